Context: an optimization exercise on an open-source flow, tuned for small area. The choices shown serve that exercise and are no tape-out recipe.
Where RTL was checked, it was by simulation tests only, not by an equivalence proof against the original.
Runs are listed by start time; runs that overlapped did not see each other's results, and the first one shown may already differ from the original design.
Some runs may be left out. An edit can pass the tests and still lose a function that they never use.
No functional check of the RTL was part of runs 3, 6, 7, 12 and 15.
No activity file was given, so power comes from the tool's default toggle rates.

==> flow/design.v <==
module VERILOGStart04(clk, rst, buttonWaitingIN, buttonLeftIN, buttonRightIN, buttonSelectionIN, led1, led5, en);
	output[3:0] led1, en;
	output[6:0] led5;
	input clk, rst, buttonWaitingIN, buttonLeftIN, buttonRightIN, buttonSelectionIN;
	parameter Waiting = 0,
					Selection = 1,
					Payment = 2,
					Implementation = 3,
					Unsuccessful = 4;
	reg[4:0] clkForIndication;
	reg[1:0] indicator;
	reg[3:0] en, led1;
	reg latch, buttonWaitingPrev, buttonLeftPrev, buttonRightPrev, buttonSelectionPrev, buttonWaiting, buttonLeft, buttonRight, buttonSelection, latchButtonWaitingIN, latchButtonLeftIN, latchButtonRightIN, latchButtonSelectionIN;
	reg[10:0] counter;
	reg[6:0] led5, bufferForIndicator0, bufferForIndicator1, bufferForIndicator2, bufferForIndicator3;
	reg[1:0] selectionDrink;
	reg[2:0] stateCoffeeMachine;
	reg[7:0] money, countButtonWaitingIN, countButtonLeftIN, countButtonSelectionIN, countButtonRightIN;
	reg[7:0] procent;
	reg[10:0] procentCount;
	reg[14:0] timeForUnsuccessfulMessage;
	reg[3:0] digit1, digit2, digit3, digitBuf2, digitBuf3;
	always@(posedge clk)
	begin
		if (rst)
		begin
			clkForIndication <= 0;
			indicator <= 0;
		end
		else
		begin
			if (clkForIndication < 5'd25)
				begin
					clkForIndication <= clkForIndication + 1;
				end
			else
				begin
					clkForIndication <= 0;
					if (indicator < 2'd3)
						begin
							indicator <= indicator + 1;
						end
					else
						begin
							indicator <= 0;
						end
				end
		end
	end
	always@(posedge clk)
	begin
		if (rst)
		begin
			en <= 4'b1111;
			led5 <= 7'b0000000;
		end
		else
		begin
			case (indicator)
				2'd0 :
					begin
						en <= 4'b0111;
						led5 <= bufferForIndicator0;
					end
				2'd1 :
					begin
						en <= 4'b1011;
						led5 <= bufferForIndicator1;
					end
				2'd2 :
					begin
						en <= 4'b1101;
						led5 <= bufferForIndicator2;
					end
				2'd3 :
					begin
						en <= 4'b1110;
						led5 <= bufferForIndicator3;
					end
				default :
					begin
						en <= 4'b1111;
						led5 <= 8'b0000000;
					end
			endcase;
		end
	end
	always@(posedge clk)
	begin
		if (rst)
		begin
			counter <= 0;
			latch <= 0;
			led1 <= 4'b0000;
		end
		else
		begin
			case (stateCoffeeMachine)
				Waiting :
					begin
						if (counter < 11'd1667)
							begin
								counter <= counter + 1;
							end
						else
							begin
								counter <= 0;
								if (latch == 1'b0)
									begin
										latch <= 1;
										led1 <= 4'b1111;
									end
								else
									begin
										led1 <= ~led1;
									end
							end
					end
				Selection :
					begin
						latch <= 0;
						led1 <= 4'b0011;
					end
				Payment :
					begin
						latch <= 0;
						led1 <= 4'b0001;
					end
				Implementation :
					begin
						latch <= 0;
						led1 <= 4'b0000;
					end
				Unsuccessful :
					begin
						latch <= 0;
						led1 <= 4'b0000;
					end
				default :
					begin
						latch <= 0;
						led1 <= 4'b1111;
					end
			endcase
		end
	end
	always@(posedge clk)
	begin
		if (rst)
		begin
			buttonWaitingPrev <= 1;
			buttonLeftPrev <= 1;
			buttonRightPrev <= 1;
			buttonSelectionPrev <= 1;
		end
		else
		begin
			buttonWaitingPrev <= buttonWaiting;
			buttonLeftPrev <= buttonLeft;
			buttonRightPrev <= buttonRight;
			buttonSelectionPrev <= buttonSelection;
		end
	end
	always@(posedge clk)
	begin
		if (rst)
		begin
			latchButtonWaitingIN <= 0;
			countButtonWaitingIN <= 0;
			buttonWaiting <= 1;
		end
		else
		begin
			if (buttonWaitingIN == 1)
				begin
					if (latchButtonWaitingIN == 0)
						begin
							latchButtonWaitingIN <= 1;
							countButtonWaitingIN <= 0;
						end
					else
						begin
							if (countButtonWaitingIN < 100)
								countButtonWaitingIN <= countButtonWaitingIN + 1;
							else
								begin
									buttonWaiting <= 1;
									countButtonWaitingIN <= 0;
								end
						end
				end
			else
				begin
					if (latchButtonWaitingIN == 1)
						begin
							latchButtonWaitingIN <= 0;
							countButtonWaitingIN <= 0;
						end
					else
						begin
							if (countButtonWaitingIN < 100)
								countButtonWaitingIN <= countButtonWaitingIN + 1;
							else
								begin
									buttonWaiting <= 0;
									countButtonWaitingIN <= 0;
								end
						end
				end
		end
	end
	always@(posedge clk)
	begin
		if (rst)
		begin
			latchButtonLeftIN <= 1;
			countButtonLeftIN <= 0;
			buttonLeft <= 1;
		end
		else
		begin
			if (buttonLeftIN == 1)
				begin
					if (latchButtonLeftIN == 0)
						begin
							latchButtonLeftIN <= 1;
							countButtonLeftIN <= 0;
						end
					else
						begin
							if (countButtonLeftIN < 100)
								countButtonLeftIN <= countButtonLeftIN + 1;
							else
								begin
									buttonLeft <= 1;
									countButtonLeftIN <= 0;
								end
						end
				end
			else
				begin
					if (latchButtonLeftIN == 1)
						begin
							latchButtonLeftIN <= 0;
							countButtonLeftIN <= 0;
						end
					else
						begin
							if (countButtonLeftIN < 100)
								countButtonLeftIN <= countButtonLeftIN + 1;
							else
								begin
									buttonLeft <= 0;
									countButtonLeftIN <= 0;
								end
						end
				end
		end
	end
	always@(posedge clk)
	begin
		if (rst)
		begin
			latchButtonRightIN <= 1;
			countButtonRightIN <= 0;
			buttonRight <= 1;
		end
		else
		begin
			if (buttonRightIN == 1)
				begin
					if (latchButtonRightIN == 0)
						begin
							latchButtonRightIN <= 1;
							countButtonRightIN <= 0;
						end
					else
						begin
							if (countButtonRightIN < 100)
								countButtonRightIN <= countButtonRightIN + 1;
							else
								begin
									buttonRight <= 1;
									countButtonRightIN <= 0;
								end
						end
				end
			else
				begin
					if (latchButtonRightIN == 1)
						begin
							latchButtonRightIN <= 0;
							countButtonRightIN <= 0;
						end
					else
						begin
							if (countButtonRightIN < 100)
								countButtonRightIN <= countButtonRightIN + 1;
							else
								begin
									buttonRight <= 0;
									countButtonRightIN <= 0;
								end
						end
				end
		end
	end
	always@(posedge clk)
	begin
		if (rst)
		begin
			latchButtonSelectionIN <= 1;
			countButtonSelectionIN <= 0;
			buttonSelection <= 1;
		end
		else
		begin
			if (buttonSelectionIN == 1)
				begin
					if (latchButtonSelectionIN == 0)
						begin
							latchButtonSelectionIN <= 1;
							countButtonSelectionIN <= 0;
						end
					else
						begin
							if (countButtonSelectionIN < 100)
								countButtonSelectionIN <= countButtonSelectionIN + 1;
							else
								begin
									buttonSelection <= 1;
									countButtonSelectionIN <= 0;
								end
						end
				end
			else
				begin
					if (latchButtonSelectionIN == 1)
						begin
							latchButtonSelectionIN <= 0;
							countButtonSelectionIN <= 0;
						end
					else
						begin
							if (countButtonSelectionIN < 100)
								countButtonSelectionIN <= countButtonSelectionIN + 1;
							else
								begin
									buttonSelection <= 0;
									countButtonSelectionIN <= 0;
								end
						end
				end
		end
	end
	always@(posedge clk)
	begin
		if (rst)
		begin
			stateCoffeeMachine <= Waiting;
			selectionDrink <= 0;
			money <= 0;
			procent <= 0;
			procentCount <= 0;
			timeForUnsuccessfulMessage <= 0;
		end
		else
		begin
				case (stateCoffeeMachine)
					Waiting :
						begin
							if ((buttonWaiting == 0 && buttonWaitingPrev == 1) ||
								(buttonLeft == 0 && buttonLeftPrev == 1) ||
								(buttonRight == 0 && buttonRightPrev == 1) ||
								(buttonSelection == 0 && buttonSelectionPrev == 1))
								begin
									stateCoffeeMachine <= Selection;
								end
							selectionDrink <= 0;
							money <= 0;
							procent <= 0;
							procentCount <= 0;
							timeForUnsuccessfulMessage <= 0;
						end
					Selection :
						begin
							if (buttonLeft == 0 && buttonLeftPrev == 1)
								begin
									if (selectionDrink == 0)
										selectionDrink <= 3;
									else
										selectionDrink <= selectionDrink - 1;
								end
							else if (buttonRight == 0 && buttonRightPrev == 1)
								begin
									if (selectionDrink == 3)
										selectionDrink <= 0;
									else
										selectionDrink <= selectionDrink + 1;
								end
							else if (buttonSelection == 0 && buttonSelectionPrev == 1)
								begin
									stateCoffeeMachine <= Payment;
								end
							else if (buttonWaiting == 0 && buttonWaitingPrev == 1)
								begin
									stateCoffeeMachine <= Waiting;
								end
						end
					Payment :
						begin
							if (buttonLeft == 0 && buttonLeftPrev == 1)
								begin
									if (money > 0)
										money <= money - 5;
								end
							else if (buttonRight == 0 && buttonRightPrev == 1)
								begin
									if (money < 50)
										money <= money + 5;
								end
							else if (buttonSelection == 0 && buttonSelectionPrev == 1)
								begin
									case (selectionDrink)
										0 :
											begin
												if (money >= 10)
													stateCoffeeMachine <= Implementation;
												else
													stateCoffeeMachine <= Unsuccessful;
											end
										1 :
											begin
												if (money >= 20)
													stateCoffeeMachine <= Implementation;
												else
													stateCoffeeMachine <= Unsuccessful;
											end
										2 :
											begin
												if (money >= 35)
													stateCoffeeMachine <= Implementation;
												else
													stateCoffeeMachine <= Unsuccessful;
											end
										3 :
											begin
												if (money >= 50)
													stateCoffeeMachine <= Implementation;
												else
													stateCoffeeMachine <= Unsuccessful;
											end
										default : stateCoffeeMachine <= Waiting;
									endcase
								end
							else if (buttonWaiting == 0 && buttonWaitingPrev == 1)
								begin
									stateCoffeeMachine <= Waiting;
								end
						end
					Implementation :
						begin
							if (procent > 100)
								stateCoffeeMachine <= Waiting;
							else
								begin
									if (procentCount < 2000)
										procentCount <= procentCount + 1;
									else
										begin
											procentCount <= 0;
											procent <= procent + 1;
										end
								end
						end
					Unsuccessful :
						begin
							if (timeForUnsuccessfulMessage < 20000)
								timeForUnsuccessfulMessage <= timeForUnsuccessfulMessage + 1;
							else
								stateCoffeeMachine <= Waiting;
						end
					default : ;
				endcase
		end
	end
	always@(posedge clk)
	begin
		if (rst)
		begin
			bufferForIndicator0 <= 0;
			bufferForIndicator1 <= 0;
			bufferForIndicator2 <= 0;
			bufferForIndicator3 <= 0;
			digit1 <= 0;
			digit2 <= 0;
			digit3 <= 0;
			digitBuf2 <= 0;
			digitBuf3 <= 0;
		end
		else
		begin
				case (stateCoffeeMachine)
					Waiting :
						begin
							bufferForIndicator0 <= 7'b1111111;
							bufferForIndicator1 <= 7'b1111111;
							bufferForIndicator2 <= 7'b1111111;
							bufferForIndicator3 <= 7'b1111111;
						end
					Selection :
						begin
							case (selectionDrink)
								2'd0 :
									begin
										bufferForIndicator0 <= 7'b1111111;
										bufferForIndicator1 <= 7'b0110000;
										bufferForIndicator2 <= 7'b0100100;
										bufferForIndicator3 <= 7'b0011000;
									end
								2'd1 :
									begin
										bufferForIndicator0 <= 7'b1111111;
										bufferForIndicator1 <= 7'b0110001;
										bufferForIndicator2 <= 7'b0000001;
										bufferForIndicator3 <= 7'b0111000;
									end
								2'd2 :
									begin
										bufferForIndicator0 <= 7'b1111111;
										bufferForIndicator1 <= 7'b0110001;
										bufferForIndicator2 <= 7'b0001000;
										bufferForIndicator3 <= 7'b0011000;
									end
								2'd3 :
									begin
										bufferForIndicator0 <= 7'b1111111;
										bufferForIndicator1 <= 7'b1110001;
										bufferForIndicator2 <= 7'b0001000;
										bufferForIndicator3 <= 7'b1110000;
									end
								default
									begin
										bufferForIndicator0 <= 7'b1111111;
										bufferForIndicator1 <= 7'b1111111;
										bufferForIndicator2 <= 7'b1111111;
										bufferForIndicator3 <= 7'b1111111;
									end
							endcase
						end
					Payment :
						begin
							bufferForIndicator0 <= 7'b1111111;
							bufferForIndicator1 <= 7'b1111111;
							digitBuf3 <= money % 10;
							digitBuf2 <= (money - (money % 10)) / 10;
							digit3 <= digitBuf3;
							digit2 <= digitBuf2;
								case (digit3)
									0 : bufferForIndicator3 <= 7'b0000001;
									1 : bufferForIndicator3 <= 7'b1001111;
									2 : bufferForIndicator3 <= 7'b0010010;
									3 : bufferForIndicator3 <= 7'b0000110;
									4 : bufferForIndicator3 <= 7'b1001100;
									5 : bufferForIndicator3 <= 7'b0100100;
									6 : bufferForIndicator3 <= 7'b0100000;
									7 : bufferForIndicator3 <= 7'b0001111;
									8 : bufferForIndicator3 <= 7'b0000000;
									9 : bufferForIndicator3 <= 7'b0000100;
									default : bufferForIndicator3 <= 7'b0000001;
								endcase
								case (digit2)
									0 :
										begin
											if (money > 9)
												bufferForIndicator2 <= 7'b0000001;
											else
												bufferForIndicator2 <= 7'b1111111;
										end
									1 : bufferForIndicator2 <= 7'b1001111;
									2 : bufferForIndicator2 <= 7'b0010010;
									3 : bufferForIndicator2 <= 7'b0000110;
									4 : bufferForIndicator2 <= 7'b1001100;
									5 : bufferForIndicator2 <= 7'b0100100;
									6 : bufferForIndicator2 <= 7'b0100000;
									7 : bufferForIndicator2 <= 7'b0001111;
									8 : bufferForIndicator2 <= 7'b0000000;
									9 : bufferForIndicator2 <= 7'b0000100;
									default : bufferForIndicator2 <= 7'b0000001;
								endcase
						end
					Implementation :
						begin
							bufferForIndicator0 <= 7'b1111111;
							digit3 <= procent % 10;
							if (procent == 100)
								digit2 <= 0;
							else
								digit2 <= (procent - (procent % 10)) / 10;
							digit1 <= (procent - (procent % 100)) / 100;
							case (digit3)
									0 : bufferForIndicator3 <= 7'b0000001;
									1 : bufferForIndicator3 <= 7'b1001111;
									2 : bufferForIndicator3 <= 7'b0010010;
									3 : bufferForIndicator3 <= 7'b0000110;
									4 : bufferForIndicator3 <= 7'b1001100;
									5 : bufferForIndicator3 <= 7'b0100100;
									6 : bufferForIndicator3 <= 7'b0100000;
									7 : bufferForIndicator3 <= 7'b0001111;
									8 : bufferForIndicator3 <= 7'b0000000;
									9 : bufferForIndicator3 <= 7'b0000100;
									default : bufferForIndicator3 <= 7'b0000001;
							endcase
								case (digit2)
									0 :
										begin
											if (procent > 9)
													bufferForIndicator2 <= 7'b0000001;
											else
												bufferForIndicator2 <= 7'b1111111;
										end
									1 : bufferForIndicator2 <= 7'b1001111;
									2 : bufferForIndicator2 <= 7'b0010010;
									3 : bufferForIndicator2 <= 7'b0000110;
									4 : bufferForIndicator2 <= 7'b1001100;
									5 : bufferForIndicator2 <= 7'b0100100;
									6 : bufferForIndicator2 <= 7'b0100000;
									7 : bufferForIndicator2 <= 7'b0001111;
									8 : bufferForIndicator2 <= 7'b0000000;
									9 : bufferForIndicator2 <= 7'b0000100;
									default : bufferForIndicator2 <= 7'b0000001;
								endcase
								case (digit1)
									0 :
										begin
											if (procent > 99)
												bufferForIndicator1 <= 7'b0000001;
											else
												bufferForIndicator1 <= 7'b1111111;
										end
									1 : bufferForIndicator1 <= 7'b1001111;
									2 : bufferForIndicator1 <= 7'b0010010;
									3 : bufferForIndicator1 <= 7'b0000110;
									4 : bufferForIndicator1 <= 7'b1001100;
									5 : bufferForIndicator1 <= 7'b0100100;
									6 : bufferForIndicator1 <= 7'b0100000;
									7 : bufferForIndicator1 <= 7'b0001111;
									8 : bufferForIndicator1 <= 7'b0000000;
									9 : bufferForIndicator1 <= 7'b0000100;
									default : bufferForIndicator1 <= 7'b0000001;
								endcase
						end
					Unsuccessful :
						begin
							bufferForIndicator0 <= 7'b1111111;
							bufferForIndicator1 <= 7'b1110001;
							bufferForIndicator2 <= 7'b0100100;
							bufferForIndicator3 <= 7'b0100100;
						end
					default :
						begin
							bufferForIndicator0 <= 7'b1111111;
							bufferForIndicator1 <= 7'b1111111;
							bufferForIndicator2 <= 7'b1111111;
							bufferForIndicator3 <= 7'b1111111;
						end
				endcase
		end
	end
endmodule
==> flow/run.sh <==
#!/bin/bash
# synth_recipe.tcl (not shown) runs the flow's synth.tcl, then flattens the netlist and writes it again
# the make line also repeats each setting of config.mk as NAME=value (left out here)
make -C /OpenROAD-flow-scripts/flow DESIGN_CONFIG=/design/flow/config.mk WORK_HOME=/design/flow/orfs CLKGATE_MAP_FILE= SYNTH_SCRIPT=/design/flow/synth_recipe.tcl finish
==> flow/config.mk <==
export PLATFORM = sky130hd
export DESIGN_NAME = VERILOGStart04
export DESIGN_NICKNAME = VERILOGStart04
export VERILOG_FILES = /design/flow/design.v
export SDC_FILE = /design/flow/constraint.sdc
export NUM_CORES = 4
export LEC_CHECK = 0
export CAP_MARGIN = 20
export CORE_MARGIN = 2
export CORE_UTILIZATION = 40
export SLEW_MARGIN = 20
==> flow/constraint.sdc <==
create_clock -name core_clock -period 20.0 [get_ports {clk}]
set_input_delay 4.0000 -clock core_clock [delete_from_list [all_inputs] [get_ports {clk}]]
set_output_delay 4.0000 -clock core_clock [all_outputs]
set_load 0.01 [all_outputs]
==> results of run 1 <==
[registers in the layout (all words and copies together), names as in the netlist, 4 cells and up, named ones only]
name	cells
digit2	4
money	8
procentCount	11
countButtonRightIN	8
bufferForIndicator2	7
countButtonLeftIN	8
digit1	4
counter	11
countButtonWaitingIN	8
digitBuf2	4
bufferForIndicator3	7
en	4
clkForIndication	5
bufferForIndicator1	7
digit3	4
led5	7
procent	8
countButtonSelectionIN	8
digitBuf3	4
led1	4
timeForUnsuccessfulMessage	15
[metrics by stage]
step           total power, mW  setup WS [ns]    util  hold WS (ns)  cell area [um^2]
6_report                 3.059          8.759  0.4382        0.4398             16580
5_1_grt                  3.305          7.810  0.4382        0.4623             16580
4_1_cts                  3.014          8.923  0.4382        0.4446             16580
3_5_place_dp             2.672          8.988  0.4227        0.4343             16000
3_3_place_gp             2.646          9.301  0.4227        0.4243             16000
2_1_floorplan            2.254          10.72       -        0.4132             15450
[placed cells by master (no fill, tap or decap), drive strengths merged, types with 18 or more instances in the layout]
cell / count
a21oi: 167
o21ai: 128
and2: 23
or2: 30
a22oi: 19
inv: 73
nor2: 267
o31ai: 29
a211oi: 39
a21o: 38
and3: 35
or3: 24
nor3: 81
o21a: 20
a31oi: 37
nand2: 210
dfxtp: 174
nand4: 31
clkdlybuf4s50: 19
o211ai: 20
nand2b: 27
clkbuf: 18
xnor2: 71
nor4: 22
ha: 69
nand3: 58
xor2: 47
[layout make-up]
type,count,area share
multi-input combinational,1760,0.6833
sequential,174,0.2101
tap,511,0.03856
clock buffer,18,0.02648
timing repair buffer,33,0.01766
inverter,67,0.01517
clock inverter,14,0.008753
[layer usage]
metal  vias to the layer above  track usage  wire length, um
li1                       7672            -                -
met1                      7165       0.2573            19010
met2                       385       0.3171            18300
met3                        59      0.02468             1560
met4                         0      0.05106              642
met5                         -            0                0
[critical path: cells and delay by family, from the launching register on]
| family | cells | cell delay, ns |
|---|---|---|
| AOI/OAI and AO/OA | 20 | 4.57 |
| and+or+nand+nor | 15 | 4.05 |
| DFF | 1 | 0.90 |
| adders and majority gates | 2 | 0.81 |
| muxes | 1 | 0.61 |
| buffers and inverters | 1 | 0.14 |
[worst max path at each step]
stage / from / endpoint / slack (ns) / cells after the start
6_report: money[5] / digitBuf2[0] / 8.76 / 39
5_1_grt: money[5] / digitBuf2[0] / 7.81 / 39
4_1_cts: money[5] / digitBuf2[0] / 8.92 / 39
3_5_place_dp: money[5] / digitBuf2[0] / 8.99 / 39
3_3_place_gp: money[5] / digitBuf2[0] / 9.30 / 39
2_1_floorplan: money[6] / digitBuf2[0] / 10.72 / 41
[power by group]
part,switching (mW),total (mW),internal (mW)
clock network,0.152,0.331,0.179
logic,1.45,2.30,0.849
registers,0.0429,0.432,0.390
total,1.64,3.06,1.42
[logic make-up (layout without fill, tap and decap cells)]
group / Yosys count / after routing / synth area share
compound gates: 683 / 683 / 0.3130
xor+xnor: 118 / 118 / 0.06693
fa+ha+maj: 80 / 80 / 0.06385
buf+inv: 159 / 132 / 0.04133
flops: 174 / 174 / 0.2256
mux: 19 / 19 / 0.01337
other cells: 1 / 4 / 0.0002429
simple gates: 856 / 856 / 0.2757
==> flow_summary.yaml, run 1 <==
status:
  status: "finished clean"
layout:
  fill_cells: 3854
  multi_input_area_um2: 11330
  drive_above_1_share: 0.07599
  nets: 2129
  num_antenna_cells: 0
  regArea_um2: 3483
  fin_cells: 2577
  area_growth_pct: 7.390
floorplanning:
  die_w_um: 200.5
  die_area_um2: 40190
  rows: 71
  start_util: 0.4080
  die_y_um: 200.5
  num_io_pins: 21
  core_region_area_um2: 37840
yosys:
  yosysWarningCount: 1
  async_flop_share: 0
  avgSynthCellArea_um2: 7.388
  ys_ff_latch: 174
  synth_top_area_share: 0.2256
  ys_types: 120
  synth_area_leaders: "dfxtp_1, nor2_1, ha_1, a21oi_1, nand2_1"
  synth_seq_area_share: 0.2256
  syn_area_um2: 15440
  synth_edf_count: 0
  synth_ff_type: "dfxtp_1"
  postSynthCellCount: 2090
  ys_top_cells_by_count: "nor2_1, nand2_1, dfxtp_1"
  synth_top_cell_by_area: "dfxtp_1"
  synth.most_common_cell: "nor2_1"
clock_tree:
  clkTransAtPathRegs_ns: 0.07
  cts_hold_buffers: 0
  cts_setup_buffers: 0
  ctsResizeCount: 0
  cts_made_buffers: 17
  htree_num_levels: 4
  cts.sinks: 174
  clk_latency_ns: 0.44
  tritoncts: "yes"
  clock_path_buffers: 2
  cts_root_buf: "clkbuf_16"
setup_path:
  r2r_slack_ns: 8.76
  critical_path_class: "reg -> reg"
  crit_path_end_kind: "register"
  critPathLaunchType: "register"
  arrival_ns: 11.54
  cpMostUsedCell: "nor3_1"
  r2r-start: "money[5]"
  r2r_end: "digitBuf2[0]"
  max_stage_delay_ns: 0.90
  r2r_cells: 39
  crit_required_ns: 20.30
  worst-path-max-fanout: 26
  cpMaxStageDelayCell: "dfxtp_1"
placed_design:
  dpl.cell_count: 2545
  dp_hpwl_mm: 29.00
  io_buffer_count: 20
  gp_congestion: 0.9096
route:
  num_vias: 15281
  drt_iter0_markers: 1068
  wl_mm: 39.52
  antenna_left: 0
  viasPerCell: 5.930
  drc_errors: 0
  first_pass_iters: 5
  post_drt_wl_per_cell_um: 15.33
worst_hold_path:
  min_path_type: "reg -> reg"
  holdPathStages: 1
  hp-start: "countButtonRightIN[0]"
  min_to: "countButtonRightIN[0]"
sta:
  finalMaxSlewViolations: 0
  finalHoldViolations: 0
  max_slew_margin: 0.3688
  post-route-period-util: 0.5620
  finalSetupViolCount: 0
  final.setup_skew_ns: 0.01591
  tightest_slew_ns: 0.9350
  rsz0062_at_grt: "false"
  fin_crit_ns: 11.24
  fin_tns_setup_ns: 0
  fmax_ghz: 0.08896
global_routing:
  grt_pass1_vias: 13970
  grt_usage: 0.1898
  grt_max_degree: 73
  antenna_found_initial: 0
  grt_pass1_wl_mm: 66.45
  grt_overflow_total: 0
run:
  cap_violations: 0
pwr:
  powerDensity_nw_per_um2: 184.5
  peakVddDrop_uv: 251.7
  p_leak_nw: 6.251
==> run 2: changes to the inputs <==
==> flow/design.v (replaced) <==
module deb #(parameter INIT_L = 1'b1, parameter INIT_C = 7'h7f, parameter SEED = 7'b0001101) (
	input clk, rst, x,
	output press);
	reg l;
	reg [6:0] c;
	wire settled = &c[5:0];
	wire fb = ~(c[6] ^ c[5]) | settled;
	assign press = settled & ~c[6] & ~l;
	always @(posedge clk)
		if (rst) begin
			l <= INIT_L;
			c <= INIT_C;
		end else begin
			l <= x;
			if (x != l) c <= settled ? SEED : 7'h7f;
			else c <= {c[5:0], fb};
		end
endmodule
module VERILOGStart04(clk, rst, buttonWaitingIN, buttonLeftIN, buttonRightIN, buttonSelectionIN, led1, led5, en);
	output[3:0] led1, en;
	output[6:0] led5;
	input clk, rst, buttonWaitingIN, buttonLeftIN, buttonRightIN, buttonSelectionIN;
	localparam Waiting = 3'd0, Selection = 3'd1, Payment = 3'd2, Implementation = 3'd3, Unsuccessful = 3'd4;
	localparam BL = 4'd10, L1 = 4'd11, L2 = 4'd12, L3 = 4'd13, RS = 4'd15;
	reg [4:0] scan;
	reg [1:0] ind;
	wire [1:0] ind_n = (scan == 5'd25) ? ind + 1'b1 : ind;
	always @(posedge clk)
		if (rst) begin
			scan <= 0;
			ind <= 0;
		end else begin
			scan <= (scan == 5'd25) ? 5'd0 : scan + 1'b1;
			ind <= ind_n;
		end
	wire pW, pL, pR, pS;
	deb #(.INIT_L(1'b0), .INIT_C(7'b0001101)) dW (.clk(clk), .rst(rst), .x(buttonWaitingIN), .press(pW));
	deb dL (.clk(clk), .rst(rst), .x(buttonLeftIN), .press(pL));
	deb dR (.clk(clk), .rst(rst), .x(buttonRightIN), .press(pR));
	deb dS (.clk(clk), .rst(rst), .x(buttonSelectionIN), .press(pS));
	reg [2:0] st;
	reg [1:0] sel;
	reg [3:0] tens, ones;        
	reg [10:0] tm;               
	wire tens0 = (tens == 4'd0);
	reg ok;
	always @(*)
		case (sel)
			2'd0: ok = ~tens0;
			2'd1: ok = tens >= 4'd2;
			2'd2: ok = (tens >= 4'd4) | ((tens == 4'd3) & ones[0]);
			default: ok = tens >= 4'd5;
		endcase
	always @(posedge clk)
		if (rst)
			st <= Waiting;
		else
			case (st)
				Waiting: begin
					if (pW | pL | pR | pS) st <= Selection;
					sel <= 0;
					tens <= 0;
					ones <= 0;
					tm <= 0;
				end
				Selection: begin
					if (pL) sel <= sel - 1'b1;
					else if (pR) sel <= sel + 1'b1;
					else if (pS) st <= Payment;
					else if (pW) st <= Waiting;
				end
				Payment: begin
					if (pL) begin
						if (ones[0]) ones <= 0;
						else if (~tens0) begin ones <= 4'd5; tens <= tens - 1'b1; end
					end else if (pR) begin
						if (tens != 4'd5) begin
							if (ones[0]) begin ones <= 0; tens <= tens + 1'b1; end
							else ones <= 4'd5;
						end
					end else if (pS) begin
						st <= ok ? Implementation : Unsuccessful;
						tens <= 0;
						ones <= 0;
					end else if (pW)
						st <= Waiting;
				end
				Implementation, Unsuccessful: begin
					if (st == Implementation ? ((tens == 4'd10) & ones[0]) : ((ones == 4'd9) & (tm == 11'd1991)))
						st <= Waiting;
					else if (tm != 11'd2000)
						tm <= tm + 1'b1;
					else begin
						tm <= 0;
						if (ones == 4'd9) begin
							ones <= 0;
							tens <= tens + 1'b1;
						end else
							ones <= ones + 1'b1;
					end
				end
				default: ;
			endcase
	reg [10:0] blink;
	reg [1:0] lv;                
	assign led1 = {lv == 2'd3, lv == 2'd3, lv[1], lv != 2'd0};
	always @(posedge clk)
		if (rst) begin
			blink <= 0;
			lv <= 0;
		end else
			case (st)
				Waiting:
					if (blink != 11'd1667)
						blink <= blink + 1'b1;
					else begin
						blink <= 0;
						lv <= (lv == 2'd3) ? 2'd0 : 2'd3;
					end
				Selection: lv <= 2'd2;
				Payment: lv <= 2'd1;
				default: lv <= 2'd0;
			endcase
	reg db3;                     
	reg [2:0] db2;               
	reg [3:0] d3, d2;
	reg d1;
	always @(posedge clk)
		if (rst) begin
			db3 <= 0; db2 <= 0;
			d3 <= 0; d2 <= 0; d1 <= 0;
		end else
			case (st)
				Payment: begin
					db3 <= ones[0];
					db2 <= tens[2:0];
					d3 <= db3 ? 4'd5 : 4'd0;
					d2 <= {1'b0, db2};
				end
				Implementation: begin
					d3 <= ones;
					d2 <= ((tens == 4'd10) & (ones == 4'd0)) ? 4'd0 : tens;
					d1 <= (tens == 4'd10);
				end
				default: ;
			endcase
	wire [3:0] d2c = (d2 == 4'd0) ? (tens0 ? BL : 4'd0) : ((d2 > 4'd9) ? 4'd0 : d2);
	reg [3:0] f1, f2, f3, fn;
	always @(*) begin
		case (st)
			Selection: begin
				f1 = (sel == 2'd0) ? L1 : (sel == 2'd3) ? L3 : L2;
				f2 = (sel == 2'd0) ? 4'd5 : (sel == 2'd1) ? 4'd0 : L1;
				f3 = (sel == 2'd1) ? L2 : (sel == 2'd3) ? L3 : L1;
			end
			Payment: begin
				f1 = BL;
				f2 = d2c;
				f3 = d3;
			end
			Implementation: begin
				f1 = d1 ? 4'd1 : (tens == 4'd10) ? 4'd0 : BL;
				f2 = d2c;
				f3 = d3;
			end
			Unsuccessful: begin
				f1 = L3;
				f2 = 4'd5;
				f3 = 4'd5;
			end
			default: begin
				f1 = BL;
				f2 = BL;
				f3 = BL;
			end
		endcase
		case (ind_n)
			2'd0: fn = BL;
			2'd1: fn = f1;
			2'd2: fn = f2;
			default: fn = f3;
		endcase
	end
	reg [3:0] bsel, z;
	always @(posedge clk)
		if (rst) begin
			bsel <= 4'd8;
			z <= RS;
		end else begin
			bsel <= fn;
			z <= bsel;
		end
	wire [1:0] eind = (scan == 5'd0) ? ind - 1'b1 : ind;
	assign en = (z == RS) ? 4'b1111 : ~(4'b1000 >> eind);
	reg [6:0] seg;
	always @(*)
		case (z)
			4'd0: seg = 7'b0000001;
			4'd1: seg = 7'b1001111;
			4'd2: seg = 7'b0010010;
			4'd3: seg = 7'b0000110;
			4'd4: seg = 7'b1001100;
			4'd5: seg = 7'b0100100;
			4'd6: seg = 7'b0100000;
			4'd7: seg = 7'b0001111;
			4'd8: seg = 7'b0000000;
			4'd9: seg = 7'b0000100;
			L1: seg = (eind == 2'd1) ? 7'b0110000 : (eind == 2'd2) ? 7'b0001000 : 7'b0011000;
			L2: seg = (eind == 2'd1) ? 7'b0110001 : 7'b0111000;
			L3: seg = (eind == 2'd1) ? 7'b1110001 : 7'b1110000;
			RS: seg = 7'b0000000;
			default: seg = 7'b1111111;
		endcase
	assign led5 = seg;
endmodule
==> run 2 against run 1 <==
Still clean. Register-to-register slack gained 8.5 ns. Worst setup slack gained 4.6 ns. Routed wire length shrank 72%. Global-route usage shrank 2.2 points. Synthesized area shrank 66%. Sequential power shrank 41%. Critical endpoint is now led5[0]. Core utilization grew 1.8 points. Sequential share of layout area grew 16 points. Critical path depth shrank 30. Largest cell class unchanged. First-iteration DRC count shrank 81%. Cell count shrank 70%. Flip-flop and latch count shrank 77.
==> flow_summary.yaml, run 2 <==
clock_tree:
  clkTransAtPathRegs_ns: 0.07
  tritoncts: "yes"
  cts_hold_buffers: 0
  ctsResizeCount: 0
  clk_latency_ns: 0.35
  clock_path_buffers: 2
  htree_num_levels: 3
  cts_made_buffers: 9
  cts_root_buf: "clkbuf_16"
  cts_setup_buffers: 0
  cts.sinks: 97
floorplanning:
  core_region_area_um2: 12670
  start_util: 0.4106
  die_area_um2: 13930
  die_w_um: 118.0
  die_y_um: 118.0
  num_io_pins: 21
  rows: 41
layout:
  num_antenna_cells: 0
  nets: 622
  stdcell_area_um2: 5786
  fin_cells: 775
  area_growth_pct: 11.21
  largest_registers: "blink x11, tm x11"
  layout_commonest_cell: "nor2_1"
  drive_above_1_share: 0.08789
  layout_common_cells: "nor2_1, dfxtp_1, nand2_1, a21oi_1, inv_1"
route:
  post_drt_wl_per_cell_um: 14.37
  num_vias: 4195
  drc_errors: 0
  first_pass_iters: 6
  wl_mm: 11.13
  antenna_left: 0
  drt_iter0_markers: 207
  viasPerCell: 5.413
yosys:
  ys_types: 84
  async_flop_share: 0
  avgSynthCellArea_um2: 8.788
  yosysWarningCount: 3
  synth_top_area_share: 0.2924
  syn_area_um2: 5202
  synth_edf_count: 21
  synth.most_common_cell: "nor2_1"
  synth_area_leaders: "dfxtp_1, edfxtp_1, nor2_1, ha_1, nand2_1"
  synth_ff_type: "dfxtp_1"
  ys_top_cells_by_count: "nor2_1, dfxtp_1, nand2_1"
  synth_seq_area_share: 0.4137
  postSynthCellCount: 592
  ys_ff_latch: 97
  synth_top_cell_by_area: "dfxtp_1"
global_routing:
  grt_pass1_wl_mm: 19.31
  grt_overflow_total: 0
  antenna_found_initial: 0
  grt_pass1_vias: 3948
  grt_max_degree: 71
  grt_usage: 0.1681
setup_path:
  r2r_end: "ones[3]"
  r2r-start: "st[1]"
  critical_path_class: "reg -> out"
  critPathLaunchType: "register"
  r2r_cells: 6
  crit_path_end_kind: "output pin"
  r2r_slack_ns: 17.22
  crit_required_ns: 16.00
  arrival_ns: 2.67
  worst-path-max-fanout: 5
worst_hold_path:
  min_path_type: "reg -> reg"
  min_to: "z[3]"
  holdPathStages: 1
  hp-start: "bsel[3]"
pwr:
  total_power_mw: 0.5684
  p_leak_nw: 2.160
  powerDensity_nw_per_um2: 98.25
  peakVddDrop_uv: 41.09
placed_design:
  gp_congestion: 0.8648
  placed_area_um2: 5475
  dp_hpwl_mm: 7.687
  io_buffer_count: 20
  dpl.cell_count: 758
sta:
  tightest_slew_ns: 0.8735
  final.setup_skew_ns: 0.009110
  holdWs_ns: 0.4076
  post-route-period-util: 0.3335
  finalSetupViolCount: 0
  rsz0062_at_grt: "false"
  max_slew_margin: 0.4169
  fmax_ghz: 0.1499
  finalMaxSlewViolations: 0
  finalHoldViolations: 0
  fin_crit_ns: 6.669
  fin_tns_setup_ns: 0
run:
  cap_violations: 0
status:
  status: "finished clean"
run 2: layout make-up:
| type | count | area (um^2) |
|---|---|---|
| sequential | 97 | 2152 |
| multi-input combinational | 442 | 2800 |
| clock buffer | 12 | 257.7 |
| timing repair buffer | 24 | 222.7 |
| fill | 1248 | 6885 |
| clock inverter | 4 | 47.55 |
| tap | 172 | 215.2 |
| inverter | 24 | 90.09 |
run 2: how the worst max path moves through the flow:
stage          startpoint  endpoint  depth (start not counted)
2_1_floorplan     scan[0]   led5[5]                          7
3_3_place_gp      scan[0]   led5[5]                          8
3_5_place_dp      scan[0]   led5[0]                          9
4_1_cts           scan[0]   led5[0]                          9
5_1_grt           scan[0]   led5[0]                          9
6_report          scan[0]   led5[0]                          9
run 2: power by group:
part	total (mW)	internal [mW]	switching (mW)	leakage [nW]
sequential	0.254	0.224	0.0299	0.832
combinational	0.134	0.0573	0.0763	1.18
clock	0.181	0.105	0.0759	0.153
total	0.568	0.386	0.182	2.16
run 2: per-stage QoR:
stage	setup WS, ns	util
after floorplan	14.31	-
after global placement	13.73	0.4321
after detailed placement	13.69	0.4321
after CTS	13.30	0.4562
after global routing	13.09	0.4566
final	13.33	0.4566
run 2: metal layers:
metal / share of wire / vias to the layer above / track usage
li1: - / 2118 / -
met1: 0.48 / 1962 / 0.2270
met2: 0.46 / 91 / 0.2649
met3: 0.031 / 24 / 0.02568
met4: 0.023 / 0 / 0.07681
met5: 0 / - / 0
run 2: cells by family after synthesis:
group                      synth area share
buffers and inverters               0.04954
muxes                              0.009861
adders and majority gates           0.04329
AOI/OAI and AO/OA                    0.1770
xor gates and xnor gates            0.05219
and+or+nand+nor                      0.2545
DFF                                  0.4137
run 2: worst max-delay path: stages (launching register included):
cell             delay [ns]
dfxtp_1                0.35
inv_1                  0.07
ha_1                   0.13
nor4b_2                0.39
nand2_1                0.10
o22ai_1                0.33
and3_1                 0.20
nor3_1                 0.04
a21oi_1                0.14
clkdlybuf4s50_1        0.55
==> run 3: changes to the inputs <==
--- a/flow/design.v
+++ b/flow/design.v
@@ -24,13 +24,14 @@
 	localparam BL = 4'd10, L1 = 4'd11, L2 = 4'd12, L3 = 4'd13, RS = 4'd15;
 	reg [4:0] scan;
 	reg [1:0] ind;
-	wire [1:0] ind_n = (scan == 5'd25) ? ind + 1'b1 : ind;
+	wire scan_end = (scan == 5'b01001);
+	wire [1:0] ind_n = scan_end ? ind + 1'b1 : ind;
 	always @(posedge clk)
 		if (rst) begin
 			scan <= 0;
 			ind <= 0;
 		end else begin
-			scan <= (scan == 5'd25) ? 5'd0 : scan + 1'b1;
+			scan <= scan_end ? 5'd0 : {scan[3:0], ~(scan[4] ^ scan[2])};
 			ind <= ind_n;
 		end
 	wire pW, pL, pR, pS;
@@ -42,6 +43,8 @@
 	reg [1:0] sel;
 	reg [3:0] tens, ones;        
 	reg [10:0] tm;               
+	wire [10:0] tm_n = {tm[9:0], ~(tm[10] ^ tm[8])};
+	localparam TM1991 = 11'b11110110101, TM2000 = 11'b01110100111;
 	wire tens0 = (tens == 4'd0);
 	reg ok;
 	always @(*)
@@ -51,6 +54,12 @@
 			2'd2: ok = (tens >= 4'd4) | ((tens == 4'd3) & ones[0]);
 			default: ok = tens >= 4'd5;
 		endcase
+	wire tm_run = (st == Implementation) | (st == Unsuccessful);
+	always @(posedge clk)
+		if (~tm_run | (tm == TM2000))
+			tm <= 0;
+		else
+			tm <= tm_n;
 	always @(posedge clk)
 		if (rst)
 			st <= Waiting;
@@ -61,7 +70,6 @@
 					sel <= 0;
 					tens <= 0;
 					ones <= 0;
-					tm <= 0;
 				end
 				Selection: begin
 					if (pL) sel <= sel - 1'b1;
@@ -86,12 +94,9 @@
 						st <= Waiting;
 				end
 				Implementation, Unsuccessful: begin
-					if (st == Implementation ? ((tens == 4'd10) & ones[0]) : ((ones == 4'd9) & (tm == 11'd1991)))
+					if (st == Implementation ? ((tens == 4'd10) & ones[0]) : ((ones == 4'd9) & (tm == TM1991)))
 						st <= Waiting;
-					else if (tm != 11'd2000)
-						tm <= tm + 1'b1;
-					else begin
-						tm <= 0;
+					else if (tm == TM2000) begin
 						if (ones == 4'd9) begin
 							ones <= 0;
 							tens <= tens + 1'b1;
@@ -101,7 +106,7 @@
 				end
 				default: ;
 			endcase
-	reg [10:0] blink;
+	reg [10:0] blink;            
 	reg [1:0] lv;                
 	assign led1 = {lv == 2'd3, lv == 2'd3, lv[1], lv != 2'd0};
 	always @(posedge clk)
@@ -111,8 +116,8 @@
 		end else
 			case (st)
 				Waiting:
-					if (blink != 11'd1667)
-						blink <= blink + 1'b1;
+					if (blink != 11'b01111100010)
+						blink <= {blink[9:0], ~(blink[10] ^ blink[8])};
 					else begin
 						blink <= 0;
 						lv <= (lv == 2'd3) ? 2'd0 : 2'd3;
--- a/flow/config.mk
+++ b/flow/config.mk
@@ -8,4 +8,5 @@
 export CAP_MARGIN = 20
 export CORE_MARGIN = 2
 export CORE_UTILIZATION = 40
+export CTS_BUF_LIST = sky130_fd_sc_hd__clkbuf_8
 export SLEW_MARGIN = 20
==> run 3 against run 2 <==
Clock-buffer cell count down 3. Synthesized area down 10%. First-iteration DRC count up 95%. Worst setup slack better by 0.18 ns. Routed wire length down 5.9%. Sequential power down 6%. Clock skew up 0.0049 ns. Maximum frequency up 2.7%. Worst hold slack better by 0.0080 ns. Core utilization down 1.0 points. Register-to-register slack worse by 0.18 ns. Cell count down 10%. Largest cell class unchanged. Largest power group unchanged.
==> flow_summary.yaml, run 3 <==
setup_path:
  critPathLaunchType: "register"
  r2r_cells: 4
  worst-path-max-fanout: 5
  path_cells: "nor3_1 -> nand2_1 -> nand3_1 -> o21ai_1 -> o32a_1 -> o21ai_1 -> clkdlybuf4s50_1"
  cpMaxStageDelayCell: "clkdlybuf4s50_1"
  cpMostUsedCell: "o21ai_1"
  arrival_ns: 2.49
  crit_required_ns: 16.00
  r2r-start: "st[0]"
  critical_path_class: "reg -> out"
  crit_path_end_kind: "output pin"
  r2r_end: "tens[0]"
  max_stage_delay_ns: 0.55
  r2r_slack_ns: 17.04
pwr:
  clkPwrFrac: 0.249
  powerDensity_nw_per_um2: 93.36
  peakVddDrop_uv: 46.63
  internal-power_mw: 0.3111
  switching_power_mw: 0.1648
  p_comb_frac: 0.249
  seqPwrFrac: 0.501
  swShare: 0.3462
  p_leak_nw: 1.872
layout:
  drive_above_1_share: 0.06171
  area_growth_pct: 9.106
  num_antenna_cells: 0
  fill_cells: 1165
  largest_registers: "blink x11, tm x11"
  nets: 563
  layout_common_cells: "dfxtp_1, nor2_1, nand2_1, a21oi_1, nor3_1"
  multi_input_area_um2: 2416
  regArea_um2: 2042
  layout_commonest_cell: "dfxtp_1"
  finish.utilization: 0.4464
placed_design:
  dp_hpwl_mm: 7.265
  io_buffer_count: 20
  gp_congestion: 0.8704
route:
  wl_mm: 10.48
  num_vias: 3888
  drc_errors: 0
  first_pass_iters: 5
  viasPerCell: 5.602
  antenna_left: 0
  drt_iter0_markers: 404
  post_drt_wl_per_cell_um: 15.10
floorplanning:
  die_w_um: 112.1
  core_region_area_um2: 11420
  num_io_pins: 21
  die_area_um2: 12560
  rows: 39
  die_y_um: 112.1
  start_util: 0.4092
yosys:
  yosysWarningCount: 3
  postSynthCellCount: 548
  synth_area_leaders: "dfxtp_1, edfxtp_1, nor2_1, a21oi_1, nand2_1"
  async_flop_share: 0
  synth_top_area_share: 0.3728
  synth_edf_count: 10
  avgSynthCellArea_um2: 8.526
  ys_top_cells_by_count: "dfxtp_1, nor2_1, nand2_1"
  synth.most_common_cell: "dfxtp_1"
  ys_types: 68
  ys_ff_latch: 97
  synth_ff_type: "dfxtp_1"
  syn_area_um2: 4672
  synth_top_cell_by_area: "dfxtp_1"
  synth_seq_area_share: 0.4371
global_routing:
  grt_pass1_vias: 3708
  grt_overflow_total: 0
  antenna_found_initial: 0
  grt_pass1_wl_mm: 18.17
  grtUsageMet1: 0.2295
  gr-max-usage-layer: "met2"
  grtUsageMet2: 0.2844
  grt_max_degree: 78
  use_met3: 0.03078
  grt_usage: 0.1749
clock_tree:
  cts_hold_buffers: 0
  cts_setup_buffers: 0
  cts_root_buf: "clkbuf_8"
  cts.sinks: 97
  clock_path_buffers: 2
  clkTransAtPathRegs_ns: 0.09
  clk_latency_ns: 0.38
  htree_num_levels: 3
  tritoncts: "yes"
  cts_made_buffers: 9
  ctsResizeCount: 0
sta:
  finalHoldViolations: 0
  final.setup_skew_ns: 0.01403
  fin_crit_ns: 6.491
  max_slew_margin: 0.4503
  post-route-period-util: 0.3246
  tightest_slew_ns: 0.8246
  finalSetupViolCount: 0
  rsz0062_at_grt: "false"
  finalMaxSlewViolations: 0
  fmax_ghz: 0.1541
  fin_tns_setup_ns: 0
status:
  status: "finished clean"
worst_hold_path:
  holdPathStages: 1
  min_to: "z[1]"
  min_path_type: "reg -> reg"
  hp-start: "bsel[1]"
run:
  cap_violations: 0
==> run 3: worst max-delay path by stage <==
stage	slack, ns	cells after the start	to	startpoint
detailed placement	13.90	7	led5[3]	scan[2]
finish	13.51	7	led5[3]	scan[2]
floorplan	14.56	5	led5[5]	scan[2]
global placement	13.94	7	led5[3]	scan[2]
CTS	13.47	7	led5[3]	scan[2]
global route	13.26	7	led5[3]	scan[2]
==> run 3: power groups by stage <==
stage               clock network [mW]  registers (mW)  logic (mW)
floorplan                            0           0.230      0.0963
global placement                     0           0.242       0.116
detailed placement                   0           0.243       0.118
CTS                              0.122           0.239       0.118
global route                     0.129           0.242       0.133
finish                           0.119           0.239       0.119
==> run 3: worst max-delay path, delay by kind of cell, from the launching register on <==
kind / cells / cell delay (ns)
AO/OA/AOI/OAI: 3 / 0.58
AND/OR/NAND/NOR: 3 / 0.67
buffers and inverters: 1 / 0.55
flip-flops: 1 / 0.34
==> run 3: cell families (layout without fill, tap and decap cells) <==
family	after synthesis	after routing	synth area share
and+or+nand+nor	225	225	0.2448
AOI/OAI and AO/OA	141	141	0.2046
DFF	97	97	0.4371
buffers and inverters	54	57	0.04579
xor gates and xnor gates	17	17	0.03187
adders and majority gates	12	12	0.03160
muxes	2	2	0.004285
==> run 3: area by class of cell <==
class / instances / share of cell area
clock buffer: 9 / 0.02430
clock inverter: 7 / 0.01080
tap: 143 / 0.03510
timing repair buffer: 22 / 0.04124
multi-input combinational: 397 / 0.4740
sequential: 97 / 0.4006
inverter: 19 / 0.01399
==> run 3: layer usage <==
| layer | wire [um] | part of all wire | vias to the layer above |
|---|---|---|---|
| met5 | 0 | 0 | - |
| met4 | 250 | 0.024 | 0 |
| met3 | 404 | 0.039 | 16 |
| met2 | 4825 | 0.46 | 92 |
| met1 | 4999 | 0.48 | 1818 |
| li1 | - | - | 1962 |
==> run 3: per-stage QoR <==
| step | total power [mW] | hold slack (ns) | cell area [um^2] | setup slack [ns] | std cells |
|---|---|---|---|---|---|
| final | 0.4759 | 0.4156 | 5097 | 13.51 | 694 |
| after global routing | 0.5038 | 0.4356 | 5097 | 13.26 | 694 |
| after CTS | 0.4786 | 0.4192 | 5097 | 13.47 | 694 |
| after detailed placement | 0.3607 | 0.3992 | 4918 | 13.90 | 678 |
| after global placement | 0.3583 | 0.3955 | 4918 | 13.94 | 678 |
| after floorplan | 0.3259 | 0.3895 | 4672 | 14.56 | 548 |
==> run 4: changes to the inputs <==
--- a/flow/design.v
+++ b/flow/design.v
@@ -21,7 +21,7 @@
 	output[6:0] led5;
 	input clk, rst, buttonWaitingIN, buttonLeftIN, buttonRightIN, buttonSelectionIN;
 	localparam Waiting = 3'd0, Selection = 3'd1, Payment = 3'd2, Implementation = 3'd3, Unsuccessful = 3'd4;
-	localparam BL = 4'd10, L1 = 4'd11, L2 = 4'd12, L3 = 4'd13, RS = 4'd15;
+	localparam BL = 4'd15, L1 = 4'd11, L2 = 4'd12, L3 = 4'd13, RS = 4'd14;
 	reg [4:0] scan;
 	reg [1:0] ind;
 	wire scan_end = (scan == 5'b01001);
@@ -42,6 +42,7 @@
 	reg [2:0] st;
 	reg [1:0] sel;
 	reg [3:0] tens, ones;        
+	wire [3:0] m = {tens[2:0], ones[0]};
 	reg [10:0] tm;               
 	wire [10:0] tm_n = {tm[9:0], ~(tm[10] ^ tm[8])};
 	localparam TM1991 = 11'b11110110101, TM2000 = 11'b01110100111;
@@ -79,13 +80,9 @@
 				end
 				Payment: begin
 					if (pL) begin
-						if (ones[0]) ones <= 0;
-						else if (~tens0) begin ones <= 4'd5; tens <= tens - 1'b1; end
+						if (m != 4'd0) {tens[2:0], ones[0]} <= m - 1'b1;
 					end else if (pR) begin
-						if (tens != 4'd5) begin
-							if (ones[0]) begin ones <= 0; tens <= tens + 1'b1; end
-							else ones <= 4'd5;
-						end
+						if (m != 4'd10) {tens[2:0], ones[0]} <= m + 1'b1;
 					end else if (pS) begin
 						st <= ok ? Implementation : Unsuccessful;
 						tens <= 0;
@@ -137,19 +134,18 @@
 		end else
 			case (st)
 				Payment: begin
-					db3 <= ones[0];
-					db2 <= tens[2:0];
+					{db2, db3} <= m;
 					d3 <= db3 ? 4'd5 : 4'd0;
 					d2 <= {1'b0, db2};
 				end
 				Implementation: begin
 					d3 <= ones;
-					d2 <= ((tens == 4'd10) & (ones == 4'd0)) ? 4'd0 : tens;
+					d2 <= tens;          
 					d1 <= (tens == 4'd10);
 				end
 				default: ;
 			endcase
-	wire [3:0] d2c = (d2 == 4'd0) ? (tens0 ? BL : 4'd0) : ((d2 > 4'd9) ? 4'd0 : d2);
+	wire [3:0] d2c = ((d2 == 4'd0) & tens0) ? BL : d2;
 	reg [3:0] f1, f2, f3, fn;
 	always @(*) begin
 		case (st)
@@ -210,6 +206,7 @@
 			4'd7: seg = 7'b0001111;
 			4'd8: seg = 7'b0000000;
 			4'd9: seg = 7'b0000100;
+			4'd10: seg = 7'b0000001;
 			L1: seg = (eind == 2'd1) ? 7'b0110000 : (eind == 2'd2) ? 7'b0001000 : 7'b0011000;
 			L2: seg = (eind == 2'd1) ? 7'b0110001 : 7'b0111000;
 			L3: seg = (eind == 2'd1) ? 7'b1110001 : 7'b1110000;
==> run 4 against run 3 <==
Still clean. Maximum frequency about the same. Global-route usage down 1.3 points. Worst hold slack improved by 0.0016 ns. Cell count decreased by 1.3%. Combinational power down about 10%. Synthesized area rose by 1.5%. Core utilization grew 0.10 points. Sequential share of layout area fell by 0.43 points. Critical path type unchanged. Highest routed layer unchanged.
==> flow_summary.yaml, run 4 <==
status:
  status: "finished clean"
global_routing:
  antenna_found_initial: 0
  grt_overflow_total: 0
  grt_usage: 0.1622
  grt_max_degree: 72
  grt_pass1_vias: 3537
  grt_pass1_wl_mm: 16.69
clock_tree:
  cts_setup_buffers: 0
  clk_latency_ns: 0.38
  ctsResizeCount: 0
  cts.sinks: 97
  htree_num_levels: 3
  cts_root_buf: "clkbuf_8"
  cts_hold_buffers: 0
  clock_path_buffers: 2
  clkTransAtPathRegs_ns: 0.10
  cts_made_buffers: 9
  tritoncts: "yes"
yosys:
  synth_area_leaders: "dfxtp_1, edfxtp_1, nand2_1, a21oi_1, nor2_1"
  ys_ff_latch: 97
  synth_seq_area_share: 0.4306
  synth_ff_type: "dfxtp_1"
  synth_edf_count: 10
  synth.most_common_cell: "dfxtp_1"
  syn_area_um2: 4742
  ys_types: 76
  async_flop_share: 0
  postSynthCellCount: 534
  synth_top_area_share: 0.3673
  avgSynthCellArea_um2: 8.880
  ys_top_cells_by_count: "dfxtp_1, nand2_1, nor2_1"
  yosysWarningCount: 3
  synth_top_cell_by_area: "dfxtp_1"
setup_path:
  arrival_ns: 2.49
  critical_path_buf_inv_count: 1
  cpMaxStageDelayCell: "clkdlybuf4s50_1"
  worst-path-max-fanout: 6
  path_cells: "nor3_2 -> nand2_1 -> o2bb2ai_1 -> nand3_1 -> o31ai_1 -> a22o_1 -> clkdlybuf4s50_1"
  critPathLaunchType: "register"
  critical_path_class: "reg -> out"
  max_stage_delay_ns: 0.53
  crit_required_ns: 16.00
  cpLargestDelayFamily: "simple AND/OR/NAND/NOR gates"
  crit_path_end_kind: "output pin"
floorplanning:
  core_region_area_um2: 11520
  die_w_um: 112.9
  num_io_pins: 21
  die_y_um: 112.9
  rows: 39
  start_util: 0.4118
  die_area_um2: 12740
sta:
  fmax_ghz: 0.1540
  final.setup_skew_ns: 0.01143
  rsz0062_at_grt: "false"
  tightest_slew_ns: 0.9314
  post-route-period-util: 0.3247
  fin_crit_ns: 6.494
  max_slew_margin: 0.3782
  finalSetupViolCount: 0
  fin_tns_setup_ns: 0
  finalMaxSlewViolations: 0
  finalHoldViolations: 0
route:
  antenna_left: 0
  drt_iter0_markers: 287
  wl_mm: 9.668
  drc_errors: 0
  post_drt_wl_per_cell_um: 14.11
  viasPerCell: 5.400
  num_vias: 3699
  first_pass_iters: 16
placed_design:
  gp_congestion: 0.8803
  io_buffer_count: 20
  dp_hpwl_mm: 6.859
  placed_area_um2: 4935
pwr:
  p_leak_nw: 1.874
  powerDensity_nw_per_um2: 93.19
  peakVddDrop_uv: 28.60
layout:
  layout_common_cells: "dfxtp_1, nand2_1, nor2_1, a21oi_1"
  area_growth_pct: 8.654
  stdcell_area_um2: 5152
  fill_cells: 1130
  nets: 556
  finish.utilization: 0.4474
  num_antenna_cells: 0
  drive_above_1_share: 0.08118
  layout_commonest_cell: "dfxtp_1"
  largest_registers: "blink x11, tm x11"
worst_hold_path:
  min_path_type: "reg -> reg"
run:
  cap_violations: 0
==> run 4: per-stage QoR <==
step | total power [mW] | cells | hold slack [ns] | worst slack, ns
after floorplan | 0.3180 | 534 | 0.3895 | 14.61
after global placement | 0.3443 | 669 | 0.3907 | 14.00
after detailed placement | 0.3465 | 669 | 0.3988 | 13.94
after CTS | 0.4871 | 685 | 0.4194 | 13.49
after global routing | 0.5092 | 685 | 0.4224 | 13.32
final | 0.4802 | 685 | 0.4172 | 13.51
==> run 4: cells by family after synthesis <==
kind of cell             count (synthesis)  synth area share
AO/OA/AOI/OAI                          126            0.1778
AND/OR/NAND/NOR                        226            0.2488
multiplexers                             7           0.01504
buffers and inverters                   42           0.05092
XOR/XNOR                                23           0.04248
flip-flops                              97            0.4306
adder cells (fa/ha/maj)                 13           0.03430
==> run 4: worst paths after layout <==
check | from | slack, ns | cells after the start | end
min reg2reg | bsel[2] | 0.42 | 1 | z[2]
max reg2reg | st[0] | 17.01 | 6 | tens[0]
min | bsel[2] | 0.42 | 1 | z[2]
max | scan[2] | 13.51 | 7 | led5[5]
==> run 4: cell type report <==
cell class	count	area [um^2]	area share
multi-input cells	395	2459	0.4772
flip-flops and latches	97	2042	0.3963
well taps	143	178.9	0.03473
inverters	12	45.04	0.008742
clock buffers	9	123.9	0.02404
repair buffers	22	210.2	0.04080
clock inverters	7	93.84	0.01821
==> run 4: layer usage <==
layer	routed length, um	vias to the layer above	share of wire	track usage
li1	-	1884	-	-
met4	221	0	0.023	0.08699
met2	4386	80	0.45	0.2530
met3	369	18	0.038	0.03428
met5	0	-	0	0
met1	4691	1717	0.49	0.2116
==> run 4: power breakdown <==
group          internal, mW  switching (mW)
registers             0.213          0.0223
clock network        0.0704          0.0680
logic                0.0468          0.0600
total                 0.330           0.150
==> run 5: changes to the inputs <==
==> flow/flow/run.sh (new file) <==
#!/bin/bash
# Standard layout, with the port buffers made from the smallest buffer cell.
set -euo pipefail
export BUFFER_PORTS_ARGS="-buffer_cell sky130_fd_sc_hd__buf_1"
bash standard.sh finish > standard.log 2>&1
==> flow/standard.sh (new file) <==
#!/bin/bash
# synth_recipe.tcl (not shown) runs the flow's synth.tcl, then flattens the netlist and writes it again
# the make line also repeats each setting of config.mk as NAME=value (left out here)
make -C /OpenROAD-flow-scripts/flow DESIGN_CONFIG=/design/flow/config.mk WORK_HOME=/design/flow/orfs CLKGATE_MAP_FILE= SYNTH_SCRIPT=/design/flow/synth_recipe.tcl "${@:-finish}"
removed: flow/run.sh
==> run 5 against run 4 <==
Flip-flop and latch count unchanged. Still clean on timing, DRC and antenna. Die area unchanged. Critical path depth did not move. Largest power group unchanged. Final area is 1.9% lower. Power grew 1.1%. Synthesized cell count unchanged.
==> flow_summary.yaml, run 5 <==
status:
  status: "finished clean"
yosys:
  yosys.area_share.simple: 0.2488
  yosysWarningCount: 3
  ys_top_cells_by_count: "dfxtp_1, nand2_1, nor2_1"
  ys_ff_latch: 97
  synth_top_area_share: 0.3673
  synth_adder_area_share: 0.03430
  synth.most_common_cell: "dfxtp_1"
  synth_top_cell_by_area: "dfxtp_1"
  syn_area_um2: 4742
  ys_types: 76
  synth_compound_area_frac: 0.1778
  synth_edf_count: 10
  synth_ff_type: "dfxtp_1"
  synth_xor_area_frac: 0.04248
  avgSynthCellArea_um2: 8.880
  synth_area_leaders: "dfxtp_1, edfxtp_1, nand2_1, a21oi_1, nor2_1"
  muxShareOfSynthArea: 0.01504
  synth_seq_area_share: 0.4306
  postSynthCellCount: 534
  synth_top_family_by_area: "simple AND/OR/NAND/NOR gates"
  async_flop_share: 0
floorplanning:
  die_w_um: 112.9
  die_area_um2: 12740
  die_y_um: 112.9
  num_io_pins: 21
  rows: 39
  core_region_area_um2: 11520
  start_util: 0.4118
route:
  drt_iter0_markers: 318
  first_pass_iters: 16
  num_vias: 3797
  post_drt_wl_per_cell_um: 14.42
  wl_mm: 9.875
  viasPerCell: 5.543
  antenna_left: 0
  drc_errors: 0
global_routing:
  grt_overflow_total: 0
  antenna_found_initial: 0
  grt_pass1_vias: 3524
  grt_max_degree: 72
  grt_pass1_wl_mm: 16.42
  grt_usage: 0.1595
layout:
  nets: 556
  layout_commonest_cell: "dfxtp_1"
  drive_above_1_share: 0.08303
  stdcell_area_um2: 5052
  fin_cells: 685
  area_growth_pct: 6.544
  largest_registers: "blink x11, tm x11"
  layout_common_cells: "dfxtp_1, nand2_1, nor2_1, a21oi_1"
  num_antenna_cells: 0
run:
  cap_violations: 0
pwr:
  powerDensity_nw_per_um2: 96.06
  p_leak_nw: 1.833
  peakVddDrop_uv: 39.64
setup_path:
  critical_path_class: "reg -> out"
  critPathLaunchType: "register"
  path_cells: "nor3_2 -> nand2_1 -> o2bb2ai_1 -> nand3_1 -> o31ai_1 -> a22o_1 -> buf_1"
  cpMaxStageDelayCell: "dfxtp_1"
  crit_required_ns: 16.00
  critical_path_buf_inv_count: 1
  arrival_ns: 2.12
  cpLargestDelayFamily: "compound AO/OA/AOI/OAI gates"
  crit_path_end_kind: "output pin"
  worst-path-max-fanout: 6
  max_stage_delay_ns: 0.35
clock_tree:
  htree_num_levels: 3
  clock_path_buffers: 2
  clkTransAtPathRegs_ns: 0.10
  cts_root_buf: "clkbuf_8"
  cts.sinks: 97
  clk_latency_ns: 0.39
  cts_made_buffers: 9
  ctsResizeCount: 0
  cts_setup_buffers: 0
  tritoncts: "yes"
  cts_hold_buffers: 0
placed_design:
  placed_area_um2: 4816
  dpl.cell_count: 669
  io_buffer_count: 20
  dp_hpwl_mm: 6.933
  gp_congestion: 0.8858
worst_hold_path:
  min_path_type: "reg -> reg"
sta:
  fin_tns_setup_ns: 0
  fin_crit_ns: 6.119
  max_slew_margin: 0.3713
  tightest_slew_ns: 0.9418
  fmax_ghz: 0.1634
  rsz0062_at_grt: "false"
  finalMaxSlewViolations: 0
  finalSetupViolCount: 0
  post-route-period-util: 0.3059
  final.setup_skew_ns: 0.01403
  finalHoldViolations: 0
==> run 5: path summary, 6_finish.rpt <==
| check | depth (start not counted) | startpoint | endpoint | slack [ns] |
|---|---|---|---|---|
| max reg2reg | 6 | st[0] | tens[1] | 17.07 |
| min | 1 | bsel[2] | z[2] | 0.43 |
| min reg2reg | 1 | bsel[2] | z[2] | 0.43 |
| max | 7 | scan[2] | led5[5] | 13.88 |
==> run 5: area by class of cell <==
class                           instances  area (um^2)
Tap cell                              143        178.9
Multi-Input combinational cell        395         2459
Clock buffer                           11        151.4
Timing Repair Buffer                   22        91.34
Inverter                               12        45.04
Clock inverter                          5        85.08
Fill cell                            1143         6464
Sequential cell                        97         2042
==> run 5: where the power goes <==
group	internal, mW	switching, mW
Sequential	0.213	0.0226
Clock	0.0779	0.0704
Combinational	0.0410	0.0608
Total	0.332	0.154
==> run 5: cell families after synthesis <==
group                    count (synthesis)
AND/OR/NAND/NOR                        226
AO/OA/AOI/OAI                          126
flip-flops                              97
buffers and inverters                   42
XOR/XNOR                                23
adder cells (fa/ha/maj)                 13
multiplexers                             7
==> run 5: through the flow <==
stage               setup WS, ns  hold slack [ns]  total power [mW]    util
floorplan                  14.61           0.3895            0.3180       -
global placement           14.37           0.3923            0.3380  0.4182
detailed placement         14.29           0.4053            0.3412  0.4182
CTS                        13.85           0.4282            0.4893  0.4387
global route               13.64           0.4413            0.5118  0.4387
finish                     13.88           0.4254            0.4853  0.4387
==> run 5: per-layer routing <==
metal,global-route usage,vias up,routed length [um]
li1,-,1884,-
met1,0.2063,1793,4572
met2,0.2478,99,4527
met3,0.03053,21,445
met4,0.09593,0,329
met5,0,-,0
==> run 6: changes to the inputs <==
--- a/flow/design.v
+++ b/flow/design.v
@@ -61,48 +61,48 @@
 			tm <= 0;
 		else
 			tm <= tm_n;
+	wire sW = (st == Waiting), sSel = (st == Selection), sPay = (st == Payment);
+	wire sImpl = (st == Implementation), sUns = (st == Unsuccessful);
+	wire anyp = pW | pL | pR | pS;
+	wire pay_sel = pS & ~pL & ~pR;                   
+	wire pay_wait = pW & ~pL & ~pR & ~pS;            
+	wire tm_end = (tm == TM2000);
 	always @(posedge clk)
 		if (rst)
 			st <= Waiting;
-		else
-			case (st)
-				Waiting: begin
-					if (pW | pL | pR | pS) st <= Selection;
-					sel <= 0;
-					tens <= 0;
-					ones <= 0;
-				end
-				Selection: begin
-					if (pL) sel <= sel - 1'b1;
-					else if (pR) sel <= sel + 1'b1;
-					else if (pS) st <= Payment;
-					else if (pW) st <= Waiting;
-				end
-				Payment: begin
-					if (pL) begin
-						if (m != 4'd0) {tens[2:0], ones[0]} <= m - 1'b1;
-					end else if (pR) begin
-						if (m != 4'd10) {tens[2:0], ones[0]} <= m + 1'b1;
-					end else if (pS) begin
-						st <= ok ? Implementation : Unsuccessful;
-						tens <= 0;
-						ones <= 0;
-					end else if (pW)
-						st <= Waiting;
-				end
-				Implementation, Unsuccessful: begin
-					if (st == Implementation ? ((tens == 4'd10) & ones[0]) : ((ones == 4'd9) & (tm == TM1991)))
-						st <= Waiting;
-					else if (tm == TM2000) begin
-						if (ones == 4'd9) begin
-							ones <= 0;
-							tens <= tens + 1'b1;
-						end else
-							ones <= ones + 1'b1;
-					end
-				end
-				default: ;
-			endcase
+		else if (sW & anyp)
+			st <= Selection;
+		else if ((sSel | sPay) & pay_wait)
+			st <= Waiting;
+		else if (sSel & pay_sel)
+			st <= Payment;
+		else if (sPay & pay_sel)
+			st <= ok ? Implementation : Unsuccessful;
+		else if (sImpl & (tens == 4'd10) & ones[0])
+			st <= Waiting;
+		else if (sUns & (ones == 4'd9) & (tm == TM1991))    
+			st <= Waiting;
+	always @(posedge clk)
+		if (sW)
+			sel <= 0;
+		else if (sSel & pL)
+			sel <= sel - 1'b1;
+		else if (sSel & pR)
+			sel <= sel + 1'b1;
+	wire up = sPay ? (pR & ~pL & (m != 4'd10)) : (tm_run & tm_end);
+	wire dn = sPay & pL & (m != 4'd0);
+	wire carry = ones[0] & (sPay | ones[3]);        
+	always @(posedge clk)
+		if (sW | (sPay & pay_sel)) begin
+			tens <= 0;
+			ones <= 0;
+		end else if (up) begin
+			ones <= carry ? 4'd0 : ones + 1'b1;
+			if (carry) tens <= tens + 1'b1;
+		end else if (dn) begin
+			ones[0] <= ~ones[0];
+			if (~ones[0]) tens <= tens - 1'b1;
+		end
 	reg [10:0] blink;            
 	reg [1:0] lv;                
 	assign led1 = {lv == 2'd3, lv == 2'd3, lv[1], lv != 2'd0};
==> flow/flow/run.sh (replaced) <==
#!/bin/bash
# Standard ORFS layout with two changes:
#  - synthesis maps the logic with an area-oriented ABC script (flow/abc.script) in place of
#    ORFS's abc_area.script; the rest of synthesis (synth_recipe.tcl) is unchanged, so the
#    registers are the standard synthesis's;
#  - the port buffers use the smallest buffer cell.
set -euo pipefail
here=$(pwd)
rm -rf "$here/scripts_abc"
cp -r "$FLOW_HOME/scripts" "$here/scripts_abc"
cp "$here/flow/abc.script" "$here/scripts_abc/abc_area.script"
bash standard.sh SCRIPTS_DIR="$here/scripts_abc" synth > "$here/synth.log" 2>&1
export BUFFER_PORTS_ARGS="-buffer_cell sky130_fd_sc_hd__buf_1"
bash standard.sh finish > "$here/layout.log" 2>&1
==> flow/flow/abc.script (new file) <==
strash
&get -n
&deepsyn -I 20 -J 10
&put
dch -f
map -a
topo
--- a/flow/config.mk
+++ b/flow/config.mk
@@ -5,6 +5,7 @@
 export SDC_FILE = /design/flow/constraint.sdc
 export NUM_CORES = 4
 export LEC_CHECK = 0
+export ABC_AREA = 1
 export CAP_MARGIN = 20
 export CORE_MARGIN = 2
 export CORE_UTILIZATION = 40
==> run 6 against run 5 <==
Still clean. Synthesized area down 15%. Via count down 9.5%. Maximum frequency up 4.0%. Synthesized cell count is 1.1% higher. Register-to-register slack got worse by 0.20 ns. Clock skew decreased by 0.0015 ns. Critical endpoint is now led5[6].
==> flow_summary.yaml, run 6 <==
status:
  status: "finished clean"
yosys:
  synth_ff_type: "dfxtp_1"
  postSynthCellCount: 540
  synth_top_area_share: 0.4792
  yosysWarningCount: 3
  synth_area_leaders: "dfxtp_1, clkinv_1, nor2_1, nand2_1, o21ai_0"
  synth_top_family_by_area: "simple AND/OR/NAND/NOR gates"
  synth_compound_area_frac: 0.1429
  async_flop_share: 0
  ys_ff_latch: 97
  ys_types: 26
  synth_seq_area_share: 0.4792
  syn_area_um2: 4053
  synth.most_common_cell: "clkinv_1"
  synth_xor_area_frac: 0.02593
  avgSynthCellArea_um2: 7.505
  synth_adder_area_share: 0.02161
  synth_edf_count: 0
  synth_top_cell_by_area: "dfxtp_1"
  yosys.area_share.simple: 0.2303
  muxShareOfSynthArea: 0
  ys_top_cells_by_count: "clkinv_1, dfxtp_1, nor2_1"
global_routing:
  antenna_found_initial: 0
  grt_pass1_vias: 3219
  grt_max_degree: 35
  grt_usage: 0.1631
  grt_pass1_wl_mm: 14.59
  grt_overflow_total: 0
setup_path:
  cpLargestDelayFamily: "buffers and inverters"
  crit_required_ns: 16.00
  cp_num_cells: 10
  r2r_slack_ns: 16.87
  r2r_cells: 15
  crit_path_end_kind: "output pin"
  critPathLaunchType: "register"
  cpMostUsedCell: "clkinv_1"
  critical_path_buf_inv_count: 4
  worst-path-max-fanout: 5
  arrival_ns: 1.89
  path_cells: "clkinv_1 -> nor2_1 -> nand2_1 -> clkinv_1 -> nor2_1 -> clkinv_1 -> a211oi_1 -> nand3_1 -> o21ai_0 -> buf_1"
  critical_path_class: "reg -> out"
  max_stage_delay_ns: 0.35
  cpMaxStageDelayCell: "dfxtp_1"
sta:
  post-route-period-util: 0.2943
  fin_tns_setup_ns: 0
  finalMaxSlewViolations: 0
  tightest_slew_ns: 0.9950
  rsz0062_at_grt: "false"
  max_slew_margin: 0.3296
  finalSetupViolCount: 0
  final.setup_skew_ns: 0.01249
  finalHoldViolations: 0
  fmax_ghz: 0.1699
  fin_crit_ns: 5.885
  fin_ws_ns: 14.11
route:
  num_vias: 3435
  antenna_left: 0
  post_drt_wl_per_cell_um: 11.81
  wl_mm: 8.358
  viasPerCell: 4.852
  first_pass_iters: 4
  drc_errors: 0
  drt_iter0_markers: 184
layout:
  layout_commonest_cell: "clkinv_1"
  finish.utilization: 0.4580
  num_antenna_cells: 0
  layout_common_cells: "clkinv_1, dfxtp_1, nor2_1, nand2_1, o21ai_0"
  largest_registers: "blink x11, tm x11"
  fin_cells: 708
  area_growth_pct: 10.96
  drive_above_1_share: 0.04174
  nets: 583
  stdcell_area_um2: 4497
floorplanning:
  die_y_um: 104.7
  die_w_um: 104.7
  num_io_pins: 21
  core_region_area_um2: 9819
  die_area_um2: 10950
  start_util: 0.4127
  rows: 36
run:
  cap_violations: 0
placed_design:
  io_buffer_count: 20
  dpl.cell_count: 692
  placed_area_um2: 4287
  dp_hpwl_mm: 6.412
  dp_slack_ns: 14.40
  gp_congestion: 0.9229
worst_hold_path:
  min_path_type: "reg -> reg"
  holdPathStages: 1
clock_tree:
  cts_hold_buffers: 0
  ctsResizeCount: 0
  htree_num_levels: 3
  tritoncts: "yes"
  clock_path_buffers: 2
  clk_latency_ns: 0.36
  cts_setup_buffers: 0
  cts_root_buf: "clkbuf_8"
  cts_made_buffers: 9
  cts.sinks: 97
  clkTransAtPathRegs_ns: 0.09
pwr:
  peakVddDrop_uv: 31.73
  p_leak_nw: 1.613
  powerDensity_nw_per_um2: 86.57
==> run 6: cells by family (layout without fill, tap and decap cells) <==
kind of cell             after synthesis  count (layout)
AND/OR/NAND/NOR                      219             219
buffers and inverters                106             141
AO/OA/AOI/OAI                         99              99
flip-flops                            97              97
XOR/XNOR                              12              12
adder cells (fa/ha/maj)                7               7
==> run 6: layout make-up <==
cell class | instances | area, um^2
clock buffer | 9 | 123.9
clock inverter | 7 | 86.33
fill | 1026 | 5323
inverter | 104 | 390.4
multi-input combinational | 337 | 1705
sequential | 97 | 1942
tap | 133 | 166.4
timing repair buffer | 21 | 82.58
==> run 6: per-layer routing <==
metal / share of wire / GRT usage
met2: 0.44 / 0.2610
met1: 0.51 / 0.2159
met3: 0.032 / 0.02807
met5: 0 / 0
met4: 0.014 / 0.07333
==> run 6: worst reg2reg max path: stages, from the launching register on <==
cell and delay [ns]:
dfxtp_1 0.44, clkinv_1 0.16, nor2_1 0.31, clkinv_1 0.19
nor2_1 0.19, clkinv_1 0.33, a31oi_1 0.25, nand3_1 0.11
nand2_1 0.28, nand2_1 0.11, nand2_1 0.08, ha_1 0.15
nor2_1 0.05, a21oi_1 0.15, o21ai_0 0.12, a21oi_1 0.14
==> run 6: power breakdown <==
part	total, mW	internal (mW)	switching [mW]
Sequential	0.211	0.204	0.00677
Clock	0.134	0.0696	0.0645
Combinational	0.0445	0.0148	0.0297
==> run 6: final timing paths <==
kind            from      end
min          bsel[3]     z[3]
max reg2reg    st[1]  tens[2]
min reg2reg  bsel[3]     z[3]
max             z[0]  led5[6]
==> run 6: through the flow <==
stage | hold WS [ns] | total power [mW]
2_1_floorplan | 0.3833 | 0.2473
3_3_place_gp | 0.3944 | 0.2592
3_5_place_dp | 0.3966 | 0.2602
4_1_cts | 0.4185 | 0.3939
5_1_grt | 0.4313 | 0.4094
6_report | 0.4172 | 0.3893
==> run 7: changes to the inputs <==
--- a/flow/design.v
+++ b/flow/design.v
@@ -21,7 +21,7 @@
 	output[6:0] led5;
 	input clk, rst, buttonWaitingIN, buttonLeftIN, buttonRightIN, buttonSelectionIN;
 	localparam Waiting = 3'd0, Selection = 3'd1, Payment = 3'd2, Implementation = 3'd3, Unsuccessful = 3'd4;
-	localparam BL = 4'd15, L1 = 4'd11, L2 = 4'd12, L3 = 4'd13, RS = 4'd14;
+	localparam BL = 4'd11, RS = 4'd10;
 	reg [4:0] scan;
 	reg [1:0] ind;
 	wire scan_end = (scan == 5'b01001);
@@ -150,9 +150,9 @@
 	always @(*) begin
 		case (st)
 			Selection: begin
-				f1 = (sel == 2'd0) ? L1 : (sel == 2'd3) ? L3 : L2;
-				f2 = (sel == 2'd0) ? 4'd5 : (sel == 2'd1) ? 4'd0 : L1;
-				f3 = (sel == 2'd1) ? L2 : (sel == 2'd3) ? L3 : L1;
+				f1 = {2'b11, sel};
+				f2 = {2'b11, sel};
+				f3 = {2'b11, sel};
 			end
 			Payment: begin
 				f1 = BL;
@@ -165,7 +165,7 @@
 				f3 = d3;
 			end
 			Unsuccessful: begin
-				f1 = L3;
+				f1 = 4'd15;
 				f2 = 4'd5;
 				f3 = 4'd5;
 			end
@@ -192,7 +192,8 @@
 			z <= bsel;
 		end
 	wire [1:0] eind = (scan == 5'd0) ? ind - 1'b1 : ind;
-	assign en = (z == RS) ? 4'b1111 : ~(4'b1000 >> eind);
+	wire rs = (z == RS) & (eind == 2'd3);
+	assign en = {eind != 2'd0, eind != 2'd1, eind != 2'd2, (eind != 2'd3) | rs};
 	reg [6:0] seg;
 	always @(*)
 		case (z)
@@ -206,12 +207,22 @@
 			4'd7: seg = 7'b0001111;
 			4'd8: seg = 7'b0000000;
 			4'd9: seg = 7'b0000100;
-			4'd10: seg = 7'b0000001;
-			L1: seg = (eind == 2'd1) ? 7'b0110000 : (eind == 2'd2) ? 7'b0001000 : 7'b0011000;
-			L2: seg = (eind == 2'd1) ? 7'b0110001 : 7'b0111000;
-			L3: seg = (eind == 2'd1) ? 7'b1110001 : 7'b1110000;
-			RS: seg = 7'b0000000;
-			default: seg = 7'b1111111;
+			4'd10: seg = {6'b000000, ~eind[0]};      
+			4'd11: seg = 7'b1111111;
+			default:
+				case ({eind, z[1:0]})
+					4'b1000: seg = 7'b0100100;
+					4'b1001: seg = 7'b0000001;
+					4'b1010: seg = 7'b0001000;
+					4'b1011: seg = 7'b0001000;
+					4'b1100: seg = 7'b0011000;
+					4'b1101: seg = 7'b0111000;
+					4'b1110: seg = 7'b0011000;
+					4'b1111: seg = 7'b1110000;
+					4'b0100, 4'b0000: seg = 7'b0110000;
+					4'b0111, 4'b0011: seg = 7'b1110001;
+					default: seg = 7'b0110001;
+				endcase
 		endcase
 	assign led5 = seg;
 endmodule
==> flow/flow/run.sh (replaced) <==
#!/bin/bash
# Standard ORFS layout with three changes:
#  - synthesis maps the logic with an area-oriented ABC script (flow/abc.script) in place of
#    ORFS's abc_area.script; the rest of synthesis (synth_recipe.tcl) is unchanged, so the
#    registers are the standard synthesis's;
#  - the port buffers use the smallest buffer cell;
#  - clock tree synthesis uses clkbuf_8 and adds no dummy loads.
set -euo pipefail
here=$(pwd)
rm -rf "$here/scripts_abc"
cp -r "$FLOW_HOME/scripts" "$here/scripts_abc"
cp "$here/flow/abc.script" "$here/scripts_abc/abc_area.script"
bash standard.sh SCRIPTS_DIR="$here/scripts_abc" synth > "$here/synth.log" 2>&1
export BUFFER_PORTS_ARGS="-buffer_cell sky130_fd_sc_hd__buf_1"
export CTS_ARGS="-sink_clustering_enable -repair_clock_nets -buf_list sky130_fd_sc_hd__clkbuf_8 -dont_use_dummy_load"
bash standard.sh finish > "$here/layout.log" 2>&1
==> flow/flow/abc.script (replaced) <==
strash
&get -n
&deepsyn -I 20 -J 10
&dch -f
&nf -R 1000 -E 100
&put
topo
==> run 7 against run 6 <==
Global-route usage shrank 0.76 points. Power shrank 11%. Cell count shrank 19%. Clock power shrank 28%. Worst hold slack lost 0.0046 ns. Synthesized area shrank 4.4%. Largest cell class unchanged.
==> flow_summary.yaml, run 7 <==
status:
  status: "finished clean"
pwr:
  clkPwrFrac: 0.277
  powerDensity_nw_per_um2: 82.33
  seqPwrFrac: 0.609
  internal-power_mw: 0.2609
  total_power_mw: 0.3483
  p_leak_nw: 1.557
  swShare: 0.2510
  switching_power_mw: 0.08742
  p_comb_frac: 0.114
  peakVddDrop_uv: 44.33
layout:
  area_growth_pct: 9.135
  finish.utilization: 0.4535
  fin_cells: 576
  num_antenna_cells: 0
  largest_registers: "blink x11, tm x11"
  fill_cells: 922
  layout_common_cells: "dfxtp_1, nor2_1, nand2_1, o21ai_0, a22o_1"
  drive_above_1_share: 0.02461
  nets: 462
  layout_commonest_cell: "dfxtp_1"
clock_tree:
  clkTransAtPathRegs_ns: 0.07
  cts.sinks: 97
  cts_hold_buffers: 0
  htree_num_levels: 3
  cts_root_buf: "clkbuf_8"
  tritoncts: "yes"
  clock_path_buffers: 2
  cts_made_buffers: 9
  cts_setup_buffers: 0
  clk_latency_ns: 0.35
  ctsResizeCount: 0
sta:
  fin_crit_ns: 6.705
  post-route-period-util: 0.3352
  fin_ws_ns: 13.30
  finalHoldViolations: 0
  finalSetupViolCount: 0
  fin_tns_setup_ns: 0
  fmax_ghz: 0.1491
  rsz0062_at_grt: "false"
  finalMaxSlewViolations: 0
  max_slew_margin: 0.4741
  tightest_slew_ns: 0.7889
  final.setup_skew_ns: 0.01855
setup_path:
  cpLargestDelayFamily: "simple AND/OR/NAND/NOR gates"
  critical_path_buf_inv_count: 2
  critPathLaunchType: "register"
  crit_required_ns: 16.00
  critical_path_class: "reg -> out"
  path_cells: "or3_1 -> or4_1 -> nand2_1 -> o21ai_0 -> a2111oi_0 -> a211oi_1 -> clkinv_1 -> o21ai_0 -> nand2_1 -> buf_1"
  worst-path-max-fanout: 4
  max_stage_delay_ns: 0.45
  cpMaxStageDelayCell: "or4_1"
  arrival_ns: 2.70
  crit_path_end_kind: "output pin"
global_routing:
  grt_max_degree: 41
  grt_overflow_total: 0
  grt_pass1_wl_mm: 12.86
  antenna_found_initial: 0
  grt_pass1_vias: 2785
  grt_usage: 0.1556
route:
  viasPerCell: 5.285
  num_vias: 3044
  wl_mm: 7.494
  post_drt_wl_per_cell_um: 13.01
  drc_errors: 0
  first_pass_iters: 4
  antenna_left: 0
  drt_iter0_markers: 137
floorplanning:
  core_region_area_um2: 9328
  die_y_um: 102.4
  die_w_um: 102.4
  num_io_pins: 21
  start_util: 0.4156
  rows: 35
  die_area_um2: 10490
placed_design:
  io_buffer_count: 20
  dp_slack_ns: 13.66
  dpl.cell_count: 567
  dp_hpwl_mm: 5.513
  gp_congestion: 0.7689
yosys:
  synth.most_common_cell: "dfxtp_1"
  yosysWarningCount: 3
  synth_area_leaders: "dfxtp_1, nor2_1, a22o_1, o21ai_0, nand2_1"
  synth_edf_count: 0
  synth_seq_area_share: 0.5010
  postSynthCellCount: 419
  ys_ff_latch: 97
  async_flop_share: 0
  ys_top_cells_by_count: "dfxtp_1, nor2_1, nand2_1"
  synth_ff_type: "dfxtp_1"
  synth_top_cell_by_area: "dfxtp_1"
  ys_types: 47
  syn_area_um2: 3876
  synth_top_area_share: 0.5010
  avgSynthCellArea_um2: 9.251
worst_hold_path:
  min_path_type: "reg -> reg"
run:
  cap_violations: 0
==> run 7: cells by family after synthesis <==
group           count (synthesis)  share of synthesized area
xor+xnor                       18                    0.04067
buf+inv                        18                    0.01937
flops                          97                     0.5010
fa+ha+maj                       7                    0.02259
mux                             2                   0.005165
simple gates                  181                     0.2360
compound gates                 96                     0.1753
==> run 7: through the flow <==
step / hold WS, ns / instance area [um^2]
3_3_place_gp: 0.3927 / 4106
6_report: 0.4127 / 4230
2_1_floorplan: 0.3909 / 3876
5_1_grt: 0.4375 / 4230
3_5_place_dp: 0.3989 / 4106
4_1_cts: 0.4173 / 4230
==> run 7: worst reg2reg max path, delay by kind of cell, from the launching register on <==
family | cells | cell delay (ns)
DFF | 1 | 0.50
AOI/OAI and AO/OA | 4 | 1.20
xor gates and xnor gates | 1 | 0.16
and+or+nand+nor | 5 | 1.55
==> run 7: final cells by class <==
type	instances	area (um^2)	share of cell area
Clock buffer	9	123.9	0.02928
Inverter	16	60.06	0.01420
Multi-Input combinational cell	304	1859	0.4395
Sequential cell	97	1942	0.4590
Tap cell	129	161.4	0.03815
Timing Repair Buffer	21	83.83	0.01982
==> run 7: worst paths after layout <==
path	from	endpoint	slack, ns	cells past startpoint
max	scan[1]	led5[5]	13.30	10
min	bsel[3]	z[3]	0.41	1
max reg2reg	st[1]	tens[3]	16.48	10
min reg2reg	bsel[3]	z[3]	0.41	1
==> run 7: power by group through the flow <==
| stage | sequential [mW] | clock, mW | combinational, mW |
|---|---|---|---|
| 3_5_place_dp | 0.217 | 0 | 0.0403 |
| 5_1_grt | 0.214 | 0.109 | 0.0453 |
| 3_3_place_gp | 0.217 | 0 | 0.0396 |
| 2_1_floorplan | 0.215 | 0 | 0.0313 |
| 4_1_cts | 0.212 | 0.102 | 0.0404 |
| 6_report | 0.212 | 0.0963 | 0.0398 |
==> run 7: layer usage <==
metal  vias up  GRT usage  wire length (um)  part of all wire
met5         -          0                 0                 0
met4         0    0.05436                84             0.011
met3         6    0.05472               280             0.037
met2        46     0.2474              3468              0.46
met1      1429     0.1963              3660              0.49
li1       1563          -                 -                 -
==> run 8: changes to the inputs <==
--- a/flow/design.v
+++ b/flow/design.v
@@ -45,7 +45,7 @@
 	wire [3:0] m = {tens[2:0], ones[0]};
 	reg [10:0] tm;               
 	wire [10:0] tm_n = {tm[9:0], ~(tm[10] ^ tm[8])};
-	localparam TM1991 = 11'b11110110101, TM2000 = 11'b01110100111;
+	localparam TM2000 = 11'b01110100111;
 	wire tens0 = (tens == 4'd0);
 	reg ok;
 	always @(*)
@@ -57,8 +57,10 @@
 		endcase
 	wire tm_run = (st == Implementation) | (st == Unsuccessful);
 	always @(posedge clk)
-		if (~tm_run | (tm == TM2000))
+		if (~tm_run)
 			tm <= 0;
+		else if (tm == TM2000)
+			tm <= {10'd0, st == Unsuccessful};
 		else
 			tm <= tm_n;
 	wire sW = (st == Waiting), sSel = (st == Selection), sPay = (st == Payment);
@@ -80,7 +82,7 @@
 			st <= ok ? Implementation : Unsuccessful;
 		else if (sImpl & (tens == 4'd10) & ones[0])
 			st <= Waiting;
-		else if (sUns & (ones == 4'd9) & (tm == TM1991))    
+		else if (sUns & (ones == 4'd9) & tm_end)
 			st <= Waiting;
 	always @(posedge clk)
 		if (sW)
==> run 8 against run 7 <==
Maximum frequency up 5.8%. Sequential share of layout area shrank 0.36 points. Worst setup slack better by 0.37 ns. Highest routed layer unchanged. Worst hold slack improved by 0.0020 ns. Via count up 1.1%. Still clean on timing, DRC and antenna. Clock-buffer cell count unchanged.
==> flow_summary.yaml, run 8 <==
sta:
  fin_crit_ns: 6.339
  fmax_ghz: 0.1577
  finalMaxSlewViolations: 0
  final.setup_skew_ns: 0.02792
  finalSetupViolCount: 0
  tightest_slew_ns: 0.8468
  max_slew_margin: 0.4343
  finalHoldViolations: 0
  fin_tns_setup_ns: 0
  post-route-period-util: 0.3170
  rsz0062_at_grt: "false"
  holdWs_ns: 0.4147
floorplanning:
  die_area_um2: 10570
  rows: 36
  die_w_um: 102.8
  die_y_um: 102.8
  num_io_pins: 21
  core_region_area_um2: 9639
  start_util: 0.4052
placed_design:
  io_buffer_count: 20
  placed_area_um2: 4134
  gp_congestion: 0.7898
  dp_hpwl_mm: 5.431
layout:
  area_growth_pct: 9.161
  fill_cells: 967
  num_antenna_cells: 0
  regArea_um2: 1942
  stdcell_area_um2: 4264
  layout_common_cells: "dfxtp_1, nor2_1, nand2_1, a22o_1, buf_1"
  multi_input_area_um2: 1903
  layout_commonest_cell: "dfxtp_1"
  nets: 471
  largest_registers: "blink x11, tm x11"
  drive_above_1_share: 0.02412
setup_path:
  max_stage_delay_ns: 0.38
  arrival_ns: 2.34
  worst-path-max-fanout: 3
  crit_path_end_kind: "output pin"
  critPathLaunchType: "register"
  r2r_slack_ns: 16.89
  crit_start: "scan[1]"
  critical_path_class: "reg -> out"
  crit_required_ns: 16.00
  critical_path_buf_inv_count: 1
  path_cells: "or3_1 -> nor3_1 -> xor2_1 -> nor2_1 -> o211ai_1 -> nor2_1 -> a211oi_1 -> nand2_1 -> buf_1"
  cpLargestDelayFamily: "simple AND/OR/NAND/NOR gates"
  cpMaxStageDelayCell: "or3_1"
  r2r_end: "tens[1]"
  cpMostUsedCell: "nor2_1"
  r2r-start: "st[1]"
  r2r_cells: 8
pwr:
  total_power_mw: 0.3503
  peakVddDrop_uv: 43.33
  powerDensity_nw_per_um2: 82.14
  p_leak_nw: 1.571
yosys:
  synth_area_leaders: "dfxtp_1, nor2_1, a22o_1, nand2_1, ha_1"
  avgSynthCellArea_um2: 9.105
  synth.most_common_cell: "dfxtp_1"
  synth_ff_type: "dfxtp_1"
  yosysWarningCount: 3
  ys_ff_latch: 97
  syn_area_um2: 3906
  synth_seq_area_share: 0.4971
  async_flop_share: 0
  synth_top_cell_by_area: "dfxtp_1"
  synth_edf_count: 0
  synth_top_area_share: 0.4971
  ys_top_cells_by_count: "dfxtp_1, nor2_1, nand2_1"
  ys_types: 49
  postSynthCellCount: 429
worst_hold_path:
  hp-start: "bsel[1]"
  holdPathStages: 1
  min_path_type: "reg -> reg"
  min_to: "z[1]"
global_routing:
  grt_overflow_total: 0
  grt_pass1_wl_mm: 12.94
  antenna_found_initial: 0
  grt_usage: 0.1555
  grt_max_degree: 44
  grt_pass1_vias: 2885
clock_tree:
  clock_path_buffers: 2
  clk_latency_ns: 0.37
  cts_made_buffers: 9
  cts_setup_buffers: 0
  clkTransAtPathRegs_ns: 0.08
  cts_root_buf: "clkbuf_8"
  cts_hold_buffers: 0
  tritoncts: "yes"
  cts.sinks: 97
  htree_num_levels: 3
  ctsResizeCount: 0
route:
  antenna_left: 0
  wl_met2_mm: 3.442
  num_vias: 3078
  first_pass_iters: 4
  route.met3.wl_um: 290
  highest_layer: "met4"
  drc_errors: 0
  post_drt_wl_per_cell_um: 12.81
  viasPerCell: 5.226
  wl_mm: 7.548
  wl_met1_mm: 3.668
  drt_iter0_markers: 183
run:
  cap_violations: 0
status:
  status: "finished clean"
==> run 8: final cells by class <==
class / count / area share
Tap cell: 133 / 0.03903
Inverter: 14 / 0.01232
Multi-Input combinational cell: 316 / 0.4463
Timing Repair Buffer: 20 / 0.01790
Sequential cell: 97 / 0.4554
Clock buffer: 9 / 0.02905
==> run 8: metal layers <==
layer / up-vias / global-route usage
met1: 1424 / 0.1992
met5: - / 0
met4: 0 / 0.06478
met3: 12 / 0.03458
met2: 51 / 0.2544
li1: 1591 / -
==> run 8: per-stage QoR <==
stage | setup WS [ns] | std cells | utilization
floorplan | 14.27 | 429 | -
global placement | 14.08 | 580 | 0.4289
detailed placement | 14.01 | 580 | 0.4289
CTS | 13.66 | 589 | 0.4417
global route | 13.44 | 589 | 0.4424
finish | 13.66 | 589 | 0.4424
==> run 8: cells by family (layout without fill, tap and decap cells) <==
logic type,count (synthesis),in the layout,share of synthesized area
AOI/OAI and AO/OA,88,88,0.1602
xor gates and xnor gates,19,19,0.04260
adders and majority gates,7,7,0.02242
buffers and inverters,16,43,0.01730
DFF,97,97,0.4971
muxes,1,1,0.002563
and+or+nand+nor,201,201,0.2579
==> run 8: worst max path at each step <==
stage	end	slack (ns)	depth (start not counted)
2_1_floorplan	led5[0]	14.27	8
3_3_place_gp	blink[2]	14.08	4
3_5_place_dp	blink[10]	14.01	4
4_1_cts	led5[0]	13.66	9
5_1_grt	led5[0]	13.44	9
6_report	led5[0]	13.66	9
==> run 8: worst reg2reg max path, stage by stage (launching register included) <==
cell,delay (ns)
dfxtp_1,0.45
nor2b_1,0.72
a21oi_1,0.37
o22ai_1,0.60
and2_0,0.24
o21ai_0,0.14
o21ai_0,0.16
nor3_1,0.11
a22o_1,0.22
==> run 8: power breakdown <==
group / internal [mW] / switching (mW) / total, mW
sequential: 0.204 / 0.00819 / 0.212
clock: 0.0404 / 0.0588 / 0.0992
combinational: 0.0158 / 0.0231 / 0.0388
total: 0.260 / 0.0900 / 0.350
==> run 9: changes to the inputs <==
--- a/flow/flow/run.sh
+++ b/flow/flow/run.sh
@@ -12,5 +12,5 @@
 cp "$here/flow/abc.script" "$here/scripts_abc/abc_area.script"
 bash standard.sh SCRIPTS_DIR="$here/scripts_abc" synth > "$here/synth.log" 2>&1
 export BUFFER_PORTS_ARGS="-buffer_cell sky130_fd_sc_hd__buf_1"
-export CTS_ARGS="-sink_clustering_enable -repair_clock_nets -buf_list sky130_fd_sc_hd__clkbuf_8 -dont_use_dummy_load"
+export CTS_ARGS="-sink_clustering_enable -repair_clock_nets -buf_list sky130_fd_sc_hd__clkbuf_8 -dont_use_dummy_load -sink_clustering_size 16"
 bash standard.sh finish > "$here/layout.log" 2>&1
==> run 9 against run 8 <==
Clock-buffer cell count did not move. Non-clock buffer count unchanged. Global-route usage stayed put. Flip-flop and latch count unchanged. Core utilization is the same. Final area stayed put. Combinational power about the same. Power is the same.
==> flow_summary.yaml, run 9 <==
sta:
  fmax_ghz: 0.1577
  finalSetupViolCount: 0
  fin_crit_ns: 6.339
  rsz0062_at_grt: "false"
  fin_tns_setup_ns: 0
  tightest_slew_ns: 0.8468
  max_slew_margin: 0.4343
  final.setup_skew_ns: 0.02792
  post-route-period-util: 0.3170
  finalHoldViolations: 0
  holdWs_ns: 0.4147
  finalMaxSlewViolations: 0
clock_tree:
  clkTransAtPathRegs_ns: 0.08
  clock_path_buffers: 2
  cts_setup_buffers: 0
  cts_root_buf: "clkbuf_8"
  htree_num_levels: 3
  ctsResizeCount: 0
  cts.sinks: 97
  clk_latency_ns: 0.37
  tritoncts: "yes"
  cts_made_buffers: 9
  cts_hold_buffers: 0
pwr:
  internal-power_mw: 0.2603
  peakVddDrop_uv: 43.33
  powerDensity_nw_per_um2: 82.14
  p_leak_nw: 1.571
  swShare: 0.2570
  seqPwrFrac: 0.606
  p_comb_frac: 0.111
  clkPwrFrac: 0.283
  switching_power_mw: 0.09001
floorplanning:
  die_area_um2: 10570
  num_io_pins: 21
  die_y_um: 102.8
  start_util: 0.4052
  rows: 36
  die_w_um: 102.8
  core_region_area_um2: 9639
yosys:
  synth_edf_count: 0
  synth_seq_area_share: 0.4971
  postSynthCellCount: 429
  synth_top_area_share: 0.4971
  syn_area_um2: 3906
  async_flop_share: 0
  yosysWarningCount: 3
  ys_top_cells_by_count: "dfxtp_1, nor2_1, nand2_1"
  synth_ff_type: "dfxtp_1"
  synth_top_cell_by_area: "dfxtp_1"
  synth_area_leaders: "dfxtp_1, nor2_1, a22o_1, nand2_1, ha_1"
  ys_types: 49
  avgSynthCellArea_um2: 9.105
  ys_ff_latch: 97
  synth.most_common_cell: "dfxtp_1"
layout:
  finish.utilization: 0.4424
  fill_cells: 967
  area_growth_pct: 9.161
  stdcell_area_um2: 4264
  fin_cells: 589
  layout_commonest_cell: "dfxtp_1"
  drive_above_1_share: 0.02412
  largest_registers: "blink x11, tm x11"
  num_antenna_cells: 0
  nets: 471
  layout_common_cells: "dfxtp_1, nor2_1, nand2_1, a22o_1, buf_1"
placed_design:
  gp_congestion: 0.7898
  placed_area_um2: 4134
  dpl.cell_count: 580
  io_buffer_count: 20
  dp_hpwl_mm: 5.431
global_routing:
  grt_max_degree: 44
  antenna_found_initial: 0
  grt_overflow_total: 0
  grt_pass1_wl_mm: 12.94
  grt_usage: 0.1555
  grt_pass1_vias: 2885
worst_hold_path:
  hp-start: "bsel[1]"
  min_path_type: "reg -> reg"
  holdPathStages: 1
  min_to: "z[1]"
run:
  cap_violations: 0
setup_path:
  r2r_slack_ns: 16.89
  crit_path_end_kind: "output pin"
  worst-path-max-fanout: 3
  crit_required_ns: 16.00
  r2r-start: "st[1]"
  r2r_cells: 8
  arrival_ns: 2.34
  critPathLaunchType: "register"
  r2r_end: "tens[1]"
  critical_path_class: "reg -> out"
route:
  drt_iter0_markers: 183
  num_vias: 3078
  drc_errors: 0
  first_pass_iters: 4
  wl_mm: 7.548
  antenna_left: 0
  viasPerCell: 5.226
  post_drt_wl_per_cell_um: 12.81
status:
  status: "finished clean"
==> run 9: cell counts after synthesis <==
No cell type changed its count.
==> run 9: layout make-up <==
type,count,area (um^2),share of cell area
clock buffer,9,123.9,0.02905
inverter,14,52.55,0.01232
multi-input combinational,316,1903,0.4463
sequential,97,1942,0.4554
tap,133,166.4,0.03903
timing repair buffer,20,76.32,0.01790
==> run 9: cell families (layout without fill, tap and decap cells) <==
kind of cell,Yosys count,in the layout,synth area share
simple gates,201,201,0.2579
flops,97,97,0.4971
compound gates,88,88,0.1602
xor+xnor,19,19,0.04260
buf+inv,16,43,0.01730
fa+ha+maj,7,7,0.02242
mux,1,1,0.002563
==> run 9: metal layers <==
metal  up-vias  wire (um)  GRT usage
met2        51       3442     0.2544
met3        12        290    0.03458
met5         -          0          0
met1      1424       3668     0.1992
li1       1591          -          -
met4         0        146    0.06478
==> run 9: worst max path at each step <==
stage                  from   endpoint  slack [ns]  cells past startpoint
finish              scan[1]    led5[0]       13.66                      9
global route        scan[1]    led5[0]       13.44                      9
CTS                 scan[1]    led5[0]       13.66                      9
detailed placement      rst  blink[10]       14.01                      4
global placement        rst   blink[2]       14.08                      4
floorplan           scan[1]    led5[0]       14.27                      8
==> run 9: through the flow <==
step | setup slack (ns) | total power, mW
6_report | 13.66 | 0.3503
5_1_grt | 13.44 | 0.3684
4_1_cts | 13.66 | 0.3537
3_5_place_dp | 14.01 | 0.2556
3_3_place_gp | 14.08 | 0.2547
2_1_floorplan | 14.27 | 0.2452
==> run 9: critical path, cell delays in order (launching register included) <==
cell,delay [ns]
dfxtp_1,0.32
or3_1,0.38
nor3_1,0.29
xor2_1,0.21
nor2_1,0.06
o211ai_1,0.27
nor2_1,0.07
a211oi_1,0.19
nand2_1,0.08
buf_1,0.13
==> run 9: power groups by stage <==
stage | sequential, mW | combinational [mW] | clock (mW)
floorplan | 0.214 | 0.0308 | 0
global placement | 0.216 | 0.0384 | 0
detailed placement | 0.217 | 0.0390 | 0
CTS | 0.212 | 0.0390 | 0.102
global route | 0.214 | 0.0446 | 0.110
finish | 0.212 | 0.0388 | 0.0992
==> run 10: changes to the inputs <==
--- a/flow/flow/run.sh
+++ b/flow/flow/run.sh
@@ -12,5 +12,5 @@
 cp "$here/flow/abc.script" "$here/scripts_abc/abc_area.script"
 bash standard.sh SCRIPTS_DIR="$here/scripts_abc" synth > "$here/synth.log" 2>&1
 export BUFFER_PORTS_ARGS="-buffer_cell sky130_fd_sc_hd__buf_1"
-export CTS_ARGS="-sink_clustering_enable -repair_clock_nets -buf_list sky130_fd_sc_hd__clkbuf_8 -dont_use_dummy_load -sink_clustering_size 16"
+export CTS_ARGS="-sink_clustering_enable -repair_clock_nets -buf_list sky130_fd_sc_hd__clkbuf_8 -dont_use_dummy_load -sink_clustering_size 32 -sink_clustering_max_diameter 200"
 bash standard.sh finish > "$here/layout.log" 2>&1
==> run 10 against run 9 <==
Still clean. Cell count unchanged. Sequential power barely moved. Clock-buffer cell count unchanged. Flip-flop and latch count stayed put. Maximum frequency did not move. Synthesized area stayed put. Routed wire length unchanged. Critical path depth is the same. Clock skew is the same. Critical path type unchanged. Largest power group unchanged.
==> flow_summary.yaml, run 10 <==
route:
  post_drt_wl_per_cell_um: 12.81
  antenna_left: 0
  drt_iter0_markers: 183
  viasPerCell: 5.226
  wl_mm: 7.548
  first_pass_iters: 4
  drc_errors: 0
  num_vias: 3078
yosys:
  synth.most_common_cell: "dfxtp_1"
  postSynthCellCount: 429
  yosysWarningCount: 3
  syn_area_um2: 3906
  ys_top_cells_by_count: "dfxtp_1, nor2_1, nand2_1"
  synth_edf_count: 0
  ys_types: 49
  synth_ff_type: "dfxtp_1"
  async_flop_share: 0
  synth_top_area_share: 0.4971
  synth_seq_area_share: 0.4971
  avgSynthCellArea_um2: 9.105
  synth_top_cell_by_area: "dfxtp_1"
  ys_ff_latch: 97
  synth_area_leaders: "dfxtp_1, nor2_1, a22o_1, nand2_1, ha_1"
setup_path:
  crit_required_ns: 16.00
  critPathLaunchType: "register"
  worst-path-max-fanout: 3
  arrival_ns: 2.34
  r2r_slack_ns: 16.89
  crit_path_end_kind: "output pin"
  critical_path_class: "reg -> out"
placed_design:
  io_buffer_count: 20
  placed_area_um2: 4134
  gp_congestion: 0.7898
  dp_hpwl_mm: 5.431
floorplanning:
  core_region_area_um2: 9639
  die_y_um: 102.8
  num_io_pins: 21
  die_area_um2: 10570
  start_util: 0.4052
  rows: 36
  die_w_um: 102.8
global_routing:
  antenna_found_initial: 0
  grt_max_degree: 44
  grt_usage: 0.1555
  grt_overflow_total: 0
  grt_pass1_wl_mm: 12.94
  grt_pass1_vias: 2885
sta:
  rsz0062_at_grt: "false"
  tightest_slew_ns: 0.8468
  finalHoldViolations: 0
  fin_crit_ns: 6.339
  final.setup_skew_ns: 0.02792
  max_slew_margin: 0.4343
  post-route-period-util: 0.3170
  finalMaxSlewViolations: 0
  fin_tns_setup_ns: 0
  fmax_ghz: 0.1577
  finalSetupViolCount: 0
clock_tree:
  cts_root_buf: "clkbuf_8"
  clock_path_buffers: 2
  cts.sinks: 97
  clk_latency_ns: 0.37
  cts_hold_buffers: 0
  htree_num_levels: 3
  cts_made_buffers: 9
  ctsResizeCount: 0
  tritoncts: "yes"
  cts_setup_buffers: 0
  clkTransAtPathRegs_ns: 0.08
pwr:
  peakVddDrop_uv: 43.33
  p_comb_frac: 0.111
  seqPwrFrac: 0.606
  switching_power_mw: 0.09001
  powerDensity_nw_per_um2: 82.14
  swShare: 0.2570
  p_leak_nw: 1.571
  clkPwrFrac: 0.283
  internal-power_mw: 0.2603
layout:
  stdcell_area_um2: 4264
  nets: 471
  largest_registers: "blink x11, tm x11"
  drive_above_1_share: 0.02412
  area_growth_pct: 9.161
  layout_commonest_cell: "dfxtp_1"
  num_antenna_cells: 0
  layout_common_cells: "dfxtp_1, nor2_1, nand2_1, a22o_1, buf_1"
  fill_cells: 967
status:
  status: "finished clean"
run:
  cap_violations: 0
worst_hold_path:
  min_path_type: "reg -> reg"
run 10: cell counts after synthesis:
No cell type changed its count.
run 10: logic make-up (layout without fill, tap and decap cells):
| group | Yosys count | after routing | share of synthesized area |
|---|---|---|---|
| AOI/OAI and AO/OA | 88 | 88 | 0.1602 |
| xor gates and xnor gates | 19 | 19 | 0.04260 |
| muxes | 1 | 1 | 0.002563 |
| adders and majority gates | 7 | 7 | 0.02242 |
| and+or+nand+nor | 201 | 201 | 0.2579 |
| buffers and inverters | 16 | 43 | 0.01730 |
| DFF | 97 | 97 | 0.4971 |
run 10: path summary, 6_finish.rpt:
path,start,endpoint,cells past startpoint
max,scan[1],led5[0],9
min,bsel[1],z[1],1
max reg2reg,st[1],tens[1],8
min reg2reg,bsel[1],z[1],1
run 10: power by group through the flow:
stage / logic [mW] / registers [mW] / clock network (mW)
after detailed placement: 0.0390 / 0.217 / 0
after global placement: 0.0384 / 0.216 / 0
final: 0.0388 / 0.212 / 0.0992
after floorplan: 0.0308 / 0.214 / 0
after global routing: 0.0446 / 0.214 / 0.110
after CTS: 0.0390 / 0.212 / 0.102
run 10: critical path, cell delays in order (launching register included):
cell	delay, ns
dfxtp_1	0.32
or3_1	0.38
nor3_1	0.29
xor2_1	0.21
nor2_1	0.06
o211ai_1	0.27
nor2_1	0.07
a211oi_1	0.19
nand2_1	0.08
buf_1	0.13
run 10: metrics by stage:
step                std cells  hold slack (ns)  worst slack, ns  power [mW]    util
finish                    589           0.4147            13.66      0.3503  0.4424
floorplan                 429           0.3909            14.27      0.2452       -
global route              589           0.4415            13.44      0.3684  0.4424
CTS                       589           0.4204            13.66      0.3537  0.4417
detailed placement        580           0.4027            14.01      0.2556  0.4289
global placement          580           0.3950            14.08      0.2547  0.4289
run 10: final cells by class:
class | instances | area, um^2 | area share
sequential | 97 | 1942 | 0.4554
multi-input combinational | 316 | 1903 | 0.4463
tap | 133 | 166.4 | 0.03903
clock buffer | 9 | 123.9 | 0.02905
timing repair buffer | 20 | 76.32 | 0.01790
inverter | 14 | 52.55 | 0.01232
run 10: layer usage:
metal,track usage,share of wire,vias up,routed length [um]
met2,0.2544,0.46,51,3442
li1,-,-,1591,-
met3,0.03458,0.038,12,290
met1,0.1992,0.49,1424,3668
met5,0,0,-,0
met4,0.06478,0.019,0,146
==> run 11: changes to the inputs <==
--- a/flow/flow/run.sh
+++ b/flow/flow/run.sh
@@ -12,5 +12,5 @@
 cp "$here/flow/abc.script" "$here/scripts_abc/abc_area.script"
 bash standard.sh SCRIPTS_DIR="$here/scripts_abc" synth > "$here/synth.log" 2>&1
 export BUFFER_PORTS_ARGS="-buffer_cell sky130_fd_sc_hd__buf_1"
-export CTS_ARGS="-sink_clustering_enable -repair_clock_nets -buf_list sky130_fd_sc_hd__clkbuf_8 -dont_use_dummy_load -sink_clustering_size 32 -sink_clustering_max_diameter 200"
+export CTS_ARGS="-sink_clustering_enable -repair_clock_nets -buf_list sky130_fd_sc_hd__clkbuf_8 -dont_use_dummy_load -sink_clustering_size 24 -sink_clustering_max_diameter 200"
 bash standard.sh finish > "$here/layout.log" 2>&1
==> run 11 against run 10 <==
Still clean on timing, DRC and antenna. Flip-flop and latch count unchanged. First-iteration DRC count unchanged. Sequential share of layout area did not move. Synthesized cell count unchanged. Combinational power about the same. Maximum frequency is the same. Non-clock buffer count unchanged. Worst hold slack unchanged. Critical path type unchanged. Largest cell class unchanged. Largest power group unchanged.
==> flow_summary.yaml, run 11 <==
sta:
  tightest_slew_ns: 0.8468
  rsz0062_at_grt: "false"
  finalMaxSlewViolations: 0
  final.setup_skew_ns: 0.02792
  finalHoldViolations: 0
  max_slew_margin: 0.4343
  fin_crit_ns: 6.339
  post-route-period-util: 0.3170
  fmax_ghz: 0.1577
  fin_tns_setup_ns: 0
  fin_ws_ns: 13.66
  finalSetupViolCount: 0
yosys:
  async_flop_share: 0
  avgSynthCellArea_um2: 9.105
  synth_top_area_share: 0.4971
  synth_edf_count: 0
  ys_top_cells_by_count: "dfxtp_1, nor2_1, nand2_1"
  syn_area_um2: 3906
  synth_seq_area_share: 0.4971
  ys_types: 49
  synth_top_cell_by_area: "dfxtp_1"
  yosysWarningCount: 3
  synth_area_leaders: "dfxtp_1, nor2_1, a22o_1, nand2_1, ha_1"
  synth_ff_type: "dfxtp_1"
  ys_ff_latch: 97
  synth.most_common_cell: "dfxtp_1"
  postSynthCellCount: 429
placed_design:
  gp_congestion: 0.7898
  dpl.cell_count: 580
  dp_slack_ns: 14.01
  io_buffer_count: 20
  dp_hpwl_mm: 5.431
setup_path:
  critPathLaunchType: "register"
  worst-path-max-fanout: 3
  path_cells: "or3_1 -> nor3_1 -> xor2_1 -> nor2_1 -> o211ai_1 -> nor2_1 -> a211oi_1 -> nand2_1 -> buf_1"
  arrival_ns: 2.34
  max_stage_delay_ns: 0.38
  cpMaxStageDelayCell: "or3_1"
  critical_path_class: "reg -> out"
  crit_path_end_kind: "output pin"
  cpMostUsedCell: "nor2_1"
  crit_required_ns: 16.00
clock_tree:
  cts_hold_buffers: 0
  cts_root_buf: "clkbuf_8"
  cts.sinks: 97
  clk_latency_ns: 0.37
  ctsResizeCount: 0
  tritoncts: "yes"
  clkTransAtPathRegs_ns: 0.08
  htree_num_levels: 3
  cts_made_buffers: 9
  clock_path_buffers: 2
  cts_setup_buffers: 0
route:
  drt_iter0_markers: 183
  first_pass_iters: 4
  viasPerCell: 5.226
  post_drt_wl_per_cell_um: 12.81
  antenna_left: 0
  num_vias: 3078
  wl_mm: 7.548
  drc_errors: 0
layout:
  num_antenna_cells: 0
  layout_common_cells: "dfxtp_1, nor2_1, nand2_1, a22o_1, buf_1"
  area_growth_pct: 9.161
  fill_cells: 967
  layout_commonest_cell: "dfxtp_1"
  nets: 471
  regArea_um2: 1942
  multi_input_area_um2: 1903
  drive_above_1_share: 0.02412
  largest_registers: "blink x11, tm x11"
  finish.utilization: 0.4424
  fin_cells: 589
global_routing:
  grt_usage: 0.1555
  grt_overflow_total: 0
  grt_pass1_vias: 2885
  grt_pass1_wl_mm: 12.94
  antenna_found_initial: 0
  grt_max_degree: 44
worst_hold_path:
  min_path_type: "reg -> reg"
floorplanning:
  core_region_area_um2: 9639
  die_area_um2: 10570
  start_util: 0.4052
  num_io_pins: 21
  rows: 36
  die_y_um: 102.8
  die_w_um: 102.8
run:
  cap_violations: 0
pwr:
  peakVddDrop_uv: 43.33
  powerDensity_nw_per_um2: 82.14
  total_power_mw: 0.3503
  p_leak_nw: 1.571
status:
  status: "finished clean"
## run 11: cell counts after synthesis
Identical to the previous run, type by type.
## run 11: final timing paths
| kind | slack (ns) | start | cells past startpoint | to |
|---|---|---|---|---|
| max | 13.66 | scan[1] | 9 | led5[0] |
| min | 0.41 | bsel[1] | 1 | z[1] |
| min reg2reg | 0.41 | bsel[1] | 1 | z[1] |
| max reg2reg | 16.89 | st[1] | 8 | tens[1] |
## run 11: logic make-up after synthesis
family	synth area share
flops	0.4971
mux	0.002563
fa+ha+maj	0.02242
xor+xnor	0.04260
simple gates	0.2579
compound gates	0.1602
buf+inv	0.01730
## run 11: layout make-up
class                      count  share of cell area
tap                          133             0.03903
clock buffer                   9             0.02905
timing repair buffer          20             0.01790
inverter                      14             0.01232
multi-input combinational    316              0.4463
sequential                    97              0.4554
## run 11: critical path, delay by kind of cell (launching register included)
| kind | cells | cell delay, ns |
|---|---|---|
| simple gates | 5 | 0.88 |
| compound gates | 2 | 0.46 |
| flops | 1 | 0.32 |
| xor+xnor | 1 | 0.21 |
| buf+inv | 1 | 0.13 |
## run 11: per-layer routing
| layer | share of wire | global-route usage |
|---|---|---|
| met4 | 0.019 | 0.06478 |
| met2 | 0.46 | 0.2544 |
| met1 | 0.49 | 0.1992 |
| met5 | 0 | 0 |
| met3 | 0.038 | 0.03458 |
## run 11: power breakdown
part / switching, mW / internal, mW
Clock: 0.0588 / 0.0404
Sequential: 0.00819 / 0.204
Combinational: 0.0231 / 0.0158
Total: 0.0900 / 0.260
## run 11: metrics by stage
| stage | area, um^2 | hold slack, ns |
|---|---|---|
| floorplan | 3906 | 0.3909 |
| global placement | 4134 | 0.3950 |
| detailed placement | 4134 | 0.4027 |
| CTS | 4258 | 0.4204 |
| global route | 4264 | 0.4415 |
| finish | 4264 | 0.4147 |
==> run 12: changes to the inputs <==
--- a/flow/design.v
+++ b/flow/design.v
@@ -20,7 +20,7 @@
 	output[3:0] led1, en;
 	output[6:0] led5;
 	input clk, rst, buttonWaitingIN, buttonLeftIN, buttonRightIN, buttonSelectionIN;
-	localparam Waiting = 3'd0, Selection = 3'd1, Payment = 3'd2, Implementation = 3'd3, Unsuccessful = 3'd4;
+	localparam Waiting = 3'd0, Selection = 3'd2, Payment = 3'd3, Implementation = 3'd6, Unsuccessful = 3'd4;
 	localparam BL = 4'd11, RS = 4'd10;
 	reg [4:0] scan;
 	reg [1:0] ind;
--- a/flow/flow/run.sh
+++ b/flow/flow/run.sh
@@ -12,5 +12,5 @@
 cp "$here/flow/abc.script" "$here/scripts_abc/abc_area.script"
 bash standard.sh SCRIPTS_DIR="$here/scripts_abc" synth > "$here/synth.log" 2>&1
 export BUFFER_PORTS_ARGS="-buffer_cell sky130_fd_sc_hd__buf_1"
-export CTS_ARGS="-sink_clustering_enable -repair_clock_nets -buf_list sky130_fd_sc_hd__clkbuf_8 -dont_use_dummy_load -sink_clustering_size 24 -sink_clustering_max_diameter 200"
+export CTS_ARGS="-sink_clustering_enable -repair_clock_nets -buf_list sky130_fd_sc_hd__clkbuf_8 -dont_use_dummy_load"
 bash standard.sh finish > "$here/layout.log" 2>&1
==> run 12 against run 11 <==
Routed wire length increased by 0.49%. Critical path depth unchanged. Core utilization increased by 1.0 points.
==> flow_summary.yaml, run 12 <==
status:
  status: "finished clean"
setup_path:
  crit_required_ns: 16.00
  crit_start: "scan[2]"
  cp_num_cells: 9
  cpLargestDelayFamily: "simple AND/OR/NAND/NOR gates"
  max_stage_delay_ns: 0.38
  cpMaxStageDelayCell: "xor2_1"
  path_cells: "nor3_1 -> nand2_1 -> xor2_1 -> nor2_1 -> a311oi_1 -> a31oi_1 -> and2_0 -> mux2i_1 -> buf_1"
  r2r_slack_ns: 16.89
  r2r_end: "tens[0]"
  worst-path-max-fanout: 7
  endpoint: "led5[5]"
  critical_path_buf_inv_count: 1
  critical_path_class: "reg -> out"
  crit_path_end_kind: "output pin"
  arrival_ns: 2.38
  r2r_cells: 9
  r2r-start: "st[0]"
  critPathLaunchType: "register"
clock_tree:
  clkTransAtPathRegs_ns: 0.08
  cts_made_buffers: 9
  cts_hold_buffers: 0
  clock_path_buffers: 2
  cts_root_buf: "clkbuf_8"
  ctsResizeCount: 0
  htree_num_levels: 3
  clk_latency_ns: 0.35
  tritoncts: "yes"
  cts.sinks: 97
  cts_setup_buffers: 0
sta:
  fmax_ghz: 0.1567
  rsz0062_at_grt: "false"
  finalHoldViolations: 0
  fin_crit_ns: 6.383
  tightest_slew_ns: 0.8417
  post-route-period-util: 0.3192
  finalSetupViolCount: 0
  fin_tns_setup_ns: 0
  final.setup_skew_ns: 0.02161
  max_slew_margin: 0.4337
  finalMaxSlewViolations: 0
layout:
  layout_common_cells: "dfxtp_1, nor2_1, a21oi_1, nand2_1, clkinv_1"
  area_growth_pct: 9.197
  nets: 458
  drive_above_1_share: 0.02483
  num_antenna_cells: 0
  stdcell_area_um2: 4204
  fill_cells: 938
  layout_commonest_cell: "dfxtp_1"
  largest_registers: "blink x11, tm x11"
global_routing:
  grt_pass1_wl_mm: 13.39
  antenna_found_initial: 0
  grt_max_degree: 43
  grt_overflow_total: 0
  grt_usage: 0.1626
  grt_pass1_vias: 2882
yosys:
  yosysWarningCount: 3
  synth_seq_area_share: 0.5044
  synth.most_common_cell: "dfxtp_1"
  synth_area_leaders: "dfxtp_1, a22o_1, nor2_1, a21oi_1, xor2_1"
  avgSynthCellArea_um2: 9.277
  synth_top_area_share: 0.5044
  ys_top_cells_by_count: "dfxtp_1, nor2_1, a21oi_1"
  synth_ff_type: "dfxtp_1"
  postSynthCellCount: 415
  async_flop_share: 0
  ys_types: 48
  ys_ff_latch: 97
  synth_top_cell_by_area: "dfxtp_1"
  synth_edf_count: 0
  syn_area_um2: 3850
run:
  cap_violations: 0
route:
  drc_errors: 0
  viasPerCell: 5.154
  first_pass_iters: 4
  wl_mm: 7.585
  post_drt_wl_per_cell_um: 13.26
  antenna_left: 0
  num_vias: 2948
  drt_iter0_markers: 175
worst_hold_path:
  min_path_type: "reg -> reg"
  hp-start: "bsel[1]"
placed_design:
  gp_congestion: 0.7906
  dp_hpwl_mm: 5.440
  io_buffer_count: 20
  placed_area_um2: 4080
floorplanning:
  core_region_area_um2: 9284
  start_util: 0.4147
  die_y_um: 102.1
  die_area_um2: 10430
  die_w_um: 102.1
  num_io_pins: 21
  rows: 35
pwr:
  p_leak_nw: 1.587
  powerDensity_nw_per_um2: 82.90
  peakVddDrop_uv: 46.96
==> run 12: layer usage <==
metal,share of wire,GRT usage,vias to the layer above,routed length (um)
li1,-,-,1531,-
met1,0.51,0.2227,1367,3902
met2,0.44,0.2540,39,3354
met3,0.027,0.03283,11,207
met4,0.016,0.06154,0,120
met5,0,0,-,0
==> run 12: per-stage QoR <==
step / total power [mW] / util / setup slack (ns) / hold WS [ns] / instances
2_1_floorplan: 0.2436 / - / 14.19 / 0.3909 / 415
6_report: 0.3485 / 0.4528 / 13.62 / 0.4194 / 572
4_1_cts: 0.3523 / 0.4528 / 13.56 / 0.4241 / 572
3_3_place_gp: 0.2536 / 0.4395 / 14.06 / 0.3922 / 563
3_5_place_dp: 0.2548 / 0.4395 / 13.97 / 0.4063 / 563
5_1_grt: 0.3680 / 0.4528 / 13.23 / 0.4531 / 572
==> run 12: cell families after synthesis <==
kind of cell / Yosys count / synth area share
and+or+nand+nor: 163 / 0.2125
AOI/OAI and AO/OA: 99 / 0.1794
DFF: 97 / 0.5044
buffers and inverters: 26 / 0.02730
xor gates and xnor gates: 20 / 0.04550
adders and majority gates: 7 / 0.02275
muxes: 3 / 0.008125
==> run 12: power by group <==
group	internal, mW	switching [mW]	total (mW)
Sequential	0.204	0.00816	0.212
Combinational	0.0149	0.0232	0.0381
Clock	0.0405	0.0580	0.0985
Total	0.259	0.0893	0.349
==> run 12: how the worst min path moves through the flow <==
stage,cells past startpoint,end
after global routing,2,dR.c[5]
final,1,z[1]
after floorplan,1,z[1]
after global placement,1,z[3]
after detailed placement,1,z[1]
after CTS,1,z[1]
==> run 12: layout make-up <==
| type | count | area [um^2] | share of cell area |
|---|---|---|---|
| Clock buffer | 9 | 123.9 | 0.02946 |
| Inverter | 24 | 90.09 | 0.02143 |
| Multi-Input combinational cell | 292 | 1803 | 0.4289 |
| Sequential cell | 97 | 1942 | 0.4619 |
| Tap cell | 129 | 161.4 | 0.03839 |
| Timing Repair Buffer | 21 | 83.83 | 0.01994 |
==> run 12: worst reg2reg max path, cell delays in order (launching register included) <==
cell and delay, ns:
dfxtp_1 0.65, nand3_1 0.40, a311o_1 0.42, o41ai_1 0.31
buf_4 0.22, and2_0 0.19, o21ai_0 0.21, nand2b_1 0.21
nor2b_1 0.08, mux2_1 0.29
==> run 13: changes to the inputs <==
--- a/flow/design.v
+++ b/flow/design.v
@@ -25,7 +25,7 @@
 	reg [4:0] scan;
 	reg [1:0] ind;
 	wire scan_end = (scan == 5'b01001);
-	wire [1:0] ind_n = scan_end ? ind + 1'b1 : ind;
+	wire [1:0] ind_n = {ind[1] ^ (scan_end & ind[0]), ind[0] ^ scan_end};
 	always @(posedge clk)
 		if (rst) begin
 			scan <= 0;
@@ -49,11 +49,11 @@
 	wire tens0 = (tens == 4'd0);
 	reg ok;
 	always @(*)
-		case (sel)
-			2'd0: ok = ~tens0;
-			2'd1: ok = tens >= 4'd2;
-			2'd2: ok = (tens >= 4'd4) | ((tens == 4'd3) & ones[0]);
-			default: ok = tens >= 4'd5;
+		case (sel)                        
+			2'd0: ok = m[3] | m[2] | m[1];                    
+			2'd1: ok = m[3] | m[2];                           
+			2'd2: ok = m[3] | (m[2] & m[1] & m[0]);           
+			default: ok = m[3] & m[1];                        
 		endcase
 	wire tm_run = (st == Implementation) | (st == Unsuccessful);
 	always @(posedge clk)
@@ -84,26 +84,28 @@
 			st <= Waiting;
 		else if (sUns & (ones == 4'd9) & tm_end)
 			st <= Waiting;
-	always @(posedge clk)
-		if (sW)
-			sel <= 0;
-		else if (sSel & pL)
-			sel <= sel - 1'b1;
-		else if (sSel & pR)
-			sel <= sel + 1'b1;
+	wire sel_step = sSel & (pL | pR);
+	wire sel_carry = sSel & (pL ? ~sel[0] : pR & sel[0]);
+	always @(posedge clk)
+		sel <= sW ? 2'd0 : {sel[1] ^ sel_carry, sel[0] ^ sel_step};
 	wire up = sPay ? (pR & ~pL & (m != 4'd10)) : (tm_run & tm_end);
 	wire dn = sPay & pL & (m != 4'd0);
 	wire carry = ones[0] & (sPay | ones[3]);        
+	wire tinc = up & carry;                          
+	wire tdec = dn & ~ones[0];                       
 	always @(posedge clk)
 		if (sW | (sPay & pay_sel)) begin
 			tens <= 0;
 			ones <= 0;
-		end else if (up) begin
-			ones <= carry ? 4'd0 : ones + 1'b1;
-			if (carry) tens <= tens + 1'b1;
-		end else if (dn) begin
-			ones[0] <= ~ones[0];
-			if (~ones[0]) tens <= tens - 1'b1;
+		end else begin
+			if (up & carry)
+				ones <= 4'd0;
+			else if (up | dn)
+				ones <= {ones[3] ^ (up & ones[2] & ones[1] & ones[0]), ones[2] ^ (up & ones[1] & ones[0]),
+					ones[1] ^ (up & ones[0]), ~ones[0]};
+			tens <= tens ^ {(tinc & tens[2] & tens[1] & tens[0]) | (tdec & ~tens[2] & ~tens[1] & ~tens[0]),
+				(tinc & tens[1] & tens[0]) | (tdec & ~tens[1] & ~tens[0]),
+				(tinc & tens[0]) | (tdec & ~tens[0]), tinc | tdec};
 		end
 	reg [10:0] blink;            
 	reg [1:0] lv;                
@@ -193,7 +195,8 @@
 			bsel <= fn;
 			z <= bsel;
 		end
-	wire [1:0] eind = (scan == 5'd0) ? ind - 1'b1 : ind;
+	wire scan_start = (scan == 5'd0);
+	wire [1:0] eind = {ind[1] ^ (scan_start & ~ind[0]), ind[0] ^ scan_start};
 	wire rs = (z == RS) & (eind == 2'd3);
 	assign en = {eind != 2'd0, eind != 2'd1, eind != 2'd2, (eind != 2'd3) | rs};
 	reg [6:0] seg;
==> run 13 against run 12 <==
Power rose by 0.11%. Cell count down 2.8%. Critical path depth is the same. Worst setup slack better by 0.047 ns. Flip-flop and latch count unchanged. Still clean.
==> flow_summary.yaml, run 13 <==
yosys:
  ys_ff_latch: 97
  synth_seq_area_share: 0.5132
  synth_area_leaders: "dfxtp_1, nor2_1, a22o_1, nand2_1, o21ai_0"
  syn_area_um2: 3784
  synth_ff_type: "dfxtp_1"
  synth.most_common_cell: "dfxtp_1"
  synth_top_cell_by_area: "dfxtp_1"
  postSynthCellCount: 417
  avgSynthCellArea_um2: 9.073
  synth_edf_count: 0
  ys_top_cells_by_count: "dfxtp_1, nor2_1, nand2_1"
  async_flop_share: 0
  ys_types: 42
  yosysWarningCount: 3
  synth_top_area_share: 0.5132
pwr:
  peakVddDrop_uv: 32.82
  p_leak_nw: 1.530
  powerDensity_nw_per_um2: 84.81
setup_path:
  worst-path-max-fanout: 7
  cpLargestDelayFamily: "simple AND/OR/NAND/NOR gates"
  max_stage_delay_ns: 0.33
  arrival_ns: 2.34
  critical_path_class: "reg -> out"
  crit_path_end_kind: "output pin"
  critical_path_buf_inv_count: 1
  r2r_end: "ones[1]"
  r2r-start: "dL.c[5]"
  crit_required_ns: 16.00
  r2r_cells: 9
  path_cells: "nor3_1 -> nor3b_1 -> ha_1 -> xnor2_1 -> nand2b_1 -> a211oi_1 -> o21ai_0 -> nand3_1 -> buf_1"
  cpMaxStageDelayCell: "dfxtp_1"
  critPathLaunchType: "register"
  r2r_slack_ns: 17.51
route:
  post_drt_wl_per_cell_um: 13.22
  drc_errors: 0
  wl_mm: 7.353
  antenna_left: 0
  num_vias: 2983
  drt_iter0_markers: 137
  first_pass_iters: 6
  viasPerCell: 5.365
layout:
  drive_above_1_share: 0.02247
  fin_cells: 556
  layout_common_cells: "dfxtp_1, nor2_1, nand2_1, o21ai_0"
  largest_registers: "blink x11, tm x11"
  finish.utilization: 0.4473
  area_growth_pct: 8.730
  num_antenna_cells: 0
  layout_commonest_cell: "dfxtp_1"
  nets: 455
sta:
  max_slew_margin: 0.5011
  rsz0062_at_grt: "false"
  tightest_slew_ns: 0.7415
  fin_tns_setup_ns: 0
  finalMaxSlewViolations: 0
  fin_crit_ns: 6.336
  finalSetupViolCount: 0
  final.setup_skew_ns: 0.01719
  finalHoldViolations: 0
  post-route-period-util: 0.3168
  fmax_ghz: 0.1578
floorplanning:
  num_io_pins: 21
  die_y_um: 101.3
  start_util: 0.4114
  rows: 35
  die_area_um2: 10250
  die_w_um: 101.3
  core_region_area_um2: 9196
global_routing:
  grt_usage: 0.1542
  grt_pass1_wl_mm: 12.70
  antenna_found_initial: 0
  grt_pass1_vias: 2739
  grt_max_degree: 40
  grt_overflow_total: 0
worst_hold_path:
  holdPathStages: 1
  min_to: "z[1]"
  hp-start: "bsel[1]"
  min_path_type: "reg -> reg"
placed_design:
  gp_congestion: 0.8329
  io_buffer_count: 20
  dp_hpwl_mm: 5.156
  dpl.cell_count: 547
clock_tree:
  clk_latency_ns: 0.35
  clkTransAtPathRegs_ns: 0.09
  cts_hold_buffers: 0
  cts.sinks: 97
  tritoncts: "yes"
  htree_num_levels: 3
  clock_path_buffers: 2
  cts_made_buffers: 9
  cts_setup_buffers: 0
  cts_root_buf: "clkbuf_8"
  ctsResizeCount: 0
run:
  cap_violations: 0
status:
  status: "finished clean"
==> run 13: changes by cell type after synthesis, moves of 7 or more <==
cell	delta
and2_0	-7
and3_1	+11
a21oi_1	-15
nor2_1	+13
xor2_1	-8
or2_0	+7
o21ai_0	+12
clkinv_1	-10
==> run 13: through the flow <==
step                area, um^2  setup WS (ns)  hold slack (ns)  power (mW)
finish                    4114          13.66           0.4171      0.3489
global route              4114          13.33           0.4342      0.3676
CTS                       4114          13.64           0.4218      0.3538
detailed placement        3990          14.04           0.4041      0.2561
global placement          3990          14.07           0.3954      0.2552
floorplan                 3784          14.24           0.3909      0.2454
==> run 13: layout make-up <==
type                    count  area [um^2]
multi-input cells         304         1774
clock buffers               9        123.9
repair buffers             21        82.58
fillers                   930         5082
inverters                  14        52.55
well taps                 111        138.9
flip-flops and latches     97         1942
==> run 13: layer usage <==
layer,up-vias,share of wire,GRT usage
met5,-,0,0
met4,0,0.022,0.07796
met3,13,0.038,0.03175
met2,59,0.46,0.2420
met1,1370,0.48,0.2016
li1,1541,-,-
==> run 13: kinds of logic after synthesis <==
kind of cell	count (synthesis)	share of synthesized area
flip-flops	97	0.5132
buffers and inverters	16	0.01786
AO/OA/AOI/OAI	85	0.1548
XOR/XNOR	15	0.03472
adder cells (fa/ha/maj)	2	0.006613
AND/OR/NAND/NOR	202	0.2728
==> run 13: worst reg2reg max path, stage by stage (launching register included) <==
cell and delay, ns:
dfxtp_1 0.36, and4_1 0.19, nand3_1 0.11, or3_1 0.42
clkinv_1 0.11, nor2_1 0.08, nand4_1 0.18, nor2b_1 0.43
o21ai_0 0.31, nor3b_1 0.24
==> run 13: report_power, final <==
| group | switching, mW | internal (mW) |
|---|---|---|
| logic | 0.0228 | 0.0162 |
| registers | 0.00791 | 0.204 |
| clock network | 0.0573 | 0.0404 |
| total | 0.0881 | 0.261 |
==> run 13: worst max-delay path by stage <==
| stage | startpoint | slack (ns) | endpoint | cells past startpoint |
|---|---|---|---|---|
| floorplan | scan[4] | 14.24 | led5[6] | 7 |
| global placement | scan[4] | 14.07 | led5[5] | 9 |
| detailed placement | scan[4] | 14.04 | led5[5] | 9 |
| CTS | scan[4] | 13.64 | led5[5] | 9 |
| global route | scan[4] | 13.33 | led5[5] | 9 |
| finish | scan[4] | 13.66 | led5[5] | 9 |
==> run 14: changes to the inputs <==
--- a/flow/flow/run.sh
+++ b/flow/flow/run.sh
@@ -12,5 +12,5 @@
 cp "$here/flow/abc.script" "$here/scripts_abc/abc_area.script"
 bash standard.sh SCRIPTS_DIR="$here/scripts_abc" synth > "$here/synth.log" 2>&1
 export BUFFER_PORTS_ARGS="-buffer_cell sky130_fd_sc_hd__buf_1"
-export CTS_ARGS="-sink_clustering_enable -repair_clock_nets -buf_list sky130_fd_sc_hd__clkbuf_8 -dont_use_dummy_load"
+export CTS_ARGS="-sink_clustering_enable -repair_clock_nets -buf_list sky130_fd_sc_hd__clkbuf_16 -dont_use_dummy_load"
 bash standard.sh finish > "$here/layout.log" 2>&1
==> run 14 against run 13 <==
Synthesized area unchanged. Sequential share of layout area down 1.1 points. Critical path depth unchanged. Clock-buffer cell count unchanged. Clock power up 44%. Still clean on timing, DRC and antenna. Core utilization up 1.1 points. First-iteration DRC count down 1.5%. Highest routed layer unchanged. Flip-flop and latch count unchanged.
==> flow_summary.yaml, run 14 <==
sta:
  max_slew_margin: 0.5061
  rsz0062_at_grt: "false"
  fin_crit_ns: 6.300
  finalSetupViolCount: 0
  tightest_slew_ns: 0.7374
  fmax_ghz: 0.1587
  fin_tns_setup_ns: 0
  finalMaxSlewViolations: 0
  final.setup_skew_ns: 0.009325
  finalHoldViolations: 0
  post-route-period-util: 0.3150
layout:
  layout_commonest_cell: "dfxtp_1"
  drive_above_1_share: 0.02247
  nets: 455
  fill_cells: 913
  largest_registers: "blink x11, tm x11"
  regArea_um2: 1942
  num_antenna_cells: 0
  multi_input_area_um2: 1774
  layout_common_cells: "dfxtp_1, nor2_1, nand2_1, o21ai_0"
  finish.utilization: 0.4584
  fin_cells: 556
  area_growth_pct: 11.41
route:
  post_drt_wl_per_cell_um: 13.25
  viasPerCell: 5.448
  antenna_left: 0
  first_pass_iters: 5
  drc_errors: 0
  wl_mm: 7.368
  num_vias: 3029
  drt_iter0_markers: 135
setup_path:
  r2r_slack_ns: 17.51
  arrival_ns: 2.30
  worst-path-max-fanout: 7
  crit_path_end_kind: "output pin"
  critical_path_class: "reg -> out"
  critPathLaunchType: "register"
  crit_required_ns: 16.00
floorplanning:
  rows: 35
  die_area_um2: 10250
  start_util: 0.4114
  num_io_pins: 21
  die_y_um: 101.3
  die_w_um: 101.3
  core_region_area_um2: 9196
clock_tree:
  cts_setup_buffers: 0
  ctsResizeCount: 0
  cts_root_buf: "clkbuf_16"
  clock_path_buffers: 2
  tritoncts: "yes"
  cts.sinks: 97
  cts_hold_buffers: 0
  htree_num_levels: 3
  clkTransAtPathRegs_ns: 0.06
  clk_latency_ns: 0.33
  cts_made_buffers: 9
global_routing:
  grt_usage: 0.1546
  grt_pass1_vias: 2764
  grt_max_degree: 40
  grt_overflow_total: 0
  antenna_found_initial: 0
  grt_pass1_wl_mm: 12.79
pwr:
  p_leak_nw: 1.576
  peakVddDrop_uv: 40.52
  swShare: 0.2358
  p_comb_frac: 0.100
  powerDensity_nw_per_um2: 93.10
  internal-power_mw: 0.2999
  seqPwrFrac: 0.541
  switching_power_mw: 0.09253
  clkPwrFrac: 0.359
yosys:
  synth_seq_area_share: 0.5132
  synth_area_leaders: "dfxtp_1, nor2_1, a22o_1, nand2_1, o21ai_0"
  avgSynthCellArea_um2: 9.073
  ys_ff_latch: 97
  syn_area_um2: 3784
  synth_top_area_share: 0.5132
  ys_top_cells_by_count: "dfxtp_1, nor2_1, nand2_1"
  synth_edf_count: 0
  async_flop_share: 0
  synth_ff_type: "dfxtp_1"
  ys_types: 42
  yosysWarningCount: 3
  synth_top_cell_by_area: "dfxtp_1"
  synth.most_common_cell: "dfxtp_1"
  postSynthCellCount: 417
run:
  cap_violations: 0
placed_design:
  io_buffer_count: 20
  dp_hpwl_mm: 5.156
  gp_congestion: 0.8329
  dpl.cell_count: 547
worst_hold_path:
  min_path_type: "reg -> reg"
status:
  status: "finished clean"
==> run 14: routing by layer <==
layer | GRT usage | part of all wire
met2 | 0.2415 | 0.46
met5 | 0 | 0
met1 | 0.2018 | 0.48
met4 | 0.06341 | 0.014
met3 | 0.04417 | 0.046
==> run 14: cell families after synthesis <==
logic type,count (synthesis),synth area share
AND/OR/NAND/NOR,202,0.2728
flip-flops,97,0.5132
XOR/XNOR,15,0.03472
AO/OA/AOI/OAI,85,0.1548
adder cells (fa/ha/maj),2,0.006613
buffers and inverters,16,0.01786
==> run 14: worst max-delay path: stages, from the launching register on <==
cell and delay (ns):
dfxtp_1 0.32, nor3_1 0.20, nor3b_1 0.22, ha_1 0.19, xnor2_1 0.14, nand2b_1 0.23, a211oi_1 0.31, o21ai_0 0.12
nand3_1 0.10, buf_1 0.15
==> run 14: path summary, 6_finish.rpt <==
path	cells past startpoint	startpoint	end
min	1	bsel[1]	z[1]
max	9	scan[4]	led5[5]
max reg2reg	9	dL.c[5]	ones[1]
min reg2reg	1	bsel[1]	z[1]
==> run 14: cell type report <==
cell class	instances	share of cell area
tap	111	0.03295
inverter	14	0.01247
multi-input combinational	304	0.4209
clock buffer	9	0.05343
sequential	97	0.4607
timing repair buffer	21	0.01959
==> run 14: per-stage QoR <==
step | instance area [um^2] | setup slack (ns) | hold WS, ns | power, mW
final | 4215 | 13.70 | 0.4117 | 0.3924
after CTS | 4215 | 13.68 | 0.4170 | 0.3975
after global routing | 4215 | 13.37 | 0.4284 | 0.4118
after floorplan | 3784 | 14.24 | 0.3909 | 0.2454
after detailed placement | 3990 | 14.04 | 0.4041 | 0.2561
after global placement | 3990 | 14.07 | 0.3954 | 0.2552
==> run 14: power by group through the flow <==
stage               Sequential (mW)  Combinational (mW)  Clock, mW
floorplan                     0.214              0.0312          0
global placement              0.216              0.0388          0
detailed placement            0.217              0.0395          0
CTS                           0.212              0.0395      0.145
global route                  0.214              0.0452      0.153
finish                        0.212              0.0391      0.141
==> run 15: changes to the inputs <==
--- a/flow/design.v
+++ b/flow/design.v
@@ -108,8 +108,8 @@
 				(tinc & tens[0]) | (tdec & ~tens[0]), tinc | tdec};
 		end
 	reg [10:0] blink;            
-	reg [1:0] lv;                
-	assign led1 = {lv == 2'd3, lv == 2'd3, lv[1], lv != 2'd0};
+	reg [2:0] lv;                
+	assign led1 = {lv[2], lv};
 	always @(posedge clk)
 		if (rst) begin
 			blink <= 0;
@@ -121,11 +121,11 @@
 						blink <= {blink[9:0], ~(blink[10] ^ blink[8])};
 					else begin
 						blink <= 0;
-						lv <= (lv == 2'd3) ? 2'd0 : 2'd3;
+						lv <= {3{~lv[2]}};
 					end
-				Selection: lv <= 2'd2;
-				Payment: lv <= 2'd1;
-				default: lv <= 2'd0;
+				Selection: lv <= 3'b011;
+				Payment: lv <= 3'b001;
+				default: lv <= 3'b000;
 			endcase
 	reg db3;                     
 	reg [2:0] db2;               
--- a/flow/flow/run.sh
+++ b/flow/flow/run.sh
@@ -12,5 +12,5 @@
 cp "$here/flow/abc.script" "$here/scripts_abc/abc_area.script"
 bash standard.sh SCRIPTS_DIR="$here/scripts_abc" synth > "$here/synth.log" 2>&1
 export BUFFER_PORTS_ARGS="-buffer_cell sky130_fd_sc_hd__buf_1"
-export CTS_ARGS="-sink_clustering_enable -repair_clock_nets -buf_list sky130_fd_sc_hd__clkbuf_16 -dont_use_dummy_load"
+export CTS_ARGS="-sink_clustering_enable -repair_clock_nets -buf_list sky130_fd_sc_hd__clkbuf_8 -dont_use_dummy_load"
 bash standard.sh finish > "$here/layout.log" 2>&1
==> run 15 against run 14 <==
Still clean. Maximum frequency shrank 11%. Die area shrank 0.40%. Sequential share of layout area grew 1.6 points. Non-clock buffer count grew 1. Worst setup slack lost 0.80 ns. Combinational power shrank 9.7%. Critical path depth grew 3. Critical path type unchanged. Highest routed layer unchanged.
==> flow_summary.yaml, run 15 <==
sta:
  holdWs_ns: 0.4153
  post-route-period-util: 0.3551
  fmax_ghz: 0.1408
  fin_crit_ns: 7.102
  tightest_slew_ns: 0.5790
  finalMaxSlewViolations: 0
  finalHoldViolations: 0
  final.setup_skew_ns: 0.01666
  rsz0062_at_grt: "false"
  max_slew_margin: 0.6040
  finalSetupViolCount: 0
  fin_tns_setup_ns: 0
  fin_ws_ns: 12.90
global_routing:
  grt_usage: 0.1533
  grt_overflow_total: 0
  grt_pass1_wl_mm: 12.58
  grt_max_degree: 44
  antenna_found_initial: 0
  grt_pass1_vias: 2819
clock_tree:
  cts_hold_buffers: 0
  clk_latency_ns: 0.36
  tritoncts: "yes"
  clock_path_buffers: 2
  cts_setup_buffers: 0
  cts_root_buf: "clkbuf_8"
  cts_made_buffers: 9
  cts.sinks: 98
  ctsResizeCount: 0
  clkTransAtPathRegs_ns: 0.07
  htree_num_levels: 3
yosys:
  ys_top_cells_by_count: "dfxtp_1, nor2_1, nand2_1"
  avgSynthCellArea_um2: 9.144
  ys_ff_latch: 98
  synth.most_common_cell: "dfxtp_1"
  synth_top_area_share: 0.5208
  synth_area_leaders: "dfxtp_1, nor2_1, a22o_1, a21oi_1, nand2_1"
  ys_types: 45
  async_flop_share: 0
  synth_edf_count: 0
  syn_area_um2: 3767
  synth_ff_type: "dfxtp_1"
  yosysWarningCount: 3
  synth_top_cell_by_area: "dfxtp_1"
  postSynthCellCount: 412
  synth_seq_area_share: 0.5208
setup_path:
  cpLargestDelayFamily: "simple AND/OR/NAND/NOR gates"
  critical_path_class: "reg -> out"
  crit_path_end_kind: "output pin"
  cpMostUsedCell: "nand2b_1"
  worst-path-max-fanout: 5
  path_cells: "nor3_1 -> nor3b_1 -> ha_1 -> xnor2_1 -> nand2b_1 -> a21oi_1 -> nand2b_1 -> o21ba_1 -> a311o_1 -> or3_1 -> o21ai_0 -> buf_1"
  critical_path_buf_inv_count: 1
  crit_required_ns: 16.00
  arrival_ns: 3.10
  critPathLaunchType: "register"
  max_stage_delay_ns: 0.34
  cpMaxStageDelayCell: "a311o_1"
pwr:
  internal-power_mw: 0.2603
  switching_power_mw: 0.08446
  clkPwrFrac: 0.281
  p_comb_frac: 0.102
  peakVddDrop_uv: 40.43
  seqPwrFrac: 0.617
  total_power_mw: 0.3447
  p_leak_nw: 1.553
  swShare: 0.2450
  powerDensity_nw_per_um2: 83.79
floorplanning:
  die_y_um: 101.1
  die_w_um: 101.1
  start_util: 0.4097
  die_area_um2: 10210
  num_io_pins: 21
  core_region_area_um2: 9196
  rows: 35
route:
  wl_mm: 6.987
  drt_iter0_markers: 168
  first_pass_iters: 4
  drc_errors: 0
  num_vias: 2919
  post_drt_wl_per_cell_um: 12.63
  antenna_left: 0
  viasPerCell: 5.278
layout:
  layout_commonest_cell: "dfxtp_1"
  largest_registers: "blink x11, tm x11"
  nets: 452
  area_growth_pct: 9.200
  layout_common_cells: "dfxtp_1, nor2_1, nand2_1, a21oi_1, clkinv_1"
  drive_above_1_share: 0.02715
  num_antenna_cells: 0
placed_design:
  dp_slack_ns: 13.25
  gp_congestion: 0.8620
  dp_hpwl_mm: 4.903
  io_buffer_count: 20
status:
  status: "finished clean"
run:
  cap_violations: 0
worst_hold_path:
  min_path_type: "reg -> reg"
[run 15: power by group through the flow]
stage	logic (mW)	registers [mW]	clock network [mW]
after CTS	0.0357	0.213	0.101
after global placement	0.0352	0.217	0
after floorplan	0.0262	0.216	0
final	0.0353	0.213	0.0968
after global routing	0.0408	0.214	0.109
after detailed placement	0.0356	0.217	0
[run 15: worst reg2reg max path: cells and delay by family (launching register included)]
| family | cells | cell delay, ns |
|---|---|---|
| and+or+nand+nor | 5 | 1.52 |
| DFF | 1 | 0.51 |
| AOI/OAI and AO/OA | 2 | 0.51 |
| xor gates and xnor gates | 1 | 0.16 |
[run 15: layer usage]
metal	share of wire	global-route usage	wire, um	up-vias
met5	0	0	0	-
met2	0.44	0.2354	3054	52
met3	0.042	0.03953	294	11
li1	-	-	-	1512
met4	0.016	0.06341	112	0
met1	0.50	0.2049	3526	1344
[run 15: path summary, 6_finish.rpt]
check        endpoint  slack, ns  startpoint  cells after the start
min reg2reg      z[3]       0.42     bsel[3]                      1
max           led5[2]      12.90     scan[4]                     12
max reg2reg   tens[3]      17.20       st[1]                      8
min              z[3]       0.42     bsel[3]                      1
[run 15: metrics by stage]
stage            util  instances  cell area [um^2]
3_5_place_dp   0.4339        544              3990
2_1_floorplan       -        412              3767
4_1_cts        0.4473        553              4114
3_3_place_gp   0.4339        544              3990
5_1_grt        0.4473        553              4114
6_report       0.4473        553              4114
[run 15: cell type report]
cell class	count	area (um^2)
Multi-Input combinational cell	293	1723
Fill cell	890	5082
Timing Repair Buffer	22	91.34
Sequential cell	98	1962
Tap cell	111	138.9
Clock buffer	9	123.9
Inverter	20	75.07
[run 15: logic make-up (layout without fill, tap and decap cells)]
kind of cell | count (synthesis) | count (layout) | synth area share
AO/OA/AOI/OAI | 86 | 86 | 0.1561
adder cells (fa/ha/maj) | 2 | 2 | 0.006641
AND/OR/NAND/NOR | 187 | 187 | 0.2527
buffers and inverters | 21 | 51 | 0.02192
flip-flops | 98 | 98 | 0.5208
XOR/XNOR | 18 | 18 | 0.04185
==> run 16: changes to the inputs <==
--- a/flow/design.v
+++ b/flow/design.v
@@ -108,8 +108,8 @@
 				(tinc & tens[0]) | (tdec & ~tens[0]), tinc | tdec};
 		end
 	reg [10:0] blink;            
-	reg [2:0] lv;                
-	assign led1 = {lv[2], lv};
+	reg [1:0] lv;                
+	assign led1 = {lv == 2'd3, lv == 2'd3, lv[1], lv != 2'd0};
 	always @(posedge clk)
 		if (rst) begin
 			blink <= 0;
@@ -121,11 +121,11 @@
 						blink <= {blink[9:0], ~(blink[10] ^ blink[8])};
 					else begin
 						blink <= 0;
-						lv <= {3{~lv[2]}};
+						lv <= (lv == 2'd3) ? 2'd0 : 2'd3;
 					end
-				Selection: lv <= 3'b011;
-				Payment: lv <= 3'b001;
-				default: lv <= 3'b000;
+				Selection: lv <= 2'd2;
+				Payment: lv <= 2'd1;
+				default: lv <= 2'd0;
 			endcase
 	reg db3;                     
 	reg [2:0] db2;               
==> flow/flow/abc.script (replaced) <==
strash
&get -n
&deepsyn -I 40 -J 20
&dch -f
&nf -R 1000 -E 100 -p -F 10 -A 10 -C 32
&put
topo
==> run 16 against run 15 <==
Maximum frequency is 3.6% higher. Core utilization is 0.13 points lower. Combinational power is about 10% higher. Synthesized area is 0.60% lower. Sequential power hardly changed. Flip-flop and latch count is 1 lower. Largest power group unchanged.
==> flow_summary.yaml, run 16 <==
setup_path:
  critical_path_class: "reg -> out"
  max_stage_delay_ns: 0.33
  cpLargestDelayFamily: "simple AND/OR/NAND/NOR gates"
  r2r_end: "tens[3]"
  crit_path_end_kind: "output pin"
  r2r_cells: 10
  arrival_ns: 2.86
  cpMaxStageDelayCell: "dfxtp_1"
  critical_path_buf_inv_count: 1
  critPathLaunchType: "register"
  crit_required_ns: 16.00
  r2r-start: "st[1]"
  path_cells: "nor3_1 -> nor3b_1 -> ha_1 -> xnor2_1 -> nand2b_1 -> a31o_1 -> nand3_1 -> a21o_1 -> or3_1 -> o21ai_0 -> buf_1"
  r2r_slack_ns: 17.22
  worst-path-max-fanout: 6
sta:
  finalHoldViolations: 0
  max_slew_margin: 0.4004
  post-route-period-util: 0.3429
  fmax_ghz: 0.1458
  holdWs_ns: 0.4105
  finalMaxSlewViolations: 0
  fin_ws_ns: 13.14
  fin_tns_setup_ns: 0
  final.setup_skew_ns: 0.02850
  rsz0062_at_grt: "false"
  tightest_slew_ns: 0.8976
  finalSetupViolCount: 0
  fin_crit_ns: 6.858
floorplanning:
  start_util: 0.4092
  rows: 35
  core_region_area_um2: 9153
  num_io_pins: 21
  die_w_um: 100.8
  die_y_um: 100.8
  die_area_um2: 10150
route:
  first_pass_iters: 4
  drt_iter0_markers: 77
  num_vias: 2949
  post_drt_wl_per_cell_um: 12.91
  viasPerCell: 5.362
  antenna_left: 0
  drc_errors: 0
  wl_mm: 7.099
clock_tree:
  clkTransAtPathRegs_ns: 0.08
  tritoncts: "yes"
  cts_hold_buffers: 0
  htree_num_levels: 3
  cts_made_buffers: 9
  cts_root_buf: "clkbuf_8"
  cts_setup_buffers: 0
  ctsResizeCount: 0
  cts.sinks: 97
  clk_latency_ns: 0.36
  clock_path_buffers: 2
yosys:
  yosysWarningCount: 3
  ys_types: 48
  postSynthCellCount: 410
  synth_ff_type: "dfxtp_1"
  avgSynthCellArea_um2: 9.134
  synth_area_leaders: "dfxtp_1, nor2_1, nand2_1, a22o_1, nor2b_1"
  synth_top_cell_by_area: "dfxtp_1"
  syn_area_um2: 3745
  synth_seq_area_share: 0.5185
  synth.most_common_cell: "dfxtp_1"
  synth_top_area_share: 0.5185
  ys_ff_latch: 97
  synth_edf_count: 0
  async_flop_share: 0
  ys_top_cells_by_count: "dfxtp_1, nor2_1, nand2_1"
pwr:
  peakVddDrop_uv: 42.74
  swShare: 0.2535
  p_comb_frac: 0.111
  p_leak_nw: 1.506
  clkPwrFrac: 0.278
  switching_power_mw: 0.08882
  powerDensity_nw_per_um2: 85.83
  internal-power_mw: 0.2616
  seqPwrFrac: 0.611
placed_design:
  dp_hpwl_mm: 4.966
  gp_congestion: 0.8573
  dpl.cell_count: 541
  io_buffer_count: 20
  placed_area_um2: 3959
  dp_slack_ns: 13.53
layout:
  fin_cells: 550
  area_growth_pct: 9.021
  layout_common_cells: "dfxtp_1, nor2_1, nand2_1, buf_1, a21oi_1"
  nets: 449
  stdcell_area_um2: 4083
  layout_commonest_cell: "dfxtp_1"
  drive_above_1_share: 0.02506
  regArea_um2: 1942
  fill_cells: 899
  multi_input_area_um2: 1735
  num_antenna_cells: 0
  largest_registers: "blink x11, tm x11"
global_routing:
  grt_max_degree: 42
  grt_usage: 0.1529
  antenna_found_initial: 0
  grt_overflow_total: 0
  grt_pass1_wl_mm: 12.68
  grt_pass1_vias: 2878
worst_hold_path:
  min_to: "z[1]"
  holdPathStages: 1
  hp-start: "bsel[1]"
  min_path_type: "reg -> reg"
status:
  status: "finished clean"
run:
  cap_violations: 0
## run 16: changes by cell type in the layout (fill, tap and decap cells not counted), sizes merged, moves of 4 or more
cell and change:
or2 +5, nand3 -8, clkinv -6, a21oi -12
nor2 +11, xor2 -7, nor3 -4, and2 -8
a31oi +4, and3 +4, a21o +4
## run 16: cell families after synthesis
kind of cell               count (synthesis)  share of synthesized area
xor gates and xnor gates                  14                    0.03274
buffers and inverters                     16                    0.01804
DFF                                       97                     0.5185
muxes                                      1                   0.002673
adders and majority gates                  2                   0.006681
and+or+nand+nor                          192                     0.2579
AOI/OAI and AO/OA                         88                     0.1634
## run 16: power by group through the flow
stage | clock network (mW) | registers [mW] | logic, mW
3_3_place_gp | 0 | 0.218 | 0.0388
6_report | 0.0974 | 0.214 | 0.0389
5_1_grt | 0.107 | 0.216 | 0.0453
2_1_floorplan | 0 | 0.216 | 0.0304
3_5_place_dp | 0 | 0.218 | 0.0393
4_1_cts | 0.102 | 0.214 | 0.0393
## run 16: worst max-delay path by stage
stage	endpoint	depth (start not counted)	slack (ns)	from
final	led5[2]	11	13.14	scan[4]
after global placement	led5[2]	11	13.59	scan[4]
after floorplan	led5[2]	10	13.57	scan[4]
after global routing	led5[2]	11	12.88	scan[4]
after detailed placement	led5[2]	11	13.53	scan[4]
after CTS	led5[2]	11	13.13	scan[4]
## run 16: metrics by stage
step,utilization,total power [mW]
floorplan,-,0.2461
global placement,0.4325,0.2571
detailed placement,0.4325,0.2577
CTS,0.4461,0.3551
global route,0.4461,0.3683
finish,0.4461,0.3504
## run 16: layout make-up
class	count	area share
sequential	97	0.4756
multi-input combinational	297	0.4251
tap	111	0.03402
clock buffer	9	0.03034
timing repair buffer	22	0.02207
inverter	14	0.01287
## run 16: per-layer routing
layer,vias up,part of all wire,track usage
met4,0,0.017,0.06322
met1,1390,0.50,0.1886
met3,11,0.027,0.03051
li1,1508,-,-
met5,-,0,0
met2,40,0.46,0.2605
==> run 17: changes to the inputs <==
==> flow/flow/abc.script (replaced) <==
strash
&get -n
&deepsyn -I 80 -J 40
&dch -f
&nf -R 1000 -E 100 -p -F 10 -A 10 -C 32
&put
topo
==> run 17 against run 16 <==
Combinational power down 8.5%. Maximum frequency increased by 3.8%. Synthesized cell count is 2.2% lower. Non-clock buffer count shrank 1. Clock-buffer cell count unchanged. Still clean on timing, DRC and antenna. Critical path type unchanged. Global-route usage decreased by 0.19 points. Sequential share of layout area rose by 0.47 points. Worst hold slack improved by 0.0054 ns. Via count decreased by 3.6%. Power fell by 2.2%. Die area down 0.83%.
==> flow_summary.yaml, run 17 <==
setup_path:
  arrival_ns: 2.61
  crit_required_ns: 16.00
  critical_path_class: "reg -> out"
  critical_path_buf_inv_count: 1
  critPathLaunchType: "register"
  endpoint: "led5[5]"
  cpLargestDelayFamily: "simple AND/OR/NAND/NOR gates"
  r2r_end: "bsel[1]"
  path_cells: "nor3_1 -> nor3b_1 -> ha_1 -> xnor2_1 -> nand2b_1 -> nand3_1 -> o31ai_1 -> nand3_1 -> nand4_1 -> nand3_1 -> o21ai_0 -> buf_1"
  cpMostUsedCell: "nand3_1"
  crit_path_end_kind: "output pin"
  cpMaxStageDelayCell: "dfxtp_1"
  crit_start: "scan[4]"
  worst-path-max-fanout: 5
  r2r_slack_ns: 17.23
  r2r-start: "st[2]"
  cp_num_cells: 12
  max_stage_delay_ns: 0.33
  r2r_cells: 9
yosys:
  synth_top_cell_by_area: "dfxtp_1"
  synth_ff_type: "dfxtp_1"
  synth.most_common_cell: "dfxtp_1"
  synth_top_area_share: 0.5231
  ys_ff_latch: 97
  synth_edf_count: 0
  synth_seq_area_share: 0.5231
  ys_top_cells_by_count: "dfxtp_1, nor2_1, nand2_1"
  ys_types: 43
  syn_area_um2: 3712
  avgSynthCellArea_um2: 9.258
  yosysWarningCount: 3
  synth_area_leaders: "dfxtp_1, nor2_1, a22o_1, nand2_1, nor3_1"
  async_flop_share: 0
  postSynthCellCount: 401
layout:
  fin_cells: 540
  drive_above_1_share: 0.02331
  layout_commonest_cell: "dfxtp_1"
  area_growth_pct: 8.898
  largest_registers: "blink x11, tm x11"
  layout_common_cells: "dfxtp_1, nor2_1, nand2_1, buf_1, a22o_1"
  num_antenna_cells: 0
  fill_cells: 905
  nets: 439
floorplanning:
  start_util: 0.4076
  rows: 35
  die_y_um: 100.3
  die_w_um: 100.3
  die_area_um2: 10070
  core_region_area_um2: 9109
  num_io_pins: 21
sta:
  max_slew_margin: 0.4351
  finalSetupViolCount: 0
  rsz0062_at_grt: "false"
  fmax_ghz: 0.1514
  tightest_slew_ns: 0.8396
  finalMaxSlewViolations: 0
  fin_tns_setup_ns: 0
  finalHoldViolations: 0
  fin_crit_ns: 6.605
  post-route-period-util: 0.3303
  final.setup_skew_ns: 0.02375
route:
  drc_errors: 0
  drt_iter0_markers: 126
  post_drt_wl_per_cell_um: 13.21
  antenna_left: 0
  first_pass_iters: 5
  viasPerCell: 5.267
  wl_mm: 7.134
  num_vias: 2844
clock_tree:
  ctsResizeCount: 0
  htree_num_levels: 3
  clkTransAtPathRegs_ns: 0.08
  cts_root_buf: "clkbuf_8"
  cts_made_buffers: 9
  clock_path_buffers: 2
  tritoncts: "yes"
  clk_latency_ns: 0.35
  cts.sinks: 97
  cts_setup_buffers: 0
  cts_hold_buffers: 0
global_routing:
  grt_overflow_total: 0
  antenna_found_initial: 0
  grt_pass1_vias: 2668
  grt_pass1_wl_mm: 12.21
  grt_max_degree: 42
  grt_usage: 0.1510
run:
  cap_violations: 0
placed_design:
  io_buffer_count: 20
  gp_congestion: 0.8263
  dp_hpwl_mm: 5.065
  dpl.cell_count: 531
pwr:
  powerDensity_nw_per_um2: 84.78
  p_leak_nw: 1.482
  peakVddDrop_uv: 50.70
worst_hold_path:
  holdPathStages: 1
  min_path_type: "reg -> reg"
status:
  status: "finished clean"
-- run 17: kinds of logic (layout without fill, tap and decap cells) --
family | Yosys count | in the layout | share of synthesized area
buffers and inverters | 13 | 41 | 0.01517
AO/OA/AOI/OAI | 75 | 75 | 0.1483
XOR/XNOR | 14 | 14 | 0.03303
AND/OR/NAND/NOR | 200 | 200 | 0.2737
adder cells (fa/ha/maj) | 2 | 2 | 0.006740
flip-flops | 97 | 97 | 0.5231
-- run 17: routing by layer --
metal  part of all wire  routed length (um)  up-vias  track usage
met2               0.45                3237       53       0.2426
met3              0.037                 262        6      0.02646
met1               0.50                3548     1304       0.1996
li1                   -                   -     1481            -
met5                  0                   0        -            0
met4              0.012                  85        0      0.06639
-- run 17: worst min-delay path by stage --
stage	startpoint	endpoint	slack, ns
global placement	bsel[1]	z[1]	0.39
floorplan	bsel[1]	z[1]	0.39
finish	bsel[1]	z[1]	0.42
CTS	bsel[1]	z[1]	0.42
detailed placement	bsel[1]	z[1]	0.40
global route	bsel[1]	z[1]	0.44
-- run 17: metrics by stage --
stage / utilization / worst slack (ns) / area (um^2) / hold slack [ns] / power, mW
after floorplan: - / 13.75 / 3712 / 0.3909 / 0.2408
after global placement: 0.4302 / 13.84 / 3919 / 0.3947 / 0.2503
after detailed placement: 0.4302 / 13.79 / 3919 / 0.4014 / 0.2514
after CTS: 0.4438 / 13.38 / 4043 / 0.4180 / 0.3475
after global routing: 0.4438 / 13.03 / 4043 / 0.4404 / 0.3612
final: 0.4438 / 13.39 / 4043 / 0.4159 / 0.3427
-- run 17: cell type report --
| type | instances | area, um^2 | share of cell area |
|---|---|---|---|
| clock buffer | 9 | 123.9 | 0.03064 |
| timing repair buffer | 21 | 82.58 | 0.02043 |
| multi-input combinational | 291 | 1714 | 0.4240 |
| tap | 111 | 138.9 | 0.03435 |
| sequential | 97 | 1942 | 0.4803 |
| inverter | 11 | 41.29 | 0.01021 |
-- run 17: power breakdown --
part | total, mW | internal [mW] | switching [mW]
Clock | 0.0962 | 0.0404 | 0.0558
Combinational | 0.0356 | 0.0147 | 0.0209
Sequential | 0.211 | 0.204 | 0.00739
Total | 0.343 | 0.259 | 0.0840

[afterwards: timing with drivers on the ports]
The results above use ideal ports. As a check the final layouts listed here were re-extracted and re-timed, cells and wires unchanged.
Step 1: set_driving_cell puts a clkbuf_16 on clk and a buf_2 on each other input, an assumption about the parent block.
Step 2 times the ports against the registers' clock, not the clock port: input delays grow and output delays shrink by t, the midpoint of the rising clock arrivals with the driver on.
a / b / c = no drivers / after step 1 / after step 2; a / b = the first two.
run	t (ns)	setup slack, ns	latest minus earliest clock arrival (ns)	worst register clock-pin slew, ns
run 1	0.477	8.759 / 8.759 / 8.759	0.017 / 0.017	0.07 / 0.07
run 2	0.390	13.331 / 13.291 / 13.681	0.010 / 0.010	0.07 / 0.07
run 3	0.409	13.509 / 13.472 / 13.881	0.016 / 0.016	0.10 / 0.10
run 4	0.410	13.506 / 13.474 / 13.885	0.011 / 0.011	0.10 / 0.10
run 5	0.411	13.881 / 13.848 / 14.259	0.015 / 0.014	0.10 / 0.10
run 6	0.391	14.115 / 14.082 / 14.422	0.013 / 0.013	0.09 / 0.09
run 7	0.379	13.295 / 13.263 / 13.642	0.020 / 0.020	0.09 / 0.09
run 8	0.385	13.661 / 13.629 / 14.014	0.028 / 0.028	0.10 / 0.10
run 9	0.385	13.661 / 13.629 / 14.014	0.028 / 0.028	0.10 / 0.10
run 10	0.385	13.661 / 13.629 / 14.014	0.028 / 0.028	0.10 / 0.10
run 11	0.385	13.661 / 13.629 / 14.014	0.028 / 0.028	0.10 / 0.10
run 12	0.373	13.617 / 13.586 / 13.959	0.022 / 0.022	0.09 / 0.09
run 13	0.374	13.664 / 13.634 / 14.009	0.018 / 0.017	0.09 / 0.09
run 14	0.361	13.700 / 13.666 / 14.027	0.010 / 0.010	0.06 / 0.06
run 15	0.381	12.898 / 12.867 / 13.247	0.017 / 0.017	0.09 / 0.09
run 16	0.378	13.142 / 13.110 / 13.487	0.031 / 0.031	0.10 / 0.10
run 17	0.376	13.395 / 13.362 / 13.738	0.025 / 0.026	0.10 / 0.10
After both steps every run listed still meets setup and hold.
